Context: an optimization exercise on an open-source flow, tuned for a short achievable clock period and few clock cycles. The choices shown serve that exercise and are no tape-out recipe. RTL that was checked went through simulation tests only; none was proved equivalent to the original. The runs stand in the order in which they began. Some may have run side by side, so a run need not build on the results above it, and the first need not be the original design. The series may have gaps, and a smaller design here may also do less where the tests do not look. For runs 2 and 4, only the layout was checked, not whether the RTL still works. Power is estimated from default activity; no workload was simulated.

==> flow/config.mk <==
export PLATFORM = sky130hd
export DESIGN_NAME = MIPS
export DESIGN_NICKNAME = MIPS
export VERILOG_FILES = /design/flow/design.v
export SDC_FILE = /design/flow/constraint.sdc
export NUM_CORES = 4
export LEC_CHECK = 0
export CAP_MARGIN = 20
export CORE_MARGIN = 2
export CORE_UTILIZATION = 40
export PLACE_DENSITY = 0.6
export SLEW_MARGIN = 20
==> flow/constraint.sdc <==
create_clock -name core_clock -period 11.0 [get_ports {clk}]
set_input_delay 2.2000 -clock core_clock [delete_from_list [all_inputs] [get_ports {clk}]]
set_output_delay 2.2000 -clock core_clock [all_outputs]
set_load 0.01 [all_outputs]
==> flow/design.v <==
module alu(
   input  signed [31:0] A, B,
   input         [4:0]  ALUOp,
   output reg signed [31:0] C,
   output Zero
);
   integer    i;
   always @( * )
    begin
      case ( ALUOp )
          5'b00000:  C = A;                           
          5'b00010:  C = A + B;                       
          5'b00110:  C = A - B;                       
          5'b00011:  C = A & B;                       
          5'b00001:   C = A | B;                       
          5'b01101:  C = ~(A | B);                    
          5'b01110:  C = A ^ B;                       
          5'b00111:  C = (A < B) ? 32'd1 : 32'd0;     
          5'b01001:  C = (A > B) ? 32'd1 : 32'd0;     
          5'b01100: C = ({1'b0, A} < {1'b0, B}) ? 32'd1 : 32'd0;  
          5'b01111:  C = {B[15:0],16'b0};             
          5'b00100:  C = B << A[4:0];
          5'b00101:  C = B >>> A[4:0];
          5'b01000:  C = B >> A[4:0];
          5'b10000:  C = A | {16'b0,B[15:0]};
          5'b10010: C = A & {16'b0,B[15:0]};
          5'b10001: C = A ^ {16'b0,B[15:0]};
          5'b10011: C = (A > 0) ? 32'd0 : 32'd1;
          5'b10100: C = (A >= 0) ? 32'd0 : 32'd1;
          5'b10101: C = (A <= 0) ? 32'd0 : 32'd1;
          5'b10110: C = (A < 0) ? 32'd0 : 32'd1;
          5'b10111:  C = (A != B) ? 32'd0 : 32'd1;
          default:   C = A;                           
      endcase
   end  
   assign Zero = (C == 32'b0);
endmodule
module mux2 #(parameter WIDTH = 32)
             (d0, d1,
              s, y);
    input  [WIDTH-1:0] d0, d1;
    input              s;
    output [WIDTH-1:0] y;
    assign y = ( s == 1'b1 ) ? d1:d0;
endmodule
module mux2_5 #(parameter WIDTH = 5)
             (d0, d1,
              s, y);
    input  [WIDTH-1:0] d0, d1;
    input              s;
    output [WIDTH-1:0] y;
    assign y = ( s == 1'b1 ) ? d1:d0;
endmodule
module mux2_1(d0, d1,
              s, y);
    input  d0, d1;
    input   s;
    output  y;
    assign y = ( s == 1'b1 ) ? d1:d0;
endmodule
module mux4 #(parameter WIDTH = 32)
             (d0, d1, d2, d3,
              s, y);
    input  [WIDTH-1:0] d0, d1, d2, d3;
    input  [1:0] s;
    output [WIDTH-1:0] y;
    reg [WIDTH-1:0] y_r;
    always @( * ) begin
        case ( s )
            2'b00: y_r = d0;
            2'b01: y_r = d1;
            2'b10: y_r = d2;
            2'b11: y_r = d3;
            default: ;
        endcase
    end  
    assign y = y_r;
endmodule
module mux4_5 #(parameter WIDTH = 5)
             (d0, d1, d2, d3,
              s, y);
    input  [WIDTH-1:0] d0, d1, d2, d3;
    input  [1:0] s;
    output [WIDTH-1:0] y;
    reg [WIDTH-1:0] y_r;
    always @( * ) begin
        case ( s )
            2'b00: y_r = d0;
            2'b01: y_r = d1;
            2'b10: y_r = d2;
            2'b11: y_r = d3;
            default: ;
        endcase
    end  
    assign y = y_r;
endmodule
module mux8 #(parameter WIDTH = 8)
             (d0, d1, d2, d3,
              d4, d5, d6, d7,
              s, y);
    input  [WIDTH-1:0] d0, d1, d2, d3;
    input  [WIDTH-1:0] d4, d5, d6, d7;
    input  [2:0]       s;
    output [WIDTH-1:0] y;
    reg [WIDTH-1:0] y_r;
    always @( * ) begin
        case ( s )
            3'd0: y_r = d0;
            3'd1: y_r = d1;
            3'd2: y_r = d2;
            3'd3: y_r = d3;
            3'd4: y_r = d4;
            3'd5: y_r = d5;
            3'd6: y_r = d6;
            3'd7: y_r = d7;
            default: ;
        endcase
    end  
    assign y = y_r;
endmodule
module mux16 #(parameter WIDTH = 8)
             (d0, d1, d2, d3,
              d4, d5, d6, d7,
              d8, d9, d10, d11,
              d12, d13, d14, d15,
              s, y);
    input [WIDTH-1:0] d0, d1, d2, d3;
    input [WIDTH-1:0] d4, d5, d6, d7;
    input [WIDTH-1:0] d8, d9, d10, d11;
    input [WIDTH-1:0] d12, d13, d14, d15;
    input [3:0] s;
    output [WIDTH-1:0] y;
    reg [WIDTH-1:0] y_r;
    always @( * ) begin
        case ( s )
            4'd0:  y_r = d0;
            4'd1:  y_r = d1;
            4'd2:  y_r = d2;
            4'd3:  y_r = d3;
            4'd4:  y_r = d4;
            4'd5:  y_r = d5;
            4'd6:  y_r = d6;
            4'd7:  y_r = d7;
            4'd8:  y_r = d8;
            4'd9:  y_r = d9;
            4'd10: y_r = d10;
            4'd11: y_r = d11;
            4'd12: y_r = d12;
            4'd13: y_r = d13;
            4'd14: y_r = d14;
            4'd15: y_r = d15;
            default: ;
        endcase
    end  
    assign y = y_r;
endmodule
module EXT16( Imm16,EXTOp,Imm32 );
   input  [15:0] Imm16;
   input         EXTOp;
   output [31:0] Imm32;
   assign Imm32 = (EXTOp) ? {{16{Imm16[15]}}, Imm16} : {16'd0, Imm16};  
endmodule
module EXT8( Imm8,EXTOp,Imm32 );
   input  [7:0]  Imm8;
   input         EXTOp;
   output [31:0] Imm32;
   assign Imm32 = (EXTOp) ? {{24{Imm8[7]}}, Imm8} : {24'd0, Imm8};  
endmodule
module PC( clk, rst, NPC, PC, PC_Write_Final );
  input              clk;
  input              rst;
  input             PC_Write_Final;
  input       [31:0] NPC;
  output reg  [31:0] PC;
  always @(posedge clk)
    begin
    if (rst) 
      PC <= 32'h0000_0000;
    else
      begin
        if(PC_Write_Final)
          PC <= NPC;
        else
          PC <= PC;
      end
    end
endmodule
  module RF(   input         clk, 
               input         rst,
               input         RFWr, 
               input  [4:0]  A1, A2, A3, 
               input  [31:0] WD, 
               output [31:0] RD1, RD2);
  reg [31:0] rf[0:31];
  integer i;
  always @(posedge clk)
    if (rst) begin     
      for (i=0; i<32; i=i+1)
        rf[i] <= 0;  
    end
    else 
      if (RFWr) begin 
        rf[A3] <= (A3 != 0) ? WD : 0;
      end
  assign RD1 = (A1 == 0) ? 0 : (RFWr && (A3 == A1)) ? WD : rf[A1];
  assign RD2 = (A2 == 0) ? 0 : (RFWr && (A3 == A2)) ? WD : rf[A2];
endmodule 
module DM(
    input MemR,
    input MemWr,
    input [1:0] MemWrBits,
    input [2:0] MemRBits,
    input [31:0] MemData,      
    output reg [3:0] WrMask,
    output reg [31:0] ReadData
);
    always@(*)
    begin
        WrMask = 4'b0000;
        if(MemWr == 1)
            begin
            case(MemWrBits)
                2'b00: WrMask = 4'b1111;  
                2'b01: WrMask = 4'b0011;  
                2'b10: WrMask = 4'b0001;  
                default: WrMask = 4'b0000;
            endcase
            end
    end
    always@(*)
    begin
    case(MemRBits)
        3'b000:
            begin
            ReadData = (MemR == 1)? MemData : 0;
            end
        3'b010:  
            begin
            ReadData = (MemR == 1)? {16'b0,MemData[15:0]} :0; 
            end
        3'b001:  
            begin
            ReadData = (MemR == 1)? {{16{MemData[15]}},MemData[15:0]} :0; 
            end
        3'b100:  
            begin
            ReadData = (MemR == 1)? {24'b0,MemData[7:0]} : 0;    
            end
        3'b011:  
            begin
            ReadData = (MemR == 1)? {{24{MemData[7]}},MemData[7:0]} : 0;    
            end
        default:
            begin
            ReadData = 0;
            end
    endcase
    end
endmodule
module Control(clk,rst,Op,Funct,Rs,Rt,PCSrc,NPCType,RegDst,MemRead,MemtoReg,ALUOp,MemWrite,ALUSrc_A,ALUSrc_B,RegWrite,MemWrBits,MemRBits,JumpSrc);
    input clk;
    input rst;
    input [5:0] Op;
    input [4:0] Rs; 
    input [4:0] Rt;  
    input [5:0] Funct;
    output reg  MemRead,MemWrite,RegWrite;
    output reg [1:0] NPCType;
    output reg [4:0] ALUOp;
    output reg [2:0] MemRBits;
    output reg [1:0] MemWrBits;
    output reg [1:0] MemtoReg;
    output reg [1:0] ALUSrc_A;
    output reg [1:0] ALUSrc_B;
    output reg [1:0] RegDst;
    output reg PCSrc;
    output reg JumpSrc;
    always@(*)
    begin
    if(rst)
    begin
        {MemRead,MemWrite,RegWrite} <= 3'b0;
        NPCType <= 2'b00;
        ALUOp <= 5'b00000;
        MemRBits <= 3'b0;
        MemWrBits <= 2'b0;
        MemtoReg <= 2'b0;
        ALUSrc_A <= 2'b0;
        ALUSrc_B <= 2'b0;
        RegDst <= 2'b0;
        PCSrc <= 1'b0;
        JumpSrc <= 1'b0;
    end
    else
    begin
        {MemRead,MemWrite,RegWrite} <= 3'b0;
        NPCType <= 2'b00;
        ALUOp <= 5'b00000;
        MemRBits <= 3'b0;
        MemWrBits <= 2'b0;
        MemtoReg <= 2'b0;
        ALUSrc_A <= 2'b0;
        ALUSrc_B <= 2'b0;
        RegDst <= 2'b0;
        PCSrc <= 1'b0;
        JumpSrc <= 1'b0;
        case(Op)
            6'b000000,
            6'b000000,6'b000000:
            begin
                case(Funct)
                    6'b100000:
                    begin
                        RegWrite <= 1'b1;
                        RegDst <= 2'b01;  
                        MemtoReg <= 2'b00;
                        NPCType <= 2'b00;  
                        ALUOp <= 5'b00010;
                        MemRead <= 1'b0;
                        MemWrite <= 1'b0;
                        PCSrc <= 1'b0;  
                        ALUSrc_A <= 2'b00;  
                        ALUSrc_B <= 2'b00;  
                    end
                    6'b100001:
                    begin
                        RegWrite <= 1'b1;
                        RegDst <= 2'b01;  
                        MemtoReg <= 2'b00;
                        NPCType <= 2'b00;  
                        ALUOp <= 5'b00010;
                        MemRead <= 1'b0;
                        MemWrite <= 1'b0;
                        PCSrc <= 1'b0;  
                        ALUSrc_A <= 2'b00;  
                        ALUSrc_B <= 2'b00;  
                    end
                    6'b100010:
                    begin
                        RegWrite <= 1'b1;
                        RegDst <= 2'b01;  
                        MemtoReg <= 2'b00;
                        NPCType <= 2'b00;  
                        ALUOp <= 5'b00110;
                        MemRead <= 1'b0;
                        MemWrite <= 1'b0;
                        PCSrc <= 1'b0;  
                        ALUSrc_A <= 2'b00;  
                        ALUSrc_B <= 2'b00;  
                    end
                    6'b100011:
                    begin
                        RegWrite <= 1'b1;
                        RegDst <= 2'b01;  
                        MemtoReg <= 2'b00;
                        NPCType <= 2'b00;  
                        ALUOp <= 5'b00110;
                        MemRead <= 1'b0;
                        MemWrite <= 1'b0;
                        PCSrc <= 1'b0;  
                        ALUSrc_A <= 2'b00;  
                        ALUSrc_B <= 2'b00;  
                    end
                    6'b000000:
                    begin
                        RegWrite <= 1'b1;
                        RegDst <= 2'b01;  
                        MemtoReg <= 2'b00;
                        NPCType <= 2'b00;  
                        ALUOp <= 5'b00100;
                        MemRead <= 1'b0;
                        MemWrite <= 1'b0;
                        PCSrc <= 1'b0;  
                        ALUSrc_A <= 2'b01;  
                        ALUSrc_B <= 2'b00;  
                    end
                    6'b000011:
                    begin
                        RegWrite <= 1'b1;
                        RegDst <= 2'b01;  
                        MemtoReg <= 2'b00;
                        NPCType <= 2'b00;  
                        ALUOp <= 5'b00101;
                        MemRead <= 1'b0;
                        MemWrite <= 1'b0;
                        PCSrc <= 1'b0;  
                        ALUSrc_A <= 2'b01;  
                        ALUSrc_B <= 2'b00;  
                    end
                    6'b000010:
                    begin
                        RegWrite <= 1'b1;
                        RegDst <= 2'b01;  
                        MemtoReg <= 2'b00;
                        NPCType <= 2'b00;  
                        ALUOp <= 5'b01000;
                        MemRead <= 1'b0;
                        MemWrite <= 1'b0;
                        PCSrc <= 1'b0;  
                        ALUSrc_A <= 2'b01;  
                        ALUSrc_B <= 2'b00;  
                    end
                    6'b000110:
                    begin
                        RegWrite <= 1'b1;
                        RegDst <= 2'b01;  
                        MemtoReg <= 2'b00;
                        NPCType <= 2'b00;  
                        ALUOp <= 5'b01000;
                        MemRead <= 1'b0;
                        MemWrite <= 1'b0;
                        PCSrc <= 1'b0;  
                        ALUSrc_A <= 2'b00;  
                        ALUSrc_B <= 2'b00;  
                    end
                    6'b000111:
                    begin
                        RegWrite <= 1'b1;
                        RegDst <= 2'b01;  
                        MemtoReg <= 2'b00;
                        NPCType <= 2'b00;  
                        ALUOp <= 5'b00101;
                        MemRead <= 1'b0;
                        MemWrite <= 1'b0;
                        PCSrc <= 1'b0;  
                        ALUSrc_A <= 2'b00;  
                        ALUSrc_B <= 2'b00;  
                    end
                    6'b000100:
                    begin
                        RegWrite <= 1'b1;
                        RegDst <= 2'b01;  
                        MemtoReg <= 2'b00;
                        NPCType <= 2'b00;  
                        ALUOp <= 5'b00100;
                        MemRead <= 1'b0;
                        MemWrite <= 1'b0;
                        PCSrc <= 1'b0;  
                        ALUSrc_A <= 2'b00;  
                        ALUSrc_B <= 2'b00;  
                    end
                    6'b100100:
                    begin
                        RegWrite <= 1'b1;
                        RegDst <= 2'b01;  
                        MemtoReg <= 2'b00;
                        NPCType <= 2'b00;  
                        ALUOp <= 5'b00011;
                        MemRead <= 1'b0;
                        MemWrite <= 1'b0;
                        PCSrc <= 1'b0;  
                        ALUSrc_A <= 2'b00;  
                        ALUSrc_B <= 2'b00;  
                    end
                    6'b100101:
                    begin
                        RegWrite <= 1'b1;
                        RegDst <= 2'b01;  
                        MemtoReg <= 2'b00;
                        NPCType <= 2'b00;  
                        ALUOp <= 5'b00001;
                        MemRead <= 1'b0;
                        MemWrite <= 1'b0;
                        PCSrc <= 1'b0;  
                        ALUSrc_A <= 2'b00;  
                        ALUSrc_B <= 2'b00;  
                    end
                    6'b100110:
                    begin
                        RegWrite <= 1'b1;
                        RegDst <= 2'b01;  
                        MemtoReg <= 2'b00;
                        NPCType <= 2'b00;  
                        ALUOp <= 5'b01110;
                        MemRead <= 1'b0;
                        MemWrite <= 1'b0;
                        PCSrc <= 1'b0;  
                        ALUSrc_A <= 2'b00;  
                        ALUSrc_B <= 2'b00;  
                    end
                    6'b100111:
                    begin
                        RegWrite <= 1'b1;
                        RegDst <= 2'b01;  
                        MemtoReg <= 2'b00;
                        NPCType <= 2'b00;  
                        ALUOp <= 5'b01101;
                        MemRead <= 1'b0;
                        MemWrite <= 1'b0;
                        PCSrc <= 1'b0;  
                        ALUSrc_A <= 2'b00;  
                        ALUSrc_B <= 2'b00;  
                    end
                    6'b101010:
                    begin
                        RegWrite <= 1'b1;
                        RegDst <= 2'b01;  
                        MemtoReg <= 2'b00;
                        NPCType <= 2'b00;  
                        ALUOp <= 5'b00111;
                        MemRead <= 1'b0;
                        MemWrite <= 1'b0;
                        PCSrc <= 1'b0;  
                        ALUSrc_A <= 2'b00;  
                        ALUSrc_B <= 2'b00;  
                    end
                    6'b101011:
                    begin
                        RegWrite <= 1'b1;
                        RegDst <= 2'b01;  
                        MemtoReg <= 2'b00;
                        NPCType <= 2'b00;  
                        ALUOp <= 5'b01100;
                        MemRead <= 1'b0;
                        MemWrite <= 1'b0;
                        PCSrc <= 1'b0;  
                        ALUSrc_A <= 2'b00;  
                        ALUSrc_B <= 2'b00;  
                    end
                    6'b001001:
                    begin
                        RegWrite <= 1'b1;  
                        RegDst <= 2'b01;  
                        MemtoReg <= 2'b10;  
                        NPCType <= 2'b10;  
                        ALUOp <= 5'b00111;
                        MemRead <= 1'b0;
                        MemWrite <= 1'b0;
                        PCSrc <= 1'b0;  
                        ALUSrc_A <= 2'b00;  
                        ALUSrc_B <= 2'b00;  
                        JumpSrc <= 1'b1;  
                    end
                    6'b001000:  
                    begin
                        RegWrite <= 1'b0; 
                        RegDst <= 2'b00;
                        MemtoReg <= 2'b10;  
                        NPCType <= 2'b10;  
                        ALUOp <= 5'b00111;
                        MemRead <= 1'b0;
                        MemWrite <= 1'b0;
                        PCSrc <= 1'b0;  
                        ALUSrc_A <= 2'b00;  
                        ALUSrc_B <= 2'b00;  
                        JumpSrc <= 1'b1;  
                    end
                endcase
            end  
        6'b001000:
        begin
            RegDst <= 2'b00;  
            RegWrite <= 1'b1;
            MemtoReg <= 2'b00;  
            MemWrite <= 1'b0;
            MemRead <= 1'b0;
            PCSrc <= 1'b0;
            ALUSrc_A <= 2'b00 ;  
            ALUSrc_B <= 2'b01 ;  
            NPCType <= 2'b00 ;  
            ALUOp <= 5'b00010;
        end
        6'b001001:
        begin
            RegDst <= 2'b00;  
            RegWrite <= 1'b1;
            MemtoReg <= 2'b00;  
            MemWrite <= 1'b0;
            MemRead <= 1'b0;
            PCSrc <= 1'b0;
            ALUSrc_A <= 2'b00 ;  
            ALUSrc_B <= 2'b01 ;  
            NPCType <= 2'b00 ;  
            ALUOp <= 5'b00010;
        end
        6'b001100:
        begin
            RegDst <= 2'b00;  
            RegWrite <= 1'b1;
            MemtoReg <= 2'b00;  
            MemWrite <= 1'b0;
            MemRead <= 1'b0;
            PCSrc <= 1'b0;
            ALUSrc_A <= 2'b00 ;  
            ALUSrc_B <= 2'b01 ;  
            NPCType <= 2'b00 ;  
            ALUOp <= 5'b10010;
        end
        6'b001101:
        begin
            RegDst <= 2'b00;  
            RegWrite <= 1'b1;
            MemtoReg <= 2'b00;  
            MemWrite <= 1'b0;
            MemRead <= 1'b0;
            PCSrc <= 1'b0;
            ALUSrc_A <= 2'b00 ;  
            ALUSrc_B <= 2'b01 ;  
            NPCType <= 2'b00 ;  
            ALUOp <= 5'b10000;
        end
        6'b001110:
        begin
            RegDst <= 2'b00 ; 
            RegWrite <= 1'b1;
            MemtoReg <= 2'b00;  
            MemWrite <= 1'b0;
            MemRead <= 1'b0;
            PCSrc <= 1'b0;
            ALUSrc_A <= 2'b00 ;  
            ALUSrc_B <= 2'b01 ;  
            NPCType <= 2'b00 ;  
            ALUOp <= 5'b10001;
        end
        6'b001111:
        begin
            RegDst <= 2'b00;  
            RegWrite <= 1'b1;
            MemtoReg <= 2'b00;  
            MemWrite <= 1'b0;
            MemRead <= 1'b0;
            PCSrc <= 1'b0;
            ALUSrc_A <= 2'b00 ;
            ALUSrc_B <= 2'b01 ;  
            NPCType <= 2'b00 ;  
            ALUOp <= 5'b01111;
        end
        6'b001010:
        begin
            RegDst <= 2'b00 ; 
            RegWrite <= 1'b1;
            MemtoReg <= 2'b00;  
            MemWrite <= 1'b0;
            MemRead <= 1'b0;
            PCSrc <= 1'b0;
            ALUSrc_A <= 2'b00 ;  
            ALUSrc_B <= 2'b01 ;  
            NPCType <= 2'b00 ;  
            ALUOp <= 5'b00111;
        end
        6'b001011:
        begin
            RegDst <= 2'b00;  
            RegWrite <= 1'b1;
            MemtoReg <= 2'b00;  
            MemWrite <= 1'b0;
            MemRead <= 1'b0;
            PCSrc <= 1'b0;
            ALUSrc_A <= 2'b00 ;  
            ALUSrc_B <= 2'b01 ;  
            NPCType <= 2'b00 ;  
            ALUOp <= 5'b01100;
        end
        6'b100011:
        begin
            RegDst <= 2'b00;  
            RegWrite <= 1'b1;
            MemtoReg <= 2'b01;  
            MemWrite <= 1'b0;
            MemRead <= 1'b1;
            MemRBits <= 3'b000;  
            PCSrc <= 1'b0;  
            ALUSrc_A <= 2'b00 ;  
            ALUSrc_B <= 2'b01 ;  
            NPCType <= 2'b00 ;  
            ALUOp <= 5'b00010;
        end
        6'b100000:
        begin
            RegDst <= 2'b00;  
            RegWrite <= 1'b1;
            MemtoReg <= 2'b01;  
            MemWrite <= 1'b0;
            MemRead <= 1'b1;
            MemRBits <= 3'b011;  
            PCSrc <= 1'b0;  
            ALUSrc_A <= 2'b00 ;  
            ALUSrc_B <= 2'b01 ;  
            NPCType <= 2'b00 ;  
            ALUOp <= 5'b00010;
        end
        6'b100100:
        begin
            RegDst <= 2'b00;  
            RegWrite <= 1'b1;
            MemtoReg <= 2'b01;  
            MemWrite <= 1'b0;
            MemRead <= 1'b1;
            MemRBits <= 3'b100;  
            PCSrc <= 1'b0;  
            ALUSrc_A <= 2'b00 ;  
            ALUSrc_B <= 2'b01 ;  
            NPCType <= 2'b00 ;  
            ALUOp <= 5'b00010;
        end
        6'b100001:
        begin
            RegDst <= 2'b00; 
            RegWrite <= 1'b1;
            MemtoReg <= 2'b01;  
            MemWrite <= 1'b0;
            MemRead <= 1'b1;
            MemRBits <= 3'b001;  
            PCSrc <= 1'b0;  
            ALUSrc_A <= 2'b00 ;  
            ALUSrc_B <= 2'b01 ;  
            NPCType <= 2'b00 ;  
            ALUOp <= 5'b00010;
        end
        6'b100101:
        begin
            RegDst <= 2'b00;  
            RegWrite <= 1'b1;
            MemtoReg <= 2'b01;  
            MemWrite <= 1'b0;
            MemRead <= 1'b1;
            MemRBits <= 3'b010;  
            PCSrc <= 1'b0;  
            ALUSrc_A <= 2'b00 ;  
            ALUSrc_B <= 2'b01 ;  
            NPCType <= 2'b00 ;  
            ALUOp <= 5'b00010;
        end
        6'b101011:
        begin
            RegWrite <= 1'b0;
            MemWrite <= 1'b1;
            MemRead <= 1'b0;
            MemWrBits <= 2'b00;  
            PCSrc <= 1'b0;  
            ALUSrc_A <= 2'b00 ;  
            ALUSrc_B <= 2'b01 ;  
            NPCType <= 2'b00 ;  
            ALUOp <= 5'b00010;
        end
        6'b101001:
        begin
            RegWrite <= 1'b0;
            MemWrite <= 1'b1;
            MemRead <= 1'b0;
            MemWrBits <= 2'b01;  
            PCSrc <= 1'b0;  
            ALUSrc_A <= 2'b00 ;  
            ALUSrc_B <= 2'b01 ;  
            NPCType <= 2'b00 ;  
            ALUOp <= 5'b00010;
        end
        6'b101000:
        begin
            RegWrite <= 1'b0;
            MemWrite <= 1'b1;
            MemRead <= 1'b0;
            MemWrBits <= 2'b10;  
            PCSrc <= 1'b0;  
            ALUSrc_A <= 2'b00 ;  
            ALUSrc_B <= 2'b01 ;  
            NPCType <= 2'b00 ;  
            ALUOp <= 5'b00010;
        end
        6'b000100:
        begin
            RegWrite <= 1'b0;
            MemWrite <= 1'b0;
            MemRead <= 1'b0;
            PCSrc <= 1'b1;  
            ALUSrc_A <= 2'b00 ;  
            ALUSrc_B <= 2'b00 ;  
            NPCType <= 2'b01 ;
            ALUOp <= 5'b00110 ;  
        end
        6'b000110:
        begin
            RegWrite <= 1'b0;
            MemWrite <= 1'b0;
            MemRead <= 1'b0;
            PCSrc <= 1'b1;  
            ALUSrc_A <= 2'b00 ;  
            ALUSrc_B <= 2'b00 ;  
            NPCType <= 2'b01 ;
            ALUOp <= 5'b10101 ;  
        end
        6'b000111:
        begin
            RegWrite <= 1'b0;
            MemWrite <= 1'b0;
            MemRead <= 1'b0;
            PCSrc <= 1'b1;  
            ALUSrc_A <= 2'b00 ;  
            ALUSrc_B <= 2'b00 ;  
            NPCType <= 2'b01 ;
            ALUOp <= 5'b10011 ;  
        end
        6'b000101:
        begin
            RegWrite <= 1'b0;
            MemWrite <= 1'b0;
            MemRead <= 1'b0;
            PCSrc <= 1'b1;  
            ALUSrc_A <= 2'b00 ;  
            ALUSrc_B <= 2'b00 ;  
            NPCType <= 2'b01 ;
            ALUOp <= 5'b10111;  
        end
        6'b000001:
        begin
            case(Rt)
                5'b00000:  
                begin
                    RegWrite <= 1'b0;
                    MemWrite <= 1'b0;
                    MemRead <= 1'b0;
                    PCSrc <= 1'b1;  
                    ALUSrc_A <= 2'b00 ;  
                    ALUSrc_B <= 2'b00 ;  
                    NPCType <= 2'b01 ;
                    ALUOp <= 5'b10110 ; 
                end
                5'b00001:  
                begin
                    RegWrite <= 1'b0;
                    MemWrite <= 1'b0;
                    MemRead <= 1'b0;
                    PCSrc <= 1'b1;  
                    ALUSrc_A <= 2'b00 ;  
                    ALUSrc_B <= 2'b00 ;  
                    NPCType <= 2'b01 ;
                    ALUOp <= 5'b10100 ; 
                end
            endcase
        end
        6'b000010:
        begin
            RegWrite <= 1'b0;
            MemWrite <= 1'b0;
            MemRead <= 1'b0;
            PCSrc <= 1'b0;  
            ALUSrc_A <= 2'b00 ;  
            ALUSrc_B <= 2'b00 ;  
            NPCType <= 2'b10 ;  
            ALUOp <= 5'b00000 ;
            JumpSrc <= 1'b0;  
        end
        6'b000011:
        begin
            RegWrite <= 1'b1;
            RegDst <= 2'b10 ;  
            MemtoReg <= 2'b10;  
            MemWrite <= 1'b0;
            MemRead <= 1'b0;
            PCSrc <= 1'b0;  
            ALUSrc_A <= 2'b00 ;  
            ALUSrc_B <= 2'b00 ;  
            NPCType <= 2'b10 ;  
            ALUOp <= 5'b00000 ;
            JumpSrc <= 1'b0 ;  
        end
        endcase
    end
    end
endmodule
module Adder_PCPlus4(PC_o,PCPlus4);
    input [31:0] PC_o;
	output reg [31:0] PCPlus4;
	always@(*)
		begin
		PCPlus4 = PC_o + 32'd4;
		end
endmodule
module Branch_Jump_Detect(
    input [1:0] NPCType,
    input Zero,
    output reg [1:0] NextType
);
always@(*)
begin
    NextType <= 2'b00;
    case(NPCType)
    2'b00:
    begin
        NextType <= 2'b00;
    end
    2'b01:
    begin
        if(Zero == 1)
        begin
            NextType <= 2'b01;
        end
        else
        begin
            NextType <= 2'b10;  
        end
    end
    2'b10:
    begin
        NextType <= 2'b11;  
    end
    endcase
end
endmodule
module BranchAdd(
    input [31:0] PCPlus4,
    input [31:0] SignEXTOffset,
    output reg [31:0] BranchPC
);
always@(*)
		begin
		BranchPC <= PCPlus4 + (SignEXTOffset << 2);
		end
endmodule
module EXMEMReg(
    input clk,
    input rst,
    input EXMEMStall,
    input EXMEMFlush,
    input [31:0] IDEXInstruction,
    output reg [31:0] EXMEMInstruction,
    input [31:0] IDEXPCPlus4,
    output reg [31:0] EXMEMPCPlus4,
    input [31:0] IDEXMemWriteData,
    output reg [31:0] EXMEMMemWriteData,
    input [31:0] ALUResult,
    output reg [31:0] EXMEMALUResult,
    input [4:0] IDEXRegRd,
    output reg [4:0] EXMEMRegRd,
    input IDEXRegWrite,
    output reg EXMEMRegWrite,
    input IDEXMemWrite,
    output reg EXMEMMemWrite,
    input [1:0] IDEXMemWrBits,
    output reg [1:0] EXMEMMemWrBits,
    input IDEXMemRead,
    output reg EXMEMMemRead,
    input [2:0] IDEXMemRBits,
    output reg [2:0] EXMEMMemRBits,
    input [1:0] IDEXMemtoReg,
    output reg [1:0] EXMEMMemtoReg
    );
always @(posedge clk)
    begin
        if(rst)
        begin
        EXMEMRegWrite <= 1'b0;
        EXMEMRegRd <= 5'b0;
        EXMEMPCPlus4 <= 32'b0;
        EXMEMMemWriteData <= 32'b0;
        EXMEMMemWrite<= 1'b0;
        EXMEMMemWrBits<= 2'b0;
        EXMEMMemtoReg<= 2'b0;
        EXMEMMemRead<= 1'b0;
        EXMEMMemRBits<= 3'b0;
        EXMEMInstruction<= 32'b0;
        EXMEMALUResult<= 32'b0;
        end
        else if(!EXMEMStall)
            begin
                if(EXMEMFlush)
                    begin
                        EXMEMRegWrite <= 1'b0;
                        EXMEMRegRd <= 5'b0;
                        EXMEMPCPlus4 <= 32'b0;
                        EXMEMMemWriteData <= 32'b0;
                        EXMEMMemWrite<= 1'b0;
                        EXMEMMemWrBits<= 2'b0;
                        EXMEMMemtoReg<= 2'b0;
                        EXMEMMemRead<= 1'b0;
                        EXMEMMemRBits<= 3'b0;
                        EXMEMInstruction<= 32'b0;
                        EXMEMALUResult<= 32'b0;
                    end
                else
                    begin
                        EXMEMRegWrite <= IDEXRegWrite;
                        EXMEMRegRd <= IDEXRegRd;
                        EXMEMPCPlus4 <= IDEXPCPlus4;
                        EXMEMMemWriteData <= IDEXMemWriteData;
                        EXMEMMemWrite<= IDEXMemWrite;
                        EXMEMMemWrBits<= IDEXMemWrBits;
                        EXMEMMemtoReg<= IDEXMemtoReg;
                        EXMEMMemRead<= IDEXMemRead;
                        EXMEMMemRBits<= IDEXMemRBits;
                        EXMEMInstruction<= IDEXInstruction;
                        EXMEMALUResult<= ALUResult;
                    end
            end
    end
endmodule
module ForwardUnit(
    input EXMEMRegWrite,
    input [4:0] EXMEMRegRd,
    input [4:0] IDEXRegRs,
    input [4:0] IDEXRegRt,
    input MEMWBRegWrite,
    input MEMWBMemRead,
    input EXMEMMemWrite,
    input [4:0] MEMWBRegRd,
    output reg [1:0] ForwardA,
    output reg [1:0] ForwardB,
    output reg ForwardC
);
always @(*)
    begin
        ForwardA <= 2'b00;
        ForwardB <= 2'b00;
        ForwardC <= 1'b0;
        if(EXMEMRegWrite && (EXMEMRegRd != 5'b0) && (EXMEMRegRd == IDEXRegRs))
            begin
            ForwardA <=  2'b10;
            end
        if(EXMEMRegWrite && (EXMEMRegRd != 5'b0) && (EXMEMRegRd == IDEXRegRt))
            begin
            ForwardB <=  2'b10;
            end
        if(MEMWBRegWrite && (MEMWBRegRd!= 5'b0) &&
        !(EXMEMRegWrite && (EXMEMRegRd != 5'b0) && (EXMEMRegRd == IDEXRegRs)) &&
        (MEMWBRegRd == IDEXRegRs))
            begin
            ForwardA <= 2'b01;
            end
        if(MEMWBRegWrite && (MEMWBRegRd!= 5'b0) &&
        !(EXMEMRegWrite && (EXMEMRegRd != 5'b0) && (EXMEMRegRd == IDEXRegRt)) &&
        (MEMWBRegRd == IDEXRegRt))
            begin
            ForwardB <= 2'b01;
            end 
        if(MEMWBMemRead &&  EXMEMMemWrite && (MEMWBRegRd == EXMEMRegRd) && (MEMWBRegRd != 5'b0))
            begin
            ForwardC <= 1'b1;
            end
    end
endmodule
module Hazard_Detect(
    input [1:0] Nexttype,
    input IDEXMEMRead,
    input [4:0] IDEXRt,  
    input [4:0] IFIDRs,
    input [4:0] IFIDRt,
    output reg IFIDStall,
    output reg IFIDFlush,
    output reg [1:0] PCSrc,
    output reg PCWrite,
    output reg IDEXFlush
);
always @(*)
    begin
        PCWrite <= 1'b1;
        PCSrc <= 2'b00;
        IFIDStall <= 1'b0;
        IFIDFlush <= 1'b0;
        IDEXFlush <= 1'b0;
        if(IDEXMEMRead && ((IDEXRt == IFIDRs) || (IDEXRt == IFIDRt)))  
            begin
                PCWrite <= 1'b0;  
                IFIDStall <= 1'b1;
                IDEXFlush <= 1'b1;
            end
        else
            begin
                case(Nexttype)
                    2'b00:
                    begin
                        PCWrite <= 1'b1;
                        PCSrc <= 2'b00;   
                        IFIDStall <= 1'b0;
                        IFIDFlush <= 1'b0;
                        IDEXFlush <= 1'b0;
                    end
                    2'b01:
                    begin
                        PCWrite <= 1'b1;
                        PCSrc <= 2'b00;
                        IFIDStall <= 1'b0;
                        IFIDFlush <= 1'b0;
                        IDEXFlush <= 1'b1;
                    end
                    2'b10:
                    begin
                        PCWrite <= 1'b1;
                        PCSrc <= 2'b10;
                        IFIDStall <= 1'b0;
                        IFIDFlush <= 1'b1;
                        IDEXFlush <= 1'b1;
                    end
                    2'b11:
                    begin
                        PCWrite <= 1'b1;
                        PCSrc <= 2'b01;   
                        IFIDStall <= 1'b0;
                        IFIDFlush <= 1'b1;
                        IDEXFlush <= 1'b1;
                    end
                endcase
            end
    end
endmodule
module IDEXReg(
    input clk,
    input rst,
    input IDEXStall,
    input IDEXFlush,
    input [31:0] RD1_i,
    output reg [31:0] IDEXRD1,
    input [31:0] RD2_i,
    output reg [31:0] IDEXRD2,
    input [31:0] PCPlus4_i,
    output reg [31:0] IDEXPCPlus4,
    input [31:0] SignEXT_i,
    output reg [31:0] IDEXSignEXT,
    input [31:0] Instruction,
    output reg [31:0] IDEXInstruction,
    input [4:0] WriteBackDst,
    output reg [4:0] IDEXRegRd,
    input RegWrite,
    output reg IDEXRegWrite,
    input [4:0] ALUOp,
    output reg [4:0] IDEXALUOp,
    input MemRead,
    output reg IDEXMemRead,
    input MemWrite,
    output reg IDEXMemWrite,
    input [1:0] NPCType,
    output reg [1:0] IDEXNPCType,
    input [2:0] MemRBits,
    output reg [2:0] IDEXMemRBits,
    input [1:0] MemWrBits,
    output reg [1:0] IDEXMemWrBits,
    input [1:0] MemtoReg,
    output reg [1:0] IDEXMemtoReg,
    input [1:0] ALUSrc_A,
    output reg [1:0] IDEXALUSrc_A,
    input [1:0] ALUSrc_B,
    output reg [1:0] IDEXALUSrc_B,
    input JumpSrc,
    output reg IDEXJumpSrc    
);
always @(posedge clk)
begin
    if(rst)
    begin
        IDEXALUSrc_A <= 2'b0;
        IDEXALUSrc_B <= 2'b0;
        IDEXSignEXT <= 32'b0;
        IDEXRegWrite <= 1'b0;
        IDEXRD2 <= 32'b0;
        IDEXRD1 <= 32'b0;
        IDEXPCPlus4 <= 32'b0;
        IDEXNPCType<= 2'b0;
        IDEXMemWrite <= 1'b0;
        IDEXMemWrBits <= 2'b0;
        IDEXMemtoReg <= 2'b0;
        IDEXMemRead <= 1'b0;
        IDEXMemRBits <= 3'b0;
        IDEXJumpSrc <= 1'b0;
        IDEXInstruction <= 32'b0;
        IDEXALUOp <= 5'b0;
        IDEXRegRd  <= 5'b0;
    end
    else if(!IDEXStall)
    begin
        if(IDEXFlush)
        begin
            IDEXALUSrc_A <= 2'b0;
            IDEXALUSrc_B <= 2'b0;
            IDEXSignEXT <= 32'b0;
            IDEXRegWrite <= 1'b0;
            IDEXRD2 <= 32'b0;
            IDEXRD1 <= 32'b0;
            IDEXPCPlus4 <= 32'b0;
            IDEXNPCType<= 2'b0;
            IDEXMemWrite <= 1'b0;
            IDEXMemWrBits <= 2'b0;
            IDEXMemtoReg <= 2'b0;
            IDEXMemRead <= 1'b0;
            IDEXMemRBits <= 3'b0;
            IDEXJumpSrc <= 1'b0;
            IDEXInstruction <= 32'b0;
            IDEXALUOp <= 5'b0;
            IDEXRegRd  <= 5'b0;
        end
        else
        begin
            IDEXALUSrc_A <= ALUSrc_A;
            IDEXALUSrc_B <= ALUSrc_B;
            IDEXSignEXT <= SignEXT_i;
            IDEXRegWrite <= RegWrite;
            IDEXRD2 <= RD2_i;
            IDEXRD1 <= RD1_i;
            IDEXPCPlus4 <= PCPlus4_i;
            IDEXNPCType<= NPCType;
            IDEXMemWrite <= MemWrite;
            IDEXMemWrBits <= MemWrBits;
            IDEXMemtoReg <= MemtoReg;
            IDEXMemRead <= MemRead;
            IDEXMemRBits <= MemRBits;
            IDEXJumpSrc <= JumpSrc;
            IDEXInstruction <= Instruction;
            IDEXALUOp <= ALUOp;
            IDEXRegRd  <= WriteBackDst;
        end
    end
end
endmodule
module IFIDReg(clk,rst,IFIDStall,IFIDFlush,PCPlus4_i,PCPlus4_o,Instruction_i,IFIDInstruction);
    input clk;
    input rst;
    input IFIDStall;
    input IFIDFlush;
    input [31:0] PCPlus4_i;
    input [31:0] Instruction_i;
    output reg [31:0] PCPlus4_o;
    output reg [31:0] IFIDInstruction;
    always @(posedge clk)
    begin
        if(rst)
        begin
            PCPlus4_o <= 32'b0;
            IFIDInstruction <= 32'b0;
        end
        else if(!IFIDStall)
        begin
            if(IFIDFlush)
                begin
                    PCPlus4_o <= 32'b0;
                    IFIDInstruction <= 32'b0;
                end
            else
                begin
                    PCPlus4_o <= PCPlus4_i;
                    IFIDInstruction <= Instruction_i;
                end
        end
    end
endmodule
module JumpAddress(
    input [31:0] IDEXPCPlus4,
    input [31:0] IDEXInstruction,
    input [31:0] GPR_RS,
    input IDEXJumpSrc,
    output reg [31:0] JumpPC
);
always @(*)
begin
    if(IDEXJumpSrc == 0)  
    begin
        JumpPC <= {IDEXPCPlus4[31:28],IDEXInstruction[25:0],2'b00};
    end
    else  
    begin
        JumpPC <= GPR_RS;
    end
end
endmodule
module MEMWBReg(
    input clk,
    input rst,
    input MEMWBStall,
    input MEMWBFlush,
    input [31:0] EXMEMInstruction,
    output reg [31:0] MEMWBInstruction,
    input [31:0] EXMEMPCPlus4,
    output reg [31:0] MEMWBPCPlus4,
    input [31:0] EXMEMALUResult,
    output reg [31:0] MEMWBALUResult,
    input [31:0] MemoryData,
    output reg [31:0] MEMWBMemoryData,
    input [4:0] EXMEMRegRd,
    output reg [4:0] MEMWBRegRd,
    input EXMEMRegWrite,
    output reg MEMWBRegWrite,
    input [1:0] EXMEMMemtoReg,
    output reg [1:0] MEMWBMemtoReg,
    input EXMEMMemRead,
    output reg MEMWBMemRead
);
always @(posedge clk)
    begin
        if(rst)
        begin
        MEMWBInstruction <= 32'b0;
        MEMWBPCPlus4  <= 32'b0;
        MEMWBALUResult  <= 32'b0;
        MEMWBMemoryData  <= 32'b0;
        MEMWBRegRd  <= 5'b0;
        MEMWBRegWrite  <= 1'b0;
        MEMWBMemtoReg  <= 2'b0;
        MEMWBMemRead <= 1'b0;
        end
        else if(!MEMWBStall)
        begin
            if(MEMWBFlush)
                begin
                    MEMWBInstruction <= 32'b0;
                    MEMWBPCPlus4  <= 32'b0;
                    MEMWBALUResult  <= 32'b0;
                    MEMWBMemoryData  <= 32'b0;
                    MEMWBRegRd  <= 5'b0;
                    MEMWBRegWrite  <= 1'b0;
                    MEMWBMemtoReg  <= 2'b0;
                    MEMWBMemRead <= 1'b0;
                end
            else
                begin
                    MEMWBInstruction <= EXMEMInstruction;
                    MEMWBPCPlus4 <= EXMEMPCPlus4;
                    MEMWBALUResult <= EXMEMALUResult;
                    MEMWBMemoryData <= MemoryData;
                    MEMWBRegRd <= EXMEMRegRd;
                    MEMWBRegWrite <= EXMEMRegWrite;
                    MEMWBMemtoReg <= EXMEMMemtoReg;
                    MEMWBMemRead <= EXMEMMemRead;
                end
        end
    end
endmodule
module MIPS(clk,rst,imem_addr,imem_rdata,dmem_addr,dmem_wdata,dmem_wmask,dmem_rdata,wb_en,wb_rd,wb_data);
    input clk;
    input rst;
    output [31:0] imem_addr;    
    input  [31:0] imem_rdata;   
    output [31:0] dmem_addr;    
    output [31:0] dmem_wdata;   
    output [3:0]  dmem_wmask;   
    input  [31:0] dmem_rdata;   
    output        wb_en;        
    output [4:0]  wb_rd;        
    output [31:0] wb_data;      
    wire [31:0] PCPlus4;
    wire [31:0] JumpPC;
    wire [31:0] IDEXPCPlus4;
    wire [1:0] PCSrc1;
    wire [31:0] NPC_First;
    mux4 MUX_NPC1(
        .d0(PCPlus4),
        .d1(JumpPC),
        .d2(IDEXPCPlus4),
        .d3(32'b0),
        .s(PCSrc1),
        .y(NPC_First)
        );
    wire [31:0] BranchPC;
    wire [31:0] NPC;
    wire [1:0] NextType;
    wire PCSrc2;
    wire PCSrc2Final;
    assign PCSrc2Final = PCSrc2 & (NextType == 2'b00);
    mux2 MUX_NPC2(
        .d0(NPC_First),
        .d1(BranchPC),
        .s(PCSrc2Final),
        .y(NPC)
        );
    wire [31:0] PC_o;
    wire PCWrite;
    PC my_PC(
        .clk(clk),
        .rst(rst),
        .NPC(NPC),
        .PC(PC_o),
        .PC_Write_Final(PCWrite)
        );
    wire [31:0] Instruction;
    assign imem_addr = PC_o;
    assign Instruction = imem_rdata;
   Adder_PCPlus4 PCAdder4(.PC_o(PC_o),.PCPlus4(PCPlus4));
   wire IFIDStall;
   wire IFIDFlush;
   wire [31:0] IFIDInstruction;
   wire [31:0] IFIDPCPlus4;
   IFIDReg IFIDReg(
       .clk(clk),
       .rst(rst),
       .IFIDStall(IFIDStall),
       .IFIDFlush(IFIDFlush),
       .PCPlus4_i(PCPlus4),
       .Instruction_i(Instruction),
       .PCPlus4_o(IFIDPCPlus4),
       .IFIDInstruction(IFIDInstruction)
       );
    wire [4:0] MEMWBRegRd;
    wire [31:0]WriteDataFinal;
    wire [31:0] ReadData1;
    wire [31:0] ReadData2;
    wire MEMWBRegWrite;
     RF my_RF(
         .clk(clk),
         .rst(rst),
         .RFWr(MEMWBRegWrite),
         .A1(IFIDInstruction[25:21]),
         .A2(IFIDInstruction[20:16]),
         .A3(MEMWBRegRd),
         .WD(WriteDataFinal),
         .RD1(ReadData1),
         .RD2(ReadData2)
         );
    wire [1:0] RegDst; 
    wire [4:0] RegDstIn;
    mux4_5 MUX_RegDst(
        .d0(IFIDInstruction[20:16]),
        .d1(IFIDInstruction[15:11]),
        .d2(5'b11111),
        .d3(5'b00000),
        .s(RegDst),
        .y(RegDstIn)
        );
    wire [31:0] SignEXTOffset;
    EXT16 EXTOffset(
        .Imm16(IFIDInstruction[15:0]),
        .EXTOp(1'b1),
        .Imm32(SignEXTOffset)
        );
    BranchAdd BranchAdd(.PCPlus4(IFIDPCPlus4),.SignEXTOffset(SignEXTOffset),.BranchPC(BranchPC));
    wire MemRead;
    wire [1:0] MemtoReg;
    wire [4:0] ALUOp;
    wire MemWrite;
    wire [1:0] Sig_ALUSrcA;
    wire [1:0] Sig_ALUSrcB;
    wire [1:0] MemWrBits;
    wire [2:0] MemRBits;
    wire [1:0] NPCType;
    wire JumpSrc;
    wire RegWrite;
    Control Control(
        .clk(clk),.rst(rst),
        .Op(IFIDInstruction[31:26]),
        .Funct(IFIDInstruction[5:0]),
        .Rs(IFIDInstruction[25:21]),
        .Rt(IFIDInstruction[20:16]),
        .PCSrc(PCSrc2),
        .NPCType(NPCType),
        .JumpSrc(JumpSrc),
        .RegDst(RegDst),
        .MemRead(MemRead),
        .MemtoReg(MemtoReg),
        .ALUOp(ALUOp),
        .MemWrite(MemWrite),
        .ALUSrc_A(Sig_ALUSrcA),
        .ALUSrc_B(Sig_ALUSrcB),
        .RegWrite(RegWrite),
        .MemWrBits(MemWrBits),
        .MemRBits(MemRBits)
        );
    wire [31:0] IDEXInstruction;
    wire IDEXMemRead ;
    wire IDEXFlush;
    Hazard_Detect Hazard_Detect(
        .Nexttype(NextType),
        .IDEXMEMRead(IDEXMemRead),
        .IDEXRt(IDEXInstruction[20:16]),
        .IFIDRs(IFIDInstruction[25:21]),
        .IFIDRt(IFIDInstruction[20:16]),
        .IFIDStall(IFIDStall),
        .IFIDFlush(IFIDFlush),
        .PCSrc(PCSrc1),
        .PCWrite(PCWrite),
        .IDEXFlush(IDEXFlush)
        );
    wire IDEXStall;
    assign IDEXStall = 1'b0;
    wire [31:0] IDEXRD1;
    wire [31:0] IDEXRD2;
    wire [1:0] IDEXALUSrc_A ;
    wire [1:0] IDEXALUSrc_B;
    wire [31:0] IDEXSignEXT;  
    wire [1:0] IDEXNPCType ;
    wire IDEXMemWrite ;
    wire [1:0] IDEXMemWrBits; 
    wire [1:0] IDEXMemtoReg ;
    wire [2:0] IDEXMemRBits; 
    wire IDEXJumpSrc ;
    wire [4:0] IDEXALUOp ;
    wire [4:0] IDEXRegRd ;
    wire IDEXRegWrite;
    IDEXReg IDEXReg(
        .clk(clk),
        .rst(rst),
        .IDEXStall(IDEXStall),
        .IDEXFlush(IDEXFlush),
        .RD1_i(ReadData1),
        .IDEXRD1(IDEXRD1),
        .RD2_i(ReadData2),
        .IDEXRD2(IDEXRD2),
        .PCPlus4_i(IFIDPCPlus4),
        .IDEXPCPlus4(IDEXPCPlus4),
        .SignEXT_i(SignEXTOffset),
        .IDEXSignEXT(IDEXSignEXT),
        .Instruction(IFIDInstruction),
        .IDEXInstruction(IDEXInstruction),
        .WriteBackDst(RegDstIn),
        .IDEXRegRd(IDEXRegRd),
        .RegWrite(RegWrite),
        .IDEXRegWrite(IDEXRegWrite),
        .ALUOp(ALUOp),
        .IDEXALUOp(IDEXALUOp),
        .MemRead(MemRead),
        .IDEXMemRead(IDEXMemRead),
        .MemWrite(MemWrite),
        .IDEXMemWrite(IDEXMemWrite),
        .NPCType(NPCType),
        .IDEXNPCType(IDEXNPCType),
        .MemRBits(MemRBits),
        .IDEXMemRBits(IDEXMemRBits),
        .MemWrBits(MemWrBits),
        .IDEXMemWrBits(IDEXMemWrBits),
        .MemtoReg(MemtoReg),
        .IDEXMemtoReg(IDEXMemtoReg),
        .ALUSrc_A(Sig_ALUSrcA),
        .IDEXALUSrc_A(IDEXALUSrc_A),
        .ALUSrc_B(Sig_ALUSrcB),
        .IDEXALUSrc_B(IDEXALUSrc_B),
        .JumpSrc(JumpSrc),
        .IDEXJumpSrc(IDEXJumpSrc)
        );
    wire [1:0] ForwardA;
    wire  [31:0] ALUSrcA_First;
    wire [31:0] EXMEMALUResult;
    wire [31:0] EXMEMFwdData;
    wire [1:0] EXMEMMemtoReg;
    wire [31:0] EXMEMPCPlus4;
    assign EXMEMFwdData = (EXMEMMemtoReg == 2'b10) ? EXMEMPCPlus4 : EXMEMALUResult;
    mux4 MUX_ForwardA(
        .d0(IDEXRD1),
        .d1(WriteDataFinal),
        .d2(EXMEMFwdData),
        .d3(32'b0),
        .s(ForwardA),
        .y(ALUSrcA_First)
        );
    wire [31:0] ALUSrcAData;
    mux4 MUX_ALUSrcA(
        .d0(ALUSrcA_First),
        .d1({27'b0,IDEXInstruction[10:6]}),
        .d2(32'b0),
        .d3(32'b0),
        .s(IDEXALUSrc_A),
        .y(ALUSrcAData)
        );
   JumpAddress JumpAddress(
       .IDEXPCPlus4(IDEXPCPlus4),
       .IDEXInstruction(IDEXInstruction),
       .GPR_RS(ALUSrcA_First),
       .IDEXJumpSrc(IDEXJumpSrc),
       .JumpPC(JumpPC)
       );
    wire [1:0] ForwardB;
    wire [31:0] ALUSrcB_First;
    mux4 MUX_ForwardB(
        .d0(IDEXRD2),
        .d1(WriteDataFinal),
        .d2(EXMEMFwdData),
        .d3(32'b0),
        .s(ForwardB),
        .y(ALUSrcB_First)
        );
    wire [31:0] ALUSrcBData;
    mux4 MUX_ALUSrcB(
        .d0(ALUSrcB_First),
        .d1(IDEXSignEXT),
        .d2(32'b0),
        .d3(32'b0),
        .s(IDEXALUSrc_B),
        .y(ALUSrcBData)
        );
    wire Zero;
    wire [31:0] ALUResult;
    alu ALU(
        .A(ALUSrcAData),
        .B(ALUSrcBData),
        .ALUOp(IDEXALUOp),
        .C(ALUResult),
        .Zero(Zero)
        );
    Branch_Jump_Detect Branch_Jump_Detect(
        .NPCType(IDEXNPCType),
        .Zero(Zero),
        .NextType(NextType)
        );
    wire EXMEMRegWrite;
    wire [4:0] EXMEMRegRd;
    wire ForwardC;
    wire MEMWBMemRead;
    wire EXMEMMemWrite;
    ForwardUnit ForwardUnit(
        .EXMEMRegWrite(EXMEMRegWrite),
        .EXMEMRegRd(EXMEMRegRd),
        .IDEXRegRs(IDEXInstruction[25:21]),
        .IDEXRegRt(IDEXInstruction[20:16]),
        .MEMWBRegWrite(MEMWBRegWrite),
        .MEMWBRegRd(MEMWBRegRd),
        .ForwardA(ForwardA),
        .ForwardB(ForwardB),
        .ForwardC(ForwardC),
        .MEMWBMemRead(MEMWBMemRead),
        .EXMEMMemWrite(EXMEMMemWrite)
        );
    wire EXMEMStall;
    assign EXMEMStall = 1'b0;
    wire EXMEMFlush;
    assign EXMEMFlush = 1'b0;
    wire [31:0] EXMEMInstruction;
    wire [31:0] EXMEMMemWriteData;
    wire [1:0] EXMEMMemWrBits;
    wire EXMEMMemRead;
    wire [2:0] EXMEMMemRBits;
    EXMEMReg EXMEMReg(
     .clk(clk),
     .rst(rst),
     .EXMEMStall(EXMEMStall),
     .EXMEMFlush(EXMEMFlush),
     .IDEXInstruction(IDEXInstruction),
     .EXMEMInstruction(EXMEMInstruction),
     .IDEXPCPlus4(IDEXPCPlus4),
     .EXMEMPCPlus4(EXMEMPCPlus4),
     .IDEXMemWriteData(ALUSrcB_First),  
     .EXMEMMemWriteData(EXMEMMemWriteData),
     .ALUResult(ALUResult),
     .EXMEMALUResult(EXMEMALUResult),
     .IDEXRegRd(IDEXRegRd),
     .EXMEMRegRd(EXMEMRegRd),
     .IDEXRegWrite(IDEXRegWrite),
     .EXMEMRegWrite(EXMEMRegWrite),
     .IDEXMemWrite(IDEXMemWrite),
     .EXMEMMemWrite(EXMEMMemWrite),
     .IDEXMemWrBits(IDEXMemWrBits),
     .EXMEMMemWrBits(EXMEMMemWrBits),
     .IDEXMemRead(IDEXMemRead),
     .EXMEMMemRead(EXMEMMemRead),
     .IDEXMemRBits(IDEXMemRBits),
     .EXMEMMemRBits(EXMEMMemRBits),
     .IDEXMemtoReg(IDEXMemtoReg),
     .EXMEMMemtoReg(EXMEMMemtoReg)
    );
    wire [31:0] EXMEMMemWriteDataFinal;
    mux2 MUX_ForwardC(
        .d0(EXMEMMemWriteData),
        .d1(WriteDataFinal),
        .s(ForwardC),
        .y(EXMEMMemWriteDataFinal)
        );
    wire [31:0] EXMEMMemReadData;
    DM DM(
        .MemR(EXMEMMemRead),
        .MemWr(EXMEMMemWrite),
        .MemWrBits(EXMEMMemWrBits),
        .MemRBits(EXMEMMemRBits),
        .MemData(dmem_rdata),
        .WrMask(dmem_wmask),
        .ReadData(EXMEMMemReadData)
        );
    assign dmem_addr = EXMEMALUResult;
    assign dmem_wdata = EXMEMMemWriteDataFinal;
    wire MEMWBStall;
    assign MEMWBStall = 1'b0;
    wire MEMWBFlush;
    assign MEMWBFlush = 1'b0;
    wire [31:0] MEMWBInstruction;
    wire [31:0] MEMWBPCPlus4;
    wire [31:0] MEMWBALUResult;
    wire [31:0] MEMWBMemoryData;
    wire [1:0] MEMWBMemtoReg;
    MEMWBReg MEMWBReg(
        .clk(clk),
        .rst(rst),
        .MEMWBStall(MEMWBStall),
        .MEMWBFlush(MEMWBFlush),
        .EXMEMInstruction(EXMEMInstruction),
        .MEMWBInstruction(MEMWBInstruction),
        .EXMEMPCPlus4(EXMEMPCPlus4),
        .MEMWBPCPlus4(MEMWBPCPlus4),
        .EXMEMALUResult(EXMEMALUResult),
        .MEMWBALUResult(MEMWBALUResult),
        .MemoryData(EXMEMMemReadData),
        .MEMWBMemoryData(MEMWBMemoryData),
        .EXMEMRegRd(EXMEMRegRd),
        .MEMWBRegRd(MEMWBRegRd),
        .EXMEMRegWrite(EXMEMRegWrite),
        .MEMWBRegWrite(MEMWBRegWrite),
        .EXMEMMemtoReg(EXMEMMemtoReg),
        .MEMWBMemtoReg(MEMWBMemtoReg),
        .EXMEMMemRead(EXMEMMemRead),
        .MEMWBMemRead(MEMWBMemRead)
        );
    mux4 MUX_MemtoReg(
        .d0(MEMWBALUResult),
        .d1(MEMWBMemoryData),
        .d2(MEMWBPCPlus4),
        .d3(32'b0),
        .s(MEMWBMemtoReg),
        .y(WriteDataFinal)
        );
    assign wb_en = MEMWBRegWrite;
    assign wb_rd = MEMWBRegRd;
    assign wb_data = WriteDataFinal;
endmodule
==> flow/run.sh <==
#!/bin/bash
# synth_recipe.tcl (not shown) runs the flow's synth.tcl, then flattens the netlist and writes it again
# the make line also repeats each setting of config.mk as NAME=value (left out here)
make -C /OpenROAD-flow-scripts/flow DESIGN_CONFIG=/design/flow/config.mk WORK_HOME=/design/flow/orfs CLKGATE_MAP_FILE= SYNTH_SCRIPT=/design/flow/synth_recipe.tcl finish
==> run summary, run 1 <==
XOR/XNOR share of the synthesized area 0.0107; post-layout util 0.456; Final Instance Count excl. Fillers approximately 10k; gate count after technology mapping 7,425; Pleak 31.8 nW; nets between 7k and 8k; Design Power 15.6 mW; post-CTS sizing 0; DRC 0; Final Hold Vio Count 0; Post-Synth Simple-Gate Area 0.141; top post-synthesis cells by area edfxtp_1, mux4_2, dfxtp_1; switching power 5.02 mW; Synth top area share 0.368; I/O Buffers around 200; Clock Tree Buf Depth 3; largest reg by FF count my_RF.rf; sequential power share 0.413; CTS Root Cell clkbuf_16; type of the worst setup path reg2reg; PnR worst setup slack 1010 ps; vias in the first global route ~65k; CP most frequent cell buf_4; Pwr per Cell Area 165 nW/um2; H-tree Lvls 4; largest family of logic cells by synthesized area multiplexers; endpoints failing setup 0; Antenna Nets Post-Route 0; RSZ-0062 raised after global routing no; CP max FO 59; DP HPWL 251,000 um; status timing/DRC/antenna clean; number of flops mapped to enable cells by yosys 1,024; full die area between 200,000 and 250,000 um2; CTS tree built; multiplexer share of the synthesized area 0.197; final wirelength 365,000 um; share of the yosys chip area belonging to registers 0.478; Relative slew margins 0.160; Min-Delay Path Class reg2reg; fin crit period 9990 ps; Placement Setup Slack 1300 ps; Top-Level Pins slightly above 200; Hold Buf Count CTS 0; routability cong. 1.04; worst skew pair latency 830 ps; Cell Rows 167; Combinational Power Share 0.234; layout cells sized above 1 0.189; Overflow after GRT 0; routed length per instance 35.2 um; Worst IR Drop VDD around 170 uV; final setup TNS 0 ps; Clock Skew 41.3 ps; Initial DRC Count around 11k; leading area contributor after synthesis edfxtp_1; post-synthesis compound-gate area fraction 0.115; CP max stage cell o2bb2ai_1; clock power share 0.353; initial antenna violation count 21; MaxCap Viol Count 0; syn_area_per_cell around 11 um2; clock sinks roughly 1.5k; Area Growth Syn to Fin 13.1%; first drt pass iteration count 7; Max Clock Freq 0.100 GHz; die height 461 um; via count between 60k and 70k; P_int 10.6 mW; Core ar. ~210,000 um2; crit-path max cell delay 900 ps; top_reg_cell synth edfxtp_1; Async S/R FF share, synth 0; width of the die 461 um; crit end category register; CTS Buf Count around 160; critical path launch point type register; largest net degree at the start of global routing about 120; Critical Path AT between 10,000 and 15,000 ps; Worst EP required 11,720 ps; yosys warns 17; Final Slew Violations 0; max FFs per register 1,024; worst-margin pin slew 1260 ps; Worst-path clk slew ~60 ps; Vias/cell about 6.6; register bit total from synthesis 1,483; Post-CTS Repair Setup Buffers 0; hold depth 1; R2R cell count 28; Distinct cells, synth 93; DP Cell Count 10.1k; Synth Cell Area ~83,000 um2; final worst-path cycle share 0.908; first-pass GRT wire length 507,000 um; GRT Total Usage 0.338; Initial Util 0.403; sw frac 0.321; Adder-Cell Fraction of Synth Area 0.0201
[layout by cell type, fill, tap and decap left out, types with 112 or more instances in the layout]
cell             count
buf_4              294
dfxtp_1            446
a21oi_1            318
clkdlybuf4s50_1    202
ha_1               129
edfxtp_1          1024
clkbuf_16          161
nor2_1            1399
mux4_2             641
nor3_1             166
o21ai_0            254
nand2_1            362
nand3_1            128
nor2b_1            201
a211oi_1           175
inv_1              112
[worst max-delay path: cells and delay by family (launching register included)]
kind | cells | cell delay [ps]
and+or+nand+nor | 8 | 2400
adders and majority gates | 1 | 400
DFF | 1 | 360
muxes | 1 | 170
AOI/OAI and AO/OA | 12 | 4830
buffers and inverters | 6 | 1720
[worst paths after layout]
path                                        startpoint                                    to  slack [ps]
hold / removal    EXMEMReg.EXMEMPCPlus4[20]$_SDFF_PP0_  MEMWBReg.MEMWBPCPlus4[20]$_SDFF_PP0_         450
hold reg to reg   EXMEMReg.EXMEMPCPlus4[20]$_SDFF_PP0_  MEMWBReg.MEMWBPCPlus4[20]$_SDFF_PP0_         450
setup / recovery  MEMWBReg.MEMWBMemtoReg[0]$_SDFF_PP0_    IFIDReg.PCPlus4_o[12]$_SDFFE_PP0N_        1010
setup reg to reg  MEMWBReg.MEMWBMemtoReg[0]$_SDFF_PP0_    IFIDReg.PCPlus4_o[12]$_SDFFE_PP0N_        1010
[Yosys cell counts (25+ instances only)]
| cell type | instances |
|---|---|
| or2_2 | 28 |
| nor3_1 | 169 |
| or3_1 | 47 |
| ha_1 | 129 |
| nor4_1 | 29 |
| o21ai_0 | 254 |
| o211ai_1 | 73 |
| and2_1 | 26 |
| mux2i_1 | 96 |
| o2bb2ai_1 | 32 |
| buf_2 | 40 |
| nor2b_1 | 202 |
| o31ai_1 | 25 |
| a211oi_1 | 176 |
| inv_1 | 114 |
| mux4_2 | 641 |
| nand2b_1 | 61 |
| a21o_1 | 33 |
| o22ai_1 | 43 |
| edfxtp_1 | 1024 |
| a22o_1 | 38 |
| xor2_1 | 30 |
| clkbuf_1 | 566 |
| a311oi_1 | 45 |
| nor2_1 | 1405 |
| nand3_1 | 129 |
| a31oi_1 | 50 |
| mux2_2 | 92 |
| xnor2_1 | 72 |
| a221oi_1 | 45 |
| buf_1 | 86 |
| a21oi_1 | 321 |
| nand2_1 | 398 |
| dfxtp_1 | 459 |
| and3_1 | 82 |
[per-layer routing]
| metal | global-route usage | wire [um] | vias to the layer above |
|---|---|---|---|
| li1 | - | - | 28000 |
| met1 | 0.447 | 138000 | 34500 |
| met2 | 0.526 | 165000 | 4740 |
| met3 | 0.0694 | 39500 | 907 |
| met4 | 0.170 | 21900 | 4 |
| met5 | 0 | 27 | - |
[layout make-up]
cell class                      instances  area (um2)
Antenna cell                            5        12.5
Clock buffer                          201        4240
Clock inverter                         94        1060
Fill cell                           19100      113000
Inverter                              118         445
Multi-Input combinational cell       5160       40800
Sequential cell                      1483       40000
Tap cell                             2788        3490
Timing Repair Buffer                  503        4360
[logic make-up after synthesis]
| family | after synthesis |
|---|---|
| AO/OA/AOI/OAI | 1413 |
| multiplexers | 831 |
| buffers and inverters | 813 |
| XOR/XNOR | 102 |
| other | 1 |
| adder cells (fa/ha/maj) | 132 |
| AND/OR/NAND/NOR | 2650 |
| flip-flops | 1483 |
[power groups by stage]
stage | clock, mW | combinational [mW] | sequential [mW]
3_5_place_dp | 0 | 3.51 | 6.56
6_report | 5.52 | 3.65 | 6.45
3_3_place_gp | 0 | 3.51 | 6.55
4_1_cts | 5.55 | 3.52 | 6.45
2_1_floorplan | 0 | 2.07 | 6.41
5_1_grt | 5.77 | 3.75 | 6.47
[metrics by stage]
stage	hold WS, ps	area, um2
after floorplan	410	83600
after global placement	431	89100
after detailed placement	423	89100
after CTS	441	94400
after global routing	462	94400
final	448	94400
Testbench counts, summed over its fixed seeds: cycles 37,386.
==> run 2, diff against run 1 <==
==> flow/design.v (replaced) <==
module MIPS(clk,rst,imem_addr,imem_rdata,dmem_addr,dmem_wdata,dmem_wmask,dmem_rdata,wb_en,wb_rd,wb_data);
    input clk;
    input rst;
    output [31:0] imem_addr;
    input  [31:0] imem_rdata;
    output [31:0] dmem_addr;
    output [31:0] dmem_wdata;
    output [3:0]  dmem_wmask;
    input  [31:0] dmem_rdata;
    output        wb_en;
    output [4:0]  wb_rd;
    output [31:0] wb_data;
    reg [31:0] pc;
    reg        fd_v;
    reg [31:0] fd_ir;
    reg [31:0] fd_pc4;
    reg        de_v;           
    reg        de_we;          
    reg [4:0]  de_rd;
    reg        de_ld;          
    reg [2:0]  de_ldt;         
    reg        de_st;          
    reg [3:0]  de_smask;
    reg [31:0] de_a, de_b, de_s;
    reg        de_fam, de_faw, de_fbm, de_fbw, de_fsm, de_fsw;
    reg        de_shv;         
    reg [4:0]  de_sh;          
    reg        de_add, de_sub, de_and, de_or, de_xor, de_nor, de_slt, de_sltu, de_sll, de_srl, de_sra;
    reg        de_br;
    reg [2:0]  de_brt;         
    reg        de_pred;        
    reg [31:0] de_alt;         
    reg        em_we;
    reg [4:0]  em_rd;
    reg        em_ld;
    reg [2:0]  em_ldt;
    reg [3:0]  em_mask;
    reg [31:0] em_res;
    reg [31:0] em_sdata;
    reg        mw_we;
    reg [4:0]  mw_rd;
    reg [31:0] mw_res;
    reg [31:0] rf [1:31];
    wire [5:0]  op = fd_ir[31:26];
    wire [4:0]  rs = fd_ir[25:21];
    wire [4:0]  rt = fd_ir[20:16];
    wire [4:0]  rd = fd_ir[15:11];
    wire [4:0]  sa = fd_ir[10:6];
    wire [5:0]  fn = fd_ir[5:0];
    wire [15:0] imm = fd_ir[15:0];
    wire [31:0] simm = {{16{imm[15]}}, imm};
    wire [31:0] zimm = {16'b0, imm};
    wire rtype  = (op == 6'b000000);
    wire i_sll  = rtype & (fn == 6'b000000);
    wire i_srl  = rtype & (fn == 6'b000010);
    wire i_sra  = rtype & (fn == 6'b000011);
    wire i_sllv = rtype & (fn == 6'b000100);
    wire i_srlv = rtype & (fn == 6'b000110);
    wire i_srav = rtype & (fn == 6'b000111);
    wire i_jr   = rtype & (fn == 6'b001000);
    wire i_jalr = rtype & (fn == 6'b001001);
    wire i_addr = rtype & ((fn == 6'b100000) | (fn == 6'b100001));
    wire i_subr = rtype & ((fn == 6'b100010) | (fn == 6'b100011));
    wire i_andr = rtype & (fn == 6'b100100);
    wire i_orr  = rtype & (fn == 6'b100101);
    wire i_xorr = rtype & (fn == 6'b100110);
    wire i_norr = rtype & (fn == 6'b100111);
    wire i_sltr = rtype & (fn == 6'b101010);
    wire i_sltur= rtype & (fn == 6'b101011);
    wire i_regimm = (op == 6'b000001);
    wire i_bltz = i_regimm & ~rt[0];
    wire i_bgez = i_regimm &  rt[0];
    wire i_j    = (op == 6'b000010);
    wire i_jal  = (op == 6'b000011);
    wire i_beq  = (op == 6'b000100);
    wire i_bne  = (op == 6'b000101);
    wire i_blez = (op == 6'b000110);
    wire i_bgtz = (op == 6'b000111);
    wire i_addi = (op == 6'b001000) | (op == 6'b001001);
    wire i_slti = (op == 6'b001010);
    wire i_sltiu= (op == 6'b001011);
    wire i_andi = (op == 6'b001100);
    wire i_ori  = (op == 6'b001101);
    wire i_xori = (op == 6'b001110);
    wire i_lui  = (op == 6'b001111);
    wire i_lb   = (op == 6'b100000);
    wire i_lh   = (op == 6'b100001);
    wire i_lw   = (op == 6'b100011);
    wire i_lbu  = (op == 6'b100100);
    wire i_lhu  = (op == 6'b100101);
    wire i_sb   = (op == 6'b101000);
    wire i_sh   = (op == 6'b101001);
    wire i_sw   = (op == 6'b101011);
    wire i_load  = i_lb | i_lh | i_lw | i_lbu | i_lhu;
    wire i_store = i_sb | i_sh | i_sw;
    wire i_shimm = i_sll | i_srl | i_sra;
    wire i_shvar = i_sllv | i_srlv | i_srav;
    wire i_alur  = i_addr | i_subr | i_andr | i_orr | i_xorr | i_norr | i_sltr | i_sltur | i_shimm | i_shvar;
    wire i_alui  = i_addi | i_slti | i_sltiu | i_andi | i_ori | i_xori;
    wire i_branch = i_beq | i_bne | i_blez | i_bgtz | i_bltz | i_bgez;
    wire use_rs = i_alur & ~i_shimm | i_alui | i_load | i_store | i_branch | i_jr | i_jalr;
    wire use_rt = i_alur | i_beq | i_bne | i_store;
    wire use_rtB = i_alur | i_beq | i_bne;        
    wire d_we   = i_alur | i_alui | i_lui | i_load | i_jal | i_jalr;
    wire [4:0] d_rd = i_jal ? 5'd31 : (rtype ? rd : rt);
    wire [31:0] rf_rs = (rs == 5'd0) ? 32'd0 : (mw_we && mw_rd == rs) ? mw_res : rf[rs];
    wire [31:0] rf_rt = (rt == 5'd0) ? 32'd0 : (mw_we && mw_rd == rt) ? mw_res : rf[rt];
    wire e_hit_rs = de_v & de_we & (de_rd != 5'd0) & (de_rd == rs);
    wire e_hit_rt = de_v & de_we & (de_rd != 5'd0) & (de_rd == rt);
    wire m_hit_rs = em_we & (em_rd != 5'd0) & (em_rd == rs);
    wire m_hit_rt = em_we & (em_rd != 5'd0) & (em_rd == rt);
    wire ld_use   = de_ld & ((e_hit_rs & use_rs) | (e_hit_rt & use_rt));
    wire jr_wait  = (i_jr | i_jalr) & (e_hit_rs | (m_hit_rs & em_ld));
    wire d_stall  = fd_v & (ld_use | jr_wait);
    wire [31:0] jr_tgt = m_hit_rs ? em_res : rf_rs;
    wire [31:0] br_tgt = fd_pc4 + {simm[29:0], 2'b00};
    wire [31:0] j_tgt  = {fd_pc4[31:28], fd_ir[25:0], 2'b00};
    wire        br_pred = imm[15];         
    wire d_redir_raw = i_j | i_jal | i_jr | i_jalr | (i_branch & br_pred);
    wire [31:0] d_tgt = (i_jr | i_jalr) ? jr_tgt : (i_j | i_jal) ? j_tgt : br_tgt;
    wire [31:0] fa = de_fam ? em_res : de_faw ? mw_res : de_a;
    wire [31:0] fb = de_fbm ? em_res : de_fbw ? mw_res : de_b;
    wire [31:0] fs = de_fsm ? em_res : de_fsw ? mw_res : de_s;
    wire [4:0]  shamt = de_shv ? fa[4:0] : de_sh;
    wire [31:0] sum   = fa + fb;
    wire [31:0] diff  = fa - fb;
    wire        lt_s  = ($signed(fa) < $signed(fb));
    wire        lt_u  = (fa < fb);
    wire [31:0] shl   = fb << shamt;
    wire [31:0] shr   = fb >> shamt;
    wire [31:0] sar   = $signed(fb) >>> shamt;
    wire [31:0] alu =
          ({32{de_add}}  & sum)
        | ({32{de_sub}}  & diff)
        | ({32{de_and}}  & (fa & fb))
        | ({32{de_or}}   & (fa | fb))
        | ({32{de_xor}}  & (fa ^ fb))
        | ({32{de_nor}}  & ~(fa | fb))
        | ({32{de_slt}}  & {31'b0, lt_s})
        | ({32{de_sltu}} & {31'b0, lt_u})
        | ({32{de_sll}}  & shl)
        | ({32{de_srl}}  & shr)
        | ({32{de_sra}}  & sar);
    wire eq   = (fa == fb);
    wire az   = (fa == 32'd0);
    wire aneg = fa[31];
    reg  taken;
    always @(*) begin
        case (de_brt)
            3'd0: taken = eq;
            3'd1: taken = ~eq;
            3'd2: taken = aneg | az;
            3'd3: taken = ~aneg & ~az;
            3'd4: taken = aneg;
            default: taken = ~aneg;
        endcase
    end
    wire e_redir = de_v & de_br & (taken != de_pred);
    reg [31:0] ldata;
    always @(*) begin
        case (em_ldt)
            3'd1: ldata = {{16{dmem_rdata[15]}}, dmem_rdata[15:0]};
            3'd2: ldata = {16'b0, dmem_rdata[15:0]};
            3'd3: ldata = {{24{dmem_rdata[7]}}, dmem_rdata[7:0]};
            3'd4: ldata = {24'b0, dmem_rdata[7:0]};
            default: ldata = dmem_rdata;
        endcase
    end
    wire d_go = fd_v & ~d_stall & ~e_redir;    
    always @(posedge clk) begin
        if (rst) begin
            pc   <= 32'd0;
            fd_v <= 1'b0;
        end else if (e_redir) begin
            pc   <= de_alt;
            fd_v <= 1'b0;
        end else if (fd_v & d_stall) begin
        end else if (fd_v & d_redir_raw) begin
            pc   <= d_tgt;
            fd_v <= 1'b0;
        end else begin
            pc   <= pc + 32'd4;
            fd_v <= 1'b1;
        end
    end
    always @(posedge clk) begin
        if (!(fd_v & d_stall)) begin
            fd_ir  <= imem_rdata;
            fd_pc4 <= pc + 32'd4;
        end
    end
    always @(posedge clk) begin
        if (rst) begin
            de_v  <= 1'b0;
            de_we <= 1'b0;
            de_ld <= 1'b0;
            de_st <= 1'b0;
            de_br <= 1'b0;
        end else begin
            de_v  <= d_go;
            de_we <= d_go & d_we;
            de_ld <= d_go & i_load;
            de_st <= d_go & i_store;
            de_br <= d_go & i_branch;
        end
    end
    always @(posedge clk) begin
        de_rd <= d_rd;
        de_ldt <= i_lh ? 3'd1 : i_lhu ? 3'd2 : i_lb ? 3'd3 : i_lbu ? 3'd4 : 3'd0;
        de_smask <= i_sw ? 4'b1111 : i_sh ? 4'b0011 : 4'b0001;
        de_a <= (i_jal | i_jalr | i_lui) ? 32'd0 : rf_rs;
        de_b <= (i_jal | i_jalr) ? fd_pc4 : i_lui ? {imm, 16'b0} :
                (i_andi | i_ori | i_xori) ? zimm : use_rtB ? rf_rt : simm;
        de_s <= rf_rt;
        de_fam <= e_hit_rs & use_rs & ~(i_jal | i_jalr | i_lui);
        de_faw <= m_hit_rs & use_rs & ~(i_jal | i_jalr | i_lui);
        de_fbm <= e_hit_rt & use_rtB;
        de_fbw <= m_hit_rt & use_rtB;
        de_fsm <= e_hit_rt;
        de_fsw <= m_hit_rt;
        de_shv <= i_shvar;
        de_sh  <= sa;
        de_add <= i_addr | i_addi | i_load | i_store;
        de_sub <= i_subr;
        de_and <= i_andr | i_andi;
        de_or  <= i_orr | i_ori | i_lui | i_jal | i_jalr;
        de_xor <= i_xorr | i_xori;
        de_nor <= i_norr;
        de_slt <= i_sltr | i_slti;
        de_sltu<= i_sltur | i_sltiu;
        de_sll <= i_sll | i_sllv;
        de_srl <= i_srl | i_srlv;
        de_sra <= i_sra | i_srav;
        de_brt <= i_beq ? 3'd0 : i_bne ? 3'd1 : i_blez ? 3'd2 : i_bgtz ? 3'd3 : i_bltz ? 3'd4 : 3'd5;
        de_pred <= br_pred;
        de_alt  <= br_pred ? fd_pc4 : br_tgt;
    end
    always @(posedge clk) begin
        if (rst) begin
            em_we   <= 1'b0;
            em_ld   <= 1'b0;
            em_mask <= 4'b0;
        end else begin
            em_we   <= de_we;
            em_ld   <= de_ld;
            em_mask <= de_st ? de_smask : 4'b0;
        end
    end
    always @(posedge clk) begin
        em_rd    <= de_rd;
        em_ldt   <= de_ldt;
        em_res   <= alu;
        em_sdata <= fs;
    end
    always @(posedge clk) begin
        if (rst) mw_we <= 1'b0;
        else     mw_we <= em_we;
    end
    always @(posedge clk) begin
        mw_rd  <= em_rd;
        mw_res <= em_ld ? ldata : em_res;
    end
    integer i;
    always @(posedge clk) begin
        if (rst) begin
            for (i = 1; i < 32; i = i + 1) rf[i] <= 32'd0;
        end else if (mw_we && mw_rd != 5'd0) begin
            rf[mw_rd] <= mw_res;
        end
    end
    assign imem_addr  = pc;
    assign dmem_addr  = em_res;
    assign dmem_wdata = em_sdata;
    assign dmem_wmask = em_mask;
    assign wb_en      = mw_we;
    assign wb_rd      = mw_rd;
    assign wb_data    = mw_res;
endmodule
==> run 2 against run 1 <==
  * Total power down 5.0%
  * Setup slack better by 4000 ps
  * Still clean on timing, DRC and antenna
  * First-iteration DRC count shrank 11%
  * Area after synthesis shrank 2.6%
  * Sequential power is essentially flat
  * Die area is 2.6% lower
  * Critical path depth decreased by 13
  * Cell count shrank 10%
==> run summary, run 2 <==
max FFs per register 1,024 (unchanged); CP max FO 46 (was 59); critical path launch point type register (unchanged); endpoints failing setup 0 (unchanged); most common cell after layout, fill and taps aside edfxtp_1 (was nor2_1); I/O Buffers 203 (unchanged); crit-path max cell delay 630 ps (was 900 ps); routability cong. 1.01 (was 1.04); Synth top area share 0.402 (was 0.368); CTS tree built (unchanged); top post-synthesis cells by area edfxtp_1, mux4_2, dfxtp_1 (unchanged); width of the die 455 um (was 461 um); Post-CTS Repair Setup Buffers 0 (unchanged); Area Growth Syn to Fin 12.3% (was 13.1%); number of flops mapped to enable cells by yosys 1,088 (was 1,024); leading area contributor after synthesis edfxtp_1 (unchanged); nets 6,669 (was 7,623); Initial DRC Count 9,767 (was 11.0k); post-layout util 0.452 (was 0.456); Vias/cell 6.41 (was 6.58); Cell Area, Placed 86,000 um2 (was 89,100 um2); yosys warns 1 (was 17); Initial Util 0.402 (was 0.403); syn_area_per_cell 12.4 um2 (was 11.2 um2); CP max stage cell dfxtp_1 (was o2bb2ai_1); via count 59.6k (was 68.1k); Hold Buf Count CTS 0 (unchanged); layout cells sized above 1 0.191 (was 0.189); post-CTS sizing 0 (unchanged); full die area 207,000 um2 (was 212,000 um2); CTS Buf Count 159 (unchanged); Core ar. 202,000 um2 (was 207,000 um2); die height 455 um (was 461 um); Antenna Nets Post-Route 0 (unchanged); Final Hold Vio Count 0 (unchanged); crit end category register (unchanged); gate count after technology mapping 6,548 (was 7,425); Async S/R FF share, synth 0 (unchanged); Final Slew Violations 0 (unchanged); type of the worst setup path reg2reg (unchanged); Max Clock Freq 0.168 GHz (was 0.100 GHz); Worst-path clk slew 60 ps (about the same); largest reg by FF count rf (was my_RF.rf); Overflow after GRT 0 (unchanged); Top-Level Pins 204 (unchanged); Critical Path AT 6670 ps (was 10,720 ps); status timing/DRC/antenna clean (unchanged); initial antenna violation count 35 (was 21); top_reg_cell synth edfxtp_1 (unchanged); routed length per instance 35.5 um (was 35.2 um); Clock Tree Buf Depth 3 (unchanged); register bit total from synthesis 1,416 (was 1,483); DP Cell Count 8,984 (was 10.1k); Distinct cells, synth 98 (was 93); RSZ-0062 raised after global routing no (unchanged); Worst EP required 11,720 ps (about the same); Worst Hold Slack 408 ps (was 448 ps); top cells by count, synth edfxtp_1, and2_1, mux4_2 (was nor2_1, edfxtp_1, mux4_2); GRT Total Usage 0.315 (was 0.338); first-pass GRT wire length 453,000 um (was 507,000 um); vias in the first global route 56.5k (was 65.2k); Synth Cell Area 81,300 um2 (was 83,500 um2); worst-margin pin slew 1250 ps (was 1260 ps); CTS Root Cell clkbuf_16 (unchanged); worst skew pair latency 860 ps (was 830 ps); most numerous cell in the Yosys netlist edfxtp_1 (was nor2_1); first drt pass iteration count 6 (was 7); Pleak 33.3 nW (was 31.8 nW); final setup TNS 0 ps (unchanged); Non-Filler Cell Area, Final 91,300 um2 (was 94,400 um2); final wirelength 330,000 um (was 365,000 um); largest net degree at the start of global routing 93 (was 118); fill count 18.0k (was 19.1k); buffers and inverters on the worst path 3 (was 6); Clock Skew 37.2 ps (was 41.3 ps); fin crit period 5950 ps (was 9990 ps); Cell Rows 165 (was 167); CP delay by family, top simple AND/OR/NAND/NOR gates (was compound AO/OA/AOI/OAI gates); DRC 0 (unchanged); H-tree Lvls 4 (unchanged); Relative slew margins 0.167 (was 0.160); CP most frequent cell buf_4 (unchanged); worst-path cell chain buf_4, mux2i_1, o21ai_1, inv_1, ha_1, nor4_1, nand3_1, nor4_4, nor2_1, o21a_1, a211oi_4, mux2i_4, buf_4, nand4b_1, a2111oi_1; share of the yosys chip area belonging to registers 0.483 (was 0.478); most frequent cells in the layout edfxtp_1, and2_1, mux4_2, nand2_1, nor2_1 (was nor2_1, edfxtp_1, mux4_2, dfxtp_1, nand2_1); clock sinks 1,416 (was 1,483); Worst IR Drop VDD 182 uV (was 171 uV); DP HPWL 231,000 um (was 251,000 um); Pwr per Cell Area 163 nW/um2 (was 165 nW/um2); Min-Delay Path Class reg2reg (unchanged); final worst-path cycle share 0.541 (was 0.908); MaxCap Viol Count 0 (unchanged); Final Instance Count excl. Fillers 9,294 (was 10.4k)
[run 2: changes by cell type in the layout (fill, tap and decap cells not counted), sizes merged, moves of 46 or more]
| cell | previous run | this run |
|---|---|---|
| nor2b | 202 | 34 |
| o21ai | 274 | 214 |
| nor2 | 1405 | 381 |
| a211oi | 176 | 83 |
| dfxtp | 459 | 328 |
| and3 | 82 | 36 |
| buf | 300 | 160 |
| mux2i | 96 | 334 |
| nor3 | 170 | 77 |
| edfxtp | 1024 | 1088 |
| nand3 | 129 | 68 |
| and2 | 29 | 1024 |
| a21oi | 321 | 195 |
[run 2: area by class of cell]
cell class	count	area, um2	area share
clock buffer	216	4400	0.0482
sequential	1416	39300	0.430
inverter	127	479	0.00525
multi-input combinational	4408	39600	0.434
antenna	12	30.0	0.000329
clock inverter	81	867	0.00950
timing repair buffer	362	3290	0.0361
tap	2672	3340	0.0366
[run 2: worst paths after layout]
| check | slack, ps | cells past startpoint | from | end |
|---|---|---|---|---|
| worst max-delay path | 5050 | 15 | mw_res[27]$_DFF_P_ | de_ld$_SDFF_PP0_ |
| worst max register to register | 5050 | 15 | mw_res[27]$_DFF_P_ | de_ld$_SDFF_PP0_ |
| worst min-delay path | 410 | 0 | em_rd[3]$_DFF_P_ | mw_rd[3]$_DFF_P_ |
| worst min register to register | 410 | 0 | em_rd[3]$_DFF_P_ | mw_rd[3]$_DFF_P_ |
[run 2: cells by family after synthesis]
| logic type | count (synthesis) | share of synthesized area |
|---|---|---|
| AO/OA/AOI/OAI | 949 | 0.0793 |
| flip-flops | 1416 | 0.483 |
| XOR/XNOR | 88 | 0.00948 |
| multiplexers | 1054 | 0.229 |
| buffers and inverters | 755 | 0.0368 |
| adder cells (fa/ha/maj) | 129 | 0.0201 |
| other | 1 | 0.0000461 |
| AND/OR/NAND/NOR | 2156 | 0.142 |
[run 2: worst reg2reg max path: stages, from the launching register on]
cell,delay (ps)
dfxtp_1,630
buf_4,480
mux2i_1,200
o21ai_1,600
inv_1,170
ha_1,470
nor4_1,370
nand3_1,300
nor4_4,420
nor2_1,100
o21a_1,210
a211oi_4,290
mux2i_4,270
buf_4,540
nand4b_1,370
a2111oi_1,400
[run 2: through the flow]
step                power [mW]  setup slack, ps
floorplan                 7.86             6230
global placement          9.36             5200
detailed placement        9.37             5250
CTS                       14.8             5270
global route              15.1             4890
finish                    14.8             5050
[run 2: per-layer routing]
metal  routed length, um  GRT usage  vias up
met2              141000      0.456     4055
met1              122000      0.416    30300
met3               39600     0.0818      776
li1                    -          -    24400
met4               26600      0.210       12
met5                  80          0        -
[run 2: power by group]
group          switching, mW  internal, mW
sequential             0.368          6.06
combinational           1.96         0.992
clock                   2.37          3.09
==> run 3, diff against run 2 <==
--- a/flow/design.v
+++ b/flow/design.v
@@ -14,6 +14,7 @@
     reg        fd_v;
     reg [31:0] fd_ir;
     reg [31:0] fd_pc4;
+    reg        fd_pred;        
     reg        de_v;           
     reg        de_we;          
     reg [4:0]  de_rd;
@@ -41,6 +42,15 @@
     reg [4:0]  mw_rd;
     reg [31:0] mw_res;
     reg [31:0] rf [1:31];
+    wire [31:0] pc4    = pc + 32'd4;
+    wire [5:0]  f_op   = imem_rdata[31:26];
+    wire        f_jmp  = (f_op == 6'b000010) | (f_op == 6'b000011);
+    wire        f_br   = (f_op == 6'b000001) | (f_op[5:2] == 4'b0001);
+    wire        f_pred = f_br & imem_rdata[15];
+    wire [31:0] f_btgt = pc4 + {{14{imem_rdata[15]}}, imem_rdata[15:0], 2'b00};
+    wire [31:0] f_jtgt = {pc4[31:28], imem_rdata[25:0], 2'b00};
+    wire        f_redir = f_jmp | f_pred;
+    wire [31:0] f_tgt  = f_jmp ? f_jtgt : f_btgt;
     wire [5:0]  op = fd_ir[31:26];
     wire [4:0]  rs = fd_ir[25:21];
     wire [4:0]  rt = fd_ir[20:16];
@@ -112,23 +122,31 @@
     wire ld_use   = de_ld & ((e_hit_rs & use_rs) | (e_hit_rt & use_rt));
     wire jr_wait  = (i_jr | i_jalr) & (e_hit_rs | (m_hit_rs & em_ld));
     wire d_stall  = fd_v & (ld_use | jr_wait);
-    wire [31:0] jr_tgt = m_hit_rs ? em_res : rf_rs;
+    wire [31:0] d_rsv = m_hit_rs ? em_res : rf_rs;
+    wire [31:0] d_rtv = m_hit_rt ? em_res : rf_rt;
+    wire        rs_late = e_hit_rs | (m_hit_rs & em_ld);
+    wire        rt_late = e_hit_rt | (m_hit_rt & em_ld);
+    wire        br_dep = rs_late | ((i_beq | i_bne) & rt_late);
+    wire        d_eq   = (d_rsv == d_rtv);
+    wire        d_az   = (d_rsv == 32'd0);
+    wire        d_neg  = d_rsv[31];
+    wire        d_taken = i_beq ? d_eq : i_bne ? ~d_eq : i_blez ? (d_neg | d_az) :
+                          i_bgtz ? ~(d_neg | d_az) : i_bltz ? d_neg : ~d_neg;
+    wire        d_bres = i_branch & ~br_dep;
     wire [31:0] br_tgt = fd_pc4 + {simm[29:0], 2'b00};
-    wire [31:0] j_tgt  = {fd_pc4[31:28], fd_ir[25:0], 2'b00};
-    wire        br_pred = imm[15];         
-    wire d_redir_raw = i_j | i_jal | i_jr | i_jalr | (i_branch & br_pred);
-    wire [31:0] d_tgt = (i_jr | i_jalr) ? jr_tgt : (i_j | i_jal) ? j_tgt : br_tgt;
+    wire d_redir_raw = (i_jr | i_jalr) | (d_bres & (d_taken != fd_pred));
+    wire [31:0] d_tgt = (i_jr | i_jalr) ? d_rsv : d_taken ? br_tgt : fd_pc4;
     wire [31:0] fa = de_fam ? em_res : de_faw ? mw_res : de_a;
     wire [31:0] fb = de_fbm ? em_res : de_fbw ? mw_res : de_b;
     wire [31:0] fs = de_fsm ? em_res : de_fsw ? mw_res : de_s;
     wire [4:0]  shamt = de_shv ? fa[4:0] : de_sh;
     wire [31:0] sum   = fa + fb;
     wire [31:0] diff  = fa - fb;
-    wire        lt_s  = ($signed(fa) < $signed(fb));
+    wire        lt_s  = ({~fa[31], fa[30:0]} < {~fb[31], fb[30:0]});
     wire        lt_u  = (fa < fb);
     wire [31:0] shl   = fb << shamt;
     wire [31:0] shr   = fb >> shamt;
-    wire [31:0] sar   = $signed(fb) >>> shamt;
+    wire [31:0] sar   = shr | ({32{fb[31]}} & ~(32'hffffffff >> shamt));
     wire [31:0] alu =
           ({32{de_add}}  & sum)
         | ({32{de_sub}}  & diff)
@@ -178,6 +196,9 @@
         end else if (fd_v & d_redir_raw) begin
             pc   <= d_tgt;
             fd_v <= 1'b0;
+        end else if (f_redir) begin
+            pc   <= f_tgt;
+            fd_v <= 1'b1;
         end else begin
             pc   <= pc + 32'd4;
             fd_v <= 1'b1;
@@ -185,8 +206,9 @@
     end
     always @(posedge clk) begin
         if (!(fd_v & d_stall)) begin
-            fd_ir  <= imem_rdata;
-            fd_pc4 <= pc + 32'd4;
+            fd_ir   <= imem_rdata;
+            fd_pc4  <= pc4;
+            fd_pred <= f_pred;
         end
     end
     always @(posedge clk) begin
@@ -201,7 +223,7 @@
             de_we <= d_go & d_we;
             de_ld <= d_go & i_load;
             de_st <= d_go & i_store;
-            de_br <= d_go & i_branch;
+            de_br <= d_go & i_branch & br_dep;
         end
     end
     always @(posedge clk) begin
@@ -232,8 +254,8 @@
         de_srl <= i_srl | i_srlv;
         de_sra <= i_sra | i_srav;
         de_brt <= i_beq ? 3'd0 : i_bne ? 3'd1 : i_blez ? 3'd2 : i_bgtz ? 3'd3 : i_bltz ? 3'd4 : 3'd5;
-        de_pred <= br_pred;
-        de_alt  <= br_pred ? fd_pc4 : br_tgt;
+        de_pred <= fd_pred;
+        de_alt  <= fd_pred ? fd_pc4 : br_tgt;
     end
     always @(posedge clk) begin
         if (rst) begin
==> flow/flow/run.sh (new file) <==
#!/bin/bash
set -euo pipefail
bash standard.sh SETUP_SLACK_MARGIN=7.5 TNS_END_PERCENT=100 finish > run_standard.log 2>&1
==> flow/standard.sh (new file) <==
#!/bin/bash
# synth_recipe.tcl (not shown) runs the flow's synth.tcl, then flattens the netlist and writes it again
# the make line also repeats each setting of config.mk as NAME=value (left out here)
make -C /OpenROAD-flow-scripts/flow DESIGN_CONFIG=/design/flow/config.mk WORK_HOME=/design/flow/orfs CLKGATE_MAP_FILE= SYNTH_SCRIPT=/design/flow/synth_recipe.tcl "${@:-finish}"
--- a/flow/config.mk
+++ b/flow/config.mk
@@ -5,6 +5,7 @@
 export SDC_FILE = /design/flow/constraint.sdc
 export NUM_CORES = 4
 export LEC_CHECK = 0
+export ABC_CLOCK_PERIOD_IN_PS = 3500
 export CAP_MARGIN = 20
 export CORE_MARGIN = 2
 export CORE_UTILIZATION = 40
removed: flow/run.sh
==> run 3 against run 2 <==
  * Clock skew rose by 35 ps
  * Critical path depth grew 7
  * Routed wire length is 37% higher
  * Design area is 19% higher
  * Hold slack got worse by 82 ps
  * Still clean on timing, DRC and antenna
  * Maximum frequency rose by 12%
  * Combinational power rose by 66%
  * Sequential share of layout area is 6.4 points lower
  * Clock power up 0.9%
==> run summary, run 3 <==
final worst-path cycle share 0.483 (was 0.541); Synth Cell Area 84,100 um2 (was 81,300 um2); most frequent cells in the layout edfxtp_1, and2_1, mux2i_1, buf_4, nand2_1 (was edfxtp_1, and2_1, mux4_2, nand2_1, nor2_1); yosys warns 1 (unchanged); clock power share 0.327 (was 0.368); Worst EP required 11,790 ps (was 11,720 ps); Design Power 16.9 mW (was 14.8 mW); share of the yosys chip area belonging to registers 0.467 (was 0.483); I/O Buffers 203 (unchanged); routability cong. 1.04 (was 1.01); Clock Skew 72.5 ps (was 37.2 ps); leading area contributor after synthesis edfxtp_1 (unchanged); nets 8,576 (was 6,669); worst skew pair latency 900 ps (was 860 ps); number of flops mapped to enable cells by yosys 1,089 (was 1,088); top_reg_cell synth edfxtp_1 (unchanged); DP Cell Count 10.2k (was 8,984); via count 78.2k (was 59.6k); Async S/R FF share, synth 0 (unchanged); MaxCap Viol Count 0 (unchanged); vias in the first global route 72.9k (was 56.5k); final setup TNS 0 ps (unchanged); critical path launch point type register (unchanged); Initial DRC Count 14.6k (was 9,767); Max Clock Freq 0.188 GHz (was 0.168 GHz); Area Growth Syn to Fin 28.9% (was 12.3%); Critical Path AT 6100 ps (was 6670 ps); crit end category register (unchanged); Relative slew margins 0.123 (was 0.167); Top-Level Pins 204 (unchanged); CTS Buf Count 161 (was 159); most numerous cell in the Yosys netlist edfxtp_1 (unchanged); Final Hold Vio Count 0 (unchanged); Min-Delay Path Class reg2reg (unchanged); most common cell after layout, fill and taps aside edfxtp_1 (unchanged); top cells by count, synth edfxtp_1, and2_1, mux2i_1 (was edfxtp_1, and2_1, mux4_2); first-pass GRT wire length 604,000 um (was 453,000 um); max FFs per register 1,024 (unchanged); Initial Util 0.402 (about the same); Worst IR Drop VDD 181 uV (was 182 uV); clock sinks 1,417 (was 1,416); H-tree Lvls 4 (unchanged); worst-path cell chain buf_8, buf_16, buf_12, buf_4, nor2b_4, buf_12, buf_12, a22oi_2, nand3_2, nand3_4, a211oi_4, xnor2_1, nand4_1, a2111oi_4, nand2_2, mux2_4, nor2_8, mux2_4, buf_4, nand3_2, nor2_1, nor4_1 (was buf_4, mux2i_1, o21ai_1, inv_1, ha_1, nor4_1, nand3_1, nor4_4, nor2_1, o21a_1, a211oi_4, mux2i_4, buf_4, nand4b_1, a2111oi_1); register bit total from synthesis 1,417 (was 1,416); syn_area_per_cell 10.9 um2 (was 12.4 um2); CTS Root Cell clkbuf_16 (unchanged); full die area 214,000 um2 (was 207,000 um2); Combinational Power Share 0.290 (was 0.199); Core ar. 209,000 um2 (was 202,000 um2); endpoints failing setup 0 (unchanged); DRC 0 (unchanged); crit-path max cell delay 510 ps (was 630 ps); CP max FO 12 (was 46); Cell Rows 168 (was 165); die height 462 um (was 455 um); CP most frequent cell buf_12 (was buf_4); width of the die 462 um (was 455 um); top post-synthesis cells by area edfxtp_1, mux4_2, dfxtp_1 (unchanged); CP max stage cell a22oi_2 (was dfxtp_1); Antenna Nets Post-Route 0 (unchanged); first drt pass iteration count 9 (was 6); Worst-path clk slew 70 ps (was 60 ps); switching power 5.79 mW (was 4.69 mW); RSZ-0062 raised after global routing yes (was no); largest reg by FF count rf (unchanged); Distinct cells, synth 101 (was 98); GRT Total Usage 0.405 (was 0.315); largest net degree at the start of global routing 68 (was 93); P_int 11.1 mW (was 10.1 mW); layout cells sized above 1 0.299 (was 0.191); initial antenna violation count 61 (was 35); fin crit period 5310 ps (was 5950 ps); routed length per instance 39.9 um (was 35.5 um); sequential power share 0.383 (was 0.433); Final Slew Violations 0 (unchanged); worst-margin pin slew 1310 ps (was 1250 ps); final wirelength 451,000 um (was 330,000 um); Pwr per Cell Area 156 nW/um2 (was 163 nW/um2); Synth top area share 0.389 (was 0.402); gate count after technology mapping 7,702 (was 6,548); Overflow after GRT 0 (unchanged); type of the worst setup path reg2reg (unchanged); status timing/DRC/antenna clean (unchanged); sw frac 0.343 (was 0.316); Vias/cell 6.91 (was 6.41); CTS tree built (unchanged); Final Instance Count excl. Fillers 11.3k (was 9,294); DP HPWL 263,000 um (was 231,000 um); Clock Tree Buf Depth 3 (unchanged); Pleak 41.2 nW (was 33.3 nW)
run 3: cell count changes in the layout (fill, tap and decap cells not counted), moves of 162 or more:
| cell | previous run | this run |
|---|---|---|
| a22oi_1 | 29 | 202 |
| and2_1 | 1023 | 861 |
| buf_4 | 153 | 546 |
| buf_6 | 0 | 219 |
| mux2i_1 | 331 | 565 |
| mux4_2 | 638 | 323 |
run 3: routing by layer:
metal	routed length [um]	track usage	vias to the layer above
li1	-	-	30300
met1	156000	0.504	38300
met2	178000	0.555	7505
met3	73300	0.174	2044
met4	43100	0.293	52
met5	596	0.00490	-
run 3: final cells by class:
| class | instances | area, um2 |
|---|---|---|
| inverters | 147 | 588 |
| flip-flops and latches | 1417 | 39700 |
| well taps | 2805 | 3510 |
| fillers | 17900 | 101000 |
| repair inverters | 1 | 8.76 |
| diodes | 32 | 80.1 |
| repair buffers | 1097 | 13100 |
| clock buffers | 203 | 4300 |
| multi-input cells | 5525 | 46000 |
| clock inverters | 96 | 1000 |
run 3: repair_timing:
action | 4_1_cts | 5_1_grt
gates resized for setup | 1656 | 330
pin swaps | 212 | 101
hold buffers | 0 | 0
buffers inserted | 520 | 107
cloned | 124 | 12
setup endpoints to repair | 1937 | 774
run 3: final timing paths:
path	startpoint	endpoint	slack, ps	depth (start not counted)
max	register	pc[27]$_SDFFE_PP0P_	5690	22
min	de_ldt[2]$_SDFF_PP0_	em_ldt[2]$_DFF_P_	330	0
max reg2reg	register	pc[27]$_SDFFE_PP0P_	5690	22
min reg2reg	de_ldt[2]$_SDFF_PP0_	em_ldt[2]$_DFF_P_	330	0
run 3: through the flow:
stage / instance area (um2) / hold slack, ps / setup slack, ps / util
floorplan: 86000 / 310 / 5770 / -
global placement: 89400 / 313 / 3910 / 0.427
detailed placement: 89400 / 313 / 3920 / 0.428
CTS: 106000 / 328 / 5960 / 0.506
global route: 108000 / 331 / 5720 / 0.518
finish: 108000 / 326 / 5690 / 0.518
run 3: power groups by stage:
stage          Combinational (mW)  Clock, mW  Sequential (mW)
6_report                     4.89       5.51             6.45
5_1_grt                      4.90       5.69             6.45
3_3_place_gp                 2.96          0             6.65
4_1_cts                      4.45       5.49             6.42
2_1_floorplan                1.74          0             6.37
3_5_place_dp                 2.97          0             6.65
run 3: cell families after synthesis:
logic type	count (synthesis)	synth area share
and+or+nand+nor	2591	0.162
adders and majority gates	160	0.0242
buffers and inverters	847	0.0426
xor gates and xnor gates	138	0.0144
AOI/OAI and AO/OA	1580	0.126
other	1	0.0000446
DFF	1417	0.467
muxes	968	0.164
run 3: worst max-delay path, delay by kind of cell (launching register included):
family | cells | cell delay, ps
compound gates | 3 | 1020
xor+xnor | 1 | 250
buf+inv | 7 | 1070
flops | 1 | 400
mux | 2 | 800
simple gates | 9 | 1660
Testbench counts for the RTL of run 3, summed over its fixed seeds: cycles 32,609.
==> run 4, diff against run 3 <==
--- a/flow/design.v
+++ b/flow/design.v
@@ -11,46 +11,61 @@
     output [4:0]  wb_rd;
     output [31:0] wb_data;
     reg [31:0] pc;
+    reg [31:0] ra_pred;        
     reg        fd_v;
     reg [31:0] fd_ir;
     reg [31:0] fd_pc4;
     reg        fd_pred;        
+    reg        fd_pjr;         
+    reg [31:0] fd_rsv, fd_rtv;      
+    reg        fd_ers, fd_ert;      
+    reg        fd_mrs, fd_mrt;      
+    reg        fd_wrs, fd_wrt;      
     reg        de_v;           
-    reg        de_we;          
+    reg        e_kill;         
+    reg        de_we;
     reg [4:0]  de_rd;
-    reg        de_ld;          
+    reg        de_ld;
     reg [2:0]  de_ldt;         
-    reg        de_st;          
+    reg        de_st;
+    reg        de_mem;         
     reg [3:0]  de_smask;
     reg [31:0] de_a, de_b, de_s;
-    reg        de_fam, de_faw, de_fbm, de_fbw, de_fsm, de_fsw;
-    reg        de_shv;         
-    reg [4:0]  de_sh;          
+    reg        de_fa, de_fb, de_fs;    
+    reg        de_shv;
+    reg [4:0]  de_sh;
     reg        de_add, de_sub, de_and, de_or, de_xor, de_nor, de_slt, de_sltu, de_sll, de_srl, de_sra;
     reg        de_br;
     reg [2:0]  de_brt;         
-    reg        de_pred;        
-    reg [31:0] de_alt;         
+    reg        de_pred;
+    reg [31:0] de_alt;
     reg        em_we;
     reg [4:0]  em_rd;
     reg        em_ld;
     reg [2:0]  em_ldt;
     reg [3:0]  em_mask;
     reg [31:0] em_res;
+    reg [31:0] em_addr;        
     reg [31:0] em_sdata;
     reg        mw_we;
     reg [4:0]  mw_rd;
     reg [31:0] mw_res;
+    reg [31:0] wb_q;           
     reg [31:0] rf [1:31];
     wire [31:0] pc4    = pc + 32'd4;
     wire [5:0]  f_op   = imem_rdata[31:26];
+    wire [4:0]  f_rs   = imem_rdata[25:21];
+    wire [4:0]  f_rt   = imem_rdata[20:16];
     wire        f_jmp  = (f_op == 6'b000010) | (f_op == 6'b000011);
     wire        f_br   = (f_op == 6'b000001) | (f_op[5:2] == 4'b0001);
     wire        f_pred = f_br & imem_rdata[15];
     wire [31:0] f_btgt = pc4 + {{14{imem_rdata[15]}}, imem_rdata[15:0], 2'b00};
     wire [31:0] f_jtgt = {pc4[31:28], imem_rdata[25:0], 2'b00};
-    wire        f_redir = f_jmp | f_pred;
-    wire [31:0] f_tgt  = f_jmp ? f_jtgt : f_btgt;
+    wire        f_ret  = (f_op == 6'b000000) & (imem_rdata[5:0] == 6'b001000) & (f_rs == 5'd31);
+    wire        f_redir = f_jmp | f_pred | f_ret;
+    wire [31:0] f_tgt  = f_ret ? ra_pred : f_jmp ? f_jtgt : f_btgt;
+    wire [31:0] f_rsv = (f_rs == 5'd0) ? 32'd0 : (mw_we && mw_rd == f_rs) ? mw_res : rf[f_rs];
+    wire [31:0] f_rtv = (f_rt == 5'd0) ? 32'd0 : (mw_we && mw_rd == f_rt) ? mw_res : rf[f_rt];
     wire [5:0]  op = fd_ir[31:26];
     wire [4:0]  rs = fd_ir[25:21];
     wire [4:0]  rt = fd_ir[20:16];
@@ -113,19 +128,26 @@
     wire use_rtB = i_alur | i_beq | i_bne;        
     wire d_we   = i_alur | i_alui | i_lui | i_load | i_jal | i_jalr;
     wire [4:0] d_rd = i_jal ? 5'd31 : (rtype ? rd : rt);
-    wire [31:0] rf_rs = (rs == 5'd0) ? 32'd0 : (mw_we && mw_rd == rs) ? mw_res : rf[rs];
-    wire [31:0] rf_rt = (rt == 5'd0) ? 32'd0 : (mw_we && mw_rd == rt) ? mw_res : rf[rt];
-    wire e_hit_rs = de_v & de_we & (de_rd != 5'd0) & (de_rd == rs);
-    wire e_hit_rt = de_v & de_we & (de_rd != 5'd0) & (de_rd == rt);
-    wire m_hit_rs = em_we & (em_rd != 5'd0) & (em_rd == rs);
-    wire m_hit_rt = em_we & (em_rd != 5'd0) & (em_rd == rt);
-    wire ld_use   = de_ld & ((e_hit_rs & use_rs) | (e_hit_rt & use_rt));
-    wire jr_wait  = (i_jr | i_jalr) & (e_hit_rs | (m_hit_rs & em_ld));
-    wire d_stall  = fd_v & (ld_use | jr_wait);
-    wire [31:0] d_rsv = m_hit_rs ? em_res : rf_rs;
-    wire [31:0] d_rtv = m_hit_rt ? em_res : rf_rt;
-    wire        rs_late = e_hit_rs | (m_hit_rs & em_ld);
-    wire        rt_late = e_hit_rt | (m_hit_rt & em_ld);
+    reg [31:0] ldata;
+    always @(*) begin
+        case (em_ldt)
+            3'd1: ldata = {{16{dmem_rdata[15]}}, dmem_rdata[15:0]};
+            3'd2: ldata = {16'b0, dmem_rdata[15:0]};
+            3'd3: ldata = {{24{dmem_rdata[7]}}, dmem_rdata[7:0]};
+            3'd4: ldata = {24'b0, dmem_rdata[7:0]};
+            default: ldata = dmem_rdata;
+        endcase
+    end
+    wire [31:0] m_val = em_ld ? ldata : em_res;
+    wire [31:0] d_rsv = fd_mrs ? em_res : fd_wrs ? mw_res : fd_rsv;
+    wire [31:0] d_rtv = fd_mrt ? em_res : fd_wrt ? mw_res : fd_rtv;
+    wire [31:0] d_rso = fd_mrs ? m_val : fd_wrs ? mw_res : fd_rsv;
+    wire [31:0] d_rto = fd_mrt ? m_val : fd_wrt ? mw_res : fd_rtv;
+    wire rs_late = fd_ers | (fd_mrs & em_ld);
+    wire rt_late = fd_ert | (fd_mrt & em_ld);
+    wire ld_use  = de_ld & ((fd_ers & use_rs) | (fd_ert & use_rt));
+    wire jr_wait = (i_jr | i_jalr) & rs_late;
+    wire d_stall = fd_v & (ld_use | jr_wait);
     wire        br_dep = rs_late | ((i_beq | i_bne) & rt_late);
     wire        d_eq   = (d_rsv == d_rtv);
     wire        d_az   = (d_rsv == 32'd0);
@@ -134,11 +156,16 @@
                           i_bgtz ? ~(d_neg | d_az) : i_bltz ? d_neg : ~d_neg;
     wire        d_bres = i_branch & ~br_dep;
     wire [31:0] br_tgt = fd_pc4 + {simm[29:0], 2'b00};
-    wire d_redir_raw = (i_jr | i_jalr) | (d_bres & (d_taken != fd_pred));
-    wire [31:0] d_tgt = (i_jr | i_jalr) ? d_rsv : d_taken ? br_tgt : fd_pc4;
-    wire [31:0] fa = de_fam ? em_res : de_faw ? mw_res : de_a;
-    wire [31:0] fb = de_fbm ? em_res : de_fbw ? mw_res : de_b;
-    wire [31:0] fs = de_fsm ? em_res : de_fsw ? mw_res : de_s;
+    wire [31:0] br_alt = fd_pred ? fd_pc4 : br_tgt;
+    wire d_jrmis = (d_rsv != pc);
+    wire d_redir_j  = i_jalr | (i_jr & (~fd_pjr | d_jrmis));
+    wire d_redir_b  = d_bres & (d_taken != fd_pred);
+    wire d_redir_raw = d_redir_j | d_redir_b;
+    wire [31:0] d_tgt = (i_jr | i_jalr) ? d_rsv : br_alt;
+    wire e_v = de_v & ~e_kill;
+    wire [31:0] fa = de_fa ? em_res : de_a;
+    wire [31:0] fb = de_fb ? em_res : de_b;
+    wire [31:0] fs = de_fs ? em_res : de_s;
     wire [4:0]  shamt = de_shv ? fa[4:0] : de_sh;
     wire [31:0] sum   = fa + fb;
     wire [31:0] diff  = fa - fb;
@@ -173,18 +200,14 @@
             default: taken = ~aneg;
         endcase
     end
-    wire e_redir = de_v & de_br & (taken != de_pred);
-    reg [31:0] ldata;
-    always @(*) begin
-        case (em_ldt)
-            3'd1: ldata = {{16{dmem_rdata[15]}}, dmem_rdata[15:0]};
-            3'd2: ldata = {16'b0, dmem_rdata[15:0]};
-            3'd3: ldata = {{24{dmem_rdata[7]}}, dmem_rdata[7:0]};
-            3'd4: ldata = {24'b0, dmem_rdata[7:0]};
-            default: ldata = dmem_rdata;
-        endcase
-    end
-    wire d_go = fd_v & ~d_stall & ~e_redir;    
+    wire e_redir = e_v & de_br & (taken != de_pred);
+    wire hold = fd_v & d_stall;                     
+    wire d_go = fd_v & ~d_stall;                    
+    wire [4:0] nx_rs = hold ? rs : f_rs;            
+    wire [4:0] nx_rt = hold ? rt : f_rt;
+    wire e_wr = e_v & de_we & (de_rd != 5'd0);      
+    wire m_wr = em_we & (em_rd != 5'd0);
+    wire d_wr = fd_v & d_we & (d_rd != 5'd0);
     always @(posedge clk) begin
         if (rst) begin
             pc   <= 32'd0;
@@ -192,7 +215,7 @@
         end else if (e_redir) begin
             pc   <= de_alt;
             fd_v <= 1'b0;
-        end else if (fd_v & d_stall) begin
+        end else if (hold) begin
         end else if (fd_v & d_redir_raw) begin
             pc   <= d_tgt;
             fd_v <= 1'b0;
@@ -200,46 +223,62 @@
             pc   <= f_tgt;
             fd_v <= 1'b1;
         end else begin
-            pc   <= pc + 32'd4;
+            pc   <= pc4;
             fd_v <= 1'b1;
         end
     end
     always @(posedge clk) begin
-        if (!(fd_v & d_stall)) begin
+        if (!hold) begin
             fd_ir   <= imem_rdata;
             fd_pc4  <= pc4;
             fd_pred <= f_pred;
+            fd_pjr  <= f_ret;
+            fd_rsv  <= f_rsv;
+            fd_rtv  <= f_rtv;
+        end else begin
+            fd_rsv  <= d_rso;
+            fd_rtv  <= d_rto;
         end
+        fd_ers <= ~hold & d_wr & (d_rd == f_rs);
+        fd_ert <= ~hold & d_wr & (d_rd == f_rt);
+        fd_mrs <= e_wr & (de_rd == nx_rs);
+        fd_mrt <= e_wr & (de_rd == nx_rt);
+        fd_wrs <= m_wr & (em_rd == nx_rs);
+        fd_wrt <= m_wr & (em_rd == nx_rt);
+    end
+    always @(posedge clk) begin
+        if (rst)                         ra_pred <= 32'd0;
+        else if (d_go & ~e_redir & (i_jal | i_jalr)) ra_pred <= fd_pc4;
     end
     always @(posedge clk) begin
         if (rst) begin
-            de_v  <= 1'b0;
-            de_we <= 1'b0;
-            de_ld <= 1'b0;
-            de_st <= 1'b0;
-            de_br <= 1'b0;
+            de_v   <= 1'b0;
+            e_kill <= 1'b0;
+            de_we  <= 1'b0;
+            de_ld  <= 1'b0;
+            de_st  <= 1'b0;
+            de_br  <= 1'b0;
         end else begin
-            de_v  <= d_go;
-            de_we <= d_go & d_we;
-            de_ld <= d_go & i_load;
-            de_st <= d_go & i_store;
-            de_br <= d_go & i_branch & br_dep;
+            de_v   <= d_go;
+            e_kill <= e_redir;
+            de_we  <= d_go & d_we;
+            de_ld  <= d_go & i_load;
+            de_st  <= d_go & i_store;
+            de_br  <= d_go & i_branch & br_dep;
         end
     end
     always @(posedge clk) begin
         de_rd <= d_rd;
+        de_mem <= i_load | i_store;
         de_ldt <= i_lh ? 3'd1 : i_lhu ? 3'd2 : i_lb ? 3'd3 : i_lbu ? 3'd4 : 3'd0;
         de_smask <= i_sw ? 4'b1111 : i_sh ? 4'b0011 : 4'b0001;
-        de_a <= (i_jal | i_jalr | i_lui) ? 32'd0 : rf_rs;
+        de_a <= (i_jal | i_jalr | i_lui) ? 32'd0 : d_rso;
         de_b <= (i_jal | i_jalr) ? fd_pc4 : i_lui ? {imm, 16'b0} :
-                (i_andi | i_ori | i_xori) ? zimm : use_rtB ? rf_rt : simm;
-        de_s <= rf_rt;
-        de_fam <= e_hit_rs & use_rs & ~(i_jal | i_jalr | i_lui);
-        de_faw <= m_hit_rs & use_rs & ~(i_jal | i_jalr | i_lui);
-        de_fbm <= e_hit_rt & use_rtB;
-        de_fbw <= m_hit_rt & use_rtB;
-        de_fsm <= e_hit_rt;
-        de_fsw <= m_hit_rt;
+                (i_andi | i_ori | i_xori) ? zimm : use_rtB ? d_rto : simm;
+        de_s <= d_rto;
+        de_fa <= fd_ers & use_rs & ~(i_jal | i_jalr | i_lui);
+        de_fb <= fd_ert & use_rtB;
+        de_fs <= fd_ert;
         de_shv <= i_shvar;
         de_sh  <= sa;
         de_add <= i_addr | i_addi | i_load | i_store;
@@ -255,7 +294,7 @@
         de_sra <= i_sra | i_srav;
         de_brt <= i_beq ? 3'd0 : i_bne ? 3'd1 : i_blez ? 3'd2 : i_bgtz ? 3'd3 : i_bltz ? 3'd4 : 3'd5;
         de_pred <= fd_pred;
-        de_alt  <= fd_pred ? fd_pc4 : br_tgt;
+        de_alt  <= br_alt;
     end
     always @(posedge clk) begin
         if (rst) begin
@@ -263,9 +302,9 @@
             em_ld   <= 1'b0;
             em_mask <= 4'b0;
         end else begin
-            em_we   <= de_we;
-            em_ld   <= de_ld;
-            em_mask <= de_st ? de_smask : 4'b0;
+            em_we   <= de_we & ~e_kill;
+            em_ld   <= de_ld & ~e_kill;
+            em_mask <= (de_st & ~e_kill) ? de_smask : 4'b0;
         end
     end
     always @(posedge clk) begin
@@ -273,6 +312,7 @@
         em_ldt   <= de_ldt;
         em_res   <= alu;
         em_sdata <= fs;
+        if (de_mem) em_addr <= sum;
     end
     always @(posedge clk) begin
         if (rst) mw_we <= 1'b0;
@@ -280,7 +320,8 @@
     end
     always @(posedge clk) begin
         mw_rd  <= em_rd;
-        mw_res <= em_ld ? ldata : em_res;
+        mw_res <= m_val;
+        if (em_we) wb_q <= m_val;
     end
     integer i;
     always @(posedge clk) begin
@@ -291,10 +332,10 @@
         end
     end
     assign imem_addr  = pc;
-    assign dmem_addr  = em_res;
+    assign dmem_addr  = em_addr;
     assign dmem_wdata = em_sdata;
     assign dmem_wmask = em_mask;
     assign wb_en      = mw_we;
     assign wb_rd      = mw_rd;
-    assign wb_data    = mw_res;
+    assign wb_data    = wb_q;
 endmodule
==> run 4 against run 3 <==
  * Still clean on timing, DRC and antenna
  * First-iteration DRC count shrank 17%
  * Total power grew 2.2%
  * Design area grew 7.3%
  * Clock skew shrank 22 ps
  * Synthesized cell count shrank 0.12%
  * Sequential cell count grew 156
  * Routed wire length shrank 2.9%
  * Non-clock buffer count shrank 20
  * Largest power group unchanged
  * Highest routed layer unchanged
==> run summary, run 4 <==
number of flops mapped to enable cells by yosys 1,154 (was 1,089); gate count after technology mapping 7,693 (was 7,702); worst skew pair latency 890 ps (was 900 ps); worst-path cell chain buf_12, mux2i_1, buf_4, inv_2, ha_4, fa_2, a21o_1, a21oi_4, o21bai_4, a21o_1, a21oi_4, nor3_4, nor3_2, buf_4, nor2_4, o211ai_1, mux2_4, nand3b_1 (was buf_8, buf_16, buf_12, buf_4, nor2b_4, buf_12, buf_12, a22oi_2, nand3_2, nand3_4, a211oi_4, xnor2_1, nand4_1, a2111oi_4, nand2_2, mux2_4, nor2_8, mux2_4, buf_4, nand3_2, nor2_1, nor4_1); Top-Level Pins 204 (unchanged); Initial Util 0.403 (was 0.402); full die area 228,000 um2 (was 214,000 um2); Vias/cell 6.69 (was 6.91); max FFs per register 1,024 (unchanged); fin crit period 4290 ps (was 5310 ps); Worst EP required 11,610 ps (was 11,790 ps); GRT Total Usage 0.366 (was 0.405); CP max FO 5 (was 12); CTS Buf Count 179 (was 161); switching power 5.48 mW (was 5.79 mW); layout cells sized above 1 0.334 (was 0.299); Async S/R FF share, synth 0 (unchanged); top post-synthesis cells by area edfxtp_1, mux4_2, dfxtp_1 (unchanged); Min-Delay Path Class reg2reg (unchanged); largest net degree at the start of global routing 84 (was 68); Max Clock Freq 0.233 GHz (was 0.188 GHz); Worst-path clk slew 60 ps (was 70 ps); status timing/DRC/antenna clean (unchanged); via count 76.7k (was 78.2k); Final Hold Vio Count 0 (unchanged); endpoints failing setup 0 (unchanged); first-pass GRT wire length 587,000 um (was 604,000 um); H-tree Lvls 4 (unchanged); final setup TNS 0 ps (unchanged); clock power share 0.349 (was 0.327); die height 478 um (was 462 um); top cells by count, synth edfxtp_1, and2_1, clkbuf_1 (was edfxtp_1, and2_1, mux2i_1); sw frac 0.318 (was 0.343); CP max stage cell dfxtp_4 (was a22oi_2); Final Slew Violations 0 (unchanged); leading area contributor after synthesis edfxtp_1 (unchanged); top_reg_cell synth edfxtp_1 (unchanged); Area Growth Syn to Fin 29.5% (was 28.9%); yosys warns 1 (unchanged); final wirelength 438,000 um (was 451,000 um); MaxCap Viol Count 0 (unchanged); Initial DRC Count 12.1k (was 14.6k); register bit total from synthesis 1,573 (was 1,417); syn_area_per_cell 11.7 um2 (was 10.9 um2); crit end category register (unchanged); CTS tree built (unchanged); Distinct cells, synth 91 (was 101); Core ar. 223,000 um2 (was 209,000 um2); Combinational Power Share 0.237 (was 0.290); type of the worst setup path reg2reg (unchanged); DP HPWL 246,000 um (was 263,000 um); first drt pass iteration count 7 (was 9); critical path launch point type register (unchanged); Pleak 43.7 nW (was 41.2 nW); most numerous cell in the Yosys netlist edfxtp_1 (unchanged); Clock Tree Buf Depth 3 (unchanged); DRC 0 (unchanged); worst-margin pin slew 1190 ps (was 1310 ps); vias in the first global route 72.8k (was 72.9k); width of the die 478 um (was 462 um); sequential power share 0.413 (was 0.383); routed length per instance 38.2 um (was 39.9 um); nets 8,544 (was 8,576); Critical Path AT 4900 ps (was 6100 ps); Relative slew margins 0.201 (was 0.123); share of the yosys chip area belonging to registers 0.480 (was 0.467); Antenna Nets Post-Route 0 (unchanged); I/O Buffers 203 (unchanged); Clock Skew 50.3 ps (was 72.5 ps); most frequent cells in the layout edfxtp_1, and2_1, mux4_2, buf_4, nand2_1 (was edfxtp_1, and2_1, mux2i_1, buf_4, nand2_1); Overflow after GRT 0 (unchanged); most common cell after layout, fill and taps aside edfxtp_1 (unchanged); CTS Root Cell clkbuf_16 (unchanged); crit-path max cell delay 460 ps (was 510 ps); routability cong. 0.984 (was 1.04); Synth Cell Area 89,700 um2 (was 84,100 um2); Design Power 17.2 mW (was 16.9 mW); Pwr per Cell Area 148 nW/um2 (was 156 nW/um2); initial antenna violation count 25 (was 61); final worst-path cycle share 0.390 (was 0.483); RSZ-0062 raised after global routing yes (unchanged); P_int 11.7 mW (was 11.1 mW); Worst IR Drop VDD 176 uV (was 181 uV); largest reg by FF count rf (unchanged); Synth top area share 0.386 (was 0.389); Cell Rows 173 (was 168); clock sinks 1,573 (was 1,417)
==> run 4: worst max-delay path, delay by kind of cell, from the launching register on <==
| kind | cells | cell delay [ps] |
|---|---|---|
| mux | 2 | 540 |
| buf+inv | 4 | 610 |
| flops | 1 | 460 |
| simple gates | 4 | 480 |
| compound gates | 6 | 1380 |
| fa+ha+maj | 2 | 530 |
==> run 4: worst paths after layout <==
path	endpoint	cells after the start	from	slack (ps)
hold reg to reg	em_ldt[0]$_DFF_P_	0	de_ldt[0]$_SDFF_PP1_	330
setup reg to reg	em_addr[30]$_DFFE_PP_	18	de_fa$_DFF_P_	6710
setup / recovery	em_addr[30]$_DFFE_PP_	18	de_fa$_DFF_P_	6710
hold / removal	em_ldt[0]$_DFF_P_	0	de_ldt[0]$_SDFF_PP1_	330
==> run 4: cells by family (layout without fill, tap and decap cells) <==
group / Yosys count / after routing / share of synthesized area
and+or+nand+nor: 2341 / 2344 / 0.139
DFF: 1573 / 1573 / 0.480
AOI/OAI and AO/OA: 1516 / 1518 / 0.111
muxes: 1024 / 1024 / 0.190
buffers and inverters: 856 / 1597 / 0.0366
xor gates and xnor gates: 222 / 222 / 0.0217
adders and majority gates: 160 / 160 / 0.0226
other: 1 / 51 / 0.0000418
==> run 4: per-layer routing <==
layer  up-vias  share of wire  track usage
li1      30100              -            -
met1     38200           0.34        0.435
met2      6472           0.44        0.559
met3      1929           0.12       0.0979
met4         2           0.10        0.293
met5         -       0.000034            0
==> run 4: what timing repair did <==
action | 4_1_cts | 5_1_grt
hold buffers | 0 | 0
pin swaps | 207 | 239
setup endpoints to repair | 1728 | 463
gates cloned | 108 | 23
buffers inserted | 348 | 183
gates resized for setup | 1692 | 496
==> run 4: final cells by class <==
| class | count | area [um2] |
|---|---|---|
| Tap cell | 2975 | 3720 |
| Inverter | 186 | 747 |
| Timing Repair inverter | 1 | 8.76 |
| Sequential cell | 1573 | 43300 |
| Clock buffer | 259 | 5150 |
| Fill cell | 18800 | 106000 |
| Timing Repair Buffer | 1077 | 13200 |
| Multi-Input combinational cell | 5300 | 49500 |
| Antenna cell | 19 | 47.5 |
| Clock inverter | 74 | 587 |
==> run 4: power groups by stage <==
| stage | registers (mW) | logic, mW | clock network, mW |
|---|---|---|---|
| CTS | 7.08 | 3.64 | 6.00 |
| global placement | 7.20 | 3.00 | 0 |
| detailed placement | 7.21 | 3.01 | 0 |
| finish | 7.12 | 4.09 | 6.02 |
| floorplan | 7.03 | 1.82 | 0 |
| global route | 7.13 | 4.17 | 6.24 |
==> run 4: metrics by stage <==
step / util / std cells / area (um2) / setup WS [ps] / hold slack [ps]
floorplan: - / 7724 / 91900 / 6360 / 310
CTS: 0.503 / 11200 / 112000 / 6770 / 336
global placement: 0.431 / 10400 / 95900 / 4850 / 315
finish: 0.522 / 11500 / 116000 / 6710 / 330
detailed placement: 0.431 / 10500 / 95900 / 4840 / 319
global route: 0.522 / 11400 / 116000 / 6640 / 345
==> run 5, diff against run 4 <==
==> flow/design.v (replaced) <==
module MIPS(clk,rst,imem_addr,imem_rdata,dmem_addr,dmem_wdata,dmem_wmask,dmem_rdata,wb_en,wb_rd,wb_data);
    input clk;
    input rst;
    output [31:0] imem_addr;
    input  [31:0] imem_rdata;
    output [31:0] dmem_addr;
    output [31:0] dmem_wdata;
    output [3:0]  dmem_wmask;
    input  [31:0] dmem_rdata;
    output        wb_en;
    output [4:0]  wb_rd;
    output [31:0] wb_data;
    reg [31:0] pc;
    reg [31:0] ra_pred;        
    reg        fd_v;
    reg [31:0] fd_ir;
    reg [31:0] fd_pc4;
    reg        fd_pred;        
    reg        fd_pjr;         
    reg [31:0] fd_rsv, fd_rtv;      
    reg        fd_ers, fd_ert;      
    reg        fd_wrs, fd_wrt;      
    reg        de_v;           
    reg        e_kill;         
    reg        de_we;
    reg [4:0]  de_rd;
    reg        de_ld;
    reg [2:0]  de_ldt;         
    reg [3:0]  de_mask;        
    reg [31:0] de_addr;        
    reg [31:0] de_a, de_b, de_s;
    reg        de_fa, de_fb;   
    reg        de_shv;
    reg [4:0]  de_sh;
    reg        de_add, de_sub, de_and, de_or, de_xor, de_nor, de_slt, de_sltu, de_sll, de_srl, de_sra;
    reg        de_br;
    reg [2:0]  de_brt;         
    reg        de_pred;
    reg        de_eqab, de_az;      
    reg [31:0] de_alt;
    reg        ew_we;
    reg [4:0]  ew_rd;
    reg [31:0] ew_sum, ew_dif, ew_oth, ew_ld;    
    reg [31:0] wq_a, wq_b;     
    reg [31:0] rf [1:31];
    wire [31:0] ew_res = ew_sum | ew_dif | ew_oth | ew_ld;
    wire [31:0] wq     = wq_a | wq_b;
    wire [31:0] pc4    = pc + 32'd4;
    wire [5:0]  f_op   = imem_rdata[31:26];
    wire [4:0]  f_rs   = imem_rdata[25:21];
    wire [4:0]  f_rt   = imem_rdata[20:16];
    wire        f_jmp  = (f_op == 6'b000010) | (f_op == 6'b000011);
    wire        f_br   = (f_op == 6'b000001) | (f_op[5:2] == 4'b0001);
    wire        f_pred = f_br & imem_rdata[15];
    wire [16:0] f_blo  = {1'b0, pc4[17:2]} + {1'b0, imem_rdata[15:0]};
    wire [13:0] pc4_hm = pc4[31:18] - 14'd1;
    wire [31:0] f_btgt = {f_blo[16] ? pc4[31:18] : pc4_hm, f_blo[15:0], pc4[1:0]};
    wire [31:0] f_jtgt = {pc4[31:28], imem_rdata[25:0], 2'b00};
    wire        f_ret  = (f_op == 6'b000000) & (imem_rdata[5:0] == 6'b001000) & (f_rs == 5'd31);
    wire        f_redir = f_jmp | f_pred | f_ret;
    wire [31:0] f_tgt  = f_ret ? ra_pred : f_jmp ? f_jtgt : f_btgt;
    wire [31:0] f_rsv = (f_rs == 5'd0) ? 32'd0 : (ew_we && ew_rd == f_rs) ? wq : rf[f_rs];
    wire [31:0] f_rtv = (f_rt == 5'd0) ? 32'd0 : (ew_we && ew_rd == f_rt) ? wq : rf[f_rt];
    wire [5:0]  op = fd_ir[31:26];
    wire [4:0]  rs = fd_ir[25:21];
    wire [4:0]  rt = fd_ir[20:16];
    wire [4:0]  rd = fd_ir[15:11];
    wire [4:0]  sa = fd_ir[10:6];
    wire [5:0]  fn = fd_ir[5:0];
    wire [15:0] imm = fd_ir[15:0];
    wire [31:0] simm = {{16{imm[15]}}, imm};
    wire [31:0] zimm = {16'b0, imm};
    wire rtype  = (op == 6'b000000);
    wire i_sll  = rtype & (fn == 6'b000000);
    wire i_srl  = rtype & (fn == 6'b000010);
    wire i_sra  = rtype & (fn == 6'b000011);
    wire i_sllv = rtype & (fn == 6'b000100);
    wire i_srlv = rtype & (fn == 6'b000110);
    wire i_srav = rtype & (fn == 6'b000111);
    wire i_jr   = rtype & (fn == 6'b001000);
    wire i_jalr = rtype & (fn == 6'b001001);
    wire i_addr = rtype & ((fn == 6'b100000) | (fn == 6'b100001));
    wire i_subr = rtype & ((fn == 6'b100010) | (fn == 6'b100011));
    wire i_andr = rtype & (fn == 6'b100100);
    wire i_orr  = rtype & (fn == 6'b100101);
    wire i_xorr = rtype & (fn == 6'b100110);
    wire i_norr = rtype & (fn == 6'b100111);
    wire i_sltr = rtype & (fn == 6'b101010);
    wire i_sltur= rtype & (fn == 6'b101011);
    wire i_regimm = (op == 6'b000001);
    wire i_bltz = i_regimm & ~rt[0];
    wire i_bgez = i_regimm &  rt[0];
    wire i_j    = (op == 6'b000010);
    wire i_jal  = (op == 6'b000011);
    wire i_beq  = (op == 6'b000100);
    wire i_bne  = (op == 6'b000101);
    wire i_blez = (op == 6'b000110);
    wire i_bgtz = (op == 6'b000111);
    wire i_addi = (op == 6'b001000) | (op == 6'b001001);
    wire i_slti = (op == 6'b001010);
    wire i_sltiu= (op == 6'b001011);
    wire i_andi = (op == 6'b001100);
    wire i_ori  = (op == 6'b001101);
    wire i_xori = (op == 6'b001110);
    wire i_lui  = (op == 6'b001111);
    wire i_lb   = (op == 6'b100000);
    wire i_lh   = (op == 6'b100001);
    wire i_lw   = (op == 6'b100011);
    wire i_lbu  = (op == 6'b100100);
    wire i_lhu  = (op == 6'b100101);
    wire i_sb   = (op == 6'b101000);
    wire i_sh   = (op == 6'b101001);
    wire i_sw   = (op == 6'b101011);
    wire i_load  = i_lb | i_lh | i_lw | i_lbu | i_lhu;
    wire i_store = i_sb | i_sh | i_sw;
    wire i_shimm = i_sll | i_srl | i_sra;
    wire i_shvar = i_sllv | i_srlv | i_srav;
    wire i_alur  = i_addr | i_subr | i_andr | i_orr | i_xorr | i_norr | i_sltr | i_sltur | i_shimm | i_shvar;
    wire i_alui  = i_addi | i_slti | i_sltiu | i_andi | i_ori | i_xori;
    wire i_branch = i_beq | i_bne | i_blez | i_bgtz | i_bltz | i_bgez;
    wire use_rs = i_alur & ~i_shimm | i_alui | i_load | i_store | i_branch | i_jr | i_jalr;
    wire use_rt = i_alur | i_beq | i_bne | i_store;
    wire use_rtB = i_alur | i_beq | i_bne;        
    wire d_we   = i_alur | i_alui | i_lui | i_load | i_jal | i_jalr;
    wire [4:0] d_rd = i_jal ? 5'd31 : (rtype ? rd : rt);
    wire [31:0] d_rsv = fd_wrs ? ew_res : fd_rsv;
    wire [31:0] d_rtv = fd_wrt ? ew_res : fd_rtv;
    wire agi     = (i_load | i_store) & fd_ers;       
    wire jr_wait = (i_jr | i_jalr) & fd_ers;
    wire st_wait = i_store & fd_ert;                  
    wire d_stall = fd_v & (agi | jr_wait | st_wait);
    wire [31:0] addr_r = fd_rsv + simm;
    wire [31:0] addr_w = ew_res + simm;
    wire [31:0] d_addr = fd_wrs ? addr_w : addr_r;
    wire        br_dep = fd_ers | ((i_beq | i_bne) & fd_ert);
    wire s_w = fd_wrs, s_r = ~fd_wrs;
    wire t_w = fd_wrt, t_r = ~fd_wrt;
    wire eq_wr = (ew_res == fd_rtv);
    wire eq_rw = (fd_rsv == ew_res);
    wire eq_rr = (fd_rsv == fd_rtv);
    wire        d_eq   = (s_w & t_w) | (s_w & t_r & eq_wr) | (s_r & t_w & eq_rw) | (s_r & t_r & eq_rr);
    wire        d_az   = (s_w & (ew_res == 32'd0)) | (s_r & (fd_rsv == 32'd0));
    wire        d_neg  = (s_w & ew_res[31]) | (s_r & fd_rsv[31]);
    wire        d_taken = i_beq ? d_eq : i_bne ? ~d_eq : i_blez ? (d_neg | d_az) :
                          i_bgtz ? ~(d_neg | d_az) : i_bltz ? d_neg : ~d_neg;
    wire        d_bres = i_branch & ~br_dep;
    wire [31:0] br_tgt = fd_pc4 + {simm[29:0], 2'b00};
    wire [31:0] br_alt = fd_pred ? fd_pc4 : br_tgt;
    wire d_jrmis = (s_w & (ew_res != pc)) | (s_r & (fd_rsv != pc));
    wire d_redir_j  = i_jalr | (i_jr & (~fd_pjr | d_jrmis));
    wire d_redir_b  = d_bres & (d_taken != fd_pred);
    wire d_redir_raw = d_redir_j | d_redir_b;
    wire [31:0] d_tgt = (i_jr | i_jalr) ? d_rsv : br_alt;
    wire e_v = de_v & ~e_kill;
    wire [31:0] fa = de_fa ? ew_res : de_a;
    wire [31:0] fb = de_fb ? ew_res : de_b;
    wire [4:0]  shamt = de_shv ? fa[4:0] : de_sh;
    wire [31:0] sum, diff;
    ks_add32 add_u (.a(fa), .b(fb),  .ci(1'b0), .s(sum));
    ks_add32 sub_u (.a(fa), .b(~fb), .ci(1'b1), .s(diff));
    wire        lt_s  = ({~fa[31], fa[30:0]} < {~fb[31], fb[30:0]});
    wire        lt_u  = (fa < fb);
    wire [31:0] shl   = fb << shamt;
    wire [31:0] shr   = fb >> shamt;
    wire [31:0] sar   = shr | ({32{fb[31]}} & ~(32'hffffffff >> shamt));
    wire [31:0] alu_oth =
          ({32{de_and}}  & (fa & fb))
        | ({32{de_or}}   & (fa | fb))
        | ({32{de_xor}}  & (fa ^ fb))
        | ({32{de_nor}}  & ~(fa | fb))
        | ({32{de_slt}}  & {31'b0, lt_s})
        | ({32{de_sltu}} & {31'b0, lt_u})
        | ({32{de_sll}}  & shl)
        | ({32{de_srl}}  & shr)
        | ({32{de_sra}}  & sar);
    wire eq   = de_fa ? (de_fb ? 1'b1 : (ew_res == de_b)) : (de_fb ? (de_a == ew_res) : de_eqab);
    wire az   = de_fa ? (ew_res == 32'd0) : de_az;
    wire aneg = fa[31];
    reg  taken;
    always @(*) begin
        case (de_brt)
            3'd0: taken = eq;
            3'd1: taken = ~eq;
            3'd2: taken = aneg | az;
            3'd3: taken = ~aneg & ~az;
            3'd4: taken = aneg;
            default: taken = ~aneg;
        endcase
    end
    wire e_redir = e_v & de_br & (taken != de_pred);
    reg [31:0] ldata;
    always @(*) begin
        case (de_ldt)
            3'd1: ldata = {{16{dmem_rdata[15]}}, dmem_rdata[15:0]};
            3'd2: ldata = {16'b0, dmem_rdata[15:0]};
            3'd3: ldata = {{24{dmem_rdata[7]}}, dmem_rdata[7:0]};
            3'd4: ldata = {24'b0, dmem_rdata[7:0]};
            default: ldata = dmem_rdata;
        endcase
    end
    wire hold = fd_v & d_stall;                     
    wire d_go = fd_v & ~d_stall;                    
    wire [4:0] nx_rs = hold ? rs : f_rs;            
    wire [4:0] nx_rt = hold ? rt : f_rt;
    wire e_wr = e_v & de_we & (de_rd != 5'd0);      
    wire d_wr = fd_v & d_we & (d_rd != 5'd0);
    wire sel_e = e_redir;
    wire sel_h = ~e_redir & hold;
    wire sel_d = ~e_redir & ~hold & fd_v & d_redir_raw;
    wire sel_f = ~e_redir & ~hold & ~(fd_v & d_redir_raw) & f_redir;
    wire sel_n = ~e_redir & ~hold & ~(fd_v & d_redir_raw) & ~f_redir;
    wire [31:0] pc_nx = ({32{sel_e}} & de_alt) | ({32{sel_h}} & pc) | ({32{sel_d}} & d_tgt) |
                        ({32{sel_f}} & f_tgt)  | ({32{sel_n}} & pc4);
    always @(posedge clk) begin
        if (rst) begin
            pc   <= 32'd0;
            fd_v <= 1'b0;
        end else begin
            pc   <= pc_nx;
            fd_v <= sel_h ? fd_v : (sel_f | sel_n);
        end
    end
    always @(posedge clk) begin
        if (!hold) begin
            fd_ir   <= imem_rdata;
            fd_pc4  <= pc4;
            fd_pred <= f_pred;
            fd_pjr  <= f_ret;
            fd_rsv  <= f_rsv;
            fd_rtv  <= f_rtv;
        end else begin
            fd_rsv  <= d_rsv;
            fd_rtv  <= d_rtv;
        end
        fd_ers <= ~hold & d_wr & (d_rd == f_rs);
        fd_ert <= ~hold & d_wr & (d_rd == f_rt);
        fd_wrs <= e_wr & (de_rd == nx_rs);
        fd_wrt <= e_wr & (de_rd == nx_rt);
    end
    always @(posedge clk) begin
        if (rst)                          ra_pred <= 32'd0;
        else if (d_go & (i_jal | i_jalr)) ra_pred <= fd_pc4;
    end
    always @(posedge clk) begin
        if (rst) begin
            de_v    <= 1'b0;
            e_kill  <= 1'b0;
            de_we   <= 1'b0;
            de_ld   <= 1'b0;
            de_br   <= 1'b0;
            de_mask <= 4'b0;
        end else begin
            de_v    <= d_go;
            e_kill  <= e_redir;
            de_we   <= d_go & d_we;
            de_ld   <= d_go & i_load;
            de_br   <= d_go & i_branch & br_dep;
            de_mask <= (d_go & i_store) ? (i_sw ? 4'b1111 : i_sh ? 4'b0011 : 4'b0001) : 4'b0;
        end
    end
    always @(posedge clk) begin
        de_rd   <= d_rd;
        de_ldt  <= i_lh ? 3'd1 : i_lhu ? 3'd2 : i_lb ? 3'd3 : i_lbu ? 3'd4 : 3'd0;
        de_addr <= d_addr;
        de_a <= (i_jal | i_jalr | i_lui) ? 32'd0 : d_rsv;
        de_b <= (i_jal | i_jalr) ? fd_pc4 : i_lui ? {imm, 16'b0} :
                (i_andi | i_ori | i_xori) ? zimm : use_rtB ? d_rtv : simm;
        de_s <= d_rtv;
        de_fa <= fd_ers & use_rs & ~(i_jal | i_jalr | i_lui);
        de_fb <= fd_ert & use_rtB;
        de_shv <= i_shvar;
        de_sh  <= sa;
        de_add <= i_addr | i_addi;
        de_sub <= i_subr;
        de_and <= i_andr | i_andi;
        de_or  <= i_orr | i_ori | i_lui | i_jal | i_jalr;
        de_xor <= i_xorr | i_xori;
        de_nor <= i_norr;
        de_slt <= i_sltr | i_slti;
        de_sltu<= i_sltur | i_sltiu;
        de_sll <= i_sll | i_sllv;
        de_srl <= i_srl | i_srlv;
        de_sra <= i_sra | i_srav;
        de_brt <= i_beq ? 3'd0 : i_bne ? 3'd1 : i_blez ? 3'd2 : i_bgtz ? 3'd3 : i_bltz ? 3'd4 : 3'd5;
        de_pred <= fd_pred;
        de_eqab <= (d_rsv == d_rtv);
        de_az   <= (d_rsv == 32'd0);
        de_alt  <= br_alt;
    end
    always @(posedge clk) begin
        if (rst) ew_we <= 1'b0;
        else     ew_we <= de_we & ~e_kill;
    end
    always @(posedge clk) begin
        ew_rd  <= de_rd;
        ew_sum <= de_add ? sum : 32'd0;
        ew_dif <= de_sub ? diff : 32'd0;
        ew_oth <= alu_oth;
        ew_ld  <= de_ld ? ldata : 32'd0;
        if (de_we) begin
            wq_a <= (sum & {32{de_add}}) | (diff & {32{de_sub}});
            wq_b <= de_ld ? ldata : alu_oth;
        end
    end
    integer i;
    always @(posedge clk) begin
        if (rst) begin
            for (i = 1; i < 32; i = i + 1) rf[i] <= 32'd0;
        end else if (ew_we && ew_rd != 5'd0) begin
            rf[ew_rd] <= wq;
        end
    end
    assign imem_addr  = pc;
    assign dmem_addr  = de_addr;
    assign dmem_wdata = de_s;
    assign dmem_wmask = de_mask & {4{~e_kill}};
    assign wb_en      = ew_we;
    assign wb_rd      = ew_rd;
    assign wb_data    = wq;
endmodule
module ks_add32(
    input  [31:0] a,
    input  [31:0] b,
    input         ci,
    output [31:0] s
);
    reg [31:0] g [0:5];
    reg [31:0] p [0:5];
    integer k, j;
    always @(*) begin
        g[0] = a & b;
        p[0] = a ^ b;
        g[0][0] = (a[0] & b[0]) | ((a[0] ^ b[0]) & ci);
        for (k = 1; k <= 5; k = k + 1) begin
            for (j = 0; j < 32; j = j + 1) begin
                if (j >= (1 << (k - 1))) begin
                    g[k][j] = g[k-1][j] | (p[k-1][j] & g[k-1][j - (1 << (k - 1))]);
                    p[k][j] = p[k-1][j] & p[k-1][j - (1 << (k - 1))];
                end else begin
                    g[k][j] = g[k-1][j];
                    p[k][j] = p[k-1][j];
                end
            end
        end
    end
    assign s = (a ^ b) ^ {g[5][30:0], ci};
endmodule
==> flow/flow/run.sh (replaced) <==
#!/bin/bash
# Standard ORFS layout (standard.sh, unchanged synthesis), with
#  - the port buffers (one per input and output, as in the standard flow)
#    made buf_4 instead of the smallest buffer.
# The SDC (clock period, I/O delays, loads) is the design's, untouched.
set -euo pipefail
bash standard.sh SETUP_SLACK_MARGIN=7.5 TNS_END_PERCENT=100 \
  "BUFFER_PORTS_ARGS=-buffer_cell sky130_fd_sc_hd__buf_4" finish > run_standard.log 2>&1
==> run 5 against run 4 <==
  * Largest cell class unchanged
  * First-iteration DRC count is 17% higher
  * Still clean
  * Non-clock buffer count increased by 330
  * Core utilization increased by 2.9 points
  * Synthesized cell count is 1.7% higher
==> run summary, run 5 <==
Critical Path AT 5170 ps (was 4900 ps); number of flops mapped to enable cells by yosys 1,154 (unchanged); fin crit period 4470 ps (was 4290 ps); syn_area_per_cell 11.4 um2 (was 11.7 um2); most numerous cell in the Yosys netlist nor2_1 (was edfxtp_1); Worst IR Drop VDD 121 uV (was 176 uV); yosys warns 4 (was 1); worst-margin pin slew 1150 ps (was 1190 ps); Pleak 47.7 nW (was 43.7 nW); P_int 12.2 mW (was 11.7 mW); leading area contributor after synthesis edfxtp_1 (unchanged); I/O Buffers 203 (unchanged); routed length per instance 39.6 um (was 38.2 um); top_reg_cell synth edfxtp_1 (unchanged); GRT Total Usage 0.394 (was 0.366); routability cong. 1.02 (was 0.984); most frequent cells in the layout nor2_1, edfxtp_1, buf_4, mux4_2, nand2_1 (was edfxtp_1, and2_1, mux4_2, buf_4, nand2_1); Final Slew Violations 0 (unchanged); final setup TNS 0 ps (unchanged); initial antenna violation count 42 (was 25); buffers and inverters on the worst path 4 (unchanged); Distinct cells, synth 85 (was 91); R2R cell count 20 (was 18); Min-Delay Path Class reg2reg (unchanged); CP delay by family, top compound AO/OA/AOI/OAI gates (unchanged); largest reg by FF count rf (unchanged); status timing/DRC/antenna clean (unchanged); DRC 0 (unchanged); R2R setup slack 6620 ps (was 6710 ps); largest net degree at the start of global routing 64 (was 84); Hold Buf Count CTS 0 (unchanged); Synth top area share 0.388 (was 0.386); Combinational Power Share 0.252 (was 0.237); Worst path depth 18 (unchanged); Async S/R FF share, synth 0 (unchanged); Worst-path clk slew 60 ps (about the same); fill count 18.0k (was 18.8k); Pwr per Cell Area 144 nW/um2 (was 148 nW/um2); CTS tree built (unchanged); switching power 5.53 mW (was 5.48 mW); Antenna Nets Post-Route 0 (unchanged); top post-synthesis cells by area edfxtp_1, mux4_2, dfxtp_1 (unchanged); Clock Tree Buf Depth 3 (unchanged); Initial DRC Count 14.1k (was 12.1k); H-tree Lvls 4 (unchanged); max FFs per register 1,024 (unchanged); critical path launch point type primary input (was register); nets 9,074 (was 8,544); RSZ-0062 raised after global routing yes (unchanged); vias in the first global route 75.8k (was 72.8k); Area Growth Syn to Fin 37.0% (was 29.5%); worst-path cell chain buf_12, ha_4, inv_2, fa_2, nor2b_4, o31a_1, o2111ai_4, a31oi_4, a211oi_4, buf_6, and3_4, nand3_4, buf_6, nor4_4, xnor2_1, o21ai_1, a22oi_1, a21oi_1 (was buf_12, mux2i_1, buf_4, inv_2, ha_4, fa_2, a21o_1, a21oi_4, o21bai_4, a21o_1, a21oi_4, nor3_4, nor3_2, buf_4, nor2_4, o211ai_1, mux2_4, nand3b_1); first drt pass iteration count 7 (unchanged); endpoints failing setup 0 (unchanged); Core ar. 222,000 um2 (was 223,000 um2); share of the yosys chip area belonging to registers 0.492 (was 0.480); type of the worst setup path in2reg (was reg2reg); die height 477 um (was 478 um); MaxCap Viol Count 0 (unchanged); crit end category register (unchanged); DP HPWL 264,000 um (was 246,000 um); CP max FO 5 (unchanged); Max Clock Freq 0.224 GHz (was 0.233 GHz); Vias/cell 6.83 (was 6.69); final wirelength 475,000 um (was 438,000 um); gate count after technology mapping 7,827 (was 7,693); Non-Filler Cell Area, Final 122,000 um2 (was 116,000 um2); register bit total from synthesis 1,622 (was 1,573); CTS Buf Count 175 (was 179); final worst-path cycle share 0.406 (was 0.390); first-pass GRT wire length 623,000 um (was 587,000 um); worst skew pair latency 900 ps (was 890 ps); Cell Rows 173 (unchanged); most common cell after layout, fill and taps aside nor2_1 (was edfxtp_1); Final Hold Vio Count 0 (unchanged); Synth Cell Area 89,400 um2 (was 89,700 um2); Relative slew margins 0.233 (was 0.201); clock power share 0.346 (was 0.349); Sequential cell area 44,300 um2 (was 43,300 um2); Worst EP required 11,700 ps (was 11,610 ps); via count 81.8k (was 76.7k); width of the die 477 um (was 478 um); CP max stage cell o31a_1 (was dfxtp_4); sequential power share 0.402 (was 0.413); Cell Area, Placed 95,400 um2 (was 95,900 um2); clock sinks 1,622 (was 1,573); CP most frequent cell buf_6; full die area 227,000 um2 (was 228,000 um2); sw frac 0.313 (was 0.318); Clock Skew 79.4 ps (was 50.3 ps); hold depth 0 (unchanged); Initial Util 0.402 (was 0.403); Top-Level Pins 204 (unchanged); crit-path max cell delay 340 ps (was 460 ps); Overflow after GRT 0 (unchanged); top cells by count, synth nor2_1, edfxtp_1, mux4_2 (was edfxtp_1, and2_1, clkbuf_1); CTS Root Cell clkbuf_16 (unchanged); area of the multi-input gates 49,700 um2 (was 49,500 um2); layout cells sized above 1 0.394 (was 0.334)
run 5: cell count changes in the layout (fill, tap and decap cells not counted), moves of 111 or more:
cell | before | now
buf_4 | 493 | 710
buf_6 | 186 | 337
mux2i_1 | 311 | 137
xnor2_1 | 81 | 192
nor2_1 | 263 | 1401
and2_1 | 1039 | 35
run 5: what timing repair did:
action | 4_1_cts | 5_1_grt
pin swaps | 290 | 386
setup buffers | 579 | 265
resized for setup | 1420 | 732
setup endpoints to repair | 1425 | 1115
gates cloned | 148 | 43
run 5: area by class of cell:
class	instances	area share
antenna	31	0.000633
clock buffer	232	0.0394
clock inverter	89	0.00798
inverter	218	0.00818
multi-input combinational	5403	0.406
sequential	1622	0.362
tap	2975	0.0304
timing repair buffer	1407	0.145
timing repair inverter	1	0.0000715
run 5: stage by stage:
step / hold WS, ps / util / instances / total power, mW / setup slack, ps
floorplan: 346 / - / 7858 / 8.97 / 6180
CTS: 414 / 0.522 / 11600 / 17.0 / 6570
global route: 418 / 0.551 / 12000 / 18.0 / 6470
finish: 429 / 0.551 / 12000 / 17.7 / 6530
global placement: 423 / 0.429 / 10600 / 10.2 / 4620
detailed placement: 424 / 0.429 / 10600 / 10.2 / 4610
run 5: power groups by stage:
stage	combinational (mW)	sequential [mW]	clock [mW]
after floorplan	1.84	7.13	0
after global placement	2.94	7.22	0
after detailed placement	2.94	7.24	0
after CTS	3.83	7.09	6.06
after global routing	4.53	7.13	6.31
final	4.45	7.12	6.12
run 5: layer usage:
metal | GRT usage | vias to the layer above | wire length [um]
li1 | - | 31200 | -
met1 | 0.470 | 40200 | 155000
met2 | 0.571 | 7955 | 196000
met3 | 0.155 | 2304 | 74900
met4 | 0.302 | 34 | 48600
met5 | 0 | - | 443
run 5: worst reg2reg max path: cells and delay by family, from the launching register on:
family	cells	cell delay [ps]
buf+inv	3	540
flops	1	330
xor+xnor	2	480
compound gates	6	990
simple gates	8	1570
fa+ha+maj	1	380
run 5: worst paths after layout:
check | start | to
min reg2reg | de_rd[4]$_DFF_P_ | ew_rd[4]$_DFF_P_
max | imem_rdata[0] | pc[30]$_SDFF_PP0_
max reg2reg | pc[6]$_SDFF_PP0_ | pc[30]$_SDFF_PP0_
min | de_rd[4]$_DFF_P_ | ew_rd[4]$_DFF_P_
run 5: kinds of logic after synthesis:
logic type | share of synthesized area
and+or+nand+nor | 0.131
DFF | 0.492
AOI/OAI and AO/OA | 0.0980
muxes | 0.185
buffers and inverters | 0.0364
xor gates and xnor gates | 0.0315
adders and majority gates | 0.0256
other | 0.0000419
Testbench counts for the RTL of run 5, summed over its fixed seeds: cycles 32,005.
==> run 6, diff against run 5 <==
--- a/flow/design.v
+++ b/flow/design.v
@@ -19,6 +19,7 @@
     reg        fd_pjr;         
     reg [31:0] fd_rsv, fd_rtv;      
     reg        fd_ers, fd_ert;      
+    reg        fd_mrs, fd_mrt;      
     reg        fd_wrs, fd_wrt;      
     reg        de_v;           
     reg        e_kill;         
@@ -26,10 +27,11 @@
     reg [4:0]  de_rd;
     reg        de_ld;
     reg [2:0]  de_ldt;         
-    reg [3:0]  de_mask;        
-    reg [31:0] de_addr;        
+    reg        de_st;
+    reg        de_mem;         
+    reg [3:0]  de_smask;
     reg [31:0] de_a, de_b, de_s;
-    reg        de_fa, de_fb;   
+    reg        de_fa, de_fb, de_fs;    
     reg        de_shv;
     reg [4:0]  de_sh;
     reg        de_add, de_sub, de_and, de_or, de_xor, de_nor, de_slt, de_sltu, de_sll, de_srl, de_sra;
@@ -38,13 +40,19 @@
     reg        de_pred;
     reg        de_eqab, de_az;      
     reg [31:0] de_alt;
-    reg        ew_we;
-    reg [4:0]  ew_rd;
-    reg [31:0] ew_sum, ew_dif, ew_oth, ew_ld;    
-    reg [31:0] wq_a, wq_b;     
+    reg        em_we;
+    reg [4:0]  em_rd;
+    reg        em_ld;
+    reg [2:0]  em_ldt;
+    reg [3:0]  em_mask;
+    reg [31:0] em_sum, em_dif, em_oth;    
+    reg [31:0] em_addr;        
+    reg [31:0] em_sdata;
+    reg        mw_we;
+    reg [4:0]  mw_rd;
+    reg [31:0] mw_res;
+    reg [31:0] wb_q;           
     reg [31:0] rf [1:31];
-    wire [31:0] ew_res = ew_sum | ew_dif | ew_oth | ew_ld;
-    wire [31:0] wq     = wq_a | wq_b;
     wire [31:0] pc4    = pc + 32'd4;
     wire [5:0]  f_op   = imem_rdata[31:26];
     wire [4:0]  f_rs   = imem_rdata[25:21];
@@ -59,8 +67,8 @@
     wire        f_ret  = (f_op == 6'b000000) & (imem_rdata[5:0] == 6'b001000) & (f_rs == 5'd31);
     wire        f_redir = f_jmp | f_pred | f_ret;
     wire [31:0] f_tgt  = f_ret ? ra_pred : f_jmp ? f_jtgt : f_btgt;
-    wire [31:0] f_rsv = (f_rs == 5'd0) ? 32'd0 : (ew_we && ew_rd == f_rs) ? wq : rf[f_rs];
-    wire [31:0] f_rtv = (f_rt == 5'd0) ? 32'd0 : (ew_we && ew_rd == f_rt) ? wq : rf[f_rt];
+    wire [31:0] f_rsv = (f_rs == 5'd0) ? 32'd0 : (mw_we && mw_rd == f_rs) ? mw_res : rf[f_rs];
+    wire [31:0] f_rtv = (f_rt == 5'd0) ? 32'd0 : (mw_we && mw_rd == f_rt) ? mw_res : rf[f_rt];
     wire [5:0]  op = fd_ir[31:26];
     wire [4:0]  rs = fd_ir[25:21];
     wire [4:0]  rt = fd_ir[20:16];
@@ -123,37 +131,45 @@
     wire use_rtB = i_alur | i_beq | i_bne;        
     wire d_we   = i_alur | i_alui | i_lui | i_load | i_jal | i_jalr;
     wire [4:0] d_rd = i_jal ? 5'd31 : (rtype ? rd : rt);
-    wire [31:0] d_rsv = fd_wrs ? ew_res : fd_rsv;
-    wire [31:0] d_rtv = fd_wrt ? ew_res : fd_rtv;
-    wire agi     = (i_load | i_store) & fd_ers;       
-    wire jr_wait = (i_jr | i_jalr) & fd_ers;
-    wire st_wait = i_store & fd_ert;                  
-    wire d_stall = fd_v & (agi | jr_wait | st_wait);
-    wire [31:0] addr_r = fd_rsv + simm;
-    wire [31:0] addr_w = ew_res + simm;
-    wire [31:0] d_addr = fd_wrs ? addr_w : addr_r;
-    wire        br_dep = fd_ers | ((i_beq | i_bne) & fd_ert);
-    wire s_w = fd_wrs, s_r = ~fd_wrs;
-    wire t_w = fd_wrt, t_r = ~fd_wrt;
-    wire eq_wr = (ew_res == fd_rtv);
-    wire eq_rw = (fd_rsv == ew_res);
-    wire eq_rr = (fd_rsv == fd_rtv);
-    wire        d_eq   = (s_w & t_w) | (s_w & t_r & eq_wr) | (s_r & t_w & eq_rw) | (s_r & t_r & eq_rr);
-    wire        d_az   = (s_w & (ew_res == 32'd0)) | (s_r & (fd_rsv == 32'd0));
-    wire        d_neg  = (s_w & ew_res[31]) | (s_r & fd_rsv[31]);
+    reg [31:0] ldata;
+    always @(*) begin
+        case (em_ldt)
+            3'd1: ldata = {{16{dmem_rdata[15]}}, dmem_rdata[15:0]};
+            3'd2: ldata = {16'b0, dmem_rdata[15:0]};
+            3'd3: ldata = {{24{dmem_rdata[7]}}, dmem_rdata[7:0]};
+            3'd4: ldata = {24'b0, dmem_rdata[7:0]};
+            default: ldata = dmem_rdata;
+        endcase
+    end
+    wire [31:0] em_res = em_sum | em_dif | em_oth;
+    wire [31:0] m_val = em_ld ? ldata : em_res;
+    wire [31:0] d_rsv = fd_mrs ? em_res : fd_wrs ? mw_res : fd_rsv;
+    wire [31:0] d_rtv = fd_mrt ? em_res : fd_wrt ? mw_res : fd_rtv;
+    wire [31:0] d_rso = fd_mrs ? m_val : fd_wrs ? mw_res : fd_rsv;
+    wire [31:0] d_rto = fd_mrt ? m_val : fd_wrt ? mw_res : fd_rtv;
+    wire rs_late = fd_ers | (fd_mrs & em_ld);
+    wire rt_late = fd_ert | (fd_mrt & em_ld);
+    wire ld_use  = de_ld & ((fd_ers & use_rs) | (fd_ert & use_rt));
+    wire jr_wait = (i_jr | i_jalr) & rs_late;
+    wire d_stall = fd_v & (ld_use | jr_wait);
+    wire        br_dep = rs_late | ((i_beq | i_bne) & rt_late);
+    wire        d_eq   = (d_rsv == d_rtv);
+    wire        d_az   = (d_rsv == 32'd0);
+    wire        d_neg  = d_rsv[31];
     wire        d_taken = i_beq ? d_eq : i_bne ? ~d_eq : i_blez ? (d_neg | d_az) :
                           i_bgtz ? ~(d_neg | d_az) : i_bltz ? d_neg : ~d_neg;
     wire        d_bres = i_branch & ~br_dep;
     wire [31:0] br_tgt = fd_pc4 + {simm[29:0], 2'b00};
     wire [31:0] br_alt = fd_pred ? fd_pc4 : br_tgt;
-    wire d_jrmis = (s_w & (ew_res != pc)) | (s_r & (fd_rsv != pc));
+    wire d_jrmis = (d_rsv != pc);
     wire d_redir_j  = i_jalr | (i_jr & (~fd_pjr | d_jrmis));
     wire d_redir_b  = d_bres & (d_taken != fd_pred);
     wire d_redir_raw = d_redir_j | d_redir_b;
     wire [31:0] d_tgt = (i_jr | i_jalr) ? d_rsv : br_alt;
     wire e_v = de_v & ~e_kill;
-    wire [31:0] fa = de_fa ? ew_res : de_a;
-    wire [31:0] fb = de_fb ? ew_res : de_b;
+    wire [31:0] fa = de_fa ? em_res : de_a;
+    wire [31:0] fb = de_fb ? em_res : de_b;
+    wire [31:0] fs = de_fs ? em_res : de_s;
     wire [4:0]  shamt = de_shv ? fa[4:0] : de_sh;
     wire [31:0] sum, diff;
     ks_add32 add_u (.a(fa), .b(fb),  .ci(1'b0), .s(sum));
@@ -173,8 +189,8 @@
         | ({32{de_sll}}  & shl)
         | ({32{de_srl}}  & shr)
         | ({32{de_sra}}  & sar);
-    wire eq   = de_fa ? (de_fb ? 1'b1 : (ew_res == de_b)) : (de_fb ? (de_a == ew_res) : de_eqab);
-    wire az   = de_fa ? (ew_res == 32'd0) : de_az;
+    wire eq   = de_fa ? (de_fb ? 1'b1 : (em_res == de_b)) : (de_fb ? (de_a == em_res) : de_eqab);
+    wire az   = de_fa ? (em_res == 32'd0) : de_az;
     wire aneg = fa[31];
     reg  taken;
     always @(*) begin
@@ -188,36 +204,30 @@
         endcase
     end
     wire e_redir = e_v & de_br & (taken != de_pred);
-    reg [31:0] ldata;
-    always @(*) begin
-        case (de_ldt)
-            3'd1: ldata = {{16{dmem_rdata[15]}}, dmem_rdata[15:0]};
-            3'd2: ldata = {16'b0, dmem_rdata[15:0]};
-            3'd3: ldata = {{24{dmem_rdata[7]}}, dmem_rdata[7:0]};
-            3'd4: ldata = {24'b0, dmem_rdata[7:0]};
-            default: ldata = dmem_rdata;
-        endcase
-    end
     wire hold = fd_v & d_stall;                     
     wire d_go = fd_v & ~d_stall;                    
     wire [4:0] nx_rs = hold ? rs : f_rs;            
     wire [4:0] nx_rt = hold ? rt : f_rt;
     wire e_wr = e_v & de_we & (de_rd != 5'd0);      
+    wire m_wr = em_we & (em_rd != 5'd0);
     wire d_wr = fd_v & d_we & (d_rd != 5'd0);
-    wire sel_e = e_redir;
-    wire sel_h = ~e_redir & hold;
-    wire sel_d = ~e_redir & ~hold & fd_v & d_redir_raw;
-    wire sel_f = ~e_redir & ~hold & ~(fd_v & d_redir_raw) & f_redir;
-    wire sel_n = ~e_redir & ~hold & ~(fd_v & d_redir_raw) & ~f_redir;
-    wire [31:0] pc_nx = ({32{sel_e}} & de_alt) | ({32{sel_h}} & pc) | ({32{sel_d}} & d_tgt) |
-                        ({32{sel_f}} & f_tgt)  | ({32{sel_n}} & pc4);
     always @(posedge clk) begin
         if (rst) begin
             pc   <= 32'd0;
             fd_v <= 1'b0;
+        end else if (e_redir) begin
+            pc   <= de_alt;
+            fd_v <= 1'b0;
+        end else if (hold) begin
+        end else if (fd_v & d_redir_raw) begin
+            pc   <= d_tgt;
+            fd_v <= 1'b0;
+        end else if (f_redir) begin
+            pc   <= f_tgt;
+            fd_v <= 1'b1;
         end else begin
-            pc   <= pc_nx;
-            fd_v <= sel_h ? fd_v : (sel_f | sel_n);
+            pc   <= pc4;
+            fd_v <= 1'b1;
         end
     end
     always @(posedge clk) begin
@@ -229,48 +239,52 @@
             fd_rsv  <= f_rsv;
             fd_rtv  <= f_rtv;
         end else begin
-            fd_rsv  <= d_rsv;
-            fd_rtv  <= d_rtv;
+            fd_rsv  <= d_rso;
+            fd_rtv  <= d_rto;
         end
         fd_ers <= ~hold & d_wr & (d_rd == f_rs);
         fd_ert <= ~hold & d_wr & (d_rd == f_rt);
-        fd_wrs <= e_wr & (de_rd == nx_rs);
-        fd_wrt <= e_wr & (de_rd == nx_rt);
+        fd_mrs <= e_wr & (de_rd == nx_rs);
+        fd_mrt <= e_wr & (de_rd == nx_rt);
+        fd_wrs <= m_wr & (em_rd == nx_rs);
+        fd_wrt <= m_wr & (em_rd == nx_rt);
     end
     always @(posedge clk) begin
-        if (rst)                          ra_pred <= 32'd0;
+        if (rst)                         ra_pred <= 32'd0;
         else if (d_go & (i_jal | i_jalr)) ra_pred <= fd_pc4;
     end
     always @(posedge clk) begin
         if (rst) begin
-            de_v    <= 1'b0;
-            e_kill  <= 1'b0;
-            de_we   <= 1'b0;
-            de_ld   <= 1'b0;
-            de_br   <= 1'b0;
-            de_mask <= 4'b0;
+            de_v   <= 1'b0;
+            e_kill <= 1'b0;
+            de_we  <= 1'b0;
+            de_ld  <= 1'b0;
+            de_st  <= 1'b0;
+            de_br  <= 1'b0;
         end else begin
-            de_v    <= d_go;
-            e_kill  <= e_redir;
-            de_we   <= d_go & d_we;
-            de_ld   <= d_go & i_load;
-            de_br   <= d_go & i_branch & br_dep;
-            de_mask <= (d_go & i_store) ? (i_sw ? 4'b1111 : i_sh ? 4'b0011 : 4'b0001) : 4'b0;
+            de_v   <= d_go;
+            e_kill <= e_redir;
+            de_we  <= d_go & d_we;
+            de_ld  <= d_go & i_load;
+            de_st  <= d_go & i_store;
+            de_br  <= d_go & i_branch & br_dep;
         end
     end
     always @(posedge clk) begin
-        de_rd   <= d_rd;
-        de_ldt  <= i_lh ? 3'd1 : i_lhu ? 3'd2 : i_lb ? 3'd3 : i_lbu ? 3'd4 : 3'd0;
-        de_addr <= d_addr;
-        de_a <= (i_jal | i_jalr | i_lui) ? 32'd0 : d_rsv;
+        de_rd <= d_rd;
+        de_mem <= i_load | i_store;
+        de_ldt <= i_lh ? 3'd1 : i_lhu ? 3'd2 : i_lb ? 3'd3 : i_lbu ? 3'd4 : 3'd0;
+        de_smask <= i_sw ? 4'b1111 : i_sh ? 4'b0011 : 4'b0001;
+        de_a <= (i_jal | i_jalr | i_lui) ? 32'd0 : d_rso;
         de_b <= (i_jal | i_jalr) ? fd_pc4 : i_lui ? {imm, 16'b0} :
-                (i_andi | i_ori | i_xori) ? zimm : use_rtB ? d_rtv : simm;
-        de_s <= d_rtv;
+                (i_andi | i_ori | i_xori) ? zimm : use_rtB ? d_rto : simm;
+        de_s <= d_rto;
         de_fa <= fd_ers & use_rs & ~(i_jal | i_jalr | i_lui);
         de_fb <= fd_ert & use_rtB;
+        de_fs <= fd_ert;
         de_shv <= i_shvar;
         de_sh  <= sa;
-        de_add <= i_addr | i_addi;
+        de_add <= i_addr | i_addi | i_load | i_store;
         de_sub <= i_subr;
         de_and <= i_andr | i_andi;
         de_or  <= i_orr | i_ori | i_lui | i_jal | i_jalr;
@@ -283,40 +297,54 @@
         de_sra <= i_sra | i_srav;
         de_brt <= i_beq ? 3'd0 : i_bne ? 3'd1 : i_blez ? 3'd2 : i_bgtz ? 3'd3 : i_bltz ? 3'd4 : 3'd5;
         de_pred <= fd_pred;
-        de_eqab <= (d_rsv == d_rtv);
-        de_az   <= (d_rsv == 32'd0);
+        de_eqab <= (d_rso == d_rto);
+        de_az   <= (d_rso == 32'd0);
         de_alt  <= br_alt;
     end
     always @(posedge clk) begin
-        if (rst) ew_we <= 1'b0;
-        else     ew_we <= de_we & ~e_kill;
+        if (rst) begin
+            em_we   <= 1'b0;
+            em_ld   <= 1'b0;
+            em_mask <= 4'b0;
+        end else begin
+            em_we   <= de_we & ~e_kill;
+            em_ld   <= de_ld & ~e_kill;
+            em_mask <= (de_st & ~e_kill) ? de_smask : 4'b0;
+        end
+    end
+    always @(posedge clk) begin
+        em_rd    <= de_rd;
+        em_ldt   <= de_ldt;
+        em_sum   <= de_add ? sum : 32'd0;
+        em_dif   <= de_sub ? diff : 32'd0;
+        em_oth   <= alu_oth;
+        em_sdata <= fs;
+        if (de_mem) em_addr <= sum;
     end
     always @(posedge clk) begin
-        ew_rd  <= de_rd;
-        ew_sum <= de_add ? sum : 32'd0;
-        ew_dif <= de_sub ? diff : 32'd0;
-        ew_oth <= alu_oth;
-        ew_ld  <= de_ld ? ldata : 32'd0;
-        if (de_we) begin
-            wq_a <= (sum & {32{de_add}}) | (diff & {32{de_sub}});
-            wq_b <= de_ld ? ldata : alu_oth;
-        end
+        if (rst) mw_we <= 1'b0;
+        else     mw_we <= em_we;
+    end
+    always @(posedge clk) begin
+        mw_rd  <= em_rd;
+        mw_res <= m_val;
+        if (em_we) wb_q <= m_val;
     end
     integer i;
     always @(posedge clk) begin
         if (rst) begin
             for (i = 1; i < 32; i = i + 1) rf[i] <= 32'd0;
-        end else if (ew_we && ew_rd != 5'd0) begin
-            rf[ew_rd] <= wq;
+        end else if (mw_we && mw_rd != 5'd0) begin
+            rf[mw_rd] <= mw_res;
         end
     end
     assign imem_addr  = pc;
-    assign dmem_addr  = de_addr;
-    assign dmem_wdata = de_s;
-    assign dmem_wmask = de_mask & {4{~e_kill}};
-    assign wb_en      = ew_we;
-    assign wb_rd      = ew_rd;
-    assign wb_data    = wq;
+    assign dmem_addr  = em_addr;
+    assign dmem_wdata = em_sdata;
+    assign dmem_wmask = em_mask;
+    assign wb_en      = mw_we;
+    assign wb_rd      = mw_rd;
+    assign wb_data    = wb_q;
 endmodule
 module ks_add32(
     input  [31:0] a,
==> run 6 against run 5 <==
  * Still clean on timing, DRC and antenna
  * Die area up 3.0%
  * Critical path depth is 3 lower
  * Via count is 7.1% lower
  * First-iteration DRC count shrank 19%
  * Clock skew rose by 1.9 ps
  * Clock-buffer cell count up 14
==> run summary, run 6 <==
first drt pass iteration count 6 (was 7); Antenna Nets Post-Route 0 (unchanged); hold depth 0 (unchanged); initial antenna violation count 27 (was 42); leading area contributor after synthesis edfxtp_1 (unchanged); Vias/cell 6.55 (was 6.83); yosys warns 4 (unchanged); H-tree Lvls 4 (unchanged); Initial DRC Count 11.5k (was 14.1k); Top-Level Pins 204 (unchanged); Overflow after GRT 0 (unchanged); sw frac 0.314 (was 0.313); Adder-Cell Fraction of Synth Area 0.0204 (was 0.0256); Worst-path clk slew 60 ps (about the same); number of flops mapped to enable cells by yosys 1,154 (unchanged); reg-to-reg startpoint fd_wrs$_DFF_P_ (was pc[6]$_SDFF_PP0_); critical path launch point type primary input (unchanged); Core ar. 229,000 um2 (was 222,000 um2); Pleak 43.6 nW (was 47.7 nW); r2r endpoint pc[11]$_SDFFE_PP0P_ (was pc[30]$_SDFF_PP0_); routability cong. 1.01 (was 1.02); share of the yosys chip area belonging to registers 0.482 (was 0.492); largest net degree at the start of global routing 69 (was 64); hold path endpoint em_ldt[1]$_DFF_P_ (was ew_rd[4]$_DFF_P_); max FFs per register 1,024 (unchanged); CTS Root Cell clkbuf_16 (unchanged); Clock Skew 81.2 ps (was 79.4 ps); multiplexer share of the synthesized area 0.193 (was 0.185); top post-synthesis cells by area edfxtp_1, mux4_2, dfxtp_1 (unchanged); Max Clock Freq 0.230 GHz (was 0.224 GHz); final wirelength 432,000 um (was 475,000 um); top cells by count, synth edfxtp_1, and2_1, mux4_2 (was nor2_1, edfxtp_1, mux4_2); first-pass GRT wire length 586,000 um (was 623,000 um); worst-margin pin slew 1030 ps (was 1150 ps); area of the multi-input gates 49,200 um2 (was 49,700 um2); nets 8,593 (was 9,074); CTS tree built (unchanged); most common cell after layout, fill and taps aside edfxtp_1 (was nor2_1); register bit total from synthesis 1,639 (was 1,622); most frequent cells in the layout edfxtp_1, and2_1, mux4_2, buf_4, nor2_1 (was nor2_1, edfxtp_1, buf_4, mux4_2, nand2_1); via count 76.0k (was 81.8k); clock sinks 1,639 (was 1,622); vias in the first global route 72.6k (was 75.8k); layout cells sized above 1 0.320 (was 0.394); CP max FO 4 (was 5); worst skew pair latency 900 ps (about the same); Critical Path AT 5080 ps (was 5170 ps); Final Instance Count excl. Fillers 11.6k (was 12.0k); gate count after technology mapping 7,826 (was 7,827); DP Cell Count 10.7k (was 10.6k); sequential power share 0.406 (was 0.402); Area Growth Syn to Fin 26.6% (was 37.0%); crit end category register (unchanged); post-layout util 0.508 (was 0.551); largest family of logic cells by synthesized area multiplexers (unchanged); R2R cell count 17 (was 20); P_int 12.2 mW (about the same); Initial Util 0.401 (was 0.402); Worst IR Drop VDD 153 uV (was 121 uV); Worst Hold Slack 344 ps (was 429 ps); Final Slew Violations 0 (unchanged); Cell Rows 176 (was 173); Sequential cell area 44,600 um2 (was 44,300 um2); Synth top area share 0.376 (was 0.388); syn_area_per_cell 11.8 um2 (was 11.4 um2); Pwr per Cell Area 153 nW/um2 (was 144 nW/um2); Min-Delay Path Class reg2reg (unchanged); largest reg by FF count rf (unchanged); R2R setup slack 6680 ps (was 6620 ps); most numerous cell in the Yosys netlist edfxtp_1 (was nor2_1); top_reg_cell synth edfxtp_1 (unchanged); min-delay src de_ldt[1]$_SDFF_PP0_ (was de_rd[4]$_DFF_P_); type of the worst setup path in2reg (unchanged); MaxCap Viol Count 0 (unchanged); final worst-path cycle share 0.396 (was 0.406); Synth Cell Area 92,100 um2 (was 89,400 um2); I/O Buffers 203 (unchanged); Worst EP required 11,730 ps (was 11,700 ps); full die area 234,000 um2 (was 227,000 um2); fill count 19.7k (was 18.0k); Post-Synth Simple-Gate Area 0.148 (was 0.131); switching power 5.60 mW (was 5.53 mW); Distinct cells, synth 94 (was 85); fin crit period 4360 ps (was 4470 ps); Async S/R FF share, synth 0 (unchanged); GRT Total Usage 0.356 (was 0.394); DP HPWL 262,000 um (was 264,000 um); endpoints failing setup 0 (unchanged); XOR/XNOR share of the synthesized area 0.0291 (was 0.0315); clock power share 0.360 (was 0.346); Final Hold Vio Count 0 (unchanged); RSZ-0062 raised after global routing yes (unchanged); CTS Buf Count 185 (was 175); final setup TNS 0 ps (unchanged); Combinational Power Share 0.235 (was 0.252); Relative slew margins 0.293 (was 0.233); width of the die 484 um (was 477 um); status timing/DRC/antenna clean (unchanged); Clock Tree Buf Depth 3 (unchanged); post-synthesis compound-gate area fraction 0.0920 (was 0.0980); Design Power 17.8 mW (was 17.7 mW); DRC 0 (unchanged); routed length per instance 37.3 um (was 39.6 um); die height 484 um (was 477 um)
run 6: per-layer routing:
layer,track usage,wire length (um),vias to the layer above
met5,0,71,-
met4,0.271,40400,12
met3,0.0822,48500,1619
met2,0.547,192000,5810
met1,0.436,151000,38200
li1,-,-,30300
run 6: how the worst max path moves through the flow:
stage | from | endpoint | slack (ps) | depth (start not counted)
floorplan | imem_rdata[0] | pc[23]$_SDFFE_PP0P_ | 6100 | 13
global placement | imem_rdata[21] | fd_rsv[4]$_DFF_P_ | 4570 | 11
detailed placement | imem_rdata[21] | fd_rsv[7]$_DFF_P_ | 4580 | 11
CTS | fd_wrs$_DFF_P_ | pc[5]$_SDFFE_PP0P_ | 6690 | 14
global route | imem_rdata[0] | pc[23]$_SDFFE_PP0P_ | 6610 | 15
finish | imem_rdata[0] | pc[29]$_SDFFE_PP0P_ | 6640 | 15
run 6: logic make-up (layout without fill, tap and decap cells):
group | Yosys count | after routing
AOI/OAI and AO/OA | 1342 | 1342
xor gates and xnor gates | 306 | 306
adders and majority gates | 148 | 148
buffers and inverters | 853 | 1536
DFF | 1639 | 1639
muxes | 981 | 981
other | 1 | 57
and+or+nand+nor | 2556 | 2556
run 6: critical path: stages:
cell and delay [ps]:
buf_8 110, ha_4 160, fa_2 360, a21o_1 190, a21o_1 200, a21oi_4 190
o21ai_4 90, o221ai_4 260, nand4_1 180, buf_4 210, or3_4 400, o221ai_4 170
a31oi_4 40, a32oi_1 200, a311oi_1 110
run 6: layout make-up:
type                            count  area share
Timing Repair Buffer             1007       0.103
Sequential cell                  1639       0.382
Multi-Input combinational cell   5365       0.422
Clock inverter                    102     0.00874
Inverter                          181     0.00623
Tap cell                         3026      0.0325
Clock buffer                      246      0.0443
Antenna cell                       25    0.000536
run 6: power by group through the flow:
stage | Sequential [mW] | Clock, mW | Combinational (mW)
6_report | 7.23 | 6.42 | 4.18
2_1_floorplan | 7.23 | 0 | 1.95
5_1_grt | 7.25 | 6.67 | 4.28
4_1_cts | 7.22 | 6.43 | 3.79
3_3_place_gp | 7.33 | 0 | 3.17
3_5_place_dp | 7.35 | 0 | 3.18
run 6: metrics by stage:
stage	setup slack, ps	cell area (um2)
after floorplan	6100	94000
after global placement	4570	97800
after detailed placement	4580	97800
after CTS	6690	113000
after global routing	6610	117000
final	6640	117000
run 6: timing repair:
action	CTS	global route
buffers inserted	293	173
endpoints found under the setup margin	1747	902
hold buffers	0	0
gates cloned	80	17
gates resized for setup	1013	395
pin swaps	159	166
Testbench counts for the RTL of run 6, summed over its fixed seeds: cycles 32,305.
==> run 7, diff against run 6 <==
--- a/flow/design.v
+++ b/flow/design.v
@@ -17,6 +17,7 @@
     reg [31:0] fd_pc4;
     reg        fd_pred;        
     reg        fd_pjr;         
+    reg        fd_bfix;        
     reg [31:0] fd_rsv, fd_rtv;      
     reg        fd_ers, fd_ert;      
     reg        fd_mrs, fd_mrt;      
@@ -60,9 +61,11 @@
     wire        f_jmp  = (f_op == 6'b000010) | (f_op == 6'b000011);
     wire        f_br   = (f_op == 6'b000001) | (f_op[5:2] == 4'b0001);
     wire        f_pred = f_br & imem_rdata[15];
-    wire [16:0] f_blo  = {1'b0, pc4[17:2]} + {1'b0, imem_rdata[15:0]};
-    wire [13:0] pc4_hm = pc4[31:18] - 14'd1;
-    wire [31:0] f_btgt = {f_blo[16] ? pc4[31:18] : pc4_hm, f_blo[15:0], pc4[1:0]};
+    localparam FBW = 16;
+    wire [FBW:0] f_blo = {1'b0, pc4[FBW+1:2]} + {1'b0, imem_rdata[FBW-1:0]};
+    wire [31:0] f_btgt = {pc4[31:FBW+2], f_blo[FBW-1:0], pc4[1:0]};
+    wire [16:0] f_ihi  = {1'b1, imem_rdata[15:0]} >> FBW;      
+    wire        f_bfix = f_pred & ~(f_blo[FBW] & (&f_ihi[16-FBW:0]));
     wire [31:0] f_jtgt = {pc4[31:28], imem_rdata[25:0], 2'b00};
     wire        f_ret  = (f_op == 6'b000000) & (imem_rdata[5:0] == 6'b001000) & (f_rs == 5'd31);
     wire        f_redir = f_jmp | f_pred | f_ret;
@@ -158,14 +161,14 @@
     wire        d_neg  = d_rsv[31];
     wire        d_taken = i_beq ? d_eq : i_bne ? ~d_eq : i_blez ? (d_neg | d_az) :
                           i_bgtz ? ~(d_neg | d_az) : i_bltz ? d_neg : ~d_neg;
-    wire        d_bres = i_branch & ~br_dep;
+    wire        d_bres = i_branch & ~br_dep & ~fd_bfix;
     wire [31:0] br_tgt = fd_pc4 + {simm[29:0], 2'b00};
     wire [31:0] br_alt = fd_pred ? fd_pc4 : br_tgt;
     wire d_jrmis = (d_rsv != pc);
     wire d_redir_j  = i_jalr | (i_jr & (~fd_pjr | d_jrmis));
     wire d_redir_b  = d_bres & (d_taken != fd_pred);
-    wire d_redir_raw = d_redir_j | d_redir_b;
-    wire [31:0] d_tgt = (i_jr | i_jalr) ? d_rsv : br_alt;
+    wire d_redir_raw = d_redir_j | d_redir_b | fd_bfix;
+    wire [31:0] d_tgt = (i_jr | i_jalr) ? d_rsv : fd_bfix ? br_tgt : br_alt;
     wire e_v = de_v & ~e_kill;
     wire [31:0] fa = de_fa ? em_res : de_a;
     wire [31:0] fb = de_fb ? em_res : de_b;
@@ -236,6 +239,7 @@
             fd_pc4  <= pc4;
             fd_pred <= f_pred;
             fd_pjr  <= f_ret;
+            fd_bfix <= f_bfix;
             fd_rsv  <= f_rsv;
             fd_rtv  <= f_rtv;
         end else begin
@@ -267,7 +271,7 @@
             de_we  <= d_go & d_we;
             de_ld  <= d_go & i_load;
             de_st  <= d_go & i_store;
-            de_br  <= d_go & i_branch & br_dep;
+            de_br  <= d_go & i_branch & (br_dep | fd_bfix);
         end
     end
     always @(posedge clk) begin
==> run 7 against run 6 <==
  * Still clean on timing, DRC and antenna
  * Maximum frequency fell by 1.6%
  * Synthesized cell count increased by 0.84%
  * Global-route usage increased by 0.16 points
  * Core utilization up 0.25 points
  * Non-clock buffer count decreased by 51
  * Area after synthesis shrank 0.22%
  * Largest cell class unchanged
  * Highest routed layer unchanged
==> run summary, run 7 <==
status timing/DRC/antenna clean (unchanged); Initial Util 0.403 (was 0.401); RSZ-0062 raised after global routing yes (unchanged); Hold Buf Count CTS 0 (unchanged); Cell Area, Placed 97,200 um2 (was 97,800 um2); routability cong. 1.03 (was 1.01); busiest grt layer met2 (unchanged); max FFs per register 1,024 (unchanged); Final Slew Violations 0 (unchanged); vias in the first global route 72.8k (was 72.6k); leading area contributor after synthesis edfxtp_1 (unchanged); Critical Path AT 5190 ps (was 5080 ps); Min-Delay Path Class reg2reg (unchanged); Clock Skew 65.3 ps (was 81.2 ps); CTS tree built (unchanged); worst skew pair latency 880 ps (was 900 ps); type of the worst setup path reg2reg (was in2reg); final setup TNS 0 ps (unchanged); crit end category register (unchanged); post-layout util 0.511 (was 0.508); Antenna Nets Post-Route 0 (unchanged); via count 76.0k (about the same); Synth Cell Area 91,900 um2 (was 92,100 um2); yosys warns 4 (unchanged); worst-path cell chain buf_8, a211oi_4, o32ai_2, or4_4, nor4_2, o2111ai_2, or4b_4, a211oi_4, buf_6, nor2_4, buf_12, buf_16, mux2i_1, a311oi_1 (was buf_8, ha_4, fa_2, a21o_1, a21o_1, a21oi_4, o21ai_4, o221ai_4, nand4_1, buf_4, or3_4, o221ai_4, a31oi_4, a32oi_1, a311oi_1); layout cells sized above 1 0.315 (was 0.320); Placement Setup Slack 4770 ps (was 4580 ps); first-pass GRT wire length 587,000 um (was 586,000 um); nets 8,620 (was 8,593); MaxCap Viol Count 0 (unchanged); largest net degree at the start of global routing 80 (was 69); met2 Use GR 0.549 (was 0.547); worst-margin pin slew 1140 ps (was 1030 ps); CP max FO 54 (was 4); Top-Level Pins 204 (unchanged); critical path launch point type register (was primary input); crit-path max cell delay 590 ps (was 400 ps); Pwr per Cell Area 152 nW/um2 (was 153 nW/um2); largest family of logic cells by synthesized area multiplexers (unchanged); Distinct cells, synth 99 (was 94); number of flops mapped to enable cells by yosys 1,155 (was 1,154); initial antenna violation count 24 (was 27); M1 GR Usage 0.442 (was 0.436); CP delay by family, top compound AO/OA/AOI/OAI gates (unchanged); top_reg_cell synth edfxtp_1 (unchanged); register bit total from synthesis 1,640 (was 1,639); I/O Buffers 203 (unchanged); Cell Rows 175 (was 176); Initial DRC Count 11.9k (was 11.5k); PnR worst setup slack 6570 ps (was 6640 ps); H-tree Lvls 4 (unchanged); DP HPWL 256,000 um (was 262,000 um); first drt pass iteration count 7 (was 6); clock sinks 1,640 (was 1,639); XOR/XNOR share of the synthesized area 0.0284 (was 0.0291); Final Instance Count excl. Fillers 11.6k (about the same); Max Clock Freq 0.226 GHz (was 0.230 GHz); CP most frequent cell a211oi_4; Design Power 17.6 mW (was 17.8 mW); fin crit period 4430 ps (was 4360 ps); Worst Hold Slack 329 ps (was 344 ps); share of the yosys chip area belonging to registers 0.483 (was 0.482); reg-to-reg startpoint fd_mrt$_DFF_P_ (was fd_wrs$_DFF_P_); Async S/R FF share, synth 0 (unchanged); largest reg by FF count rf (unchanged); GRT Total Usage 0.358 (was 0.356); routed length per instance 37.3 um (about the same); Area Growth Syn to Fin 26.6% (about the same); area of the multi-input gates 48,900 um2 (was 49,200 um2); Relative slew margins 0.242 (was 0.293); Worst-path clk slew 60 ps (about the same); multiplexer share of the synthesized area 0.191 (was 0.193); most numerous cell in the Yosys netlist edfxtp_1 (unchanged); r2r endpoint pc[8]$_SDFFE_PP0P_ (was pc[11]$_SDFFE_PP0P_); buffers and inverters on the worst path 4 (was 2); Sequential cell area 44,700 um2 (was 44,600 um2); R2R setup slack 6570 ps (was 6680 ps); CTS Buf Count 182 (was 185); met3 Resource Use GR 0.0855 (was 0.0822); Final Hold Vio Count 0 (unchanged); Clock Tree Buf Depth 3 (unchanged); CTS Root Cell clkbuf_16 (unchanged); final wirelength 433,000 um (was 432,000 um); endpoints failing setup 0 (unchanged); DRC 0 (unchanged); Core ar. 228,000 um2 (was 229,000 um2); Non-Filler Cell Area, Final 116,000 um2 (was 117,000 um2); die height 483 um (was 484 um); Vias/cell 6.56 (was 6.55); Worst IR Drop VDD 150 uV (was 153 uV); top post-synthesis cells by area edfxtp_1, mux4_2, dfxtp_1 (unchanged); final worst-path cycle share 0.403 (was 0.396); R2R cell count 14 (was 17); most frequent cells in the layout edfxtp_1, and2_1, mux4_2, nor2_1, buf_4 (was edfxtp_1, and2_1, mux4_2, buf_4, nor2_1); most common cell after layout, fill and taps aside edfxtp_1 (unchanged); CP max stage cell or4b_4 (was or3_4); DP Cell Count 10.6k (was 10.7k); Post-Synth Simple-Gate Area 0.149 (was 0.148); Pleak 43.5 nW (was 43.6 nW); syn_area_per_cell 11.6 um2 (was 11.8 um2); Overflow after GRT 0 (unchanged); fill count 19.3k (was 19.7k); Worst path depth 14 (was 15); hold depth 0 (unchanged); top cells by count, synth edfxtp_1, and2_1, mux4_2 (unchanged); Synth top area share 0.377 (was 0.376); min-delay src de_ldt[2]$_SDFF_PP0_ (was de_ldt[1]$_SDFF_PP0_); full die area 234,000 um2 (about the same); post-synthesis compound-gate area fraction 0.0924 (was 0.0920); Adder-Cell Fraction of Synth Area 0.0203 (was 0.0204); hold path endpoint em_ldt[2]$_DFF_P_ (was em_ldt[1]$_DFF_P_); Worst EP required 11,760 ps (was 11,730 ps); width of the die 483 um (was 484 um); gate count after technology mapping 7,892 (was 7,826); crit path from fd_mrt$_DFF_P_ (was imem_rdata[0])
[run 7: changes by cell type after synthesis, sizes merged, moves of 15 or more]
cell    before  now
buf        140  121
o211ai      53   38
a21oi      441  503
or2          7   41
a21o        66   49
a22oi       30   46
xnor2      194  212
nand3       84   69
nand2      379  454
a211oi      60   90
xor2       112   86
clkbuf     532  567
mux2i      295  273
[run 7: per-layer routing]
layer | routed length, um | vias to the layer above
met4 | 39500 | 12
met1 | 154000 | 38000
met5 | 78 | -
li1 | - | 30300
met2 | 190000 | 6017
met3 | 49300 | 1626
[run 7: worst register-to-register path: cells and delay by family (launching register included)]
family / cells / cell delay, ps
and+or+nand+nor: 4 / 1480
buffers and inverters: 4 / 710
AOI/OAI and AO/OA: 5 / 1570
DFF: 1 / 460
muxes: 1 / 110
[run 7: final cells by class]
class                           count  area share
Tap cell                         3009      0.0323
Clock inverter                    110     0.00929
Multi-Input combinational cell   5453       0.421
Timing Repair Buffer              956       0.106
Sequential cell                  1640       0.384
Antenna cell                       17    0.000365
Clock buffer                      228      0.0419
Inverter                          174     0.00605
[run 7: kinds of logic after synthesis]
logic type      after synthesis
fa+ha+maj                   147
xor+xnor                    298
compound gates             1364
buf+inv                     862
simple gates               2616
flops                      1640
other cells                   1
mux                         964
[run 7: worst max-delay path by stage]
stage | endpoint | slack, ps
finish | pc[8]$_SDFFE_PP0P_ | 6570
global route | pc[25]$_SDFFE_PP0P_ | 6580
CTS | pc[7]$_SDFFE_PP0P_ | 6690
detailed placement | fd_rsv[26]$_DFF_P_ | 4770
global placement | fd_rsv[24]$_DFF_P_ | 4720
floorplan | fd_bfix$_DFFE_PP_ | 6540
[run 7: report_power, final]
| part | internal [mW] | total, mW | switching (mW) |
|---|---|---|---|
| registers | 6.95 | 7.25 | 0.296 |
| clock network | 3.49 | 6.22 | 2.73 |
| logic | 1.66 | 4.18 | 2.52 |
| total | 12.1 | 17.6 | 5.54 |
[run 7: what timing repair did]
| action | CTS | global route |
|---|---|---|
| buffers inserted | 368 | 105 |
| gates resized for setup | 1125 | 269 |
| endpoints found under the setup margin | 2248 | 1250 |
| pin swaps | 156 | 136 |
| cloned | 108 | 13 |
Testbench counts for the RTL of run 7, summed over its fixed seeds: cycles 32,305.
==> run 8, diff against run 7 <==
==> flow/design.v (replaced) <==
module MIPS(clk,rst,imem_addr,imem_rdata,dmem_addr,dmem_wdata,dmem_wmask,dmem_rdata,wb_en,wb_rd,wb_data);
    input clk;
    input rst;
    output [31:0] imem_addr;
    input  [31:0] imem_rdata;
    output [31:0] dmem_addr;
    output [31:0] dmem_wdata;
    output [3:0]  dmem_wmask;
    input  [31:0] dmem_rdata;
    output        wb_en;
    output [4:0]  wb_rd;
    output [31:0] wb_data;
    reg [31:0] pc;
    reg [31:0] ra_pred;        
    reg        fd_v;
    reg [31:0] fd_ir;
    reg [31:0] fd_pc4;
    reg        fd_pred;        
    reg        fd_pjr;         
    reg        fd_bfix;        
    reg [31:0] fd_rsv, fd_rtv;      
    reg        fd_ers, fd_ert;      
    reg        fd_wrs, fd_wrt;      
    reg        de_v;           
    reg        e_kill;         
    reg        de_we;
    reg [4:0]  de_rd;
    reg        de_ld;
    reg [2:0]  de_ldt;         
    reg [3:0]  de_mask;        
    reg [31:0] de_addr;        
    reg [31:0] de_a, de_b, de_s;
    reg        de_fa, de_fb;   
    reg        de_shv;
    reg [4:0]  de_sh;
    reg        de_add, de_sub, de_and, de_or, de_xor, de_nor, de_slt, de_sltu, de_sll, de_srl, de_sra;
    reg        de_br;
    reg [2:0]  de_brt;         
    reg        de_pred;
    reg        de_eqab, de_az;      
    reg [31:0] de_alt;
    reg        ew_we;
    reg [4:0]  ew_rd;
    reg [31:0] ew_sum, ew_dif, ew_oth, ew_ld;    
    reg [31:0] wq_a, wq_b;     
    reg [31:0] wo_a, wo_b;     
    reg [31:0] rf [1:31];
    wire [31:0] ew_res = ew_sum | ew_dif | ew_oth | ew_ld;
    wire [31:0] wq     = wq_a | wq_b;
    wire [31:0] pc4    = pc + 32'd4;
    wire [5:0]  f_op   = imem_rdata[31:26];
    wire [4:0]  f_rs   = imem_rdata[25:21];
    wire [4:0]  f_rt   = imem_rdata[20:16];
    wire        f_jmp  = (f_op == 6'b000010) | (f_op == 6'b000011);
    wire        f_br   = (f_op == 6'b000001) | (f_op[5:2] == 4'b0001);
    wire        f_pred = f_br & imem_rdata[15];
    localparam FBW = 16;
    wire [FBW:0] f_blo = {1'b0, pc4[FBW+1:2]} + {1'b0, imem_rdata[FBW-1:0]};
    wire [31:0] f_btgt = {pc4[31:FBW+2], f_blo[FBW-1:0], pc4[1:0]};
    wire [16:0] f_ihi  = {1'b1, imem_rdata[15:0]} >> FBW;      
    wire        f_bfix = f_pred & ~(f_blo[FBW] & (&f_ihi[16-FBW:0]));
    wire [31:0] f_jtgt = {pc4[31:28], imem_rdata[25:0], 2'b00};
    wire        f_ret  = (f_op == 6'b000000) & (imem_rdata[5:0] == 6'b001000) & (f_rs == 5'd31);
    wire        f_redir = f_jmp | f_pred | f_ret;
    wire [31:0] f_tgt  = f_ret ? ra_pred : f_jmp ? f_jtgt : f_btgt;
    wire [31:0] f_rsv = (f_rs == 5'd0) ? 32'd0 : (ew_we && ew_rd == f_rs) ? wq : rf[f_rs];
    wire [31:0] f_rtv = (f_rt == 5'd0) ? 32'd0 : (ew_we && ew_rd == f_rt) ? wq : rf[f_rt];
    wire [5:0]  op = fd_ir[31:26];
    wire [4:0]  rs = fd_ir[25:21];
    wire [4:0]  rt = fd_ir[20:16];
    wire [4:0]  rd = fd_ir[15:11];
    wire [4:0]  sa = fd_ir[10:6];
    wire [5:0]  fn = fd_ir[5:0];
    wire [15:0] imm = fd_ir[15:0];
    wire [31:0] simm = {{16{imm[15]}}, imm};
    wire [31:0] zimm = {16'b0, imm};
    wire rtype  = (op == 6'b000000);
    wire i_sll  = rtype & (fn == 6'b000000);
    wire i_srl  = rtype & (fn == 6'b000010);
    wire i_sra  = rtype & (fn == 6'b000011);
    wire i_sllv = rtype & (fn == 6'b000100);
    wire i_srlv = rtype & (fn == 6'b000110);
    wire i_srav = rtype & (fn == 6'b000111);
    wire i_jr   = rtype & (fn == 6'b001000);
    wire i_jalr = rtype & (fn == 6'b001001);
    wire i_addr = rtype & ((fn == 6'b100000) | (fn == 6'b100001));
    wire i_subr = rtype & ((fn == 6'b100010) | (fn == 6'b100011));
    wire i_andr = rtype & (fn == 6'b100100);
    wire i_orr  = rtype & (fn == 6'b100101);
    wire i_xorr = rtype & (fn == 6'b100110);
    wire i_norr = rtype & (fn == 6'b100111);
    wire i_sltr = rtype & (fn == 6'b101010);
    wire i_sltur= rtype & (fn == 6'b101011);
    wire i_regimm = (op == 6'b000001);
    wire i_bltz = i_regimm & ~rt[0];
    wire i_bgez = i_regimm &  rt[0];
    wire i_j    = (op == 6'b000010);
    wire i_jal  = (op == 6'b000011);
    wire i_beq  = (op == 6'b000100);
    wire i_bne  = (op == 6'b000101);
    wire i_blez = (op == 6'b000110);
    wire i_bgtz = (op == 6'b000111);
    wire i_addi = (op == 6'b001000) | (op == 6'b001001);
    wire i_slti = (op == 6'b001010);
    wire i_sltiu= (op == 6'b001011);
    wire i_andi = (op == 6'b001100);
    wire i_ori  = (op == 6'b001101);
    wire i_xori = (op == 6'b001110);
    wire i_lui  = (op == 6'b001111);
    wire i_lb   = (op == 6'b100000);
    wire i_lh   = (op == 6'b100001);
    wire i_lw   = (op == 6'b100011);
    wire i_lbu  = (op == 6'b100100);
    wire i_lhu  = (op == 6'b100101);
    wire i_sb   = (op == 6'b101000);
    wire i_sh   = (op == 6'b101001);
    wire i_sw   = (op == 6'b101011);
    wire i_load  = i_lb | i_lh | i_lw | i_lbu | i_lhu;
    wire i_store = i_sb | i_sh | i_sw;
    wire i_shimm = i_sll | i_srl | i_sra;
    wire i_shvar = i_sllv | i_srlv | i_srav;
    wire i_alur  = i_addr | i_subr | i_andr | i_orr | i_xorr | i_norr | i_sltr | i_sltur | i_shimm | i_shvar;
    wire i_alui  = i_addi | i_slti | i_sltiu | i_andi | i_ori | i_xori;
    wire i_branch = i_beq | i_bne | i_blez | i_bgtz | i_bltz | i_bgez;
    wire use_rs = i_alur & ~i_shimm | i_alui | i_load | i_store | i_branch | i_jr | i_jalr;
    wire use_rt = i_alur | i_beq | i_bne | i_store;
    wire use_rtB = i_alur | i_beq | i_bne;        
    wire d_we   = i_alur | i_alui | i_lui | i_load | i_jal | i_jalr;
    wire [4:0] d_rd = i_jal ? 5'd31 : (rtype ? rd : rt);
    wire [31:0] d_rsv = fd_wrs ? wq : fd_rsv;
    wire [31:0] d_rtv = fd_wrt ? wq : fd_rtv;
    wire agi     = (i_load | i_store) & fd_ers;       
    wire jr_wait = (i_jr | i_jalr) & fd_ers;
    wire st_wait = i_store & fd_ert;                  
    wire d_stall = fd_v & (agi | jr_wait | st_wait);
    wire [31:0] addr_r, addr_w;
    wire        addr_rco, addr_wco;
    ks_add #(32) agr_u (.a(fd_rsv), .b(simm), .ci(1'b0), .s(addr_r), .co(addr_rco));
    ks_add #(32) agw_u (.a(wq),     .b(simm), .ci(1'b0), .s(addr_w), .co(addr_wco));
    wire [31:0] d_addr = fd_wrs ? addr_w : addr_r;
    wire        br_dep = (fd_ers | ((i_beq | i_bne) & fd_ert)) & ~((i_beq | i_bne) & (rs == rt));
    wire s_w = fd_wrs, s_r = ~fd_wrs;
    wire t_w = fd_wrt, t_r = ~fd_wrt;
    wire eq_wr = (wq == fd_rtv);
    wire eq_rw = (fd_rsv == wq);
    wire eq_rr = (fd_rsv == fd_rtv);
    wire        d_eq   = (s_w & t_w) | (s_w & t_r & eq_wr) | (s_r & t_w & eq_rw) | (s_r & t_r & eq_rr);
    wire        d_az   = (s_w & (wq == 32'd0)) | (s_r & (fd_rsv == 32'd0));
    wire        d_neg  = (s_w & wq[31]) | (s_r & fd_rsv[31]);
    wire        d_taken = i_beq ? d_eq : i_bne ? ~d_eq : i_blez ? (d_neg | d_az) :
                          i_bgtz ? ~(d_neg | d_az) : i_bltz ? d_neg : ~d_neg;
    wire        d_bres = i_branch & ~br_dep & ~fd_bfix;
    wire [31:0] br_tgt = fd_pc4 + {simm[29:0], 2'b00};
    wire [31:0] br_alt = fd_pred ? fd_pc4 : br_tgt;
    wire d_jrmis = (s_w & (wq != pc)) | (s_r & (fd_rsv != pc));
    wire d_redir_j  = i_jalr | (i_jr & (~fd_pjr | d_jrmis));
    wire d_redir_b  = d_bres & (d_taken != fd_pred);
    wire d_redir_raw = d_redir_j | d_redir_b | fd_bfix;
    wire [31:0] d_tgt = (i_jr | i_jalr) ? d_rsv : fd_bfix ? br_tgt : br_alt;
    wire e_v = de_v & ~e_kill;
    wire [31:0] fa = de_fa ? ew_res : de_a;
    wire [31:0] fb = de_fb ? ew_res : de_b;
    wire [4:0]  shamt = de_shv ? fa[4:0] : de_sh;
    wire [31:0] sum, diff;
    wire        sum_co, dif_co;
    ks_add #(32) add_u (.a(fa), .b(fb),  .ci(1'b0), .s(sum),  .co(sum_co));
    ks_add #(32) sub_u (.a(fa), .b(~fb), .ci(1'b1), .s(diff), .co(dif_co));
    wire        lt_s  = ({~fa[31], fa[30:0]} < {~fb[31], fb[30:0]});
    wire        lt_u  = (fa < fb);
    wire [31:0] shl   = fb << shamt;
    wire [31:0] shr   = fb >> shamt;
    wire [31:0] sar   = shr | ({32{fb[31]}} & ~(32'hffffffff >> shamt));
    wire [31:0] alu_oth =
          ({32{de_and}}  & (fa & fb))
        | ({32{de_or}}   & (fa | fb))
        | ({32{de_xor}}  & (fa ^ fb))
        | ({32{de_nor}}  & ~(fa | fb))
        | ({32{de_slt}}  & {31'b0, lt_s})
        | ({32{de_sltu}} & {31'b0, lt_u})
        | ({32{de_sll}}  & shl)
        | ({32{de_srl}}  & shr)
        | ({32{de_sra}}  & sar);
    wire eq   = de_fa ? (de_fb ? 1'b1 : (ew_res == de_b)) : (de_fb ? (de_a == ew_res) : de_eqab);
    wire az   = de_fa ? (ew_res == 32'd0) : de_az;
    wire aneg = fa[31];
    reg  taken;
    always @(*) begin
        case (de_brt)
            3'd0: taken = eq;
            3'd1: taken = ~eq;
            3'd2: taken = aneg | az;
            3'd3: taken = ~aneg & ~az;
            3'd4: taken = aneg;
            default: taken = ~aneg;
        endcase
    end
    wire e_redir = e_v & de_br & (taken != de_pred);
    reg [31:0] ldata;
    always @(*) begin
        case (de_ldt)
            3'd1: ldata = {{16{dmem_rdata[15]}}, dmem_rdata[15:0]};
            3'd2: ldata = {16'b0, dmem_rdata[15:0]};
            3'd3: ldata = {{24{dmem_rdata[7]}}, dmem_rdata[7:0]};
            3'd4: ldata = {24'b0, dmem_rdata[7:0]};
            default: ldata = dmem_rdata;
        endcase
    end
    wire hold = fd_v & d_stall;                     
    wire d_go = fd_v & ~d_stall;                    
    wire [4:0] nx_rs = hold ? rs : f_rs;            
    wire [4:0] nx_rt = hold ? rt : f_rt;
    wire e_wr = e_v & de_we & (de_rd != 5'd0);      
    wire d_wr = fd_v & d_we & (d_rd != 5'd0);
    wire sel_e = e_redir;
    wire sel_h = ~e_redir & hold;
    wire sel_d = ~e_redir & ~hold & fd_v & d_redir_raw;
    wire sel_f = ~e_redir & ~hold & ~(fd_v & d_redir_raw) & f_redir;
    wire sel_n = ~e_redir & ~hold & ~(fd_v & d_redir_raw) & ~f_redir;
    wire [31:0] pc_nx = ({32{sel_e}} & de_alt) | ({32{sel_h}} & pc) | ({32{sel_d}} & d_tgt) |
                        ({32{sel_f}} & f_tgt)  | ({32{sel_n}} & pc4);
    always @(posedge clk) begin
        if (rst) begin
            pc   <= 32'd0;
            fd_v <= 1'b0;
        end else begin
            pc   <= pc_nx;
            fd_v <= sel_h ? fd_v : (sel_f | sel_n);
        end
    end
    always @(posedge clk) begin
        if (!hold) begin
            fd_ir   <= imem_rdata;
            fd_pc4  <= pc4;
            fd_pred <= f_pred;
            fd_pjr  <= f_ret;
            fd_bfix <= f_bfix;
            fd_rsv  <= f_rsv;
            fd_rtv  <= f_rtv;
        end else begin
            fd_rsv  <= d_rsv;
            fd_rtv  <= d_rtv;
        end
        fd_ers <= ~hold & d_wr & (d_rd == f_rs);
        fd_ert <= ~hold & d_wr & (d_rd == f_rt);
        fd_wrs <= e_wr & (de_rd == nx_rs);
        fd_wrt <= e_wr & (de_rd == nx_rt);
    end
    always @(posedge clk) begin
        if (rst)                          ra_pred <= 32'd0;
        else if (d_go & (i_jal | i_jalr)) ra_pred <= fd_pc4;
    end
    always @(posedge clk) begin
        if (rst) begin
            de_v    <= 1'b0;
            e_kill  <= 1'b0;
            de_we   <= 1'b0;
            de_ld   <= 1'b0;
            de_br   <= 1'b0;
            de_mask <= 4'b0;
        end else begin
            de_v    <= d_go;
            e_kill  <= e_redir;
            de_we   <= d_go & d_we;
            de_ld   <= d_go & i_load;
            de_br   <= d_go & i_branch & (br_dep | fd_bfix);
            de_mask <= (d_go & i_store) ? (i_sw ? 4'b1111 : i_sh ? 4'b0011 : 4'b0001) : 4'b0;
        end
    end
    always @(posedge clk) begin
        de_rd   <= d_rd;
        de_ldt  <= i_lh ? 3'd1 : i_lhu ? 3'd2 : i_lb ? 3'd3 : i_lbu ? 3'd4 : 3'd0;
        de_addr <= d_addr;
        de_a <= (i_jal | i_jalr | i_lui) ? 32'd0 : d_rsv;
        de_b <= (i_jal | i_jalr) ? fd_pc4 : i_lui ? {imm, 16'b0} :
                (i_andi | i_ori | i_xori) ? zimm : use_rtB ? d_rtv : simm;
        de_s <= d_rtv;
        de_fa <= fd_ers & use_rs & ~(i_jal | i_jalr | i_lui);
        de_fb <= fd_ert & use_rtB;
        de_shv <= i_shvar;
        de_sh  <= sa;
        de_add <= i_addr | i_addi;
        de_sub <= i_subr;
        de_and <= i_andr | i_andi;
        de_or  <= i_orr | i_ori | i_lui | i_jal | i_jalr;
        de_xor <= i_xorr | i_xori;
        de_nor <= i_norr;
        de_slt <= i_sltr | i_slti;
        de_sltu<= i_sltur | i_sltiu;
        de_sll <= i_sll | i_sllv;
        de_srl <= i_srl | i_srlv;
        de_sra <= i_sra | i_srav;
        de_brt <= i_beq ? 3'd0 : i_bne ? 3'd1 : i_blez ? 3'd2 : i_bgtz ? 3'd3 : i_bltz ? 3'd4 : 3'd5;
        de_pred <= fd_pred;
        de_eqab <= (d_rsv == d_rtv);
        de_az   <= (d_rsv == 32'd0);
        de_alt  <= br_alt;
    end
    always @(posedge clk) begin
        if (rst) ew_we <= 1'b0;
        else     ew_we <= de_we & ~e_kill;
    end
    always @(posedge clk) begin
        ew_rd  <= de_rd;
        ew_sum <= de_add ? sum : 32'd0;
        ew_dif <= de_sub ? diff : 32'd0;
        ew_oth <= alu_oth;
        ew_ld  <= de_ld ? ldata : 32'd0;
        wq_a <= (sum & {32{de_add}}) | (diff & {32{de_sub}});
        wq_b <= de_ld ? ldata : alu_oth;
        if (de_we) begin
            wo_a <= (sum & {32{de_add}}) | (diff & {32{de_sub}});
            wo_b <= de_ld ? ldata : alu_oth;
        end
    end
    integer i;
    always @(posedge clk) begin
        if (rst) begin
            for (i = 1; i < 32; i = i + 1) rf[i] <= 32'd0;
        end else if (ew_we && ew_rd != 5'd0) begin
            rf[ew_rd] <= wq;
        end
    end
    assign imem_addr  = pc;
    assign dmem_addr  = de_addr;
    assign dmem_wdata = de_s;
    assign dmem_wmask = de_mask & {4{~e_kill}};
    assign wb_en      = ew_we;
    assign wb_rd      = ew_rd;
    assign wb_data    = wo_a | wo_b;
endmodule
module ks_add #(parameter W = 32) (
    input  [W-1:0] a,
    input  [W-1:0] b,
    input          ci,
    output [W-1:0] s,
    output         co
);
    localparam L = (W > 16) ? 5 : (W > 8) ? 4 : (W > 4) ? 3 : (W > 2) ? 2 : 1;
    reg [W-1:0] g [0:L];
    reg [W-1:0] p [0:L];
    integer k, j;
    always @(*) begin
        g[0] = a & b;
        p[0] = a | b;
        g[0][0] = (a[0] & b[0]) | ((a[0] | b[0]) & ci);
        for (k = 1; k <= L; k = k + 1) begin
            for (j = 0; j < W; j = j + 1) begin
                if (j >= (1 << (k - 1))) begin
                    g[k][j] = g[k-1][j] | (p[k-1][j] & g[k-1][j - (1 << (k - 1))]);
                    p[k][j] = p[k-1][j] & p[k-1][j - (1 << (k - 1))];
                end else begin
                    g[k][j] = g[k-1][j];
                    p[k][j] = p[k-1][j];
                end
            end
        end
    end
    wire [W-1:0] c = {g[L][W-2:0], ci};
    assign s  = (a ^ c) ^ b;
    assign co = g[L][W-1];
endmodule
==> run 8 against run 7 <==
  * Critical path type unchanged
  * Clock skew increased by 45 ps
  * Still clean on timing, DRC and antenna
  * Non-clock buffer count increased by 192
  * Core utilization increased by 1.4 points
  * Critical endpoint is now wo_a[30]$_DFFE_PP_
  * Clock power increased by 0.8%
  * Hold slack improved by 77 ps
  * Clock-buffer cell count increased by 10
  * Register-to-register slack improved by 170 ps
==> run summary, run 8 <==
Critical Path AT 4860 ps (was 5190 ps); via count 80.0k (was 76.0k); GRT Total Usage 0.360 (was 0.358); largest reg by FF count rf (unchanged); initial antenna violation count 34 (was 24); vias in the first global route 76.0k (was 72.8k); gate count after technology mapping 8,194 (was 7,892); register bit total from synthesis 1,687 (was 1,640); top post-synthesis cells by area edfxtp_1, mux4_2, dfxtp_1 (unchanged); type of the worst setup path reg2reg (unchanged); fill count 19.1k (was 19.3k); Final Slew Violations 0 (unchanged); Top-Level Pins 204 (unchanged); top_reg_cell synth edfxtp_1 (unchanged); Worst EP required 11,610 ps (was 11,760 ps); Cell Rows 176 (was 175); H-tree Lvls 4 (unchanged); max FFs per register 1,024 (unchanged); leading area contributor after synthesis edfxtp_1 (unchanged); Placement Setup Slack 4920 ps (was 4770 ps); first-pass GRT wire length 596,000 um (was 587,000 um); fin crit period 4260 ps (was 4430 ps); routability cong. 1.01 (was 1.03); largest net degree at the start of global routing 67 (was 80); clock sinks 1,687 (was 1,640); number of flops mapped to enable cells by yosys 1,155 (unchanged); Worst-path clk slew 60 ps (about the same); yosys warns 4 (unchanged); CTS Buf Count 179 (was 182); CTS tree built (unchanged); first drt pass iteration count 9 (was 7); most numerous cell in the Yosys netlist nor2_1 (was edfxtp_1); worst-margin pin slew 1390 ps (was 1140 ps); critical path launch point type register (unchanged); hold depth 0 (unchanged); Antenna Nets Post-Route 0 (unchanged); routed length per instance 36.7 um (was 37.3 um); Min-Delay Path Class reg2reg (unchanged); MaxCap Viol Count 0 (unchanged); final wirelength 444,000 um (was 433,000 um); status timing/DRC/antenna clean (unchanged); PnR worst setup slack 6740 ps (was 6570 ps); nets 9,146 (was 8,620); Pwr per Cell Area 149 nW/um2 (was 152 nW/um2); Synth Cell Area 92,600 um2 (was 91,900 um2); worst skew pair latency 910 ps (was 880 ps); Synth top area share 0.374 (was 0.377); Hold Buf Count CTS 0 (unchanged); Clock Tree Buf Depth 3 (unchanged); most common cell after layout, fill and taps aside nor2_1 (was edfxtp_1); crit end category register (unchanged); CTS Root Cell clkbuf_16 (unchanged); I/O Buffers 203 (unchanged); Worst Hold Slack 406 ps (was 329 ps); Clock Skew 111 ps (was 65.3 ps); most frequent cells in the layout nor2_1, edfxtp_1, mux4_2, buf_4, nand2_1 (was edfxtp_1, and2_1, mux4_2, nor2_1, buf_4); Worst IR Drop VDD 191 uV (was 150 uV); top cells by count, synth nor2_1, edfxtp_1, mux4_2 (was edfxtp_1, and2_1, mux4_2); Overflow after GRT 0 (unchanged); die height 485 um (was 483 um); Pleak 44.6 nW (was 43.5 nW); Vias/cell 6.61 (was 6.56); layout cells sized above 1 0.351 (was 0.315); Core ar. 230,000 um2 (was 228,000 um2); share of the yosys chip area belonging to registers 0.489 (was 0.483); final setup TNS 0 ps (unchanged); final worst-path cycle share 0.387 (was 0.403); Final Hold Vio Count 0 (unchanged); DRC 0 (unchanged); Async S/R FF share, synth 0 (unchanged); endpoints failing setup 0 (unchanged); syn_area_per_cell 11.3 um2 (was 11.6 um2); width of the die 485 um (was 483 um); Distinct cells, synth 105 (was 99); Max Clock Freq 0.235 GHz (was 0.226 GHz); R2R cell count 20 (was 14); Relative slew margins 0.0664 (was 0.242); Area Growth Syn to Fin 30.4% (was 26.6%); DP HPWL 254,000 um (was 256,000 um); Design Power 18.0 mW (was 17.6 mW); Initial DRC Count 13.0k (was 11.9k); post-layout util 0.525 (was 0.511); Initial Util 0.403 (about the same); CP max FO 8 (was 54); full die area 235,000 um2 (was 234,000 um2); RSZ-0062 raised after global routing yes (unchanged)
## run 8: cell types whose count changed in the layout (fill, tap and decap cells not counted), sizes merged, moves of 43 or more
cell,before,now
and2,1038,44
buf,921,1088
dfxtp,485,532
inv,177,222
mux2i,273,209
nand2,456,535
nand2b,28,82
nand3,69,112
nor2,588,1498
o21ai,286,350
xnor2,212,353
## run 8: area by class of cell
cell class	count	area, um2	area share
Multi-Input combinational cell	5654	49600	0.410
Sequential cell	1687	45600	0.377
Timing Repair Buffer	1148	14800	0.122
Clock buffer	238	4990	0.0413
Tap cell	3026	3790	0.0313
Clock inverter	97	1040	0.00864
Inverter	231	991	0.00820
Timing Repair inverter	2	36.3	0.000300
Antenna cell	14	35.0	0.000290
## run 8: stage by stage
step | area, um2 | instances
finish | 121000 | 12100
global route | 121000 | 12100
CTS | 116000 | 11900
detailed placement | 98100 | 11000
global placement | 98100 | 11000
floorplan | 94900 | 8225
## run 8: logic make-up after synthesis
logic type / synth area share
compound gates: 0.0945
xor+xnor: 0.0416
fa+ha+maj: 0.0262
buf+inv: 0.0386
flops: 0.489
mux: 0.181
other cells: 0.0000405
simple gates: 0.128
## run 8: final timing paths
kind	to	startpoint	slack, ps
hold / removal	ew_rd[1]$_DFF_P_	de_rd[1]$_DFF_P_	410
hold reg to reg	ew_rd[1]$_DFF_P_	de_rd[1]$_DFF_P_	410
setup / recovery	wo_a[30]$_DFFE_PP_	de_fb$_DFF_P_	6740
setup reg to reg	wo_a[30]$_DFFE_PP_	de_fb$_DFF_P_	6740
## run 8: where the power goes
part	total [mW]	switching (mW)	internal (mW)
Clock	6.27	2.82	3.45
Sequential	7.44	0.338	7.10
Combinational	4.32	2.48	1.85
Total	18.0	5.64	12.4
## run 8: repair_timing
action | CTS | global route
endpoints found under the setup margin | 1573 | 1094
pin swaps | 249 | 235
gates resized for setup | 1288 | 474
setup buffers | 430 | 191
cloned | 130 | 22
## run 8: critical path: stages, from the launching register on
cell      delay, ps
dfxtp_4         370
buf_6           140
buf_16          160
a21oi_4         300
buf_4           190
buf_12          100
ha_4            130
inv_2            40
fa_2            360
o21bai_4        140
a21oi_2          90
o21ba_4         210
o31ai_4         270
a2111o_1        290
nand4_1         120
nand2_2         180
a221o_1         230
nand2_2          80
a21oi_2         170
mux2i_1         120
a211o_1         300
## run 8: per-layer routing
| metal | share of wire | track usage | up-vias |
|---|---|---|---|
| li1 | - | - | 31600 |
| met1 | 0.33 | 0.433 | 39500 |
| met2 | 0.43 | 0.543 | 6966 |
| met3 | 0.14 | 0.109 | 1953 |
| met4 | 0.098 | 0.269 | 30 |
| met5 | 0.00058 | 0.000612 | - |
Testbench counts for the RTL of run 8, summed over its fixed seeds: cycles 31,989.
==> run 9, diff against run 8 <==
--- a/flow/design.v
+++ b/flow/design.v
@@ -43,7 +43,7 @@
     reg [4:0]  ew_rd;
     reg [31:0] ew_sum, ew_dif, ew_oth, ew_ld;    
     reg [31:0] wq_a, wq_b;     
-    reg [31:0] wo_a, wo_b;     
+    reg [31:0] wo_s, wo_d, wo_o;   
     reg [31:0] rf [1:31];
     wire [31:0] ew_res = ew_sum | ew_dif | ew_oth | ew_ld;
     wire [31:0] wq     = wq_a | wq_b;
@@ -308,8 +308,9 @@
         wq_a <= (sum & {32{de_add}}) | (diff & {32{de_sub}});
         wq_b <= de_ld ? ldata : alu_oth;
         if (de_we) begin
-            wo_a <= (sum & {32{de_add}}) | (diff & {32{de_sub}});
-            wo_b <= de_ld ? ldata : alu_oth;
+            wo_s <= sum & {32{de_add}};
+            wo_d <= diff & {32{de_sub}};
+            wo_o <= de_ld ? ldata : alu_oth;
         end
     end
     integer i;
@@ -326,7 +327,7 @@
     assign dmem_wmask = de_mask & {4{~e_kill}};
     assign wb_en      = ew_we;
     assign wb_rd      = ew_rd;
-    assign wb_data    = wo_a | wo_b;
+    assign wb_data    = wo_s | wo_d | wo_o;
 endmodule
 module ks_add #(parameter W = 32) (
     input  [W-1:0] a,
==> run 9 against run 8 <==
  * Still clean
  * Critical path depth shrank 6
  * Via count grew 1.8%
  * Sequential power grew 2%
  * Clock skew shrank 14 ps
  * Synthesized cell count grew 2.5%
  * Hold slack gained 26 ps
  * Routed wire length shrank 0.96%
  * Cell count grew 2.5%
  * Global-route usage shrank 0.56 points
  * Critical endpoint is now wo_s[30]$_DFFE_PP_
  * Largest power group unchanged
==> run summary, run 9 <==
status timing/DRC/antenna clean (unchanged); MaxCap Viol Count 0 (unchanged); CTS Root Cell clkbuf_16 (unchanged); type of the worst setup path reg2reg (unchanged); Initial DRC Count 13.3k (was 13.0k); CP most frequent cell a21oi_2; sequential power share 0.406 (was 0.413); critical path launch point type register (unchanged); largest reg by FF count rf (unchanged); Non-Filler Cell Area, Final 123,000 um2 (was 121,000 um2); CTS Buf Count 184 (was 179); switching power 5.78 mW (was 5.64 mW); Synth Cell Area 93,800 um2 (was 92,600 um2); DP HPWL 256,000 um (was 254,000 um); CP max FO 33 (was 8); Worst IR Drop VDD 183 uV (was 191 uV); Distinct cells, synth 103 (was 105); register bit total from synthesis 1,719 (was 1,687); final setup TNS 0 ps (unchanged); top_reg_cell synth edfxtp_1 (unchanged); min-delay src fd_pc4[1]$_DFFE_PN_ (was de_rd[1]$_DFF_P_); first drt pass iteration count 9 (unchanged); hold depth 0 (unchanged); Overflow after GRT 0 (unchanged); Core ar. 233,000 um2 (was 230,000 um2); layout cells sized above 1 0.359 (was 0.351); clock sinks 1,719 (was 1,687); syn_area_per_cell 11.2 um2 (was 11.3 um2); Critical Path AT 5100 ps (was 4860 ps); endpoints failing setup 0 (unchanged); clock power share 0.357 (was 0.348); crit end category register (unchanged); CP delay by family, top compound AO/OA/AOI/OAI gates (unchanged); H-tree Lvls 4 (unchanged); leading area contributor after synthesis edfxtp_1 (unchanged); Worst Hold Slack 432 ps (was 406 ps); worst skew pair latency 920 ps (was 910 ps); RSZ-0062 raised after global routing yes (unchanged); final wirelength 439,000 um (was 444,000 um); routability cong. 1.04 (was 1.01); most numerous cell in the Yosys netlist nor2_1 (unchanged); Synth top area share 0.380 (was 0.374); GRT Total Usage 0.354 (was 0.360); routed length per instance 35.4 um (was 36.7 um); Cell Area, Placed 100,000 um2 (was 98,100 um2); most frequent cells in the layout nor2_1, edfxtp_1, mux4_2, buf_4, nand2_1 (unchanged); full die area 238,000 um2 (was 235,000 um2); Relative slew margins 0.174 (was 0.0664); share of the yosys chip area belonging to registers 0.493 (was 0.489); Max Clock Freq 0.228 GHz (was 0.235 GHz); Final Hold Vio Count 0 (unchanged); via count 81.4k (was 80.0k); Clock Tree Buf Depth 3 (unchanged); die height 488 um (was 485 um); Area Growth Syn to Fin 31.2% (was 30.4%); vias in the first global route 77.1k (was 76.0k); Pwr per Cell Area 152 nW/um2 (was 149 nW/um2); crit path from de_fb$_DFF_P_ (unchanged); Worst-path clk slew 60 ps (about the same); DRC 0 (unchanged); top cells by count, synth nor2_1, edfxtp_1, mux4_2 (unchanged); gate count after technology mapping 8,397 (was 8,194); largest net degree at the start of global routing 70 (was 67); Final Slew Violations 0 (unchanged); Cell Rows 177 (was 176); top post-synthesis cells by area edfxtp_1, mux4_2, dfxtp_1 (unchanged); most common cell after layout, fill and taps aside nor2_1 (unchanged); max FFs per register 1,024 (unchanged); Antenna Nets Post-Route 0 (unchanged); Pleak 44.9 nW (was 44.6 nW); Vias/cell 6.57 (was 6.61); worst-path cell chain bufbuf_16, a21oi_2, inv_1, ha_1, a21oi_1, nor2_1, or4_1, o311a_1, o21bai_1, a21o_1, a311oi_4, a21oi_2, mux2i_1, buf_4 (was buf_6, buf_16, a21oi_4, buf_4, buf_12, ha_4, inv_2, fa_2, o21bai_4, a21oi_2, o21ba_4, o31ai_4, a2111o_1, nand4_1, nand2_2, a221o_1, nand2_2, a21oi_2, mux2i_1, a211o_1); R2R setup slack 6620 ps (was 6740 ps); final worst-path cycle share 0.398 (was 0.387); hold path endpoint de_alt[1]$_DFF_P_ (was ew_rd[1]$_DFF_P_); Initial Util 0.403 (about the same); Top-Level Pins 204 (unchanged); sw frac 0.310 (was 0.313); buffers and inverters on the worst path 3 (was 5); reg-to-reg startpoint de_fb$_DFF_P_ (unchanged); Clock Skew 96.1 ps (was 111 ps); r2r endpoint wo_s[30]$_DFFE_PP_ (was wo_a[30]$_DFFE_PP_); crit-path max cell delay 500 ps (was 370 ps); Worst EP required 11,720 ps (was 11,610 ps); P_int 12.9 mW (was 12.4 mW); Combinational Power Share 0.237 (was 0.240); fin crit period 4380 ps (was 4260 ps); Min-Delay Path Class reg2reg (unchanged); yosys warns 4 (unchanged); R2R cell count 14 (was 20); I/O Buffers 203 (unchanged); Async S/R FF share, synth 0 (unchanged); number of flops mapped to enable cells by yosys 1,187 (was 1,155); worst-margin pin slew 1230 ps (was 1390 ps); CTS tree built (unchanged); CP max stage cell a21oi_2 (was dfxtp_4); nets 9,329 (was 9,146); first-pass GRT wire length 593,000 um (was 596,000 um); width of the die 488 um (was 485 um); initial antenna violation count 25 (was 34)
-- run 9: cell count changes after synthesis, moves of 32 or more --
| cell | delta |
|---|---|
| nor4_1 | +46 |
| xnor2_1 | -48 |
| nor2_1 | +83 |
| edfxtp_1 | +32 |
| mux2i_1 | -32 |
| xor2_1 | +33 |
| and2_1 | +40 |
| clkbuf_1 | +41 |
| a21oi_1 | +44 |
| nor4_2 | -32 |
-- run 9: per-layer routing --
layer | share of wire | GRT usage
met1 | 0.34 | 0.435
met2 | 0.43 | 0.530
met3 | 0.14 | 0.111
met4 | 0.090 | 0.247
met5 | 0.00082 | 0
-- run 9: cell families (layout without fill, tap and decap cells) --
family | count (synthesis) | in the layout | synth area share
simple gates | 2777 | 2795 | 0.129
flops | 1719 | 1719 | 0.493
compound gates | 1502 | 1502 | 0.0988
buf+inv | 928 | 1722 | 0.0381
mux | 853 | 854 | 0.176
xor+xnor | 426 | 426 | 0.0398
fa+ha+maj | 191 | 191 | 0.0254
other cells | 1 | 60 | 0.0000400
-- run 9: worst max path at each step --
stage,to,slack [ps],cells after the start
CTS,wq_a[30]$_DFF_P_,6720,19
global route,wo_s[30]$_DFFE_PP_,6540,20
floorplan,fd_bfix$_DFFE_PN_,6320,16
global placement,fd_rtv[10]$_DFF_P_,4960,8
finish,wo_s[30]$_DFFE_PP_,6620,14
detailed placement,fd_rtv[10]$_DFF_P_,4960,8
-- run 9: power by group through the flow --
stage,sequential (mW),clock [mW],combinational (mW)
final,7.58,6.67,4.43
after global routing,7.58,6.92,4.54
after CTS,7.54,6.66,3.88
after detailed placement,7.68,0,3.09
after global placement,7.67,0,3.08
after floorplan,7.50,0,1.98
-- run 9: area by class of cell --
type,instances,area [um2]
repair buffers,1150,14200
diodes,28,70.1
inverters,231,997
flip-flops and latches,1719,46600
fillers,19600,110000
clock inverters,105,1330
multi-input cells,5800,50800
well taps,3132,3920
clock buffers,236,5130
-- run 9: what timing repair did --
action / CTS / global route
setup buffers: 421 / 202
cloned: 109 / 24
pin swaps: 268 / 348
hold buffers: 0 / 0
resized for setup: 1354 / 640
endpoints found under the setup margin: 2059 / 562
-- run 9: worst register-to-register path, delay by kind of cell (launching register included) --
family	cells	cell delay, ps
DFF	1	390
muxes	1	280
AOI/OAI and AO/OA	7	1940
and+or+nand+nor	2	590
adders and majority gates	1	310
buffers and inverters	3	740
-- run 9: stage by stage --
step | utilization | worst slack, ps | std cells | power, mW
floorplan | - | 6320 | 8428 | 9.48
global placement | 0.429 | 4960 | 11300 | 10.8
global route | 0.528 | 6540 | 12400 | 19.0
CTS | 0.507 | 6720 | 12100 | 18.1
detailed placement | 0.429 | 4960 | 11300 | 10.8
finish | 0.528 | 6620 | 12400 | 18.7
Testbench counts for the RTL of run 9, summed over its fixed seeds: cycles 31,989.
==> run 10, diff against run 9 <==
--- a/flow/design.v
+++ b/flow/design.v
@@ -42,11 +42,11 @@
     reg        ew_we;
     reg [4:0]  ew_rd;
     reg [31:0] ew_sum, ew_dif, ew_oth, ew_ld;    
-    reg [31:0] wq_a, wq_b;     
+    reg [31:0] wq_o;           
     reg [31:0] wo_s, wo_d, wo_o;   
     reg [31:0] rf [1:31];
     wire [31:0] ew_res = ew_sum | ew_dif | ew_oth | ew_ld;
-    wire [31:0] wq     = wq_a | wq_b;
+    wire [31:0] wq     = ew_sum | ew_dif | wq_o;
     wire [31:0] pc4    = pc + 32'd4;
     wire [5:0]  f_op   = imem_rdata[31:26];
     wire [4:0]  f_rs   = imem_rdata[25:21];
@@ -305,8 +305,7 @@
         ew_dif <= de_sub ? diff : 32'd0;
         ew_oth <= alu_oth;
         ew_ld  <= de_ld ? ldata : 32'd0;
-        wq_a <= (sum & {32{de_add}}) | (diff & {32{de_sub}});
-        wq_b <= de_ld ? ldata : alu_oth;
+        wq_o <= de_ld ? ldata : alu_oth;
         if (de_we) begin
             wo_s <= sum & {32{de_add}};
             wo_d <= diff & {32{de_sub}};
==> run 10 against run 9 <==
  * Cell count shrank 2.2%
  * Combinational power is essentially flat
  * Design area shrank 1.1%
  * Clock power shrank 5.1%
  * Core utilization grew 0.080 points
  * Setup slack lost 61 ps
  * Register-to-register slack lost 60 ps
  * Hold slack lost 7.0 ps
  * Synthesized cell count shrank 1.9%
  * Total power shrank 2.8%
  * Maximum frequency shrank 1.4%
  * Largest cell class unchanged
==> run summary, run 10 <==
Core ar. 230,000 um2 (was 233,000 um2); nets 9,167 (was 9,329); die height 485 um (was 488 um); via count 80.3k (was 81.4k); top_reg_cell synth edfxtp_1 (unchanged); H-tree Lvls 4 (unchanged); number of flops mapped to enable cells by yosys 1,187 (unchanged); sequential power share 0.407 (was 0.406); vias in the first global route 76.3k (was 77.1k); DP Cell Count 11.0k (was 11.3k); Final Instance Count excl. Fillers 12.1k (was 12.4k); leading area contributor after synthesis edfxtp_1 (unchanged); RSZ-0062 raised after global routing yes (unchanged); crit end category register (unchanged); fin crit period 4440 ps (was 4380 ps); first drt pass iteration count 9 (unchanged); CP max FO 4 (was 33); Pwr per Cell Area 149 nW/um2 (was 152 nW/um2); layout cells sized above 1 0.357 (was 0.359); worst-margin pin slew 1330 ps (was 1230 ps); R2R cell count 17 (was 14); final wirelength 438,000 um (was 439,000 um); hold depth 0 (unchanged); Critical Path AT 5010 ps (was 5100 ps); largest reg by FF count rf (unchanged); CTS Buf Count 183 (was 184); Final Slew Violations 0 (unchanged); P_int 12.4 mW (was 12.9 mW); Pleak 44.3 nW (was 44.9 nW); routability cong. 1.03 (was 1.04); Clock Skew 119 ps (was 96.1 ps); Synth Cell Area 92,700 um2 (was 93,800 um2); routed length per instance 36.1 um (was 35.4 um); Initial DRC Count 12.7k (was 13.3k); syn_area_per_cell 11.2 um2 (about the same); busiest grt layer met2 (unchanged); most common cell after layout, fill and taps aside nor2_1 (unchanged); Min-Delay Path Class reg2reg (unchanged); switching power 5.75 mW (was 5.78 mW); Hold Buf Count CTS 0 (unchanged); endpoints failing setup 0 (unchanged); initial antenna violation count 35 (was 25); worst skew pair latency 930 ps (was 920 ps); M1 GR Usage 0.421 (was 0.435); Clock Tree Buf Depth 3 (unchanged); top cells by count, synth nor2_1, edfxtp_1, mux4_2 (unchanged); Vias/cell 6.62 (was 6.57); Initial Util 0.403 (about the same); met2 Use GR 0.529 (was 0.530); Relative slew margins 0.112 (was 0.174); GRT Total Usage 0.356 (was 0.354); clock power share 0.349 (was 0.357); most numerous cell in the Yosys netlist nor2_1 (unchanged); fill count 19.0k (was 19.6k); CTS tree built (unchanged); status timing/DRC/antenna clean (unchanged); Overflow after GRT 0 (unchanged); final setup TNS 0 ps (unchanged); Design Power 18.2 mW (was 18.7 mW); met3 Resource Use GR 0.124 (was 0.111); Worst IR Drop VDD 186 uV (was 183 uV); CTS Root Cell clkbuf_16 (unchanged); final worst-path cycle share 0.404 (was 0.398); first-pass GRT wire length 591,000 um (was 593,000 um); DP HPWL 248,000 um (was 256,000 um); Area Growth Syn to Fin 31.4% (was 31.2%); DRC 0 (unchanged); Async S/R FF share, synth 0 (unchanged); MaxCap Viol Count 0 (unchanged); Combinational Power Share 0.245 (was 0.237); Distinct cells, synth 100 (was 103); top post-synthesis cells by area edfxtp_1, mux4_2, dfxtp_1 (unchanged); Cell Rows 176 (was 177); largest net degree at the start of global routing 85 (was 70); Worst EP required 11,570 ps (was 11,720 ps); max FFs per register 1,024 (unchanged); share of the yosys chip area belonging to registers 0.493 (about the same); clock sinks 1,687 (was 1,719); yosys warns 4 (unchanged); critical path launch point type register (unchanged); most frequent cells in the layout nor2_1, edfxtp_1, mux4_2, buf_4, nand2_1 (unchanged); full die area 236,000 um2 (was 238,000 um2); I/O Buffers 203 (unchanged); width of the die 485 um (was 488 um); Synth top area share 0.385 (was 0.380); Final Hold Vio Count 0 (unchanged); Antenna Nets Post-Route 0 (unchanged); Worst-path clk slew 70 ps (was 60 ps); type of the worst setup path reg2reg (unchanged); gate count after technology mapping 8,239 (was 8,397); Top-Level Pins 204 (unchanged); register bit total from synthesis 1,687 (was 1,719); Max Clock Freq 0.225 GHz (was 0.228 GHz); sw frac 0.316 (was 0.310)
[run 10: logic make-up (layout without fill, tap and decap cells)]
family                     count (synthesis)  after routing  synth area share
other                                      1             54         0.0000405
AOI/OAI and AO/OA                       1366           1367            0.0905
buffers and inverters                    888           1665            0.0365
xor gates and xnor gates                 424            424            0.0401
adders and majority gates                192            192            0.0259
DFF                                     1687           1687             0.493
muxes                                    870            871             0.179
and+or+nand+nor                         2811           2844             0.135
[run 10: cell type report]
class	count	area, um2	share of cell area
antenna	22	55.1	0.000452
clock buffer	226	4800	0.0394
clock inverter	117	1270	0.0104
inverter	214	922	0.00757
multi-input combinational	5730	50700	0.416
sequential	1687	46000	0.377
tap	3026	3790	0.0311
timing repair buffer	1108	14300	0.117
[run 10: what timing repair did]
action / in CTS / in global routing
setup endpoints to repair: 1634 / 538
pin swaps: 247 / 303
buffers inserted: 389 / 195
gates resized for setup: 1382 / 639
cloned: 139 / 20
[run 10: worst max-delay path, stage by stage, from the launching register on]
cell       delay, ps
dfxtp_4          420
buf_12           130
nor2_1            50
a21oi_2          190
inv_2            110
fa_2             430
o21bai_4         190
a21oi_4           90
or2_4            250
a221o_1          410
a21o_4           260
o41a_1           440
o2111ai_2        280
a311oi_2         190
or2_4            320
o21ai_2          120
xnor2_1           80
and2_1           170
[run 10: per-layer routing]
| metal | up-vias | routed length [um] |
|---|---|---|
| li1 | 31800 | - |
| met1 | 39700 | 146000 |
| met2 | 6905 | 187000 |
| met3 | 1872 | 62400 |
| met4 | 34 | 42200 |
| met5 | - | 273 |
[run 10: worst paths after layout]
path / start / to / slack, ps
worst min register to register: de_rd[4]$_DFF_P_ / ew_rd[4]$_DFF_P_ / 420
worst max-delay path: de_fa$_DFF_P_ / wo_s[28]$_DFFE_PP_ / 6560
worst min-delay path: de_rd[4]$_DFF_P_ / ew_rd[4]$_DFF_P_ / 420
worst max register to register: de_fa$_DFF_P_ / wo_s[28]$_DFFE_PP_ / 6560
[run 10: power groups by stage]
stage | combinational, mW | clock (mW) | sequential [mW]
CTS | 3.88 | 6.33 | 7.36
global route | 4.54 | 6.59 | 7.40
global placement | 3.07 | 0 | 7.48
detailed placement | 3.08 | 0 | 7.50
finish | 4.44 | 6.33 | 7.39
floorplan | 1.93 | 0 | 7.38
[run 10: through the flow]
step	util	hold slack (ps)	setup WS, ps	instance area (um2)
5_1_grt	0.529	439	6540	122000
6_report	0.529	425	6560	122000
4_1_cts	0.507	426	6570	117000
2_1_floorplan	-	360	6520	95100
3_3_place_gp	0.427	422	4950	98300
3_5_place_dp	0.427	429	4960	98300
Testbench counts for the RTL of run 10, summed over its fixed seeds: cycles 31,989.

[afterwards: timing with drivers on the ports]
The flow's constraints put no driver on any port. The routed layouts listed below were extracted and timed again, unchanged, in two steps. Step 1: set_driving_cell puts a clkbuf_16 on clk and a buf_2 on each other input, an assumption about the parent block. Step 2 also shifts input and output timing later by t, the mid clock arrival at the registers, as if the neighbouring blocks saw the same clock. Slacks: no drivers / after step 1 / after step 2; pairs: no drivers / after step 1.
run	t, ns	setup slack, ns	hold slack, ns	pins driven straight from the clock port
run 1	0.904	1.007 / 1.007 / 1.007	0.448 / 0.448 / 0.448	1
run 2	0.926	5.046 / 5.046 / 5.046	0.408 / 0.408 / 0.408	1
run 3	0.960	5.691 / 5.691 / 5.049	0.326 / 0.326 / 0.326	1
run 4	0.956	6.710 / 6.710 / 5.882	0.330 / 0.330 / 0.330	1
run 5	0.959	6.535 / 6.583 / 5.624	0.429 / 0.429 / 0.429	1
run 6	0.960	6.644 / 6.679 / 5.740	0.344 / 0.344 / 0.344	1
run 7	0.942	6.572 / 6.572 / 5.791	0.329 / 0.329 / 0.329	1
run 8	0.953	6.744 / 6.744 / 5.931	0.406 / 0.406 / 0.406	1
run 9	0.956	6.622 / 6.622 / 5.929	0.432 / 0.432 / 0.432	1
run 10	0.962	6.561 / 6.561 / 5.775	0.425 / 0.425 / 0.425	1
After both steps setup and hold are still met in every run listed. For run 5, which loses most, drivers alone change the setup slack by +0.048 ns; drivers and shift together by -0.911 ns.
